From an optimization exercise on the open Yosys and OpenROAD flow, aimed at small area and a short achievable clock period; shortcuts taken in it are not production practice.
RTL that was checked went through simulation tests only; none was proved equivalent to the original.
Runs are listed by start time; runs that overlapped did not see each other's results, and the first one shown may already differ from the original design.
Not every run is shown, and edits may drop behaviour that the tests do not exercise.
The RTL of runs 2 to 4, 7 to 9, 16, 19 and 21 was laid out without a check of its function.
No activity file was given, so power comes from the tool's default toggle rates.

==> design/flow/constraint.sdc <==
create_clock -name core_clock -period 13.0 [get_ports {clk}]
set_input_delay 2.6000 -clock core_clock [delete_from_list [all_inputs] [get_ports {clk}]]
set_output_delay 2.6000 -clock core_clock [all_outputs]
set_load 0.01 [all_outputs]
==> design/flow/design.v <==
module Small_Alu(clk, res, a, b, swap, outp);
  input clk,res;
  input [31:0] a, b;
  output swap;
  output reg [8:0] outp;
  wire [7:0] exp_a, exp_b;
  assign exp_a = (a[30:23] == 8'd0) ? 8'd1 : a[30:23];
  assign exp_b = (b[30:23] == 8'd0) ? 8'd1 : b[30:23];
  assign swap = (exp_a < exp_b);
  always @(posedge clk)
    begin
      if(res == 0)
        outp <= 0;
      else if(!swap)
        outp <= {1'b0, exp_a - exp_b};
      else
        outp <= {1'b1, exp_b - exp_a};
    end
endmodule
module Mux_2 (clk, res, x, y, en, out);
    input clk, res, en;
    input [31:0] x, y;
    output reg [31:0] out;
    always @(posedge clk) begin
      if(!res)
        out <= 0;
      else if(en)
        out <= x;
      else
        out <= y;
    end
endmodule
module Mux_3 (clk, res, x, y, en, out);
    input clk, res, en;
    input [31:0] x, y;
    output reg [31:0] out;
    always @(posedge clk) begin
      if(!res)
        out <= 0;
      else if(en)
        out <= y;
      else
        out <= x;
    end
endmodule
module Shift_Right(clk, res, shift, mux, outp);
  input clk,res;
  input [31:0] mux;
  input [7:0] shift;
  output reg [27:0] outp;
  reg [26:0] fra;
  reg [53:0] wide;
  reg sticky;
  integer i;
  always @(*) begin
    wide = {(mux[30:23] != 8'd0), mux[22:0], 30'd0};
    if(shift > 27)
      wide = {53'd0, (mux[30:23] != 8'd0) || (mux[22:0] != 23'd0)};
    else
      wide = wide >> shift;
    sticky = 0;
    for(i = 0; i < 28; i = i + 1)
      sticky = sticky | wide[i];
    fra = {wide[53:28], sticky};
  end
  always @(posedge clk) begin
    if(!res)
      outp <= 0;
    else
      outp <= {mux[31], fra};
  end
endmodule
module Big_Alu(clk, res, a, b, outp);
  input clk,res;
  input [27:0] a;
  input [31:0] b;
  output reg [28:0] outp;
  wire sig_a = a[27];
  wire sig_b = b[31];
  wire [27:0] fra_a = {1'b0, a[26:0]};
  wire [27:0] fra_b = {1'b0, (b[30:23] != 8'd0), b[22:0], 3'b000};
  always @(posedge clk)
    begin
      if(res == 0)
        outp <= 0;
      else if(sig_a == sig_b)
        outp <= {sig_b, fra_a + fra_b};
      else if(fra_a > fra_b)
        outp <= {sig_a, fra_a - fra_b};
      else if(fra_a < fra_b)
        outp <= {sig_b, fra_b - fra_a};
      else
        outp <= 0;
    end
endmodule
module Control(clk, res, big_alu_result, shift_left_bits);
  input clk,res;
  input [27:0] big_alu_result;
  output reg [4:0] shift_left_bits;
  reg [4:0] n;
  reg found;
  integer i;
  always @(*) begin
    n = 0;
    found = 0;
    for(i = 26; i >= 0; i = i - 1)
      if(!found) begin
        if(big_alu_result[i])
          found = 1;
        else
          n = n + 1;
      end
  end
  always @(posedge clk) begin
    if(!res)
      shift_left_bits <= 0;
    else
      shift_left_bits <= n;
  end
endmodule
module Incre_Decre(incre_en, decre_bit, exp_in, shift_left, exp_out);
  input incre_en;
  input [4:0] decre_bit;
  input [8:0] exp_in;
  output reg [4:0] shift_left;
  output reg [8:0] exp_out;
  always @(*) begin
    if(incre_en) begin
      shift_left = 0;
      exp_out = exp_in + 9'd1;
    end else if({4'd0, decre_bit} < exp_in) begin
      shift_left = decre_bit;
      exp_out = exp_in - {4'd0, decre_bit};
    end else begin
      shift_left = exp_in[4:0] - 5'd1;
      exp_out = 9'd1;
    end
  end
endmodule
module Shift_Left_Right(shift_left_bits, shift_right_en, big_alu_result, out);
  input shift_right_en;
  input [4:0] shift_left_bits;
  input [27:0] big_alu_result;
  output reg [26:0] out;
  always @(*) begin
    if(shift_right_en)
      out = {big_alu_result[27:2], big_alu_result[1] | big_alu_result[0]};
    else
      out = big_alu_result[26:0] << shift_left_bits;
  end
endmodule
module Rounding(clk, res, sign, fra, exp, special, result, overflow);
  input clk,res;
  input sign;
  input [26:0] fra;
  input [8:0] exp;
  input [2:0] special;
  output reg [31:0] result;
  output reg overflow;
  wire up = fra[2] & (fra[1] | fra[0] | fra[3]);
  wire [24:0] rnd = {1'b0, fra[26:3]} + {24'd0, up};
  wire [8:0] exp_r = rnd[24] ? exp + 9'd1 : (rnd[23] ? exp : 9'd0);
  wire [22:0] man_r = rnd[24] ? rnd[23:1] : rnd[22:0];
  wire ovf = (exp_r >= 9'd255);
  always @(posedge clk) begin
    if(!res) begin
      result <= 0;
      overflow <= 0;
    end else if(special[2]) begin
      result <= 32'h7fc00000;
      overflow <= 0;
    end else if(special[1]) begin
      result <= {special[0], 8'hff, 23'd0};
      overflow <= 0;
    end else if(ovf) begin
      result <= {sign, 8'hff, 23'd0};
      overflow <= 1;
    end else begin
      result <= {sign, exp_r[7:0], man_r};
      overflow <= 0;
    end
  end
endmodule
module Floating_Point_Addition(clk, reset, in_valid, x, y, out_valid, result, overflow);
input clk, reset;
input in_valid;
input [31:0] x, y;
output out_valid;
output [31:0] result;
output overflow;
wire nan_x = (x[30:23] == 8'hff) && (x[22:0] != 0);
wire nan_y = (y[30:23] == 8'hff) && (y[22:0] != 0);
wire inf_x = (x[30:23] == 8'hff) && (x[22:0] == 0);
wire inf_y = (y[30:23] == 8'hff) && (y[22:0] == 0);
wire [2:0] special_in = {nan_x | nan_y | (inf_x & inf_y & (x[31] ^ y[31])),
                         inf_x | inf_y,
                         inf_x ? x[31] : y[31]};
reg [6:1] valid;
reg [2:0] special_1, special_2, special_3, special_4, special_5;
always @(posedge clk) begin
  if(!reset) begin
    valid <= 0;
    special_1 <= 0; special_2 <= 0; special_3 <= 0; special_4 <= 0; special_5 <= 0;
  end else begin
    valid <= {valid[5:1], in_valid};
    special_1 <= special_in;
    special_2 <= special_1;
    special_3 <= special_2;
    special_4 <= special_3;
    special_5 <= special_4;
  end
end
wire swap;
wire [8:0] exp_diff;
wire [31:0] mux_2_output;  
wire [31:0] mux_3_output;  
Small_Alu Small_Alu_instance(.clk(clk), .res(reset), .a(x), .b(y), .swap(swap), .outp(exp_diff));
Mux_2 Mux_2_instance(.clk(clk), .res(reset), .x(x), .y(y), .en(swap), .out(mux_2_output));
Mux_3 Mux_3_instance(.clk(clk), .res(reset), .x(x), .y(y), .en(swap), .out(mux_3_output));
wire [27:0] shift_right_output;
reg [31:0] big_2;
Shift_Right Shift_Right_instance(.clk(clk), .res(reset), .shift(exp_diff[7:0]),
  .mux(mux_2_output), .outp(shift_right_output));
always @(posedge clk) begin
  if(!reset) big_2 <= 0;
  else big_2 <= mux_3_output;
end
wire [28:0] big_alu_result;
reg [7:0] exp_3;
Big_Alu Big_Alu_instance(.clk(clk), .res(reset), .a(shift_right_output), .b(big_2),
  .outp(big_alu_result));
always @(posedge clk) begin
  if(!reset) exp_3 <= 0;
  else exp_3 <= (big_2[30:23] == 8'd0) ? 8'd1 : big_2[30:23];
end
wire [4:0] shift_left_bits;
reg [28:0] sum_4;
reg [7:0] exp_4;
Control Control_instance(.clk(clk), .res(reset), .big_alu_result(big_alu_result[27:0]),
  .shift_left_bits(shift_left_bits));
always @(posedge clk) begin
  if(!reset) begin
    sum_4 <= 0;
    exp_4 <= 0;
  end else begin
    sum_4 <= big_alu_result;
    exp_4 <= exp_3;
  end
end
wire [4:0] shift_left;
wire [8:0] exp_norm;
wire [26:0] fra_norm;
reg [26:0] fra_5;
reg [8:0] exp_5;
reg sign_5;
Incre_Decre Incre_Decre_instance(.incre_en(sum_4[27]), .decre_bit(shift_left_bits),
  .exp_in({1'b0, exp_4}), .shift_left(shift_left), .exp_out(exp_norm));
Shift_Left_Right Shift_Left_Right_instance(.shift_left_bits(shift_left),
  .shift_right_en(sum_4[27]), .big_alu_result(sum_4[27:0]), .out(fra_norm));
always @(posedge clk) begin
  if(!reset) begin
    fra_5 <= 0;
    exp_5 <= 0;
    sign_5 <= 0;
  end else begin
    fra_5 <= fra_norm;
    exp_5 <= exp_norm;
    sign_5 <= sum_4[28];
  end
end
Rounding Rounding_instance(.clk(clk), .res(reset), .sign(sign_5), .fra(fra_5), .exp(exp_5),
  .special(special_5), .result(result), .overflow(overflow));
assign out_valid = valid[6];
endmodule
==> design/flow/run.sh <==
#!/bin/bash
# synth_recipe.tcl (not shown) runs the flow's synth.tcl, then flattens the netlist and writes it again
# the make line also repeats each setting of config.mk as NAME=value (left out here)
make -C /OpenROAD-flow-scripts/flow DESIGN_CONFIG=/design/flow/config.mk WORK_HOME=/design/flow/orfs CLKGATE_MAP_FILE= SYNTH_SCRIPT=/design/flow/synth_recipe.tcl finish
==> design/flow/config.mk <==
export PLATFORM = sky130hd
export DESIGN_NAME = Floating_Point_Addition
export DESIGN_NICKNAME = Floating_Point_Addition
export VERILOG_FILES = /design/flow/design.v
export SDC_FILE = /design/flow/constraint.sdc
export NUM_CORES = 4
export LEC_CHECK = 0
export CAP_MARGIN = 20
export CORE_MARGIN = 2
export CORE_UTILIZATION = 40
export SLEW_MARGIN = 20
==> summary.txt, run 1 <==
Status = no timing/DRC/antenna violations
Drt initial violations = 1,209
Element type at the critical path end = flop
Detailed-route wire length = 56,900 um
Fmax = 89.7 MHz
Row cnt = 81
WS Path Type = flop to flop
Worst Hold End = exp_4[3]$_SDFF_PN0_
Worst Tran Pin Value = 995 ps
Synth warn = 10
Pleak = 0.00923 uW
Initial Utilization = 40.7%
CTS Sinks = 302
Primary FF master, synth = dfxtp_1
Drt wl/cell = 17.6 um
CTS Buf Count = 35
H-Tree Depth = 2
Clk latency of the worst-skew pair = 540 ps
FF+latch area = 0.00605 sq mm
Mapped Avg Cell Area = 7.88 sq um
Buf+Inv Stages, Crit Path = 3
Period Utilization, post-route = 85.8%
DRT Pass-1 Iters = 5
Stages on the worst setup path = 64
Min-Delay Path Depth = 1
Yosys top cell area share = 30.2%
Worst path required time = 13,390 ps
Setup tns final = 0 ps
Post-route DRC = 0
Worst path max stage delay = 360 ps
Post-synth EDFFs = 0
Final slew viol count = 0
Worst R2R End = Control_instance.shift_left_bits[4]$_SDFF_PN0_
Library cells used by synthesis = 88
CTS resizes = 0
Critical Path AT = 11,540 ps
CP Max Fanout = 7
Clk_skew = 15.8 ps
Die outline height = 228 um
Grt met3 use = 2.76%
Grt met2 use = 37.5%
VDD IR-drop max = 79.2 uV
Top delay family on crit path = compound AO/OA/AOI/OAI gates
Ranking of synthesized cells by area = dfxtp_1, ha_1, mux2i_1
Worst slew margin = 32.0%
Layout cells sized above 1 = 5.65%
Mapped cell area = 0.0200 sq mm
Count leader, synth = dfxtp_1
Mapped Cells = 2,538
Max stage delay cell, worst path = dfxtp_1
Min-delay src = exp_3[3]$_SDFF_PP0_
Core area = 0.0492 sq mm
R2R cell count = 64
Final #Nets = 2,737
Via Count = 18.0k
Flops & latches, synth = 302
DP Wirelength = 43,000 um
R2r startpoint = Big_Alu_instance.outp[25]$_SDFF_PN0_
Initial antenna violation count = 1
Global-route usage over all layers = 21.9%
HP Class = flop to flop
Busiest grt layer = met2
Synth cell count leaders = dfxtp_1, nand2_1, nor2_1, a21oi_1, clkbuf_1
RePlAce Congestion = 0.937
First-pass GRT wire length = 91,500 um
Diodes inserted = 0
Final setup fails = 0
Port buffer count = 100
Final hold violation count = 0
Via density = 5.56
Cts hold-fix bufs = 0
Crit path launch type = flop
Total power = 4210 uW
Filler Cell Count = 4,918
Post-synthesis sequential area ratio = 30.2%
Async S/R FF share, synth = 0%
Most frequent CP cell = ha_1
# IOs = 101
Die width = 228 um
Synth area leader = dfxtp_1
Layout area overhead = 13.0%
RSZ-0062 raised after global routing = no
Multi-input gate area = 0.0129 sq mm
Die area = 0.0518 sq mm
Clk slew on worst S/H paths = 60 ps
Vias in the first global route = 17.1k
Pwr dens = 186 mW/mm^2
R2R setup slack = 1850 ps
TritonCTS clock tree = yes
Clock tree root driver cell = clkbuf_16
Maxcap violations = 0
Antenna-violating nets left = 0
Largest net degree at the start of global routing = 75
Synthesized Nets = 2,729
Minimum clock period = 11,150 ps
Total gr overflow = 0
Clock Path Buffers = 3
Postcts setup bufs = 0
Met1 Use GR = 28.9%
-- cell families after synthesis --
| group | share of synthesized area (%) |
|---|---|
| AO/OA/AOI/OAI | 19.3 |
| XOR/XNOR | 5.01 |
| adder cells (fa/ha/maj) | 8.00 |
| buffers and inverters | 5.28 |
| flip-flops | 30.2 |
| multiplexers | 8.15 |
| AND/OR/NAND/NOR | 24.1 |
-- registers in the layout (all words and copies together) (netlist names), 27 cells and up --
| signal | flops |
|---|---|
| Shift_Right_instance.outp | 28 |
| Mux_2_instance.out | 32 |
| Mux_3_instance.out | 32 |
| big_2 | 32 |
| Rounding_instance.result | 32 |
| sum_4 | 29 |
| Big_Alu_instance.outp | 29 |
| fra_5 | 27 |
-- where the power goes --
part	switching [uW]	leakage (uW)	internal [uW]
combinational	1220	0.00618	847
sequential	106	0.00247	1020
clock	388	0.000571	615
total	1720	0.00923	2490
-- placed cells by master (no fill, tap or decap), types with 37 or more instances in the layout --
| cell | count |
|---|---|
| nor2_1 | 264 |
| a211oi_1 | 39 |
| clkdlybuf4s50_1 | 99 |
| nand2_1 | 279 |
| clkbuf_16 | 37 |
| nand2b_1 | 41 |
| and2_1 | 106 |
| dfxtp_1 | 302 |
| xnor2_1 | 62 |
| nor3_1 | 64 |
| o21ai_0 | 90 |
| ha_1 | 119 |
| mux2i_1 | 115 |
| inv_1 | 125 |
| nand3_1 | 50 |
| a21oi_1 | 215 |
-- worst max path at each step --
stage	slack, ps	startpoint	to
floorplan	3300	Big_Alu_instance.outp[25]$_SDFF_PN0_	Control_instance.shift_left_bits[4]$_SDFF_PN0_
global placement	2600	Big_Alu_instance.outp[25]$_SDFF_PN0_	Control_instance.shift_left_bits[4]$_SDFF_PN0_
detailed placement	2040	Big_Alu_instance.outp[25]$_SDFF_PN0_	Control_instance.shift_left_bits[4]$_SDFF_PN0_
CTS	1940	Big_Alu_instance.outp[25]$_SDFF_PN0_	Control_instance.shift_left_bits[4]$_SDFF_PN0_
global route	870	Big_Alu_instance.outp[26]$_SDFF_PN0_	Control_instance.shift_left_bits[4]$_SDFF_PN0_
finish	1850	Big_Alu_instance.outp[25]$_SDFF_PN0_	Control_instance.shift_left_bits[4]$_SDFF_PN0_
-- worst register-to-register path: cells and delay by family, from the launching register on --
kind | cells | cell delay (ps)
muxes | 5 | 530
buffers and inverters | 3 | 290
DFF | 1 | 360
adders and majority gates | 12 | 3310
AOI/OAI and AO/OA | 26 | 4350
and+or+nand+nor | 16 | 1850
xor gates and xnor gates | 2 | 310
-- through the flow --
stage / area [sq um] / instances / hold slack (ps) / worst slack (ps) / utilization (%)
6_report: 22600 / 3231 / 427 / 1850 / 46.0
5_1_grt: 22600 / 3231 / 444 / 875 / 46.0
4_1_cts: 22600 / 3231 / 429 / 1940 / 46.0
3_5_place_dp: 21400 / 3173 / 417 / 2040 / 43.6
3_3_place_gp: 21400 / 3173 / 414 / 2600 / 43.6
2_1_floorplan: 20000 / 2538 / 412 / 3300 / -
-- layer usage --
layer	share of wire [%]	up-vias
li1	-	8912
met1	46	8532
met2	47	446
met3	4.5	86
met4	2.1	0
met5	0	-
-- area by class of cell --
| class | count | share of cell area (%) |
|---|---|---|
| Timing Repair Buffer | 119 | 5.04 |
| Clock inverter | 15 | 0.875 |
| Clock buffer | 43 | 4.33 |
| Multi-Input combinational cell | 1960 | 57.2 |
| Inverter | 128 | 2.14 |
| Sequential cell | 302 | 26.8 |
| Tap cell | 664 | 3.68 |
==> inputs of run 2 (changes only) <==
==> design/flow/design.v (replaced) <==
module Small_Alu(x, y, swap, eb, d, hb, hs, sign, sub, spec, nan);
  input [31:0] x, y;
  output swap;           
  output [7:0] eb;       
  output [7:0] d;        
  output hb, hs;         
  output sign;           
  output sub;            
  output spec;           
  output nan;            
  wire [7:0] ex = x[30:23], ey = y[30:23];
  assign swap = x[30:0] < y[30:0];
  wire [7:0] eb_raw = swap ? ey : ex;
  wire [7:0] es_raw = swap ? ex : ey;
  assign hb = |eb_raw;
  assign hs = |es_raw;
  assign eb = {eb_raw[7:1], eb_raw[0] | ~hb};
  wire [7:0] es = {es_raw[7:1], es_raw[0] | ~hs};
  assign d = eb - es;
  assign sign = swap ? y[31] : x[31];
  assign sub = x[31] ^ y[31];
  assign spec = &eb_raw;
  assign nan = spec & ((|(swap ? y[22:0] : x[22:0])) | (sub & (&es_raw)));
endmodule
module Mux_2(x, y, en, out);
  input [22:0] x, y;
  input en;
  output [22:0] out;
  assign out = en ? x : y;
endmodule
module Mux_3(x, y, en, out);
  input [22:0] x, y;
  input en;
  output [22:0] out;
  assign out = en ? y : x;
endmodule
module Shift_Right(d, m, outp);
  input [5:0] d;    
  input [23:0] m;
  output [26:0] outp;
  reg [25:0] al;
  reg st;
  always @(*) begin
    al = {m, 2'b00};
    st = 1'b0;
    if (d[5]) begin
      st = |m;
      al = 26'd0;
    end else begin
      if (d[4]) begin st = st | (|al[15:0]); al = al >> 16; end
      if (d[3]) begin st = st | (|al[7:0]);  al = al >> 8;  end
      if (d[2]) begin st = st | (|al[3:0]);  al = al >> 4;  end
      if (d[1]) begin st = st | (|al[1:0]);  al = al >> 2;  end
      if (d[0]) begin st = st | al[0];       al = al >> 1;  end
    end
  end
  assign outp = {al, st};
endmodule
module Big_Alu(sub, a, b, outp);
  input sub;
  input [23:0] a;        
  input [26:0] b;        
  output [27:0] outp;
  assign outp = {1'b0, a, 3'b000} + ({1'b0, b} ^ {28{sub}}) + {27'd0, sub};
endmodule
module Control(s, eb, sh, zero);
  input [27:0] s;
  input [7:0] eb;
  output [4:0] sh;
  output zero;
  reg [4:0] lz;
  reg found;
  integer i;
  always @(*) begin
    lz = 5'd28;
    found = 1'b0;
    for (i = 27; i >= 0; i = i - 1)
      if (!found && s[i]) begin
        lz = 27 - i;
        found = 1'b1;
      end
  end
  assign zero = ~|s;
  assign sh = ({3'd0, lz} < eb) ? lz : eb[4:0];
endmodule
module Incre_Decre(eb, sh, e);
  input [7:0] eb;
  input [4:0] sh;
  output [7:0] e;
  assign e = eb + 8'd1 - {3'd0, sh};
endmodule
module Shift_Left_Right(s, sh, out);
  input [27:0] s;
  input [4:0] sh;
  output [25:0] out;
  wire [27:0] t = s << sh;
  assign out = {t[27:3], |t[2:0]};
endmodule
module Rounding(sign, t, e, spec, nan, result, overflow);
  input sign;
  input [25:0] t;        
  input [7:0] e;
  input spec, nan;
  output [31:0] result;
  output overflow;
  wire up = t[1] & (t[2] | t[0]);
  wire [31:0] pk = {1'b0, (t[25] ? e : 8'd0), t[24:2]} + {31'd0, up};
  wire ovf = pk[31] | (&pk[30:23]);
  assign overflow = ~spec & ovf;
  assign result = spec ? (nan ? 32'h7fc00000 : {sign, 8'hff, 23'd0}) :
                  ovf ? {sign, 8'hff, 23'd0} : {sign, pk[30:0]};
endmodule
module Floating_Point_Addition(clk, reset, in_valid, x, y, out_valid, result, overflow);
input clk, reset;
input in_valid;
input [31:0] x, y;
output out_valid;
output [31:0] result;
output overflow;
localparam CUT0 = 0;
localparam CUT1 = 1;
localparam CUT2 = 1;
localparam CUT3 = 1;
localparam CUT4 = 1;
localparam CUT5 = 1;
localparam N = CUT0 + CUT1 + CUT2 + CUT3 + CUT4 + CUT5 + 1;
reg [N-1:0] valid;
always @(posedge clk) begin
  if (!reset) valid <= 0;
  else valid <= {valid, in_valid};
end
assign out_valid = valid[N-1];
reg [31:0] x0, y0;
generate if (CUT0) begin : c0
  always @(posedge clk) begin x0 <= x; y0 <= y; end
end else begin : n0
  always @(*) begin x0 = x; y0 = y; end
end endgenerate
wire swap, hb, hs, sign_w, sub_w, spec_w, nan_w;
wire [7:0] eb_w, d_w;
wire [22:0] fs_w, fb_w;
Small_Alu u_small_alu(.x(x0), .y(y0), .swap(swap), .eb(eb_w), .d(d_w), .hb(hb), .hs(hs),
  .sign(sign_w), .sub(sub_w), .spec(spec_w), .nan(nan_w));
Mux_2 u_mux_2(.x(x0[22:0]), .y(y0[22:0]), .en(swap), .out(fs_w));
Mux_3 u_mux_3(.x(x0[22:0]), .y(y0[22:0]), .en(swap), .out(fb_w));
reg [23:0] mb1, ms1;
reg [7:0] eb1;
reg [5:0] d1;    
reg sign1, sub1, spec1, nan1;
generate if (CUT1) begin : c1
  always @(posedge clk) begin
    mb1 <= {hb, fb_w}; ms1 <= {hs, fs_w}; eb1 <= eb_w; d1 <= {|d_w[7:5], d_w[4:0]};
    sign1 <= sign_w; sub1 <= sub_w; spec1 <= spec_w; nan1 <= nan_w;
  end
end else begin : n1
  always @(*) begin
    mb1 = {hb, fb_w}; ms1 = {hs, fs_w}; eb1 = eb_w; d1 = {|d_w[7:5], d_w[4:0]};
    sign1 = sign_w; sub1 = sub_w; spec1 = spec_w; nan1 = nan_w;
  end
end endgenerate
wire [26:0] al_w;
Shift_Right u_shift_right(.d(d1), .m(ms1), .outp(al_w));
reg [23:0] mb2;
reg [26:0] ms2;
reg [7:0] eb2;
reg sign2, sub2, spec2, nan2;
generate if (CUT2) begin : c2
  always @(posedge clk) begin
    mb2 <= mb1; ms2 <= al_w; eb2 <= eb1; sign2 <= sign1; sub2 <= sub1; spec2 <= spec1; nan2 <= nan1;
  end
end else begin : n2
  always @(*) begin
    mb2 = mb1; ms2 = al_w; eb2 = eb1; sign2 = sign1; sub2 = sub1; spec2 = spec1; nan2 = nan1;
  end
end endgenerate
wire [27:0] sum_w;
Big_Alu u_big_alu(.sub(sub2), .a(mb2), .b(ms2), .outp(sum_w));
reg [27:0] s3;
reg [7:0] eb3;
reg sign3, sub3, spec3, nan3;
generate if (CUT3) begin : c3
  always @(posedge clk) begin
    s3 <= sum_w; eb3 <= eb2; sign3 <= sign2; sub3 <= sub2; spec3 <= spec2; nan3 <= nan2;
  end
end else begin : n3
  always @(*) begin
    s3 = sum_w; eb3 = eb2; sign3 = sign2; sub3 = sub2; spec3 = spec2; nan3 = nan2;
  end
end endgenerate
wire [4:0] sh_w;
wire zero_w;
Control u_control(.s(s3), .eb(eb3), .sh(sh_w), .zero(zero_w));
reg [27:0] s4;
reg [4:0] sh4;
reg [7:0] eb4;
reg sign4, spec4, nan4;
generate if (CUT4) begin : c4
  always @(posedge clk) begin
    s4 <= s3; sh4 <= sh_w; eb4 <= eb3; sign4 <= sign3 & ~(sub3 & zero_w); spec4 <= spec3; nan4 <= nan3;
  end
end else begin : n4
  always @(*) begin
    s4 = s3; sh4 = sh_w; eb4 = eb3; sign4 = sign3 & ~(sub3 & zero_w); spec4 = spec3; nan4 = nan3;
  end
end endgenerate
wire [25:0] t_w;
wire [7:0] e_w;
Shift_Left_Right u_shift_left_right(.s(s4), .sh(sh4), .out(t_w));
Incre_Decre u_incre_decre(.eb(eb4), .sh(sh4), .e(e_w));
reg [25:0] t5;
reg [7:0] e5;
reg sign5, spec5, nan5;
generate if (CUT5) begin : c5
  always @(posedge clk) begin
    t5 <= t_w; e5 <= e_w; sign5 <= sign4; spec5 <= spec4; nan5 <= nan4;
  end
end else begin : n5
  always @(*) begin
    t5 = t_w; e5 = e_w; sign5 = sign4; spec5 = spec4; nan5 = nan4;
  end
end endgenerate
wire [31:0] res_w;
wire ovf_w;
Rounding u_rounding(.sign(sign5), .t(t5), .e(e5), .spec(spec5), .nan(nan5),
  .result(res_w), .overflow(ovf_w));
reg [31:0] result;
reg overflow;
always @(posedge clk) begin
  result <= res_w;
  overflow <= ovf_w;
end
endmodule
--- a/design/flow/config.mk
+++ b/design/flow/config.mk
@@ -6,4 +6,5 @@
 export NUM_CORES = 4
 export LEC_CHECK = 0
+export ABC_CLOCK_PERIOD_IN_PS = 3500
 export CAP_MARGIN = 20
 export CORE_MARGIN = 2
==> run 2 against run 1 <==
Still clean. Sequential power increased by 18%. First-iteration DRC count down 62%. Sequential share of layout area up 9.3 points. Via count down 44%. Global-route usage shrank 4.7 points. Maximum frequency up 59%. Area after synthesis decreased by 32%. Clock power decreased by 5%. Critical path depth fell by 44. Worst setup slack better by 4100 ps. Critical endpoint is now d1[5]$_DFF_P_.
==> summary.txt, run 2 <==
Critical Path AT = 7490 ps (-4050 ps)
Mapped cell area = 0.0135 sq mm (-32%)
Antenna-violating nets left = 0 (unchanged)
Top Registers = result: 32 flops, s3: 28 flops, s4: 28 flops
Largest register FFs = 32
Clock tree root driver cell = clkbuf_16
R2R setup slack = 8770 ps (+6920 ps)
TritonCTS clock tree = yes
Worst slew margin = 35.6% (+3.6 points)
Synth area leader = dfxtp_1
Post-Synth XOR/XNOR Area = 6.01% (+1.0 points)
Via Count = 10.0k (-44%)
Mapped Avg Cell Area = 9.43 sq um (+20%)
Final #Nets = 1,655 (-40%)
Most frequent cells in the layout = dfxtp_1, nor2_1, nand2_1, clkdlybuf4s50_1, a21oi_1
Max stage delay cell, worst path = nor3_4
Synthesized Nets = 1,579 (-42%)
Compound-Gate Fraction of Synth Area = 11.7% (-7.5 points)
H-Tree Depth = 1 (-1)
Pwr dens = 220 mW/mm^2 (+18%)
Mux contribution to synthesized area = 12.4% (+4.3 points)
CTS Sinks = 289 (-4.3%)
Post-synthesis adder-cell area fraction = 6.98% (-1.0 points)
Detailed-route wire length = 30,300 um (-47%)
Final hold violation count = 0 (unchanged)
Synth warn = 3 (-7)
Core area = 0.0334 sq mm (-32%)
Post-route cell area = 0.0160 sq mm (-29%)
Mapped Cells = 1,437 (-43%)
Crit path launch type = primary input
Largest family of logic cells by synthesized area = simple AND/OR/NAND/NOR gates
Largest net degree at the start of global routing = 77 (+2.7%)
Drt wl/cell = 15.2 um (-14%)
Layout area overhead = 18.3%
Pleak = 0.00674 uW (-27%)
Setup tns final = 0 ps (unchanged)
Multi-input gate area = 0.00720 sq mm (-44%)
Yosys top cell area share = 42.7% (+12 points)
Worst path required time = 13,460 ps (+70 ps)
CTS Buf Count = 31 (-11%)
RSZ-0062 raised after global routing = no
DP Wirelength = 24,100 um (-44%)
CP cell instances = clkdlybuf4s50_1 -> inv_1 -> ha_1 -> nand4_1 -> nor4_1 -> a211oi_2 -> o41ai_2 -> nor3_4 -> mux2_2 -> or4_1 -> nand2_1 -> inv_2 -> ha_1 -> inv_1 -> ha_1 -> nand2_1 -> a21oi_1 -> a311oi_1 -> mux2i_1 -> a31oi_1
FF+latch area = 0.00579 sq mm (-4.3%)
Die area = 0.0354 sq mm (-32%)
Flops & latches, synth = 289 (-4.3%)
Post-synthesis sequential area ratio = 42.7% (+12 points)
Cts hold-fix bufs = 0 (unchanged)
Die width = 188 um (-17%)
Layout cells sized above 1 = 9.50% (+3.9 points)
Clock Path Buffers = 3 (unchanged)
Status = no timing/DRC/antenna violations
Final Util = 47.9% (+2.0 points)
Async S/R FF share, synth = 0% (unchanged)
Port buffer count = 100 (unchanged)
Library cells used by synthesis = 76 (-14%)
Filler Cell Count = 3,181 (-35%)
Worst path max stage delay = 810 ps (+450 ps)
Global-route usage over all layers = 17.2% (-4.7 points)
Total gr overflow = 0 (unchanged)
Via density = 5.04 (-9.4%)
HP Class = flop to flop
RePlAce Congestion = 0.872 (-7.0%)
Period Utilization, post-route = 54.1% (-32 points)
CP Max Fanout = 22 (+15)
Synth cell count leaders = dfxtp_1, nor2_1, nand2_1, a21oi_1, ha_1
Fmax = 142 MHz (+59%)
Setup ws final = 5970 ps (+4120 ps)
Initial Utilization = 40.5% (-0.18 points)
Post-synth EDFFs = 0 (unchanged)
Commonest non-fill, non-tap cell in the layout = dfxtp_1
Post-synthesis simple-gate area fraction = 16.0% (-8.1 points)
Clk_skew = 9.13 ps (-6.71 ps)
Most frequent CP cell = ha_1
Minimum clock period = 7030 ps (-4120 ps)
Final setup fails = 0 (unchanged)
First-pass GRT wire length = 49,500 um (-46%)
VDD IR-drop max = 118 uV (+50%)
Placement Setup Slack = 5340 ps (+3290 ps)
Primary FF master, synth = dfxtp_1
WS Path Type = primary input to flop
Count leader, synth = dfxtp_1
Postcts setup bufs = 0 (unchanged)
Vias in the first global route = 9,608 (-44%)
Die outline height = 188 um (-17%)
CTS resizes = 0 (unchanged)
Row cnt = 67 (-17%)
Clk latency of the worst-skew pair = 560 ps (+20 ps)
Total power = 3530 uW (-16%)
Diodes inserted = 0 (unchanged)
Placed inst area = 0.0149 sq mm (-31%)
# IOs = 101 (unchanged)
Drt initial violations = 456 (-62%)
Worst Tran Pin Value = 963 ps (-31.4 ps)
Post-route DRC = 0 (unchanged)
Maxcap violations = 0 (unchanged)
DRT Pass-1 Iters = 5 (unchanged)
Initial antenna violation count = 0 (-1)
Ranking of synthesized cells by area = dfxtp_1, ha_1, mux2i_1
Clk slew on worst S/H paths = 60 ps (about the same)
Reg with most FFs = result
Final slew viol count = 0 (unchanged)
Element type at the critical path end = flop
==> run 2: changes by cell type in the layout (fill, tap and decap cells not counted), sizes merged, moves of 32 or more <==
cell / change
nand2: -145
a21oi: -129
nor2: -124
and2: -92
inv: -54
nor3: -48
mux2i: -47
ha: -45
nand2b: -32
==> run 2: layout make-up <==
cell class              count  area share (%)
clock buffers              36            5.14
clock inverters            21            2.01
inverters                  72            1.69
multi-input cells        1010            44.9
flip-flops and latches    289            36.1
well taps                 448            3.50
repair buffers            109            6.67
==> run 2: cells by family (layout without fill, tap and decap cells) <==
kind of cell    after synthesis  in the layout
mux                         134            134
simple gates                452            452
compound gates              256            256
flops                       289            289
buf+inv                     138            238
xor+xnor                     93             93
fa+ha+maj                    75             75
==> run 2: stage by stage <==
| stage | cells | hold WS, ps |
|---|---|---|
| final | 1985 | 322 |
| after global routing | 1985 | 328 |
| after CTS | 1985 | 324 |
| after detailed placement | 1928 | 312 |
| after global placement | 1928 | 311 |
| after floorplan | 1437 | 310 |
==> run 2: per-layer routing <==
layer | GRT usage, % | vias up | routed length [um]
met3 | 2.36 | 66 | 1130
met2 | 29.7 | 209 | 14200
met1 | 21.7 | 4522 | 13900
met4 | 6.63 | 0 | 1090
met5 | 0 | - | 0
li1 | - | 5207 | -
==> run 2: where the power goes <==
part | internal (uW) | leakage [uW] | switching, uW
registers | 1150 | 0.00242 | 183
clock network | 599 | 0.000567 | 354
logic | 605 | 0.00375 | 645
total | 2350 | 0.00674 | 1180
==> run 2: critical path: cells and delay by family <==
family,cells,cell delay [ps]
multiplexers,2,600
AND/OR/NAND/NOR,6,1820
adder cells (fa/ha/maj),3,750
buffers and inverters,4,830
AO/OA/AOI/OAI,5,870
==> run 2: final timing paths <==
| check | from | endpoint | depth (start not counted) |
|---|---|---|---|
| max | y[27] | d1[5]$_DFF_P_ | 20 |
| min | eb2[3]$_DFF_P_ | eb3[3]$_DFF_P_ | 0 |
| max reg2reg | s3[23]$_DFF_P_ | sh4[3]$_DFF_P_ | 13 |
| min reg2reg | eb2[3]$_DFF_P_ | eb3[3]$_DFF_P_ | 0 |
==> inputs of run 3 (changes only) <==
--- a/design/flow/design.v
+++ b/design/flow/design.v
@@ -118,9 +118,9 @@
 output [31:0] result;
 output overflow;
-localparam CUT0 = 0;
+localparam CUT0 = 1;
 localparam CUT1 = 1;
 localparam CUT2 = 1;
 localparam CUT3 = 1;
-localparam CUT4 = 1;
+localparam CUT4 = 0;
 localparam CUT5 = 1;
 localparam N = CUT0 + CUT1 + CUT2 + CUT3 + CUT4 + CUT5 + 1;
==> run 3 against run 2 <==
Sequential power is 3% higher. Still clean on timing, DRC and antenna. Worst hold slack worse by 2.8 ps. Routed wire length is 15% higher. Largest cell class unchanged. Flip-flop and latch count is 20 higher. Critical path type is now flop to flop.
==> summary.txt, run 3 <==
R2R cell count = 21 (+8)
Diodes inserted = 0 (unchanged)
WS Path Type = flop to flop
Worst Hold End = sign3$_DFF_P_
Clk_skew = 22.1 ps (+13.0 ps)
Final #Nets = 1,774 (+7.2%)
Element type at the critical path end = flop
TritonCTS clock tree = yes
Synthesized Nets = 1,696 (+7.4%)
Min-delay src = sign2$_DFF_P_
CP Max Fanout = 23 (+4.5%)
CTS Sinks = 309 (+6.9%)
Drt wl/cell = 16.4 um (+7.4%)
Synth cell count leaders = dfxtp_1, nor2_1, nand2_1, inv_1, mux2i_1
Postcts setup bufs = 0 (unchanged)
DRT Pass-1 Iters = 19 (+14)
Clock Path Buffers = 3 (unchanged)
Core area = 0.0357 sq mm (+6.6%)
Async S/R FF share, synth = 0% (unchanged)
Mux contribution to synthesized area = 10.1% (-2.3 points)
Library cells used by synthesis = 88 (+16%)
Mapped cell area = 0.0145 sq mm (+7.0%)
Largest net degree at the start of global routing = 75 (-2.6%)
Post-route DRC = 0 (unchanged)
Global-route usage over all layers = 18.0% (+0.83 points)
Clock tree root driver cell = clkbuf_16
R2R setup slack = 7140 ps (-1630 ps)
Mapped Avg Cell Area = 9.31 sq um (-1.3%)
Post-Synth XOR/XNOR Area = 5.56% (-0.46 points)
Min-Delay Path Depth = 0 (unchanged)
Layout cells sized above 1 = 8.43% (-1.1 points)
Detailed-route wire length = 34,700 um (+15%)
Drt initial violations = 586 (+29%)
Worst Tran Pin Value = 890 ps (-73.7 ps)
Crit path launch type = flop
Mapped Cells = 1,558 (+8.4%)
Post-synthesis simple-gate area fraction = 16.3% (+0.38 points)
Die width = 194 um (+3.4%)
Count leader, synth = dfxtp_1
Final setup fails = 0 (unchanged)
RSZ-0062 raised after global routing = no
Clk slew on worst S/H paths = 60 ps (about the same)
# IOs = 101 (unchanged)
Ranking of synthesized cells by area = dfxtp_1, ha_1, mux2i_1
Final slew viol count = 0 (unchanged)
Synth area leader = dfxtp_1
Worst R2R End = e5[7]$_DFF_P_
Top Registers = result: 32 flops, x0: 32 flops, y0: 32 flops
Post-synth EDFFs = 0 (unchanged)
Period Utilization, post-route = 45.1% (-9.0 points)
Antenna-violating nets left = 0 (unchanged)
First-pass GRT wire length = 55,000 um (+11%)
Initial Utilization = 40.7% (+0.16 points)
Minimum clock period = 5860 ps (-1170 ps)
Pwr dens = 218 mW/mm^2 (-0.93%)
VDD IR-drop max = 118 uV (-0.19%)
R2r startpoint = s3[19]$_DFF_P_
Flops & latches, synth = 309 (+6.9%)
RePlAce Congestion = 0.913 (+4.7%)
Layout area overhead = 17.5%
Initial antenna violation count = 0 (unchanged)
Total gr overflow = 0 (unchanged)
Setup crit start = s3[19]$_DFF_P_
Final hold violation count = 0 (unchanged)
Die area = 0.0378 sq mm (+6.9%)
Vias in the first global route = 10.6k (+10%)
Setup tns final = 0 ps (unchanged)
Port buffer count = 100 (unchanged)
Post-synthesis adder-cell area fraction = 6.18% (-0.80 points)
Maxcap violations = 0 (unchanged)
Cts hold-fix bufs = 0 (unchanged)
Most frequent cells in the layout = dfxtp_1, nor2_1, nand2_1, clkdlybuf4s50_1, inv_1
Commonest non-fill, non-tap cell in the layout = dfxtp_1
Critical Path AT = 6310 ps (-1180 ps)
Yosys top cell area share = 42.7% (-0.043 points)
H-Tree Depth = 2 (+1)
Largest family of logic cells by synthesized area = simple AND/OR/NAND/NOR gates
Pleak = 0.00701 uW (+3.9%)
Total power = 3720 uW (+5.3%)
Via density = 5.25 (+4.3%)
Fmax = 171 MHz (+20%)
Synth warn = 3 (unchanged)
CTS resizes = 0 (unchanged)
Clk latency of the worst-skew pair = 530 ps (-30 ps)
Non-Filler Instances = 2,121 (+6.9%)
Via Count = 11.1k (+11%)
Worst slew margin = 39.0% (+3.4 points)
HP Class = flop to flop
CTS Buf Count = 34 (+9.7%)
Die outline height = 194 um (+3.4%)
DP Wirelength = 26,600 um (+10%)
Compound-Gate Fraction of Synth Area = 14.8% (+3.1 points)
Status = no timing/DRC/antenna violations
Row cnt = 69 (+3.0%)
Primary FF master, synth = dfxtp_1
Post-synthesis sequential area ratio = 42.7% (-0.043 points)
Final Util = 47.8% (-0.15 points)
Placed Cells = 2,061 (+6.9%)
Worst path required time = 13,450 ps (about the same)
run 3: metrics by stage:
| stage | cell area, sq um | hold slack (ps) | setup WS (ps) |
|---|---|---|---|
| 2_1_floorplan | 14500 | 310 | 7760 |
| 3_3_place_gp | 15900 | 310 | 7300 |
| 3_5_place_dp | 15900 | 312 | 7190 |
| 4_1_cts | 17000 | 321 | 7170 |
| 5_1_grt | 17000 | 330 | 6750 |
| 6_report | 17000 | 319 | 7140 |
run 3: cell families (layout without fill, tap and decap cells):
group                    count (synthesis)  in the layout
AO/OA/AOI/OAI                          315            315
XOR/XNOR                                92             92
adder cells (fa/ha/maj)                 71             71
buffers and inverters                  152            254
flip-flops                             309            309
multiplexers                           127            127
AND/OR/NAND/NOR                        492            492
run 3: final cells by class:
cell class | count | area [sq um]
clock buffer | 46 | 946
clock inverter | 14 | 221
fill | 3355 | 18600
inverter | 82 | 308
multi-input combinational | 1097 | 7700
sequential | 309 | 6190
tap | 461 | 577
timing repair buffer | 112 | 1090
run 3: where the power goes:
part	total, uW	internal [uW]	switching [uW]	leakage, uW
clock	993	614	379	0.000575
sequential	1370	1170	200	0.00259
combinational	1360	610	749	0.00384
total	3720	2390	1330	0.00701
run 3: worst max path at each step:
| stage | slack, ps | end | cells after the start |
|---|---|---|---|
| global placement | 7300 | e5[7]$_DFF_P_ | 21 |
| global route | 6750 | e5[7]$_DFF_P_ | 21 |
| floorplan | 7760 | d1[5]$_DFF_P_ | 22 |
| detailed placement | 7190 | e5[7]$_DFF_P_ | 21 |
| finish | 7140 | e5[7]$_DFF_P_ | 21 |
| CTS | 7170 | e5[7]$_DFF_P_ | 21 |
run 3: metal layers:
layer	up-vias	global-route usage, %	share of wire (%)
met1	5115	22.0	44
met3	84	2.86	4.0
met4	0	8.32	4.0
met5	-	0	0
li1	5684	-	-
met2	262	31.2	48
run 3: critical path, stage by stage, from the launching register on:
cell      delay, ps
dfxtp_1         410
nor4_2          440
nand3_1         230
nor2_1          470
ha_1            370
nand4_1         170
nor3_1          100
or2_2           480
a211oi_4        550
mux2i_2         270
buf_4           290
inv_2           200
ha_1            320
inv_1            40
ha_1            220
fa_1            420
a21oi_1         180
nor2_1           60
nor2_1          150
o21bai_1         80
a21oi_1         180
xor2_1          140
==> inputs of run 4 (changes only) <==
--- a/design/flow/design.v
+++ b/design/flow/design.v
@@ -122,5 +122,5 @@
 localparam CUT2 = 1;
 localparam CUT3 = 1;
-localparam CUT4 = 0;
+localparam CUT4 = 1;
 localparam CUT5 = 1;
 localparam N = CUT0 + CUT1 + CUT2 + CUT3 + CUT4 + CUT5 + 1;
==> run 4 against run 3 <==
Still clean. Core utilization up 0.45 points. Clock-buffer cell count increased by 7. Routed wire length shrank 4.8%. Highest routed layer unchanged.
==> summary.txt, run 4 <==
Status = no timing/DRC/antenna violations
Postcts setup bufs = 0 (unchanged)
Core area = 0.0368 sq mm (+3.2%)
Commonest non-fill, non-tap cell in the layout = dfxtp_1
HP Class = flop to flop
Clk latency of the worst-skew pair = 550 ps (+20 ps)
WS Path Type = flop to flop
Global-route usage over all layers = 17.1% (-0.89 points)
Via Count = 10.8k (-3.0%)
Initial Utilization = 40.8% (+0.18 points)
Ranking of synthesized cells by area = dfxtp_1, ha_1, nand2_1
Synthesized Nets = 1,702 (+0.35%)
Primary FF master, synth = dfxtp_1
Non-Filler Instances = 2,146 (+1.2%)
Count leader, synth = dfxtp_1
DP Wirelength = 25,600 um (-3.8%)
Mapped Avg Cell Area = 9.63 sq um (+3.5%)
CTS Buf Count = 38 (+12%)
Crit path launch type = flop
TritonCTS clock tree = yes
Final Util = 48.2% (+0.45 points)
Top Registers = result: 32 flops, x0: 32 flops, y0: 32 flops
Pleak = 0.00748 uW (+6.8%)
CP cell instances = inv_1 -> ha_1 -> nand4_1 -> nor4_2 -> o211ai_1 -> a221oi_4 -> or2_2 -> nor2_1 -> a21oi_1 -> nand3_1 -> nand2_1 -> inv_1 -> ha_1 -> inv_1 -> ha_1 -> nand2_1 -> o311ai_4 -> o2111a_1 -> o21ai_0 -> a211oi_1 -> a211oi_1
Post-synthesis adder-cell area fraction = 6.30% (+0.12 points)
Detailed-route wire length = 33,000 um (-4.8%)
H-Tree Depth = 2 (unchanged)
Antenna-violating nets left = 0 (unchanged)
Layout cells sized above 1 = 8.05% (-0.39 points)
Library cells used by synthesis = 78 (-11%)
Initial antenna violation count = 0 (unchanged)
Max stage delay cell, worst path = or2_2
Post-synth EDFFs = 0 (unchanged)
Worst path max stage delay = 550 ps (about the same)
CTS resizes = 0 (unchanged)
Mux contribution to synthesized area = 8.62% (-1.5 points)
Synth cell count leaders = dfxtp_1, nand2_1, nor2_1, o21ai_0, a21oi_1
Top delay family on crit path = compound AO/OA/AOI/OAI gates
Layout area overhead = 18.0%
First-pass GRT wire length = 53,400 um (-2.9%)
Pwr dens = 223 mW/mm^2 (+2.1%)
Maxcap violations = 0 (unchanged)
Minimum clock period = 4980 ps (-878 ps)
Critical Path AT = 5400 ps (-910 ps)
Mapped Cells = 1,560 (+0.13%)
Fmax = 201 MHz (+18%)
Clock Path Buffers = 3 (unchanged)
Die area = 0.0391 sq mm (+3.6%)
Total gr overflow = 0 (unchanged)
Diodes inserted = 0 (unchanged)
Post-synthesis sequential area ratio = 47.2% (+4.5 points)
Worst slew margin = 37.9% (-1.1 points)
Vias in the first global route = 10.5k (-1.4%)
Die width = 198 um (+1.8%)
VDD IR-drop max = 109 uV (-8.1%)
Async S/R FF share, synth = 0% (unchanged)
Flops & latches, synth = 354 (+15%)
CTS Sinks = 354 (+15%)
Hold slack = 317 ps (-1.84 ps)
Compound-Gate Fraction of Synth Area = 13.8% (-0.98 points)
Setup tns final = 0 ps (unchanged)
Yosys top cell area share = 47.2% (+4.5 points)
Buf+Inv Stages, Crit Path = 3 (unchanged)
Worst path required time = 13,420 ps (-30 ps)
Element type at the critical path end = flop
Post-Synth XOR/XNOR Area = 4.84% (-0.72 points)
Synth warn = 3 (unchanged)
Period Utilization, post-route = 38.3% (-6.8 points)
Clk slew on worst S/H paths = 60 ps (about the same)
Clock tree root driver cell = clkbuf_16
Via density = 5.04 (-4.1%)
Clk_skew = 23.2 ps (+1.02 ps)
Post-route DRC = 0 (unchanged)
Drt initial violations = 446 (-24%)
Synth area leader = dfxtp_1
Mapped cell area = 0.0150 sq mm (+3.6%)
Row cnt = 70 (+1.4%)
RePlAce Congestion = 0.872 (-4.5%)
Die outline height = 198 um (+1.8%)
Final #Nets = 1,790 (+0.90%)
Drt wl/cell = 15.4 um (-5.9%)
Post-synthesis simple-gate area fraction = 15.4% (-0.94 points)
Largest family of logic cells by synthesized area = simple AND/OR/NAND/NOR gates
CP Max Fanout = 25 (+8.7%)
Worst Tran Pin Value = 931 ps (+41.4 ps)
Placed Cells = 2,075 (+0.68%)
RSZ-0062 raised after global routing = no
Final hold violation count = 0 (unchanged)
Cts hold-fix bufs = 0 (unchanged)
# IOs = 101 (unchanged)
Final setup fails = 0 (unchanged)
Largest net degree at the start of global routing = 56 (-25%)
Port buffer count = 100 (unchanged)
Most frequent cells in the layout = dfxtp_1, nand2_1, nor2_1, clkdlybuf4s50_1, o21ai_0
DRT Pass-1 Iters = 5 (-14)
Final slew viol count = 0 (unchanged)
[run 4: cell count changes in the layout (fill, tap and decap cells not counted), sizes merged, moves of 21 or more]
cell    before  now
nor2       169  146
dfxtp      309  354
o211ai      42   11
nand2      116  157
nand4       34   13
mux2i       78   57
mux2        38   13
o21ai       72   95
[run 4: cell type report]
cell class,instances,area (sq um)
Sequential cell,354,7090
Fill cell,3483,19000
Clock inverter,17,220
Multi-Input combinational cell,1065,7370
Clock buffer,53,1080
Inverter,77,289
Timing Repair Buffer,112,1110
Tap cell,468,586
[run 4: worst paths after layout]
path / end / slack, ps / from / cells past startpoint
setup / recovery: d1[5]$_DFF_P_ / 8020 / y0[27]$_DFF_P_ / 21
setup reg to reg: d1[5]$_DFF_P_ / 8020 / y0[27]$_DFF_P_ / 21
hold / removal: eb3[4]$_DFF_P_ / 320 / eb2[4]$_DFF_P_ / 0
hold reg to reg: eb3[4]$_DFF_P_ / 320 / eb2[4]$_DFF_P_ / 0
[run 4: routing by layer]
metal	share of wire (%)	track usage, %
met3	4.0	2.81
met2	48	29.7
met4	3.3	7.10
met5	0	0
met1	45	21.0
[run 4: report_power, final]
part | leakage [uW] | internal, uW | switching, uW
sequential | 0.00297 | 1370 | 199
clock | 0.000635 | 666 | 433
combinational | 0.00388 | 623 | 667
[run 4: stage by stage]
step	setup WS [ps]	area (sq um)	power [uW]
after global placement	8030	16400	2870
after global routing	7580	17700	4210
final	8020	17700	3960
after detailed placement	8010	16400	2880
after floorplan	8950	15000	2480
after CTS	7970	17700	4000
[run 4: kinds of logic after synthesis]
family          after synthesis
buf+inv                     141
compound gates              323
flops                       354
xor+xnor                     83
mux                          95
fa+ha+maj                    75
simple gates                489
==> inputs of run 5 (changes only) <==
--- a/design/flow/design.v
+++ b/design/flow/design.v
@@ -10,16 +10,20 @@
   output nan;            
   wire [7:0] ex = x[30:23], ey = y[30:23];
+  wire hx = |ex, hy = |ey;
+  wire [7:0] exe = {ex[7:1], ex[0] | ~hx};
+  wire [7:0] eye = {ey[7:1], ey[0] | ~hy};
+  wire [7:0] dxy = exe - eye;
+  wire [7:0] dyx = eye - exe;
   assign swap = x[30:0] < y[30:0];
-  wire [7:0] eb_raw = swap ? ey : ex;
-  wire [7:0] es_raw = swap ? ex : ey;
-  assign hb = |eb_raw;
-  assign hs = |es_raw;
-  assign eb = {eb_raw[7:1], eb_raw[0] | ~hb};
-  wire [7:0] es = {es_raw[7:1], es_raw[0] | ~hs};
-  assign d = eb - es;
+  assign d = swap ? dyx : dxy;
+  assign hb = swap ? hy : hx;
+  assign hs = swap ? hx : hy;
+  assign eb = swap ? eye : exe;
   assign sign = swap ? y[31] : x[31];
   assign sub = x[31] ^ y[31];
-  assign spec = &eb_raw;
-  assign nan = spec & ((|(swap ? y[22:0] : x[22:0])) | (sub & (&es_raw)));
+  wire sx = &ex, sy = &ey;
+  wire zx = ~|x[22:0], zy = ~|y[22:0];
+  assign spec = sx | sy;
+  assign nan = (sx & ~zx) | (sy & ~zy) | (sx & sy & sub);
 endmodule
 module Mux_2(x, y, en, out);
@@ -59,8 +63,33 @@
 module Big_Alu(sub, a, b, outp);
   input sub;
-  input [23:0] a;        
-  input [26:0] b;        
+  input [23:0] a;
+  input [26:0] b;
   output [27:0] outp;
-  assign outp = {1'b0, a, 3'b000} + ({1'b0, b} ^ {28{sub}}) + {27'd0, sub};
+  wire [26:0] A = {a, 3'b000};
+  wire [26:0] B = b ^ {27{sub}};
+  reg [27:0] g, p;
+  reg [27:0] G, P;
+  integer i, k;
+  always @(*) begin
+    g[0] = sub; p[0] = 1'b0;
+    for (i = 0; i < 27; i = i + 1) begin
+      g[i+1] = A[i] & B[i];
+      p[i+1] = A[i] ^ B[i];
+    end
+    G = g; P = p;
+    for (k = 1; k < 28; k = k * 2)
+      for (i = 2*k - 1; i < 28; i = i + 2*k) begin
+        G[i] = G[i] | (P[i] & G[i-k]);
+        P[i] = P[i] & P[i-k];
+      end
+    for (k = 8; k >= 1; k = k / 2)
+      for (i = 3*k - 1; i < 28; i = i + 2*k) begin
+        G[i] = G[i] | (P[i] & G[i-k]);
+        P[i] = P[i] & P[i-k];
+      end
+  end
+  wire [26:0] s = p[27:1] ^ G[26:0];
+  wire cout = g[27] | (p[27] & G[26]);
+  assign outp = {cout ^ sub, s};
 endmodule
 module Control(s, eb, sh, zero);
==> design/flow/flow/run.sh (new file) <==
#!/bin/bash
# Standard layout, with two changes to how it is optimised:
#  - the port buffers are buf_2 cells instead of the resizer's default pick
#  - repair_timing aims for a setup margin so that paths are sized for a
#    shorter period than the 13 ns constraint (the SDC is unchanged)
set -euo pipefail
export BUFFER_PORTS_ARGS="-buffer_cell sky130_fd_sc_hd__buf_2"
export SETUP_SLACK_MARGIN=9
bash standard.sh > standard.log 2>&1
==> design/flow/standard.sh (new file) <==
#!/bin/bash
# synth_recipe.tcl (not shown) runs the flow's synth.tcl, then flattens the netlist and writes it again
# the make line also repeats each setting of config.mk as NAME=value (left out here)
make -C /OpenROAD-flow-scripts/flow DESIGN_CONFIG=/design/flow/config.mk WORK_HOME=/design/flow/orfs CLKGATE_MAP_FILE= SYNTH_SCRIPT=/design/flow/synth_recipe.tcl "${@:-finish}"
removed: design/flow/run.sh
==> run 5 against run 4 <==
Still clean on timing, DRC and antenna. Non-clock buffer count did not move. Clock skew fell by 8.3 ps. First-iteration DRC count rose by 27%. Critical path depth fell by 6. Routed wire length fell by 5.3%. Worst setup slack improved by 1300 ps. Via count fell by 2.7%. Critical path type unchanged. Largest cell class unchanged.
==> summary.txt, run 5 <==
Post-synth EDFFs = 0 (unchanged)
Yosys top cell area share = 47.3% (+0.10 points)
HP Class = flop to flop
Pwr dens = 222 mW/mm^2 (-0.60%)
Ranking of synthesized cells by area = dfxtp_1, ha_1, mux2i_1
Largest net degree at the start of global routing = 69 (+23%)
Post-Synth XOR/XNOR Area = 4.73% (-0.11 points)
Die width = 198 um (-0.11%)
Status = no timing/DRC/antenna violations
Initial antenna violation count = 1 (+1)
Final hold violation count = 0 (unchanged)
Clock Path Buffers = 3 (unchanged)
CP Max Fanout = 32 (+28%)
Layout cells sized above 1 = 15.3% (+7.3 points)
Via Count = 10.5k (-2.7%)
Pleak = 0.00752 uW (+0.51%)
Row cnt = 70 (unchanged)
Worst path required time = 13,480 ps (+60 ps)
# IOs = 101 (unchanged)
Final setup fails = 0 (unchanged)
Crit path launch type = flop
Setup tns final = 0 ps (unchanged)
Layout area overhead = 14.8%
RSZ-0062 raised after global routing = no
Flops & latches, synth = 354 (unchanged)
Clk_skew = 14.8 ps (-8.31 ps)
DP Wirelength = 24,400 um (-4.5%)
Element type at the critical path end = flop
Total gr overflow = 0 (unchanged)
Critical Path AT = 4210 ps (-1190 ps)
Compound-Gate Fraction of Synth Area = 10.8% (-3.1 points)
Synth area leader = dfxtp_1
Post-route DRC = 0 (unchanged)
Most frequent cells in the layout = dfxtp_1, nor2_1, nand2_1, inv_1, buf_2
Drt initial violations = 565 (+27%)
Synthesized Nets = 1,673 (-1.7%)
Minimum clock period = 3720 ps (-1260 ps)
Multi-input gate area = 0.00726 sq mm (-1.5%)
Synth warn = 4 (+1)
FF+latch area = 0.00709 sq mm (unchanged)
Filler Cell Count = 3,581 (+2.8%)
Period Utilization, post-route = 28.6% (-9.7 points)
DRT Pass-1 Iters = 5 (unchanged)
Count leader, synth = dfxtp_1
Clk slew on worst S/H paths = 60 ps (about the same)
VDD IR-drop max = 121 uV (+11%)
Clock tree root driver cell = clkbuf_16
Cts hold-fix bufs = 0 (unchanged)
Commonest non-fill, non-tap cell in the layout = dfxtp_1
Port buffer count = 100 (unchanged)
Global-route usage over all layers = 16.4% (-0.76 points)
Worst slew margin = 38.4% (+0.50 points)
Post-synthesis simple-gate area fraction = 13.6% (-1.8 points)
Initial Utilization = 40.8% (-0.088 points)
Maxcap violations = 0 (unchanged)
Via density = 5.01 (-0.62%)
TritonCTS clock tree = yes
Detailed-route wire length = 31,300 um (-5.3%)
H-Tree Depth = 2 (unchanged)
Core area = 0.0368 sq mm (unchanged)
Die outline height = 198 um (-0.11%)
Mapped cell area = 0.0150 sq mm (-0.22%)
Final slew viol count = 0 (unchanged)
Antenna-violating nets left = 0 (unchanged)
Mux contribution to synthesized area = 10.5% (+1.9 points)
Worst Tran Pin Value = 923 ps (-7.48 ps)
Top Registers = result: 32 flops, x0: 32 flops, y0: 32 flops
Final #Nets = 1,765 (-1.4%)
Mapped Avg Cell Area = 9.92 sq um (+3.0%)
CTS Buf Count = 39 (+2.6%)
Primary FF master, synth = dfxtp_1
Post-synthesis adder-cell area fraction = 8.65% (+2.4 points)
Largest family of logic cells by synthesized area = simple AND/OR/NAND/NOR gates
Async S/R FF share, synth = 0% (unchanged)
Final Util = 46.8% (-1.4 points)
WS Path Type = flop to flop
Diodes inserted = 0 (unchanged)
Drt wl/cell = 14.9 um (-3.3%)
Die area = 0.0390 sq mm (-0.21%)
RePlAce Congestion = 0.862 (-1.1%)
R2R setup slack = 9280 ps (+1260 ps)
First-pass GRT wire length = 51,100 um (-4.2%)
Library cells used by synthesis = 68 (-13%)
Synth cell count leaders = dfxtp_1, nor2_1, nand2_1, inv_1, ha_1
Mapped Cells = 1,512 (-3.1%)
Fmax = 269 MHz (+34%)
Vias in the first global route = 10.2k (-2.4%)
Hold slack = 320 ps (+3.14 ps)
Clk latency of the worst-skew pair = 540 ps (about the same)
Post-synthesis sequential area ratio = 47.3% (+0.10 points)
CTS Sinks = 354 (unchanged)
==> run 5: changes by cell type after synthesis, moves of 8 or more <==
cell	previous run	this run
a21o_1	21	9
a21oi_1	86	77
and3_1	19	11
fa_1	1	16
inv_1	74	104
mux2_2	9	38
nand2_1	156	115
nand3_1	33	24
nor2_1	146	136
nor4_1	18	27
o21ai_0	88	71
==> run 5: area by class of cell <==
class | instances | share of cell area [%]
timing repair buffer | 112 | 3.50
sequential | 354 | 41.2
clock buffer | 56 | 6.70
inverter | 110 | 2.40
multi-input combinational | 987 | 42.2
clock inverter | 13 | 0.640
tap | 468 | 3.40
==> run 5: cell families after synthesis <==
family,after synthesis
AND/OR/NAND/NOR,429
flip-flops,354
AO/OA/AOI/OAI,259
buffers and inverters,171
multiplexers,124
adder cells (fa/ha/maj),94
XOR/XNOR,81
==> run 5: metal layers <==
layer	track usage, %	wire length, um
met5	0	0
met4	7.83	1320
met3	2.97	1120
met2	28.0	15100
met1	19.8	13700
==> run 5: what timing repair did <==
item / 4_1_cts / 5_1_grt
endpoints found under the setup margin: 0 / 2
setup buffers: 0 / 0
hold endpoints to repair: 0 / 0
gates resized for setup: 0 / 5
==> run 5: critical path, stage by stage, from the launching register on <==
cell	delay (ps)
dfxtp_1	350
buf_12	220
xor2_1	190
ha_1	300
a21o_1	200
a21oi_1	210
nand3_2	150
a311o_1	320
nand2_1	70
o21ai_0	90
or4_1	440
a31o_2	250
a21oi_1	170
fa_1	210
fa_1	420
inv_1	60
==> run 5: path summary, 6_finish.rpt <==
check	from	end	cells after the start
setup / recovery	sub2$_DFF_P_	s3[26]$_DFF_P_	15
hold / removal	mb1[12]$_DFF_P_	mb2[12]$_DFF_P_	0
hold reg to reg	mb1[12]$_DFF_P_	mb2[12]$_DFF_P_	0
setup reg to reg	sub2$_DFF_P_	s3[26]$_DFF_P_	15
==> run 5: where the power goes <==
group / total, uW / switching (uW) / internal, uW
Clock: 1060 / 423 / 638
Combinational: 1190 / 638 / 547
Sequential: 1570 / 203 / 1360
Total: 3810 / 1260 / 2550
==> run 5: per-stage QoR <==
| stage | instances | cell area [sq um] | power (uW) | worst slack (ps) |
|---|---|---|---|---|
| after global routing | 2100 | 17200 | 4060 | 9020 |
| final | 2100 | 17200 | 3810 | 9280 |
| after CTS | 2100 | 17200 | 3850 | 9070 |
| after global placement | 2031 | 15900 | 2760 | 9170 |
| after floorplan | 1512 | 15000 | 2440 | 9050 |
| after detailed placement | 2031 | 15900 | 2780 | 9100 |
==> inputs of run 6 (changes only) <==
==> design/flow/run.sh (new file) <==
#!/bin/bash
# synth_recipe.tcl (not shown) runs the flow's synth.tcl, then flattens the netlist and writes it again
# the make line also repeats each setting of config.mk as NAME=value (left out here)
make -C /OpenROAD-flow-scripts/flow DESIGN_CONFIG=/design/flow/config.mk WORK_HOME=/design/flow/orfs CLKGATE_MAP_FILE= SYNTH_SCRIPT=/design/flow/synth_recipe.tcl finish
removed: design/flow/flow/run.sh
removed: design/flow/standard.sh
==> run 6 against run 5 <==
Still clean on timing, DRC and antenna. Sequential power is essentially flat. Flip-flop and latch count is the same. Non-clock buffer count is the same. Clock skew grew 0.98 ps. Critical path type is now flop to output pin. Critical endpoint is now result[1]. Largest cell class unchanged.
==> summary.txt, run 6 <==
Via Count = 10.5k (+0.029%)
Flops & latches, synth = 354 (unchanged)
Synth warn = 4 (unchanged)
Pwr dens = 221 mW/mm^2 (-0.47%)
Element type at the critical path end = output pin
Row cnt = 70 (unchanged)
Met1 Use GR = 19.4% (-0.46 points)
WS Path Type = flop to output pin
Clock share of power = 28.2% (+0.4 points)
Period Utilization, post-route = 30.7% (+2.1 points)
Die outline height = 198 um (unchanged)
VDD IR-drop max = 110 uV (-9.4%)
Port buffer count = 100 (unchanged)
# IOs = 101 (unchanged)
Clk latency of the worst-skew pair = 550 ps (about the same)
Commonest non-fill, non-tap cell in the layout = dfxtp_1
Net Sw Frac = 32.6% (-0.51 points)
Non-Filler Instances = 2,102 (+0.095%)
Ranking of synthesized cells by area = dfxtp_1, ha_1, mux2i_1
Internal = 2640 uW (+3.4%)
Most frequent cells in the layout = dfxtp_1, nor2_1, nand2_1, inv_1, clkdlybuf4s50_1
First-pass GRT wire length = 50,900 um (-0.39%)
Yosys top cell area share = 47.3% (unchanged)
Pleak = 0.00751 uW (-0.16%)
DP Wirelength = 24,600 um (+0.73%)
Diodes inserted = 0 (unchanged)
Mapped Cells = 1,512 (unchanged)
Placed Cells = 2,031 (unchanged)
Vias in the first global route = 10.1k (-1.1%)
Multi-input gate area = 0.00725 sq mm (about the same)
H-Tree Depth = 2 (unchanged)
Worst path required time = 10,400 ps (-3080 ps)
Fmax = 250 MHz (-6.9%)
Library cells used by synthesis = 68 (unchanged)
Layout area overhead = 18.4%
Postcts setup bufs = 0 (unchanged)
Die area = 0.0390 sq mm (unchanged)
Cts hold-fix bufs = 0 (unchanged)
Synthesized Nets = 1,673 (unchanged)
Hold slack = 311 ps (-9.25 ps)
Grt met3 use = 3.11% (+0.14 points)
Primary FF master, synth = dfxtp_1
Final setup fails = 0 (unchanged)
Final #Nets = 1,765 (unchanged)
Largest net degree at the start of global routing = 69 (unchanged)
Detailed-route wire length = 31,600 um (+0.92%)
Post-synthesis sequential area ratio = 47.3% (unchanged)
Total gr overflow = 0 (unchanged)
Maxcap violations = 0 (unchanged)
Antenna-violating nets left = 0 (unchanged)
Crit path launch type = flop
Drt wl/cell = 15.0 um (+0.82%)
Layout cells sized above 1 = 9.49% (-5.8 points)
Initial antenna violation count = 0 (-1)
Mapped Avg Cell Area = 9.92 sq um (unchanged)
Clock tree root driver cell = clkbuf_16
CTS Buf Count = 39 (unchanged)
FF+latch area = 0.00709 sq mm (unchanged)
DRT Pass-1 Iters = 7 (+2)
Post-synth EDFFs = 0 (unchanged)
Top delay family on crit path = buffers and inverters
Critical Path AT = 1400 ps (-2810 ps)
Initial Utilization = 40.8% (unchanged)
Via density = 5.01 (about the same)
Global-route usage over all layers = 16.3% (-0.022 points)
Clk_skew = 15.8 ps (+0.979 ps)
TritonCTS clock tree = yes
Clock Path Buffers = 3 (unchanged)
Comb pwr share = 31.7% (+0.6 points)
Die width = 198 um (unchanged)
Max stage delay cell, worst path = clkdlybuf4s50_1
HP Class = flop to flop
Status = no timing/DRC/antenna violations
Placed inst area = 0.0164 sq mm (+3.1%)
Grt met2 use = 28.6% (+0.56 points)
Drt initial violations = 545 (-3.5%)
CTS resizes = 0 (unchanged)
Clk slew on worst S/H paths = 60 ps (about the same)
Switching power = 1280 uW (+1.1%)
Final hold violation count = 0 (unchanged)
Minimum clock period = 4000 ps (+276 ps)
Part of the power in registers = 40.1% (-1.0 points)
Synth area leader = dfxtp_1
Post-route DRC = 0 (unchanged)
Worst Tran Pin Value = 923 ps (-0.518 ps)
CP Max Fanout = 1 (-97%)
Mapped cell area = 0.0150 sq mm (unchanged)
Total power = 3910 uW (+2.6%)
CP cell instances = clkdlybuf4s50_1
Core area = 0.0368 sq mm (unchanged)
RSZ-0062 raised after global routing = no
Busiest grt layer = met2
Post-route cell area = 0.0177 sq mm (+3.1%)
CTS Sinks = 354 (unchanged)
Top Registers = result: 32 flops, x0: 32 flops, y0: 32 flops
Final slew viol count = 0 (unchanged)
Filler Cell Count = 3,438 (-4.0%)
Count leader, synth = dfxtp_1
RePlAce Congestion = 0.862 (about the same)
Worst path max stage delay = 550 ps (+110 ps)
Buf+Inv Stages, Crit Path = 1 (-1)
Setup tns final = 0 ps (unchanged)
Async S/R FF share, synth = 0% (unchanged)
Worst slew margin = 38.5% (about the same)
Synth cell count leaders = dfxtp_1, nor2_1, nand2_1, inv_1, ha_1
-- run 6: cell counts after synthesis --
Identical to the previous run, type by type.
-- run 6: path summary, 6_finish.rpt --
check	start	slack (ps)	cells after the start	endpoint
min reg2reg	mb1[21]$_DFF_P_	310	0	mb2[21]$_DFF_P_
min	mb1[21]$_DFF_P_	310	0	mb2[21]$_DFF_P_
max	result[1]$_SDFF_PP0_	9000	1	result[1]
max reg2reg	sub2$_DFF_P_	9070	15	s3[26]$_DFF_P_
-- run 6: power groups by stage --
stage | sequential (uW) | combinational [uW] | clock, uW
floorplan | 1550 | 893 | 0
CTS | 1570 | 1250 | 1140
finish | 1570 | 1240 | 1110
global placement | 1590 | 1230 | 0
detailed placement | 1590 | 1240 | 0
global route | 1610 | 1380 | 1180
-- run 6: through the flow --
stage                     setup slack (ps)  utilization [%]
after floorplan                       8890                -
after global routing                  8730             48.2
after CTS                             8950             48.2
final                                 9000             48.2
after global placement                9170             44.7
after detailed placement              9080             44.7
-- run 6: layout make-up --
type | count | area share, %
multi-input combinational | 987 | 40.9
clock buffer | 49 | 6.05
sequential | 354 | 39.9
inverter | 110 | 2.33
clock inverter | 22 | 1.37
tap | 468 | 3.30
timing repair buffer | 112 | 6.15
-- run 6: kinds of logic (layout without fill, tap and decap cells) --
| kind of cell | after synthesis | count (layout) | synth area share [%] |
|---|---|---|---|
| adders and majority gates | 94 | 94 | 8.65 |
| buffers and inverters | 171 | 293 | 4.45 |
| DFF | 354 | 354 | 47.3 |
| and+or+nand+nor | 429 | 429 | 13.6 |
| xor gates and xnor gates | 81 | 81 | 4.73 |
| muxes | 124 | 124 | 10.5 |
| AOI/OAI and AO/OA | 259 | 259 | 10.8 |
-- run 6: per-layer routing --
layer / up-vias / share of wire (%)
met3: 69 / 3.8
li1: 5417 / -
met5: - / 0
met4: 0 / 3.6
met2: 213 / 49
met1: 4822 / 43
==> inputs of run 7 (changes only) <==
==> design/flow/design.v (replaced) <==
module Small_Alu(x, y, swap, dxy, dyx);
  input [30:0] x, y;
  output swap;
  output [5:0] dxy, dyx;
  wire [7:0] ex = x[30:23], ey = y[30:23];
  wire [7:0] exe = {ex[7:1], ex[0] | ~|ex};
  wire [7:0] eye = {ey[7:1], ey[0] | ~|ey};
  wire [7:0] a = exe - eye;
  wire [7:0] b = eye - exe;
  assign swap = x < y;
  assign dxy = {|a[7:5], a[4:0]};
  assign dyx = {|b[7:5], b[4:0]};
endmodule
module Mux_2(x, y, en, out);
  input [30:0] x, y;
  input en;
  output [30:0] out;
  assign out = en ? x : y;
endmodule
module Mux_3(x, y, en, out);
  input [30:0] x, y;
  input en;
  output [30:0] out;
  assign out = en ? y : x;
endmodule
module Shift_Right(d, m, outp);
  input [5:0] d;    
  input [23:0] m;
  output [26:0] outp;
  reg [25:0] al;
  reg st;
  always @(*) begin
    al = {m, 2'b00};
    st = 1'b0;
    if (d[5]) begin
      st = |m;
      al = 26'd0;
    end else begin
      if (d[4]) begin st = st | (|al[15:0]); al = al >> 16; end
      if (d[3]) begin st = st | (|al[7:0]);  al = al >> 8;  end
      if (d[2]) begin st = st | (|al[3:0]);  al = al >> 4;  end
      if (d[1]) begin st = st | (|al[1:0]);  al = al >> 2;  end
      if (d[0]) begin st = st | al[0];       al = al >> 1;  end
    end
  end
  assign outp = {al, st};
endmodule
module Big_Alu(sub, a, b, outp);
  input sub;
  input [23:0] a;
  input [26:0] b;
  output [27:0] outp;
  wire [26:0] A = {a, 3'b000};
  wire [26:0] B = b ^ {27{sub}};
  reg [27:0] g, p;
  reg [27:0] G, P;
  integer i, k;
  always @(*) begin
    g[0] = sub; p[0] = 1'b0;
    for (i = 0; i < 27; i = i + 1) begin
      g[i+1] = A[i] & B[i];
      p[i+1] = A[i] ^ B[i];
    end
    G = g; P = p;
    for (k = 1; k < 28; k = k * 2)
      for (i = 2*k - 1; i < 28; i = i + 2*k) begin
        G[i] = G[i] | (P[i] & G[i-k]);
        P[i] = P[i] & P[i-k];
      end
    for (k = 8; k >= 1; k = k / 2)
      for (i = 3*k - 1; i < 28; i = i + 2*k) begin
        G[i] = G[i] | (P[i] & G[i-k]);
        P[i] = P[i] & P[i-k];
      end
  end
  wire [26:0] s = p[27:1] ^ G[26:0];
  wire cout = g[27] | (p[27] & G[26]);
  assign outp = {cout ^ sub, s};
endmodule
module Control(s, eb, sh, zero);
  input [27:0] s;
  input [7:0] eb;
  output [4:0] sh;
  output zero;
  reg [4:0] lz;
  reg found;
  integer i;
  always @(*) begin
    lz = 5'd28;
    found = 1'b0;
    for (i = 27; i >= 0; i = i - 1)
      if (!found && s[i]) begin
        lz = 27 - i;
        found = 1'b1;
      end
  end
  assign zero = ~|s;
  assign sh = ({3'd0, lz} < eb) ? lz : eb[4:0];
endmodule
module Incre_Decre(eb, sh, e);
  input [7:0] eb;
  input [4:0] sh;
  output [7:0] e;
  assign e = eb + 8'd1 - {3'd0, sh};
endmodule
module Shift_Left_Right(s, sh, out);
  input [27:0] s;
  input [4:0] sh;
  output [25:0] out;
  wire [27:0] t = s << sh;
  assign out = {t[27:3], |t[2:0]};
endmodule
module Rounding(sign, t, e, spec, nan, result, overflow);
  input sign;
  input [25:0] t;        
  input [7:0] e;
  input spec, nan;
  output [31:0] result;
  output overflow;
  wire up = t[1] & (t[2] | t[0]);
  wire [31:0] pk = {1'b0, (t[25] ? e : 8'd0), t[24:2]} + {31'd0, up};
  wire ovf = pk[31] | (&pk[30:23]);
  assign overflow = ~spec & ovf;
  assign result = spec ? (nan ? 32'h7fc00000 : {sign, 8'hff, 23'd0}) :
                  ovf ? {sign, 8'hff, 23'd0} : {sign, pk[30:0]};
endmodule
module Floating_Point_Addition(clk, reset, in_valid, x, y, out_valid, result, overflow);
input clk, reset;
input in_valid;
input [31:0] x, y;
output out_valid;
output [31:0] result;
output overflow;
reg [5:0] valid;
always @(posedge clk) begin
  if (!reset) valid <= 0;
  else valid <= {valid[4:0], in_valid};
end
assign out_valid = valid[5];
wire swap_w;
wire [5:0] dxy_w, dyx_w;
Small_Alu u_small_alu(.x(x[30:0]), .y(y[30:0]), .swap(swap_w), .dxy(dxy_w), .dyx(dyx_w));
reg [31:0] x0, y0;
reg swap0;
reg [5:0] dxy0, dyx0;
always @(posedge clk) begin
  x0 <= x; y0 <= y; swap0 <= swap_w; dxy0 <= dxy_w; dyx0 <= dyx_w;
end
wire [30:0] big, sml;
Mux_3 u_mux_3(.x(x0[30:0]), .y(y0[30:0]), .en(swap0), .out(big));
Mux_2 u_mux_2(.x(x0[30:0]), .y(y0[30:0]), .en(swap0), .out(sml));
wire hb = |big[30:23];
wire hs = |sml[30:23];
wire [5:0] d = swap0 ? dyx0 : dxy0;
wire [26:0] al_w;
Shift_Right u_shift_right(.d(d), .m({hs, sml[22:0]}), .outp(al_w));
wire sx = &x0[30:23], sy = &y0[30:23];
wire sub_w = x0[31] ^ y0[31];
wire nan_w = (sx & (|x0[22:0])) | (sy & (|y0[22:0])) | (sx & sy & sub_w);
reg [23:0] mb1;
reg [26:0] ms1;
reg [7:0] eb1;
reg sign1, sub1, spec1, nan1;
always @(posedge clk) begin
  mb1 <= {hb, big[22:0]};
  ms1 <= al_w;
  eb1 <= {big[30:24], big[23] | ~hb};
  sign1 <= swap0 ? y0[31] : x0[31];
  sub1 <= sub_w;
  spec1 <= sx | sy;
  nan1 <= nan_w;
end
wire [27:0] sum_w;
Big_Alu u_big_alu(.sub(sub1), .a(mb1), .b(ms1), .outp(sum_w));
reg [27:0] s2;
reg [7:0] eb2;
reg sign2, sub2, spec2, nan2;
always @(posedge clk) begin
  s2 <= sum_w; eb2 <= eb1; sign2 <= sign1; sub2 <= sub1; spec2 <= spec1; nan2 <= nan1;
end
wire [4:0] sh_w;
wire zero_w;
Control u_control(.s(s2), .eb(eb2), .sh(sh_w), .zero(zero_w));
reg [27:0] s3;
reg [4:0] sh3;
reg [7:0] eb3;
reg sign3, spec3, nan3;
always @(posedge clk) begin
  s3 <= s2; sh3 <= sh_w; eb3 <= eb2; sign3 <= sign2 & ~(sub2 & zero_w); spec3 <= spec2; nan3 <= nan2;
end
wire [25:0] t_w;
wire [7:0] e_w;
Shift_Left_Right u_shift_left_right(.s(s3), .sh(sh3), .out(t_w));
Incre_Decre u_incre_decre(.eb(eb3), .sh(sh3), .e(e_w));
reg [25:0] t4;
reg [7:0] e4;
reg sign4, spec4, nan4;
always @(posedge clk) begin
  t4 <= t_w; e4 <= e_w; sign4 <= sign3; spec4 <= spec3; nan4 <= nan3;
end
wire [31:0] res_w;
wire ovf_w;
Rounding u_rounding(.sign(sign4), .t(t4), .e(e4), .spec(spec4), .nan(nan4),
  .result(res_w), .overflow(ovf_w));
reg [31:0] result;
reg overflow;
always @(posedge clk) begin
  result <= res_w;
  overflow <= ovf_w;
end
endmodule
==> design/flow/flow/run.sh (new file) <==
#!/bin/bash
# Standard layout, with two changes to how it is optimised:
#  - the port buffers are buf_2 cells instead of the resizer's default pick
#  - repair_timing aims for a setup margin so that paths are sized for a
#    shorter period than the 13 ns constraint (the SDC is unchanged)
set -euo pipefail
export BUFFER_PORTS_ARGS="-buffer_cell sky130_fd_sc_hd__buf_2"
export SETUP_SLACK_MARGIN=9.4
bash standard.sh > standard.log 2>&1
==> design/flow/standard.sh (new file) <==
#!/bin/bash
# synth_recipe.tcl (not shown) runs the flow's synth.tcl, then flattens the netlist and writes it again
# the make line also repeats each setting of config.mk as NAME=value (left out here)
make -C /OpenROAD-flow-scripts/flow DESIGN_CONFIG=/design/flow/config.mk WORK_HOME=/design/flow/orfs CLKGATE_MAP_FILE= SYNTH_SCRIPT=/design/flow/synth_recipe.tcl "${@:-finish}"
removed: design/flow/run.sh
==> run 7 against run 6 <==
Worst hold slack improved by 16 ps. Still clean. Register-to-register slack improved by 410 ps. Non-clock buffer count increased by 21. Flip-flop and latch count decreased by 55. Critical path depth increased by 12. Sequential power decreased by 13%. Combinational power decreased by 3%. Die area decreased by 6.3%. Clock-buffer cell count decreased by 11. Worst setup slack improved by 65 ps. Area after synthesis decreased by 6.4%.
==> summary.txt, run 7 <==
Global-route usage over all layers = 17.0% (+0.66 points)
Synth cell count leaders = dfxtp_1, nand2_1, inv_1, nor2_1, ha_1
Most frequent cells in the layout = dfxtp_1, nand2_1, inv_1, nor2_1, buf_2
Max stage delay cell, worst path = fa_2
Layout cells sized above 1 = 20.2% (+11 points)
Critical Path AT = 4390 ps (+2990 ps)
Setup tns final = 0 ps (unchanged)
First-pass GRT wire length = 50,400 um (-1.1%)
Period Utilization, post-route = 30.2% (-0.50 points)
Via Count = 10.4k (-1.2%)
Ranking of synthesized cells by area = dfxtp_1, ha_1, mux2i_1
Final #Nets = 1,736 (-1.6%)
Final setup fails = 0 (unchanged)
Post-route DRC = 0 (unchanged)
Worst path max stage delay = 350 ps (-200 ps)
Top delay family on crit path = compound AO/OA/AOI/OAI gates
Primary FF master, synth = dfxtp_1
RePlAce Congestion = 0.898 (+4.2%)
Die width = 191 um (-3.2%)
HP Class = flop to flop
# IOs = 101 (unchanged)
DRT Pass-1 Iters = 5 (-2)
Mapped cell area = 0.0140 sq mm (-6.4%)
Clk slew on worst S/H paths = 60 ps (about the same)
Clk_skew = 33.0 ps (+17.1 ps)
Port buffer count = 100 (unchanged)
Async S/R FF share, synth = 0% (unchanged)
Die area = 0.0366 sq mm (-6.3%)
Die outline height = 191 um (-3.2%)
Total gr overflow = 0 (unchanged)
Placed Cells = 1,974 (-2.8%)
Minimum clock period = 3930 ps (-64.9 ps)
Diodes inserted = 0 (unchanged)
Detailed-route wire length = 31,900 um (+0.96%)
Top Registers = result: 32 flops, x0: 32 flops, y0: 32 flops
Drt wl/cell = 15.5 um (+3.4%)
Initial Utilization = 40.6% (-0.13 points)
CP Max Fanout = 3 (+2)
Fmax = 254 MHz (+1.6%)
Buf+Inv Stages, Crit Path = 3 (+2)
Vias in the first global route = 10.0k (-0.87%)
Synth warn = 4 (unchanged)
Library cells used by synthesis = 80 (+18%)
TritonCTS clock tree = yes
Clk latency of the worst-skew pair = 580 ps (+30 ps)
VDD IR-drop max = 125 uV (+14%)
Maxcap violations = 0 (unchanged)
Clock Path Buffers = 3 (unchanged)
Final Util = 48.1% (-0.16 points)
Worst path required time = 13,460 ps (+3060 ps)
Post-synthesis sequential area ratio = 42.7% (-4.6 points)
Final slew viol count = 0 (unchanged)
Status = no timing/DRC/antenna violations
Cts hold-fix bufs = 0 (unchanged)
Clock tree root driver cell = clkbuf_16
CTS Buf Count = 31 (-21%)
Core area = 0.0345 sq mm (-6.1%)
Post-synth EDFFs = 0 (unchanged)
Pleak = 0.00732 uW (-2.5%)
Final hold violation count = 0 (unchanged)
Element type at the critical path end = flop
Mapped Avg Cell Area = 9.58 sq um (-3.4%)
Yosys top cell area share = 42.7% (-4.6 points)
Worst Tran Pin Value = 682 ps (-241 ps)
Worst slew margin = 54.5% (+16 points)
Via density = 5.06 (+1.1%)
Initial antenna violation count = 0 (unchanged)
Synth area leader = dfxtp_1
Synthesized Nets = 1,626 (-2.8%)
Most frequent CP cell = inv_2
H-Tree Depth = 1 (-1)
CTS Sinks = 299 (-16%)
Row cnt = 68 (-2.9%)
Antenna-violating nets left = 0 (unchanged)
Flops & latches, synth = 299 (-16%)
Pwr dens = 210 mW/mm^2 (-4.7%)
Total power = 3490 uW (-11%)
Crit path launch type = primary input
DP Wirelength = 24,500 um (-0.33%)
CP cell instances = buf_8 -> nor4_4 -> nand2_1 -> nand2_2 -> inv_2 -> ha_4 -> fa_2 -> inv_2 -> a21oi_2 -> o21bai_2 -> o21ai_1 -> a21oi_1 -> o22ai_1
Non-Filler Instances = 2,053 (-2.3%)
Mapped Cells = 1,465 (-3.1%)
Layout area overhead = 18.3% (about the same)
Drt initial violations = 465 (-15%)
Count leader, synth = dfxtp_1
Commonest non-fill, non-tap cell in the layout = dfxtp_1
Largest net degree at the start of global routing = 74 (+7.2%)
Hold slack = 327 ps (+16.1 ps)
RSZ-0062 raised after global routing = yes
WS Path Type = primary input to flop
[run 7: cell types whose count changed after synthesis, moves of 9 or more]
| cell | delta |
|---|---|
| mux2_2 | +13 |
| inv_1 | +11 |
| clkbuf_1 | -11 |
| o21ai_0 | -23 |
| mux4_2 | -12 |
| nor2b_1 | -11 |
| dfxtp_1 | -55 |
| nand3_1 | +14 |
| nor2_1 | -28 |
| a31oi_1 | +9 |
| nand4_1 | +10 |
| o22ai_1 | +13 |
[run 7: timing repair]
| action | in CTS | in global routing |
|---|---|---|
| hold endpoints to repair | 0 | 0 |
| resized for setup | 39 | 32 |
| setup endpoints to repair | 40 | 44 |
| buffers inserted | 9 | 13 |
| gates cloned | 1 | 0 |
| pin swaps | 27 | 23 |
[run 7: cells by family after synthesis]
family          Yosys count  share of synthesized area (%)
compound gates          279                           13.1
xor+xnor                 84                           5.24
fa+ha+maj                94                           9.24
buf+inv                 173                           4.98
flops                   299                           42.7
mux                     126                           10.5
simple gates            410                           14.3
[run 7: worst reg2reg max path, stage by stage (launching register included)]
cell and delay [ps]:
dfxtp_4 360, buf_12 150, buf_4 150, xor2_1 150, ha_1 370, nand4_1 170
o21ai_0 200, a31oi_1 80, o31ai_2 100, a31o_2 230, a31o_4 160, a211oi_1 60
or3_1 320, fa_2 350, fa_2 520, inv_1 30
[run 7: metrics by stage]
stage	setup slack (ps)	instance area, sq um
finish	9070	16600
global route	8970	16600
CTS	9100	16300
detailed placement	8340	15000
global placement	8370	15000
floorplan	8690	14100
[run 7: worst paths after layout]
check                          to           from  slack (ps)  cells past startpoint
setup / recovery  dyx0[5]$_DFF_P_          y[29]        9070                     13
hold / removal      spec3$_DFF_P_  spec2$_DFF_P_         330                      0
setup reg to reg   s2[26]$_DFF_P_   sub1$_DFF_P_        9480                     15
hold reg to reg     spec3$_DFF_P_  spec2$_DFF_P_         330                      0
[run 7: layout make-up]
type | count | area (sq um)
clock inverters | 18 | 264
repair buffers | 133 | 911
fillers | 3327 | 17900
clock buffers | 38 | 852
flip-flops and latches | 299 | 6000
well taps | 455 | 569
inverters | 117 | 447
multi-input cells | 993 | 7560
[run 7: metal layers]
layer  up-vias  part of all wire, %  GRT usage, %  wire [um]
met3        65                  3.4          2.35       1090
met1      4793                   44          20.4      13900
li1       5352                    -             -          -
met4         0                  3.2          5.92       1010
met5         -                    0             0          0
met2       182                   50          30.9      15800
[run 7: where the power goes]
group | leakage [uW] | internal (uW) | switching (uW)
combinational | 0.00427 | 548 | 649
clock | 0.000544 | 570 | 368
sequential | 0.00251 | 1170 | 189
total | 0.00732 | 2280 | 1210
==> inputs of run 8 (changes only) <==
--- a/design/flow/design.v
+++ b/design/flow/design.v
@@ -1,14 +1,9 @@
-module Small_Alu(x, y, swap, dxy, dyx);
+module Small_Alu(x, y, swap);
   input [30:0] x, y;
   output swap;
-  output [5:0] dxy, dyx;
-  wire [7:0] ex = x[30:23], ey = y[30:23];
-  wire [7:0] exe = {ex[7:1], ex[0] | ~|ex};
-  wire [7:0] eye = {ey[7:1], ey[0] | ~|ey};
-  wire [7:0] a = exe - eye;
-  wire [7:0] b = eye - exe;
-  assign swap = x < y;
-  assign dxy = {|a[7:5], a[4:0]};
-  assign dyx = {|b[7:5], b[4:0]};
+  wire elt = x[30:23] < y[30:23];
+  wire eeq = x[30:23] == y[30:23];
+  wire mlt = x[22:0] < y[22:0];
+  assign swap = elt | (eeq & mlt);
 endmodule
 module Mux_2(x, y, en, out);
@@ -33,14 +28,10 @@
     al = {m, 2'b00};
     st = 1'b0;
-    if (d[5]) begin
-      st = |m;
-      al = 26'd0;
-    end else begin
-      if (d[4]) begin st = st | (|al[15:0]); al = al >> 16; end
-      if (d[3]) begin st = st | (|al[7:0]);  al = al >> 8;  end
-      if (d[2]) begin st = st | (|al[3:0]);  al = al >> 4;  end
-      if (d[1]) begin st = st | (|al[1:0]);  al = al >> 2;  end
-      if (d[0]) begin st = st | al[0];       al = al >> 1;  end
-    end
+    if (d[0]) begin st = st | al[0];         al = al >> 1;  end
+    if (d[1]) begin st = st | (|al[1:0]);   al = al >> 2;  end
+    if (d[2]) begin st = st | (|al[3:0]);   al = al >> 4;  end
+    if (d[3]) begin st = st | (|al[7:0]);   al = al >> 8;  end
+    if (d[4]) begin st = st | (|al[15:0]);  al = al >> 16; end
+    if (d[5]) begin st = |m; al = 26'd0; end
   end
   assign outp = {al, st};
@@ -104,4 +95,15 @@
   assign e = eb + 8'd1 - {3'd0, sh};
 endmodule
+module Exp_Diff(ex, ey, swap, d);
+  input [7:0] ex, ey;
+  input swap;
+  output [5:0] d;
+  wire [7:0] exe = {ex[7:1], ex[0] | ~|ex};
+  wire [7:0] eye = {ey[7:1], ey[0] | ~|ey};
+  wire [7:0] a = exe - eye;
+  wire [7:0] b = eye - exe;
+  wire [7:0] m = swap ? b : a;
+  assign d = {|m[7:5], m[4:0]};
+endmodule
 module Shift_Left_Right(s, sh, out);
   input [27:0] s;
@@ -139,11 +141,9 @@
 assign out_valid = valid[5];
 wire swap_w;
-wire [5:0] dxy_w, dyx_w;
-Small_Alu u_small_alu(.x(x[30:0]), .y(y[30:0]), .swap(swap_w), .dxy(dxy_w), .dyx(dyx_w));
+Small_Alu u_small_alu(.x(x[30:0]), .y(y[30:0]), .swap(swap_w));
 reg [31:0] x0, y0;
 reg swap0;
-reg [5:0] dxy0, dyx0;
-always @(posedge clk) begin
-  x0 <= x; y0 <= y; swap0 <= swap_w; dxy0 <= dxy_w; dyx0 <= dyx_w;
+always @(posedge clk) begin
+  x0 <= x; y0 <= y; swap0 <= swap_w;
 end
 wire [30:0] big, sml;
@@ -152,5 +152,6 @@
 wire hb = |big[30:23];
 wire hs = |sml[30:23];
-wire [5:0] d = swap0 ? dyx0 : dxy0;
+wire [5:0] d;
+Exp_Diff u_exp_diff(.ex(x0[30:23]), .ey(y0[30:23]), .swap(swap0), .d(d));
 wire [26:0] al_w;
 Shift_Right u_shift_right(.d(d), .m({hs, sml[22:0]}), .outp(al_w));
==> run 8 against run 7 <==
Die area grew 0.54%. Routed wire length grew 6.3%. Critical endpoint is now ms1[0]$_DFF_P_. Core utilization grew 2.0 points. Total power grew 2.0%. Register-to-register slack lost 550 ps. Non-clock buffer count grew 30. Area after synthesis grew 0.55%. Largest power group unchanged. Still clean on timing, DRC and antenna. Clock-buffer cell count grew 4. Worst setup slack lost 140 ps. Maximum frequency shrank 3.4%. Combinational power grew 12%. Global-route usage grew 1.2 points.
==> summary.txt, run 8 <==
Die outline height = 192 um (+0.27%)
Clk_skew = 9.33 ps (-23.6 ps)
Row cnt = 68 (unchanged)
Placed inst area = 0.0151 sq mm (+0.50%)
Ranking of synthesized cells by area = dfxtp_1, ha_1, mux2i_1
Clock tree root driver cell = clkbuf_16
Via Count = 11.1k (+6.8%)
Crit path launch type = flop
Primary FF master, synth = dfxtp_1
TritonCTS clock tree = yes
Yosys top cell area share = 40.9% (-1.8 points)
Synth area leader = dfxtp_1
Mapped Avg Cell Area = 9.47 sq um (-1.1%)
Flops & latches, synth = 288 (-3.7%)
Vias in the first global route = 10.6k (+5.7%)
Busiest grt layer = met2
DRT Pass-1 Iters = 5 (unchanged)
RePlAce Congestion = 0.903 (+0.57%)
Period Utilization, post-route = 31.3% (+1.1 points)
Initial Utilization = 40.8% (+0.12 points)
Worst path required time = 13,430 ps (-30 ps)
Element type at the critical path end = flop
# IOs = 101 (unchanged)
CTS Buf Count = 31 (unchanged)
Total power = 3560 uW (+2.0%)
Die width = 192 um (+0.27%)
Top Registers = result: 32 flops, x0: 32 flops, y0: 32 flops
Final #Nets = 1,799 (+3.6%)
Mapped Cells = 1,490 (+1.7%)
H-Tree Depth = 1 (unchanged)
Cts hold-fix bufs = 0 (unchanged)
WS Path Type = flop to flop
VDD IR-drop max = 115 uV (-7.9%)
Clock Path Buffers = 3 (unchanged)
Layout area overhead = 23.0%
Drt wl/cell = 16.1 um (+3.5%)
RSZ-0062 raised after global routing = yes
Placed Cells = 1,994 (+1.0%)
Commonest non-fill, non-tap cell in the layout = dfxtp_1
Critical Path AT = 4500 ps (+110 ps)
Antenna-violating nets left = 0 (unchanged)
Total gr overflow = 0 (unchanged)
Pwr dens = 205 mW/mm^2 (-2.4%)
Most frequent cells in the layout = dfxtp_1, inv_1, nor2_1, nand2_1, buf_2
Post-synth EDFFs = 0 (unchanged)
Synth cell count leaders = dfxtp_1, nor2_1, inv_1, nand2_1, ha_1
Post-route cell area = 0.0174 sq mm (+4.5%)
Global-route usage over all layers = 18.1% (+1.2 points)
Library cells used by synthesis = 77 (-3.8%)
Worst Tran Pin Value = 865 ps (+183 ps)
Fmax = 246 MHz (-3.4%)
Met1 Use GR = 23.0% (+2.6 points)
Via density = 5.26 (+3.9%)
Mapped cell area = 0.0141 sq mm (+0.55%)
CP Max Fanout = 6 (+3)
Grt met2 use = 31.7% (+0.79 points)
DP Wirelength = 25,400 um (+3.6%)
Final setup fails = 0 (unchanged)
Detailed-route wire length = 33,900 um (+6.3%)
Maxcap violations = 0 (unchanged)
Initial antenna violation count = 0 (unchanged)
Async S/R FF share, synth = 0% (unchanged)
Post-route DRC = 0 (unchanged)
Setup tns final = 0 ps (unchanged)
Pleak = 0.00763 uW (+4.3%)
Grt met3 use = 2.48% (+0.14 points)
Final hold violation count = 0 (unchanged)
Port buffer count = 100 (unchanged)
Worst slew margin = 42.3% (-12 points)
Synth warn = 4 (unchanged)
Clk latency of the worst-skew pair = 560 ps (-20 ps)
Clk slew on worst S/H paths = 60 ps (about the same)
Die area = 0.0368 sq mm (+0.54%)
Drt initial violations = 704 (+51%)
Final slew viol count = 0 (unchanged)
Synthesized Nets = 1,657 (+1.9%)
Minimum clock period = 4070 ps (+137 ps)
Status = no timing/DRC/antenna violations
Non-Filler Instances = 2,110 (+2.8%)
Post-synthesis sequential area ratio = 40.9% (-1.8 points)
HP Class = flop to flop
Largest net degree at the start of global routing = 70 (-5.4%)
Layout cells sized above 1 = 24.5% (+4.3 points)
Diodes inserted = 0 (unchanged)
Count leader, synth = dfxtp_1
CTS Sinks = 288 (-3.7%)
First-pass GRT wire length = 54,000 um (+7.2%)
Core area = 0.0346 sq mm (+0.25%)
[run 8: changes by cell type after synthesis, moves of 7 or more]
cell	delta
a21oi_1	-12
a221oi_1	+8
dfxtp_1	-11
mux2_2	-9
mux2i_1	+21
nand2_1	-11
nand4_1	-7
nor2_1	+24
nor2b_1	+7
o21ai_0	-8
o21bai_1	-10
o22ai_1	+20
o31ai_1	-8
[run 8: path summary, 6_finish.rpt]
kind,startpoint,end,slack (ps),cells past startpoint
worst min register to register,nan2$_DFF_P_,nan3$_DFF_P_,330,0
worst max-delay path,y0[26]$_DFF_P_,ms1[0]$_DFF_P_,8930,15
worst min-delay path,nan2$_DFF_P_,nan3$_DFF_P_,330,0
worst max register to register,y0[26]$_DFF_P_,ms1[0]$_DFF_P_,8930,15
[run 8: critical path: stages, from the launching register on]
cell,delay (ps)
dfxtp_4,360
or4_4,510
or4_1,400
nand2b_1,110
ha_2,190
inv_2,40
fa_2,670
buf_6,130
or2_4,150
o22ai_1,100
nor3_1,320
a21oi_1,160
mux2i_2,330
nand4_1,150
nor3_1,220
a21oi_1,110
[run 8: stage by stage]
step	hold slack (ps)	util (%)	worst slack (ps)
3_5_place_dp	312	43.5	8540
2_1_floorplan	310	-	8960
5_1_grt	335	50.1	8820
3_3_place_gp	311	43.5	8590
4_1_cts	326	48.6	9120
6_report	325	50.1	8930
[run 8: logic make-up after synthesis]
family,Yosys count,synth area share [%]
flip-flops,288,40.9
multiplexers,141,11.5
buffers and inverters,180,5.05
AND/OR/NAND/NOR,439,15.6
AO/OA/AOI/OAI,263,12.3
adder cells (fa/ha/maj),100,9.72
XOR/XNOR,79,5.01
[run 8: cell type report]
class                      instances  area, sq um
timing repair buffer             163         1190
sequential                       288         5790
multi-input combinational       1027         8290
tap                              455          569
clock inverter                    14          188
inverter                         121          459
fill                            3190        17300
clock buffer                      42          867
[run 8: routing by layer]
layer | wire length [um] | vias up
li1 | - | 5504
met1 | 15000 | 5211
met2 | 16300 | 300
met3 | 1530 | 79
met4 | 1050 | 0
met5 | 0 | -
[run 8: power by group]
| part | switching, uW | leakage (uW) | total [uW] | internal (uW) |
|---|---|---|---|---|
| Clock | 342 | 0.000518 | 886 | 545 |
| Combinational | 715 | 0.00470 | 1340 | 621 |
| Sequential | 208 | 0.00241 | 1340 | 1130 |
[run 8: timing repair]
action,4_1_cts,5_1_grt
buffers inserted,31,23
gates cloned,5,1
pin swaps,21,31
setup endpoints to repair,100,72
resized for setup,89,74
==> inputs of run 9 (changes only) <==
--- a/design/flow/config.mk
+++ b/design/flow/config.mk
@@ -10,3 +10,4 @@
 export CORE_MARGIN = 2
 export CORE_UTILIZATION = 40
+export CTS_BUF_LIST = sky130_fd_sc_hd__clkbuf_8
 export SLEW_MARGIN = 20
==> run 9 against run 8 <==
Clock power is 3.3% lower. Highest routed layer unchanged. Largest cell class unchanged. Total power decreased by 1.3%. Clock-buffer cell count grew 19. Die area is the same.
==> summary.txt, run 9 <==
Status = no timing/DRC/antenna violations
R2R setup slack = 9120 ps (+190 ps)
Drt wl/cell = 16.0 um (-0.59%)
Layout area overhead = 22.0%
Worst path required time = 13,470 ps (+40 ps)
Comb pwr share = 37.6% (about the same)
Most frequent cells in the layout = dfxtp_1, inv_1, nor2_1, nand2_1, buf_2
Commonest non-fill, non-tap cell in the layout = dfxtp_1
Mapped Avg Cell Area = 9.47 sq um (unchanged)
Total gr overflow = 0 (unchanged)
Clock Path Buffers = 3 (unchanged)
Diodes inserted = 0 (unchanged)
Mapped Cells = 1,490 (unchanged)
Element type at the critical path end = flop
Die width = 192 um (unchanged)
Die area = 0.0368 sq mm (unchanged)
Fmax = 258 MHz (+4.9%)
Setup ws final = 9120 ps (+189 ps)
Min-Delay Path Depth = 0 (unchanged)
Final #Nets = 1,813 (+0.78%)
Synth warn = 4 (unchanged)
First-pass GRT wire length = 54,300 um (+0.55%)
Crit path launch type = flop
Flops & latches, synth = 288 (unchanged)
Clock tree root driver cell = clkbuf_8
Detailed-route wire length = 34,100 um (+0.63%)
Internal = 2250 uW (-2.1%)
Ranking of synthesized cells by area = dfxtp_1, ha_1, mux2i_1
RePlAce Congestion = 0.903 (unchanged)
Synth area leader = dfxtp_1
Yosys top cell area share = 40.9% (unchanged)
Worst slew margin = 42.0% (-0.36 points)
Min-delay src = nan2$_DFF_P_
Port buffer count = 100 (unchanged)
Largest net degree at the start of global routing = 70 (unchanged)
Global-route usage over all layers = 18.5% (+0.35 points)
Final hold violation count = 0 (unchanged)
TritonCTS clock tree = yes
Pwr dens = 204 mW/mm^2 (-0.53%)
Primary FF master, synth = dfxtp_1
Switching power = 1270 uW (+0.18%)
Critical Path AT = 4360 ps (-140 ps)
Period Utilization, post-route = 29.9% (-1.5 points)
Minimum clock period = 3880 ps (-189 ps)
Antenna-violating nets left = 0 (unchanged)
HP Class = flop to flop
DRT Pass-1 Iters = 5 (unchanged)
Initial antenna violation count = 0 (unchanged)
Multi-input gate area = 0.00824 sq mm (-0.53%)
Vias in the first global route = 10.7k (+1.1%)
CTS Sinks = 288 (unchanged)
R2R cell count = 16 (+1)
Post-synth EDFFs = 0 (unchanged)
Placement Setup Slack = 8540 ps (unchanged)
Mapped cell area = 0.0141 sq mm (unchanged)
Via Count = 11.1k (+0.090%)
Synth cell count leaders = dfxtp_1, nor2_1, inv_1, nand2_1, ha_1
Top Registers = result: 32 flops, x0: 32 flops, y0: 32 flops
Synthesized Nets = 1,657 (unchanged)
Worst Hold End = nan3$_DFF_P_
Clk slew on worst S/H paths = 60 ps (about the same)
Cts hold-fix bufs = 0 (unchanged)
Core area = 0.0346 sq mm (unchanged)
Net Sw Frac = 36.1% (+0.54 points)
Via density = 5.20 (-1.1%)
Post-route DRC = 0 (unchanged)
Row cnt = 68 (unchanged)
R2r startpoint = y0[24]$_DFF_P_
Maxcap violations = 0 (unchanged)
Initial Utilization = 40.8% (unchanged)
Final slew viol count = 0 (unchanged)
CP Max Fanout = 6 (unchanged)
# IOs = 101 (unchanged)
Layout cells sized above 1 = 25.1% (+0.57 points)
Async S/R FF share, synth = 0% (unchanged)
Setup tns final = 0 ps (unchanged)
Clock share of power = 24.4% (-0.5 points)
Post-synthesis sequential area ratio = 40.9% (unchanged)
H-Tree Depth = 2 (+1)
Worst Tran Pin Value = 871 ps (+5.33 ps)
VDD IR-drop max = 104 uV (-9.4%)
Worst R2R End = ms1[0]$_DFF_P_
Part of the power in registers = 38.0% (+0.4 points)
Clk_skew = 20.5 ps (+11.2 ps)
RSZ-0062 raised after global routing = yes
Count leader, synth = dfxtp_1
Final setup fails = 0 (unchanged)
DP Wirelength = 25,400 um (unchanged)
WS Path Type = flop to flop
FF+latch area = 0.00579 sq mm (about the same)
Die outline height = 192 um (unchanged)
Library cells used by synthesis = 77 (unchanged)
Drt initial violations = 671 (-4.7%)
Clk latency of the worst-skew pair = 600 ps (+40 ps)
Filler Cell Count = 3,232 (+1.3%)
Pleak = 0.00766 uW (+0.37%)
CTS Buf Count = 47 (+52%)
-- run 9: changes by cell type in the layout (fill, tap and decap cells not counted), sizes merged --
cell,before,now
inv,121,131
clkinvlp,1,2
clkbuf,42,61
buf,162,160
clkinv,9,7
-- run 9: routing by layer --
| layer | wire, um | GRT usage [%] |
|---|---|---|
| met4 | 1120 | 7.13 |
| met3 | 1590 | 3.93 |
| met2 | 16300 | 31.4 |
| met5 | 0 | 0 |
| met1 | 15100 | 22.9 |
-- run 9: worst max-delay path by stage --
stage                     slack (ps)            endpoint  depth (start not counted)      startpoint
after floorplan                 8960       swap0$_DFF_P_                         10            x[2]
after global placement          8590       swap0$_DFF_P_                         12            y[2]
after detailed placement        8540       swap0$_DFF_P_                         12            y[2]
after CTS                       9120  ms1[25]$_SDFF_PP0_                         15  y0[24]$_DFF_P_
after global routing            8920      ms1[0]$_DFF_P_                         15  x0[24]$_DFF_P_
final                           9120      ms1[0]$_DFF_P_                         16  y0[24]$_DFF_P_
-- run 9: stage by stage --
step           cell area, sq um  utilization (%)  instances  total power, uW  hold slack, ps
6_report                  17200             49.7       2136             3510             325
5_1_grt                   17200             49.7       2136             3750             336
4_1_cts                   16700             48.3       2109             3470             326
3_5_place_dp              15100             43.5       1994             2520             312
3_3_place_gp              15100             43.5       1994             2510             311
2_1_floorplan             14300                -       1490             2190             310
-- run 9: what timing repair did --
action | 4_1_cts | 5_1_grt
setup buffers | 26 | 26
endpoints found under the setup margin | 99 | 74
pin swaps | 15 | 26
cloned | 5 | 1
resized for setup | 73 | 63
-- run 9: cell type report --
class | instances | share of cell area [%]
clock inverters | 23 | 1.25
well taps | 455 | 3.31
flip-flops and latches | 288 | 33.6
repair buffers | 161 | 6.39
multi-input cells | 1027 | 47.9
inverters | 121 | 2.67
clock buffers | 61 | 4.88
-- run 9: logic make-up (layout without fill, tap and decap cells) --
| family | after synthesis | in the layout | share of synthesized area (%) |
|---|---|---|---|
| AO/OA/AOI/OAI | 263 | 263 | 12.3 |
| XOR/XNOR | 79 | 81 | 5.01 |
| AND/OR/NAND/NOR | 439 | 442 | 15.6 |
| buffers and inverters | 180 | 366 | 5.05 |
| flip-flops | 288 | 288 | 40.9 |
| adder cells (fa/ha/maj) | 100 | 100 | 9.72 |
| multiplexers | 141 | 141 | 11.5 |
-- run 9: power groups by stage --
| stage | combinational (uW) | sequential [uW] | clock, uW |
|---|---|---|---|
| floorplan | 884 | 1300 | 0 |
| global placement | 1170 | 1340 | 0 |
| detailed placement | 1170 | 1350 | 0 |
| CTS | 1250 | 1330 | 886 |
| global route | 1460 | 1370 | 924 |
| finish | 1320 | 1340 | 857 |
-- run 9: worst max-delay path, cell delays in order, from the launching register on --
cell	delay, ps
dfxtp_4	340
or4_4	530
or4_1	410
nand2b_1	110
ha_2	190
inv_2	40
fa_2	610
buf_4	150
or2_4	160
o22ai_1	110
nor2_1	190
nand2_1	70
a21boi_1	130
mux2i_1	250
nand3_1	140
nor4_2	230
a21oi_1	90
==> inputs of run 10 (changes only) <==
--- a/design/flow/design.v
+++ b/design/flow/design.v
@@ -1,9 +1,14 @@
-module Small_Alu(x, y, swap);
+module Small_Alu(x, y, swap, dxy, dyx, hx, hy);
   input [30:0] x, y;
   output swap;
-  wire elt = x[30:23] < y[30:23];
-  wire eeq = x[30:23] == y[30:23];
-  wire mlt = x[22:0] < y[22:0];
-  assign swap = elt | (eeq & mlt);
+  output [5:0] dxy, dyx;
+  output hx, hy;
+  wire [7:0] a = x[30:23] - y[30:23];
+  wire [7:0] b = y[30:23] - x[30:23];
+  assign swap = x < y;
+  assign dxy = {|a[7:5], a[4:0]};
+  assign dyx = {|b[7:5], b[4:0]};
+  assign hx = |x[30:23];
+  assign hy = |y[30:23];
 endmodule
 module Mux_2(x, y, en, out);
@@ -28,10 +33,14 @@
     al = {m, 2'b00};
     st = 1'b0;
-    if (d[0]) begin st = st | al[0];         al = al >> 1;  end
-    if (d[1]) begin st = st | (|al[1:0]);   al = al >> 2;  end
-    if (d[2]) begin st = st | (|al[3:0]);   al = al >> 4;  end
-    if (d[3]) begin st = st | (|al[7:0]);   al = al >> 8;  end
-    if (d[4]) begin st = st | (|al[15:0]);  al = al >> 16; end
-    if (d[5]) begin st = |m; al = 26'd0; end
+    if (d[5]) begin
+      st = |m;
+      al = 26'd0;
+    end else begin
+      if (d[4]) begin st = st | (|al[15:0]); al = al >> 16; end
+      if (d[3]) begin st = st | (|al[7:0]);  al = al >> 8;  end
+      if (d[2]) begin st = st | (|al[3:0]);  al = al >> 4;  end
+      if (d[1]) begin st = st | (|al[1:0]);  al = al >> 2;  end
+      if (d[0]) begin st = st | al[0];       al = al >> 1;  end
+    end
   end
   assign outp = {al, st};
@@ -95,15 +104,4 @@
   assign e = eb + 8'd1 - {3'd0, sh};
 endmodule
-module Exp_Diff(ex, ey, swap, d);
-  input [7:0] ex, ey;
-  input swap;
-  output [5:0] d;
-  wire [7:0] exe = {ex[7:1], ex[0] | ~|ex};
-  wire [7:0] eye = {ey[7:1], ey[0] | ~|ey};
-  wire [7:0] a = exe - eye;
-  wire [7:0] b = eye - exe;
-  wire [7:0] m = swap ? b : a;
-  assign d = {|m[7:5], m[4:0]};
-endmodule
 module Shift_Left_Right(s, sh, out);
   input [27:0] s;
@@ -140,20 +138,23 @@
 end
 assign out_valid = valid[5];
-wire swap_w;
-Small_Alu u_small_alu(.x(x[30:0]), .y(y[30:0]), .swap(swap_w));
+wire swap_w, hx_w, hy_w;
+wire [5:0] dxy_w, dyx_w;
+Small_Alu u_small_alu(.x(x[30:0]), .y(y[30:0]), .swap(swap_w), .dxy(dxy_w), .dyx(dyx_w),
+  .hx(hx_w), .hy(hy_w));
 reg [31:0] x0, y0;
-reg swap0;
-always @(posedge clk) begin
-  x0 <= x; y0 <= y; swap0 <= swap_w;
+reg swap0, hx0, hy0;
+reg [5:0] dxy0, dyx0;
+always @(posedge clk) begin
+  x0 <= x; y0 <= y; swap0 <= swap_w; dxy0 <= dxy_w; dyx0 <= dyx_w; hx0 <= hx_w; hy0 <= hy_w;
 end
 wire [30:0] big, sml;
 Mux_3 u_mux_3(.x(x0[30:0]), .y(y0[30:0]), .en(swap0), .out(big));
 Mux_2 u_mux_2(.x(x0[30:0]), .y(y0[30:0]), .en(swap0), .out(sml));
-wire hb = |big[30:23];
-wire hs = |sml[30:23];
-wire [5:0] d;
-Exp_Diff u_exp_diff(.ex(x0[30:23]), .ey(y0[30:23]), .swap(swap0), .d(d));
+wire hb = swap0 ? hy0 : hx0;
+wire hs = swap0 ? hx0 : hy0;
+wire [5:0] d = swap0 ? dyx0 : dxy0;
+wire [23:0] ms = (hs | ~hb) ? {hs, sml[22:0]} : {sml[22:0], 1'b0};
 wire [26:0] al_w;
-Shift_Right u_shift_right(.d(d), .m({hs, sml[22:0]}), .outp(al_w));
+Shift_Right u_shift_right(.d(d), .m(ms), .outp(al_w));
 wire sx = &x0[30:23], sy = &y0[30:23];
 wire sub_w = x0[31] ^ y0[31];
--- a/design/flow/config.mk
+++ b/design/flow/config.mk
@@ -10,4 +10,3 @@
 export CORE_MARGIN = 2
 export CORE_UTILIZATION = 40
-export CTS_BUF_LIST = sky130_fd_sc_hd__clkbuf_8
 export SLEW_MARGIN = 20
==> run 10 against run 9 <==
Still clean on timing, DRC and antenna. Combinational power hardly changed. First-iteration DRC count fell by 13%. Flip-flop and latch count rose by 13. Maximum frequency is 6.6% higher. Clock-buffer cell count is 15 lower. Via count is 3.3% higher. Sequential power is 4% higher. Largest power group unchanged.
==> summary.txt, run 10 <==
Synth cell count leaders = dfxtp_1, nor2_1, inv_1, nand2_1, a21oi_1
Worst Tran Pin Value = 696 ps (-174 ps)
Diodes inserted = 0 (unchanged)
Vias in the first global route = 11.0k (+3.1%)
# IOs = 101 (unchanged)
H-Tree Depth = 2 (unchanged)
Initial antenna violation count = 1 (+1)
Final #Nets = 1,821 (+0.44%)
Clk_skew = 18.6 ps (-1.93 ps)
Post-synthesis sequential area ratio = 41.0% (+0.11 points)
Min-delay src = eb1[7]$_DFF_P_
Most frequent cells in the layout = dfxtp_1, nor2_1, inv_1, nand2_1, buf_2
Antenna-violating nets left = 0 (unchanged)
Layout area overhead = 17.8%
Drt wl/cell = 17.6 um (+10%)
Clk slew on worst S/H paths = 60 ps (about the same)
Clock tree root driver cell = clkbuf_16
Grt met2 use = 32.8% (+1.4 points)
Flops & latches, synth = 301 (+4.5%)
Clk latency of the worst-skew pair = 540 ps (-60 ps)
Busiest grt layer = met2
Synth warn = 4 (unchanged)
Period Utilization, post-route = 28.0% (-1.8 points)
Die area = 0.0383 sq mm (+4.1%)
Final hold violation count = 0 (unchanged)
Grt met3 use = 3.16% (-0.77 points)
Pleak = 0.00747 uW (-2.5%)
Layout cells sized above 1 = 19.8% (-5.3 points)
Core area = 0.0364 sq mm (+5.2%)
Mapped cell area = 0.0147 sq mm (+4.2%)
Die outline height = 196 um (+2.0%)
WS Path Type = primary input to flop
Clock Path Buffers = 3 (unchanged)
Total gr overflow = 0 (unchanged)
Final slew viol count = 0 (unchanged)
CTS Buf Count = 34 (-28%)
Ranking of synthesized cells by area = dfxtp_1, ha_1, mux2_2
CTS Sinks = 301 (+4.5%)
Async S/R FF share, synth = 0% (unchanged)
Element type at the critical path end = flop
Post-route DRC = 0 (unchanged)
Mapped Avg Cell Area = 9.39 sq um (-0.89%)
DP Wirelength = 29,200 um (+15%)
Yosys top cell area share = 41.0% (+0.11 points)
Via density = 5.32 (+2.4%)
Library cells used by synthesis = 78 (+1.3%)
Crit path launch type = primary input
DRT Pass-1 Iters = 7 (+2)
HP Class = flop to flop
Row cnt = 70 (+2.9%)
RePlAce Congestion = 0.898 (-0.59%)
Port buffer count = 100 (unchanged)
Post-synth EDFFs = 0 (unchanged)
R2R setup slack = 9510 ps (+390 ps)
Status = no timing/DRC/antenna violations
TritonCTS clock tree = yes
Commonest non-fill, non-tap cell in the layout = dfxtp_1
Synth area leader = dfxtp_1
Worst Hold End = eb2[7]$_DFF_P_
Worst slew margin = 53.4% (+11 points)
Top Registers = result: 32 flops, x0: 32 flops, y0: 32 flops
Met1 Use GR = 25.1% (+2.2 points)
Global-route usage over all layers = 19.5% (+0.98 points)
Minimum clock period = 3640 ps (-239 ps)
Via Count = 11.5k (+3.3%)
Critical Path AT = 4050 ps (-310 ps)
Count leader, synth = dfxtp_1
Drt initial violations = 586 (-13%)
Mapped Cells = 1,567 (+5.2%)
Detailed-route wire length = 37,900 um (+11%)
Initial Utilization = 40.4% (-0.38 points)
Pwr dens = 212 mW/mm^2 (+3.9%)
Worst R2R End = s2[27]$_DFF_P_
Final setup fails = 0 (unchanged)
CP Max Fanout = 8 (+2)
Worst path required time = 13,410 ps (-60 ps)
Cts hold-fix bufs = 0 (unchanged)
Primary FF master, synth = dfxtp_1
Synthesized Nets = 1,727 (+4.2%)
Largest net degree at the start of global routing = 58 (-17%)
First-pass GRT wire length = 59,100 um (+8.9%)
VDD IR-drop max = 92.8 uV (-11%)
Setup tns final = 0 ps (unchanged)
Min-Delay Path Depth = 0 (unchanged)
Maxcap violations = 0 (unchanged)
R2r startpoint = sub1$_DFF_P_
Die width = 196 um (+2.0%)
R2R cell count = 13 (-3)
Hold slack = 324 ps (-1.04 ps)
Fmax = 275 MHz (+6.6%)
RSZ-0062 raised after global routing = yes
-- run 10: critical path: stages --
cell,delay [ps]
buf_2,130
inv_1,50
ha_1,410
nand4_1,200
nor4_1,520
a31oi_1,140
-- run 10: cell families after synthesis --
| family | after synthesis | synth area share [%] |
|---|---|---|
| AO/OA/AOI/OAI | 313 | 13.9 |
| multiplexers | 137 | 10.8 |
| adder cells (fa/ha/maj) | 93 | 8.73 |
| buffers and inverters | 184 | 5.18 |
| AND/OR/NAND/NOR | 460 | 15.7 |
| XOR/XNOR | 79 | 4.70 |
| flip-flops | 301 | 41.0 |
-- run 10: what timing repair did --
action,in CTS,in global routing
endpoints found under the hold margin,0,0
pin swaps,9,26
endpoints found under the setup margin,28,34
cloned,0,1
gates resized for setup,38,55
setup buffers,3,8
-- run 10: final cells by class --
| type | instances | area [sq um] |
|---|---|---|
| clock buffers | 46 | 967 |
| clock inverters | 16 | 219 |
| fillers | 3464 | 19100 |
| inverters | 117 | 462 |
| multi-input cells | 1082 | 8210 |
| flip-flops and latches | 301 | 6050 |
| well taps | 468 | 586 |
| repair buffers | 125 | 842 |
-- run 10: routing by layer --
layer  wire (um)  up-vias
li1            -     5718
met1       17000     5424
met2       18100      258
met3        1580       68
met4        1250        0
met5           0        -
-- run 10: metrics by stage --
| stage | instances | utilization (%) | total power [uW] | instance area, sq um | setup slack [ps] |
|---|---|---|---|---|---|
| final | 2155 | 47.6 | 3670 | 17300 | 9360 |
| after floorplan | 1567 | - | 2260 | 14800 | 9010 |
| after global routing | 2155 | 47.6 | 3920 | 17300 | 9330 |
| after global placement | 2081 | 43.0 | 2630 | 15700 | 8660 |
| after detailed placement | 2081 | 43.0 | 2640 | 15700 | 8630 |
| after CTS | 2146 | 46.7 | 3680 | 17000 | 9350 |
-- run 10: how the worst max path moves through the flow --
stage | slack [ps] | cells past startpoint | from | to
floorplan | 9010 | 10 | x[23] | dxy0[5]$_DFF_P_
global placement | 8660 | 9 | x[2] | swap0$_DFF_P_
detailed placement | 8630 | 9 | x[2] | swap0$_DFF_P_
CTS | 9350 | 11 | x[23] | dxy0[5]$_DFF_P_
global route | 9330 | 11 | x[23] | dxy0[5]$_DFF_P_
finish | 9360 | 6 | y[28] | swap0$_DFF_P_
-- run 10: where the power goes --
part | internal [uW] | switching, uW | total [uW]
Sequential | 1180 | 213 | 1390
Combinational | 576 | 711 | 1290
Clock | 608 | 385 | 993
==> inputs of run 11 (changes only) <==
--- a/design/flow/config.mk
+++ b/design/flow/config.mk
@@ -10,3 +10,5 @@
 export CORE_MARGIN = 2
 export CORE_UTILIZATION = 40
+export CTS_CLUSTER_DIAMETER = 60
+export CTS_CLUSTER_SIZE = 40
 export SLEW_MARGIN = 20
==> run 11 against run 10 <==
Still clean on timing, DRC and antenna. Total power decreased by 4.4%. Design area decreased by 1.6%. Register-to-register slack about the same. Worst hold slack improved by 5.1 ps. Worst setup slack improved by 7.7 ps. Combinational power about the same. Critical path depth increased by 3. Maximum frequency increased by 0.21%. Global-route usage decreased by 0.38 points. Routed wire length decreased by 0.84%. Core utilization decreased by 0.75 points.
==> summary.txt, run 11 <==
Final slew viol count = 0 (unchanged)
Crit path launch type = primary input
Element type at the critical path end = flop
Initial Utilization = 40.4% (unchanged)
Period Utilization, post-route = 28.0% (-0.059 points)
WS Path Type = primary input to flop
Port buffer count = 100 (unchanged)
Layout cells sized above 1 = 19.2% (-0.62 points)
Setup tns final = 0 ps (unchanged)
Fmax = 275 MHz (+0.21%)
Multi-input gate area = 0.00820 sq mm (-0.14%)
Initial antenna violation count = 2 (+1)
Library cells used by synthesis = 78 (unchanged)
Clk slew on worst S/H paths = 80 ps (+20 ps)
DP Wirelength = 29,200 um (unchanged)
Clock Path Buffers = 3 (unchanged)
Hold slack = 329 ps (+5.14 ps)
CTS Buf Count = 27 (-21%)
R2R setup slack = 9500 ps (about the same)
First-pass GRT wire length = 58,600 um (-0.97%)
Antenna-violating nets left = 0 (unchanged)
Commonest non-fill, non-tap cell in the layout = dfxtp_1
Row cnt = 70 (unchanged)
Worst Tran Pin Value = 686 ps (-10.7 ps)
Diodes inserted = 0 (unchanged)
Final setup fails = 0 (unchanged)
Drt wl/cell = 17.6 um (-0.24%)
RePlAce Congestion = 0.898 (unchanged)
Placed Cells = 2,081 (unchanged)
Clock tree root driver cell = clkbuf_16
Worst Hold End = eb2[0]$_DFF_P_
Async S/R FF share, synth = 0% (unchanged)
Critical Path AT = 4120 ps (+70 ps)
HP Class = flop to flop
Final hold violation count = 0 (unchanged)
VDD IR-drop max = 101 uV (+8.9%)
Die width = 196 um (unchanged)
H-Tree Depth = 1 (-1)
Global-route usage over all layers = 19.1% (-0.38 points)
Total power = 3510 uW (-4.4%)
Cts hold-fix bufs = 0 (unchanged)
Primary FF master, synth = dfxtp_1
DRT Pass-1 Iters = 5 (-2)
Min-delay src = eb1[0]$_DFF_P_
Worst slew margin = 53.1% (-0.24 points)
R2R cell count = 13 (unchanged)
Largest net degree at the start of global routing = 58 (unchanged)
Die outline height = 196 um (unchanged)
Mapped Cells = 1,567 (unchanged)
Ranking of synthesized cells by area = dfxtp_1, ha_1, mux2_2
Final #Nets = 1,813 (-0.44%)
Mapped Avg Cell Area = 9.39 sq um (unchanged)
TritonCTS clock tree = yes
CTS Sinks = 301 (unchanged)
Worst path required time = 13,490 ps (+80 ps)
# IOs = 101 (unchanged)
Pwr dens = 206 mW/mm^2 (-2.8%)
Most frequent cells in the layout = dfxtp_1, nor2_1, inv_1, nand2_1, buf_2
Min-Delay Path Depth = 0 (unchanged)
Maxcap violations = 0 (unchanged)
Worst R2R End = s2[27]$_DFF_P_
Filler Cell Count = 3,500 (+1.0%)
Synthesized Nets = 1,727 (unchanged)
RSZ-0062 raised after global routing = yes
R2r startpoint = sub1$_DFF_P_
Status = no timing/DRC/antenna violations
Total gr overflow = 0 (unchanged)
Non-Filler Instances = 2,142 (-0.60%)
Die area = 0.0383 sq mm (unchanged)
Detailed-route wire length = 37,600 um (-0.84%)
Via Count = 11.3k (-1.2%)
Final Util = 46.8% (-0.75 points)
Vias in the first global route = 10.9k (-1.4%)
Clk latency of the worst-skew pair = 570 ps (+30 ps)
Via density = 5.29 (-0.55%)
Post-route DRC = 0 (unchanged)
Yosys top cell area share = 41.0% (unchanged)
Post-synth EDFFs = 0 (unchanged)
Top Registers = result: 32 flops, x0: 32 flops, y0: 32 flops
Pleak = 0.00735 uW (-1.6%)
Clk_skew = 19.8 ps (+1.24 ps)
Minimum clock period = 3630 ps (-7.73 ps)
Layout area overhead = 16.0%
Count leader, synth = dfxtp_1
Flops & latches, synth = 301 (unchanged)
Synth cell count leaders = dfxtp_1, nor2_1, inv_1, nand2_1, a21oi_1
Core area = 0.0364 sq mm (unchanged)
FF+latch area = 0.00605 sq mm (about the same)
Synth warn = 4 (unchanged)
CP Max Fanout = 2 (-6)
Drt initial violations = 582 (-0.68%)
Post-synthesis sequential area ratio = 41.0% (unchanged)
Synth area leader = dfxtp_1
Mapped cell area = 0.0147 sq mm (unchanged)
-- run 11: cell counts after synthesis --
Identical to the previous run, type by type.
-- run 11: worst max-delay path, cell delays in order --
cell,delay [ps]
buf_2,120
ha_4,250
a21oi_4,130
o21ai_2,80
a21oi_2,160
o21a_1,170
o21ai_2,60
a2111o_1,420
a31oi_1,120
-- run 11: metrics by stage --
stage | setup WS, ps | instance area (sq um)
finish | 9370 | 17100
global route | 9350 | 17100
CTS | 9360 | 16800
floorplan | 9010 | 14800
detailed placement | 8630 | 15700
global placement | 8660 | 15700
-- run 11: worst max path at each step --
stage	startpoint	end	slack [ps]	cells after the start
floorplan	x[23]	dxy0[5]$_DFF_P_	9010	10
global placement	x[2]	swap0$_DFF_P_	8660	9
detailed placement	x[2]	swap0$_DFF_P_	8630	9
CTS	result[23]$_SDFF_PP1_	result[23]	9360	1
global route	result[23]$_SDFF_PP1_	result[23]	9350	1
finish	x[2]	swap0$_DFF_P_	9370	9
-- run 11: repair_timing --
action                                  4_1_cts  5_1_grt
gates resized for setup                      40       40
pin swaps                                    11       25
endpoints found under the setup margin       50       47
hold endpoints to repair                      0        0
setup buffers                                 3        7
cloned                                        0        1
-- run 11: kinds of logic (layout without fill, tap and decap cells) --
| logic type | Yosys count | count (layout) | synth area share [%] |
|---|---|---|---|
| simple gates | 460 | 460 | 15.7 |
| compound gates | 313 | 313 | 13.9 |
| flops | 301 | 301 | 41.0 |
| buf+inv | 184 | 291 | 5.18 |
| mux | 137 | 137 | 10.8 |
| fa+ha+maj | 93 | 93 | 8.73 |
| xor+xnor | 79 | 79 | 4.70 |
-- run 11: layout make-up --
cell class,instances,area share (%)
Clock inverter,19,1.25
Clock buffer,31,4.35
Sequential cell,301,35.4
Inverter,117,2.69
Timing Repair Buffer,124,4.77
Tap cell,468,3.43
Multi-Input combinational cell,1082,48.1
-- run 11: routing by layer --
metal	vias to the layer above	part of all wire, %	GRT usage, %
met3	54	3.8	2.25
li1	5699	-	-
met1	5314	46	25.3
met4	0	2.9	6.71
met2	269	48	32.3
met5	-	0	0
-- run 11: report_power, final --
group / leakage (uW) / total [uW] / internal, uW / switching [uW]
logic: 0.00436 / 1290 / 574 / 713
clock network: 0.000465 / 836 / 437 / 399
registers: 0.00252 / 1390 / 1180 / 211
total: 0.00735 / 3510 / 2190 / 1320
==> inputs of run 12 (changes only) <==
--- a/design/flow/flow/run.sh
+++ b/design/flow/flow/run.sh
@@ -6,4 +6,4 @@
 set -euo pipefail
 export BUFFER_PORTS_ARGS="-buffer_cell sky130_fd_sc_hd__buf_2"
-export SETUP_SLACK_MARGIN=9.4
+export SETUP_SLACK_MARGIN=9.7
 bash standard.sh > standard.log 2>&1
==> run 12 against run 11 <==
Still clean on timing, DRC and antenna. Register-to-register slack better by 150 ps. Die area unchanged. Sequential power hardly changed. Clock skew rose by 24 ps. Sequential share of layout area down 0.45 points. Area after synthesis stayed put. Critical path depth shrank 8. Critical endpoint is now result[11].
==> summary.txt, run 12 <==
# IOs = 101 (unchanged)
Mapped Cells = 1,567 (unchanged)
Crit path launch type = flop
Detailed-route wire length = 38,600 um (+2.6%)
Ranking of synthesized cells by area = dfxtp_1, ha_1, mux2_2
CTS Buf Count = 26 (-3.7%)
Layout area overhead = 17.4%
Mux contribution to synthesized area = 10.8% (unchanged)
Yosys top cell area share = 41.0% (unchanged)
Buf+Inv Stages, Crit Path = 1 (unchanged)
Synthesized Nets = 1,727 (unchanged)
Post-route DRC = 0 (unchanged)
Layout cells sized above 1 = 20.2% (+0.98 points)
Row cnt = 70 (unchanged)
Synth cell count leaders = dfxtp_1, nor2_1, inv_1, nand2_1, a21oi_1
Post-synthesis adder-cell area fraction = 8.73% (unchanged)
RePlAce Congestion = 0.895 (-0.37%)
Critical Path AT = 1030 ps (-3090 ps)
Post-synth EDFFs = 0 (unchanged)
Compound-Gate Fraction of Synth Area = 13.9% (unchanged)
Total power = 3550 uW (+1.1%)
WS Path Type = flop to output pin
Global-route usage over all layers = 19.8% (+0.75 points)
Final slew viol count = 0 (unchanged)
Maxcap violations = 0 (unchanged)
TritonCTS clock tree = yes
Via Count = 11.5k (+1.5%)
Final hold violation count = 0 (unchanged)
Placed Cells = 2,078 (-0.14%)
RSZ-0062 raised after global routing = yes
Status = no timing/DRC/antenna violations
Cts hold-fix bufs = 0 (unchanged)
CP Max Fanout = 1 (-1)
Pleak = 0.00742 uW (+0.94%)
Core area = 0.0364 sq mm (unchanged)
Drt initial violations = 668 (+15%)
H-Tree Depth = 1 (unchanged)
Worst path required time = 10,400 ps (-3090 ps)
Flops & latches, synth = 301 (unchanged)
Die area = 0.0383 sq mm (unchanged)
Element type at the critical path end = output pin
Mapped Avg Cell Area = 9.39 sq um (unchanged)
Die width = 196 um (unchanged)
Max stage delay cell, worst path = dfxtp_2
Library cells used by synthesis = 78 (unchanged)
Primary FF master, synth = dfxtp_1
Fmax = 276 MHz (+0.13%)
Drt wl/cell = 17.9 um (+2.2%)
Async S/R FF share, synth = 0% (unchanged)
Count leader, synth = dfxtp_1
Post-synthesis simple-gate area fraction = 15.7% (unchanged)
Worst Tran Pin Value = 704 ps (+18.0 ps)
Largest family of logic cells by synthesized area = simple AND/OR/NAND/NOR gates
Minimum clock period = 3630 ps (-4.80 ps)
Port buffer count = 100 (unchanged)
HP Class = flop to flop
Initial antenna violation count = 2 (unchanged)
Synth area leader = dfxtp_1
Top delay family on crit path = flip-flops
Clock tree root driver cell = clkbuf_16
First-pass GRT wire length = 60,300 um (+3.1%)
DP Wirelength = 29,600 um (+1.3%)
Most frequent cells in the layout = dfxtp_1, nor2_1, inv_1, nand2_1, buf_2
Clk_skew = 43.8 ps (+24.0 ps)
Worst slew margin = 51.9% (-1.2 points)
DRT Pass-1 Iters = 7 (+2)
Non-Filler Instances = 2,150 (+0.37%)
Post-Synth XOR/XNOR Area = 4.70% (unchanged)
Filler Cell Count = 3,473 (-0.77%)
Commonest non-fill, non-tap cell in the layout = dfxtp_1
Top Registers = result: 32 flops, x0: 32 flops, y0: 32 flops
Final #Nets = 1,822 (+0.50%)
CP cell instances = buf_6
Diodes inserted = 0 (unchanged)
Total gr overflow = 0 (unchanged)
Vias in the first global route = 11.3k (+3.9%)
Clk latency of the worst-skew pair = 590 ps (+20 ps)
Worst path max stage delay = 330 ps (-90 ps)
Clock Path Buffers = 3 (unchanged)
Antenna-violating nets left = 0 (unchanged)
Largest net degree at the start of global routing = 59 (+1.7%)
Setup tns final = 0 ps (unchanged)
Synth warn = 4 (unchanged)
Period Utilization, post-route = 27.9% (-0.037 points)
Via density = 5.35 (+1.1%)
Post-synthesis sequential area ratio = 41.0% (unchanged)
Clk slew on worst S/H paths = 90 ps (about the same)
Die outline height = 196 um (unchanged)
CTS Sinks = 301 (unchanged)
Initial Utilization = 40.4% (unchanged)
Mapped cell area = 0.0147 sq mm (unchanged)
Pwr dens = 206 mW/mm^2 (-0.14%)
Final setup fails = 0 (unchanged)
VDD IR-drop max = 89.7 uV (-11%)
[run 12: worst paths after layout]
path | slack [ps] | cells past startpoint | to | from
max reg2reg | 9650 | 13 | s2[26]$_DFF_P_ | sub1$_DFF_P_
max | 9370 | 1 | result[11] | result[11]$_SDFF_PP0_
min | 330 | 0 | spec2$_DFF_P_ | spec1$_DFF_P_
min reg2reg | 330 | 0 | spec2$_DFF_P_ | spec1$_DFF_P_
[run 12: power by group]
part / leakage [uW] / internal [uW] / switching (uW)
logic: 0.00443 / 585 / 727
clock network: 0.000461 / 425 / 420
registers: 0.00252 / 1180 / 217
total: 0.00742 / 2190 / 1360
[run 12: timing repair]
action | in CTS | in global routing
resized for setup | 63 | 33
pin swaps | 34 | 14
buffers inserted | 14 | 10
setup endpoints to repair | 70 | 47
[run 12: logic make-up after synthesis]
kind of cell             after synthesis
AO/OA/AOI/OAI                        313
XOR/XNOR                              79
adder cells (fa/ha/maj)               93
buffers and inverters                184
flip-flops                           301
multiplexers                         137
AND/OR/NAND/NOR                      460
[run 12: final cells by class]
cell class / count / area, sq um / share of cell area [%]
Multi-Input combinational cell: 1082 / 8300 / 48.0
Clock buffer: 26 / 651 / 3.77
Inverter: 117 / 465 / 2.70
Tap cell: 468 / 586 / 3.39
Clock inverter: 22 / 312 / 1.80
Timing Repair Buffer: 134 / 915 / 5.30
Sequential cell: 301 / 6040 / 35.0
[run 12: metrics by stage]
step	setup slack [ps]	area [sq um]	hold slack (ps)	utilization, %
2_1_floorplan	9020	14900	310	-
6_report	9370	17300	333	47.4
3_5_place_dp	8590	15700	312	43.1
5_1_grt	9260	17300	334	47.4
4_1_cts	9340	17000	334	46.7
3_3_place_gp	8630	15700	314	43.1
[run 12: per-layer routing]
layer	vias to the layer above	track usage [%]	part of all wire (%)
li1	5739	-	-
met2	235	33.7	48
met5	-	0	0
met4	0	7.74	3.3
met1	5470	25.9	45
met3	61	2.37	3.8
==> inputs of run 13 (changes only) <==
--- a/design/flow/design.v
+++ b/design/flow/design.v
@@ -1,12 +1,11 @@
-module Small_Alu(x, y, swap, dxy, dyx, hx, hy);
+module Small_Alu(x, y, swap, dxy, eeq, hx, hy);
   input [30:0] x, y;
   output swap;
-  output [5:0] dxy, dyx;
+  output [7:0] dxy;
+  output eeq;
   output hx, hy;
-  wire [7:0] a = x[30:23] - y[30:23];
-  wire [7:0] b = y[30:23] - x[30:23];
+  assign dxy = x[30:23] - y[30:23];
   assign swap = x < y;
-  assign dxy = {|a[7:5], a[4:0]};
-  assign dyx = {|b[7:5], b[4:0]};
+  assign eeq = x[30:23] == y[30:23];
   assign hx = |x[30:23];
   assign hy = |y[30:23];
@@ -26,21 +25,17 @@
 module Shift_Right(d, m, outp);
   input [5:0] d;    
-  input [23:0] m;
+  input [25:0] m;   
   output [26:0] outp;
   reg [25:0] al;
   reg st;
   always @(*) begin
-    al = {m, 2'b00};
+    al = m;
     st = 1'b0;
-    if (d[5]) begin
-      st = |m;
-      al = 26'd0;
-    end else begin
-      if (d[4]) begin st = st | (|al[15:0]); al = al >> 16; end
-      if (d[3]) begin st = st | (|al[7:0]);  al = al >> 8;  end
-      if (d[2]) begin st = st | (|al[3:0]);  al = al >> 4;  end
-      if (d[1]) begin st = st | (|al[1:0]);  al = al >> 2;  end
-      if (d[0]) begin st = st | al[0];       al = al >> 1;  end
-    end
+    if (d[0]) begin st = st | al[0];         al = al >> 1;  end
+    if (d[1]) begin st = st | (|al[1:0]);   al = al >> 2;  end
+    if (d[2]) begin st = st | (|al[3:0]);   al = al >> 4;  end
+    if (d[3]) begin st = st | (|al[7:0]);   al = al >> 8;  end
+    if (d[4]) begin st = st | (|al[15:0]);  al = al >> 16; end
+    if (d[5]) begin st = |m; al = 26'd0; end
   end
   assign outp = {al, st};
@@ -138,13 +133,13 @@
 end
 assign out_valid = valid[5];
-wire swap_w, hx_w, hy_w;
-wire [5:0] dxy_w, dyx_w;
-Small_Alu u_small_alu(.x(x[30:0]), .y(y[30:0]), .swap(swap_w), .dxy(dxy_w), .dyx(dyx_w),
+wire swap_w, eeq_w, hx_w, hy_w;
+wire [7:0] dxy_w;
+Small_Alu u_small_alu(.x(x[30:0]), .y(y[30:0]), .swap(swap_w), .dxy(dxy_w), .eeq(eeq_w),
   .hx(hx_w), .hy(hy_w));
 reg [31:0] x0, y0;
-reg swap0, hx0, hy0;
-reg [5:0] dxy0, dyx0;
-always @(posedge clk) begin
-  x0 <= x; y0 <= y; swap0 <= swap_w; dxy0 <= dxy_w; dyx0 <= dyx_w; hx0 <= hx_w; hy0 <= hy_w;
+reg swap0, eeq0, hx0, hy0;
+reg [7:0] dxy0;
+always @(posedge clk) begin
+  x0 <= x; y0 <= y; swap0 <= swap_w; dxy0 <= dxy_w; eeq0 <= eeq_w; hx0 <= hx_w; hy0 <= hy_w;
 end
 wire [30:0] big, sml;
@@ -153,6 +148,11 @@
 wire hb = swap0 ? hy0 : hx0;
 wire hs = swap0 ? hx0 : hy0;
-wire [5:0] d = swap0 ? dyx0 : dxy0;
-wire [23:0] ms = (hs | ~hb) ? {hs, sml[22:0]} : {sml[22:0], 1'b0};
+wire pre_r = swap0 & ~eeq0;
+wire [7:0] dsel = dxy0 ^ {8{pre_r}};
+wire [5:0] d = {|dsel[7:5], dsel[4:0]};
+wire pre_l = hb & ~hs;
+wire [25:0] ms = (pre_r & ~pre_l) ? {1'b0, hs, sml[22:0], 1'b0} :
+                 (pre_l & ~pre_r) ? {sml[22:0], 3'b000} :
+                                    {hs, sml[22:0], 2'b00};
 wire [26:0] al_w;
 Shift_Right u_shift_right(.d(d), .m(ms), .outp(al_w));
--- a/design/flow/flow/run.sh
+++ b/design/flow/flow/run.sh
@@ -6,4 +6,4 @@
 set -euo pipefail
 export BUFFER_PORTS_ARGS="-buffer_cell sky130_fd_sc_hd__buf_2"
-export SETUP_SLACK_MARGIN=9.7
+export SETUP_SLACK_MARGIN=9.4
 bash standard.sh > standard.log 2>&1
==> run 13 against run 12 <==
Sequential share of layout area down 1.2 points. First-iteration DRC count up 30%. Maximum frequency down 4.6%. Combinational power up 13%. Clock power down 8.5%. Total power up 1.9%. Die area up 3.3%. Still clean on timing, DRC and antenna. Non-clock buffer count up 2. Sequential power about the same. Register-to-register slack worse by 390 ps. Critical endpoint is now swap0$_DFF_P_. Worst hold slack worse by 2.6 ps.
==> summary.txt, run 13 <==
Worst path max stage delay = 260 ps (-70 ps)
Placed Cells = 2,161 (+4.0%)
Largest net degree at the start of global routing = 81 (+37%)
Cts hold-fix bufs = 0 (unchanged)
Period Utilization, post-route = 29.3% (+1.3 points)
Flops & latches, synth = 299 (-0.66%)
# IOs = 101 (unchanged)
Clk_skew = 28.9 ps (-14.9 ps)
First-pass GRT wire length = 63,400 um (+5.1%)
Pleak = 0.00755 uW (+1.8%)
Diodes inserted = 0 (unchanged)
Port buffer count = 100 (unchanged)
Mapped cell area = 0.0152 sq mm (+3.4%)
VDD IR-drop max = 109 uV (+21%)
HP Class = flop to flop
Yosys top cell area share = 39.4% (-1.6 points)
Ranking of synthesized cells by area = dfxtp_1, ha_1, mux2i_1
Detailed-route wire length = 40,700 um (+5.4%)
Drt wl/cell = 18.3 um (+2.0%)
Vias in the first global route = 11.6k (+2.3%)
Die area = 0.0396 sq mm (+3.3%)
Maxcap violations = 0 (unchanged)
Initial Utilization = 40.5% (+0.11 points)
DRT Pass-1 Iters = 6 (-1)
Final setup fails = 0 (unchanged)
Synthesized Nets = 1,757 (+1.7%)
Critical Path AT = 4280 ps (+3250 ps)
Async S/R FF share, synth = 0% (unchanged)
Placed inst area = 0.0162 sq mm (+3.4%)
Die outline height = 199 um (+1.7%)
CTS Buf Count = 22 (-15%)
Fmax = 263 MHz (-4.6%)
Pwr dens = 204 mW/mm^2 (-0.97%)
CP Max Fanout = 2 (+1)
Layout cells sized above 1 = 20.3% (+0.13 points)
Crit path launch type = primary input
WS Path Type = primary input to flop
Core area = 0.0376 sq mm (+3.1%)
Via density = 5.44 (+1.6%)
H-Tree Depth = 1 (unchanged)
Commonest non-fill, non-tap cell in the layout = dfxtp_1
Final Util = 47.3% (-0.096 points)
Filler Cell Count = 3,521 (+1.4%)
Most frequent CP cell = a21o_1
Layout area overhead = 16.9%
Post-synthesis sequential area ratio = 39.4% (-1.6 points)
Row cnt = 71 (+1.4%)
Clk slew on worst S/H paths = 100 ps (about the same)
Mapped Cells = 1,604 (+2.4%)
Status = no timing/DRC/antenna violations
Worst slew margin = 35.0% (-17 points)
Clk latency of the worst-skew pair = 560 ps (-30 ps)
Post-route DRC = 0 (unchanged)
Library cells used by synthesis = 106 (+36%)
Count leader, synth = dfxtp_1
Non-Filler Instances = 2,222 (+3.3%)
Element type at the critical path end = flop
Post-synth EDFFs = 0 (unchanged)
Synth area leader = dfxtp_1
Most frequent cells in the layout = dfxtp_1, nand2_1, inv_1, nor2_1, buf_2
Final #Nets = 1,849 (+1.5%)
CTS Sinks = 299 (-0.66%)
Worst Tran Pin Value = 973 ps (+270 ps)
Top Registers = result: 32 flops, x0: 32 flops, y0: 32 flops
R2R setup slack = 9260 ps (-390 ps)
Antenna-violating nets left = 0 (unchanged)
Synth warn = 4 (unchanged)
TritonCTS clock tree = yes
DP Wirelength = 31,200 um (+5.5%)
Via Count = 12.1k (+5.0%)
RePlAce Congestion = 0.910 (+1.7%)
Setup tns final = 0 ps (unchanged)
Die width = 199 um (+1.7%)
Total gr overflow = 0 (unchanged)
Clock Path Buffers = 3 (unchanged)
Synth cell count leaders = dfxtp_1, nand2_1, inv_1, nor2_1, ha_1
CP cell instances = buf_8 -> ha_4 -> a21o_1 -> a21o_1 -> a21o_1 -> a21o_1 -> a21oi_2 -> o21ai_2 -> a221oi_2 -> o31ai_1 -> a21oi_1
Clock tree root driver cell = clkbuf_16
Post-route cell area = 0.0178 sq mm (+2.9%)
Global-route usage over all layers = 20.2% (+0.38 points)
Final slew viol count = 0 (unchanged)
Minimum clock period = 3800 ps (+174 ps)
Primary FF master, synth = dfxtp_1
Drt initial violations = 866 (+30%)
RSZ-0062 raised after global routing = yes
Max stage delay cell, worst path = a221oi_2
Final hold violation count = 0 (unchanged)
Initial antenna violation count = 2 (unchanged)
Worst path required time = 13,480 ps (+3080 ps)
Mapped Avg Cell Area = 9.48 sq um (+1.0%)
run 13: cell count changes in the layout (fill, tap and decap cells not counted), sizes merged, moves of 9 or more:
cell / delta
a21oi: -19
nand2: +17
mux2: -16
xnor2: +9
run 13: metal layers:
layer,GRT usage (%),up-vias,routed length [um],share of wire (%)
met5,0,-,13,0.032
met4,6.63,2,1430,3.5
li1,-,5915,-,-
met3,3.54,95,2220,5.5
met2,34.0,368,19200,47
met1,26.2,5706,17800,44
run 13: worst max-delay path, delay by kind of cell:
family,cells,cell delay (ps)
AOI/OAI and AO/OA,9,1360
adders and majority gates,1,220
buffers and inverters,1,100
run 13: logic make-up (layout without fill, tap and decap cells):
logic type,after synthesis,count (layout),synth area share [%]
and+or+nand+nor,489,489,16.3
AOI/OAI and AO/OA,323,323,15.5
DFF,299,299,39.4
buffers and inverters,186,291,5.31
muxes,127,128,9.99
xor gates and xnor gates,94,95,5.71
adders and majority gates,86,86,7.82
run 13: final timing paths:
kind	from	endpoint	cells after the start
worst max register to register	swap0$_DFF_P_	ms1[0]$_DFF_P_	11
worst max-delay path	x[1]	swap0$_DFF_P_	11
worst min-delay path	sign3$_DFF_P_	sign4$_DFF_P_	0
worst min register to register	sign3$_DFF_P_	sign4$_DFF_P_	0
run 13: where the power goes:
part,switching [uW],internal (uW),total (uW),leakage [uW]
Combinational,821,656,1480,0.00464
Clock,389,382,772,0.000410
Sequential,202,1170,1370,0.00251
Total,1410,2210,3620,0.00755
run 13: what timing repair did:
action	in CTS	in global routing
gates resized for setup	36	62
setup buffers	6	12
setup endpoints to repair	50	73
gates cloned	1	3
pin swaps	13	18
endpoints found under the hold margin	0	0
run 13: area by class of cell:
class                   count  area [sq um]  share of cell area [%]
clock inverters            15           278                    1.56
multi-input cells        1121          8860                    49.9
well taps                 511           639                    3.60
inverters                 116           455                    2.56
flip-flops and latches    299          6020                    33.8
clock buffers              24           579                    3.26
repair buffers            136           946                    5.32
run 13: per-stage QoR:
| step | hold slack [ps] | worst slack [ps] | total power, uW |
|---|---|---|---|
| 2_1_floorplan | 310 | 8900 | 2370 |
| 3_3_place_gp | 311 | 8410 | 2760 |
| 3_5_place_dp | 312 | 8380 | 2770 |
| 4_1_cts | 331 | 9170 | 3570 |
| 5_1_grt | 333 | 9110 | 3860 |
| 6_report | 331 | 9200 | 3620 |
==> inputs of run 14 (changes only) <==
==> design/flow/design.v: back to that of run 10 <==
--- a/design/flow/config.mk
+++ b/design/flow/config.mk
@@ -6,5 +6,5 @@
 export NUM_CORES = 4
 export LEC_CHECK = 0
-export ABC_CLOCK_PERIOD_IN_PS = 3500
+export ABC_AREA = 1
 export CAP_MARGIN = 20
 export CORE_MARGIN = 2
==> run 14 against run 13 <==
Highest routed layer is now met4. Critical path depth is 10 lower. Combinational power is 14% lower. Clock-buffer cell count is 7 higher. Maximum frequency is 5.4% higher.
==> summary.txt, run 14 <==
Status = no timing/DRC/antenna violations
Synth cell count leaders = nand2_1, dfxtp_1, inv_1, o21ai_0, nor2_1
Setup crit start = result[18]$_SDFF_PP0_
Post-synthesis sequential area ratio = 41.8% (+2.5 points)
Diodes inserted = 0 (unchanged)
Synthesized Nets = 2,021 (+15%)
DP Wirelength = 27,300 um (-12%)
Final hold violation count = 0 (unchanged)
VDD IR-drop max = 118 uV (+8.4%)
Detailed-route wire length = 33,600 um (-17%)
Worst path max stage delay = 320 ps (+60 ps)
Min-delay src = spec3$_DFF_P_
Filler Cell Count = 3,571 (+1.4%)
Final #Nets = 2,090 (+13%)
Mapped Avg Cell Area = 7.74 sq um (-18%)
Setup tns final = 0 ps (unchanged)
Worst slew margin = 32.5% (-2.6 points)
Port buffer count = 100 (unchanged)
Fmax = 277 MHz (+5.4%)
Yosys top cell area share = 41.8% (+2.5 points)
Drt wl/cell = 13.9 um (-24%)
RSZ-0062 raised after global routing = yes
Switching power = 1360 uW (-3.4%)
Worst Tran Pin Value = 1010 ps (+40.1 ps)
Synth area leader = dfxtp_1
Layout area overhead = 14.0%
Minimum clock period = 3610 ps (-195 ps)
Setup ws final = 9390 ps (+195 ps)
Final slew viol count = 0 (unchanged)
Net Sw Frac = 39.0% (about the same)
Antenna-violating nets left = 0 (unchanged)
Crit path launch type = flop
Initial Utilization = 40.6% (+0.10 points)
Period Utilization, post-route = 27.8% (-1.5 points)
Die width = 194 um (-2.6%)
Flops & latches, synth = 301 (+0.67%)
# IOs = 101 (unchanged)
Die area = 0.0375 sq mm (-5.2%)
Critical Path AT = 1010 ps (-3270 ps)
Synth warn = 4 (unchanged)
Mapped cell area = 0.0144 sq mm (-5.3%)
CP Max Fanout = 1 (-1)
Comb pwr share = 36.2% (-4.6 points)
Placed inst area = 0.0152 sq mm (-6.0%)
Clk slew on worst S/H paths = 70 ps (-30 ps)
Max stage delay cell, worst path = dfxtp_2
HP Class = flop to flop
Clock share of power = 24.4% (+3.1 points)
Primary FF master, synth = dfxtp_1
Post-synth EDFFs = 0 (unchanged)
First-pass GRT wire length = 55,100 um (-13%)
Largest net degree at the start of global routing = 103 (+27%)
Maxcap violations = 0 (unchanged)
Top Registers = result: 32 flops, x0: 32 flops, y0: 32 flops
Mapped Cells = 1,861 (+16%)
Async S/R FF share, synth = 0% (unchanged)
Initial antenna violation count = 0 (-2)
DRT Pass-1 Iters = 5 (-1)
Element type at the critical path end = output pin
H-Tree Depth = 1 (unchanged)
Top delay family on crit path = flip-flops
Clk latency of the worst-skew pair = 580 ps (+20 ps)
Post-route DRC = 0 (unchanged)
Clk_skew = 14.2 ps (-14.7 ps)
Die outline height = 194 um (-2.6%)
Count leader, synth = nand2_1
Placement Setup Slack = 8710 ps (+331 ps)
Buf+Inv Stages, Crit Path = 1 (unchanged)
Row cnt = 69 (-2.8%)
Ranking of synthesized cells by area = dfxtp_1, nand2_1, ha_1
CTS Buf Count = 28 (+27%)
WS Path Type = flop to output pin
Pwr dens = 213 mW/mm^2 (+4.6%)
Pleak = 0.00780 uW (+3.2%)
Non-Filler Instances = 2,412 (+8.6%)
Core area = 0.0355 sq mm (-5.6%)
Clock Path Buffers = 3 (unchanged)
R2r startpoint = sub1$_DFF_P_
RePlAce Congestion = 0.905 (-0.48%)
Part of the power in registers = 39.4% (+1.5 points)
Placed Cells = 2,359 (+9.2%)
Final setup fails = 0 (unchanged)
CTS Sinks = 301 (+0.67%)
Hold slack = 329 ps (-1.76 ps)
Post-route cell area = 0.0164 sq mm (-7.6%)
Drt initial violations = 667 (-23%)
Most frequent cells in the layout = nand2_1, dfxtp_1, inv_1, o21ai_0, nor2_1
Via Count = 11.8k (-2.8%)
Via density = 4.87 (-10%)
Internal = 2140 uW (-3.3%)
Total gr overflow = 0 (unchanged)
Commonest non-fill, non-tap cell in the layout = nand2_1
Layout cells sized above 1 = 11.9% (-8.3 points)
Clock tree root driver cell = clkbuf_16
Global-route usage over all layers = 17.7% (-2.5 points)
Library cells used by synthesis = 55 (-48%)
CP cell instances = buf_6
Vias in the first global route = 11.1k (-4.3%)
Worst path required time = 10,400 ps (-3080 ps)
TritonCTS clock tree = yes
-- run 14: changes by cell type after synthesis, sizes merged, moves of 19 or more --
cell | before | now
nand2 | 123 | 405
o21ai | 55 | 203
inv | 116 | 242
mux2i | 70 | 14
mux2 | 45 | 0
nor2 | 110 | 150
nand3 | 33 | 72
a211oi | 31 | 3
nand2b | 22 | 0
nor2b | 22 | 0
nor3 | 49 | 30
-- run 14: metrics by stage --
step | utilization (%) | power (uW)
finish | 46.3 | 3500
global route | 46.3 | 3800
CTS | 45.9 | 3510
detailed placement | 42.9 | 2640
global placement | 42.9 | 2630
floorplan | - | 2290
-- run 14: final timing paths --
kind | cells past startpoint | to | slack, ps
min reg2reg | 0 | spec4$_DFF_P_ | 330
min | 0 | spec4$_DFF_P_ | 330
max reg2reg | 15 | s2[26]$_DFF_P_ | 9660
max | 1 | result[18] | 9390
-- run 14: cell type report --
cell class | count | area (sq um) | area share (%)
Multi-Input combinational cell | 1249 | 7230 | 44.1
Inverter | 243 | 921 | 5.61
Clock buffer | 31 | 742 | 4.52
Tap cell | 461 | 577 | 3.51
Clock inverter | 20 | 270 | 1.65
Timing Repair Buffer | 107 | 634 | 3.86
Sequential cell | 301 | 6040 | 36.8
-- run 14: cell families (layout without fill, tap and decap cells) --
kind of cell | Yosys count | after routing | share of synthesized area (%)
flops | 301 | 301 | 41.8
fa+ha+maj | 93 | 93 | 8.92
buf+inv | 311 | 401 | 8.59
mux | 14 | 14 | 0.973
compound gates | 329 | 329 | 12.6
simple gates | 731 | 731 | 22.1
xor+xnor | 82 | 82 | 4.99
-- run 14: power groups by stage --
stage | sequential (uW) | clock (uW) | combinational, uW
after global placement | 1390 | 0 | 1240
after detailed placement | 1400 | 0 | 1250
final | 1380 | 854 | 1270
after CTS | 1380 | 880 | 1260
after floorplan | 1350 | 0 | 939
after global routing | 1410 | 923 | 1460
-- run 14: timing repair --
action                     4_1_cts  5_1_grt
setup buffers                    0        2
gates resized for setup          9       35
setup endpoints to repair       38       67
pin swaps                        1        6
hold endpoints to repair         0        0
hold buffers                     0        0
-- run 14: per-layer routing --
layer	GRT usage, %	vias up	share of wire, %
li1	-	6193	-
met2	31.7	220	49
met3	2.17	40	3.8
met4	4.83	0	1.9
met5	0	-	0
met1	22.4	5297	45
==> inputs of run 15 (changes only) <==
==> design/flow/design.v: back to that of run 13 <==
==> run 15 against run 14 <==
Routed wire length up 21%. Via count is 11% higher. Critical endpoint is now result[26]. Die area grew 0.89%. Worst hold slack worse by 1.6 ps. Area after synthesis is 0.91% higher. Register-to-register slack got worse by 20 ps. Total power down 0.30%. Combinational power up about 10%. Still clean on timing, DRC and antenna. Maximum frequency is 0.96% higher.
==> summary.txt, run 15 <==
Mapped Avg Cell Area = 7.56 sq um (-2.2%)
Diodes inserted = 0 (unchanged)
Pleak = 0.00779 uW (-0.15%)
Library cells used by synthesis = 50 (-9.1%)
Final setup fails = 0 (unchanged)
Top delay family on crit path = flip-flops
Comb pwr share = 40.2% (+4.0 points)
Clock share of power = 21.3% (-3.1 points)
Internal = 2020 uW (-5.3%)
RePlAce Congestion = 0.928 (+2.6%)
# IOs = 101 (unchanged)
First-pass GRT wire length = 64,000 um (+16%)
Worst Tran Pin Value = 912 ps (-102 ps)
Max stage delay cell, worst path = dfxtp_1
Net Sw Frac = 42.0% (+3.0 points)
Final #Nets = 2,152 (+3.0%)
Core area = 0.0357 sq mm (+0.49%)
Clock tree root driver cell = clkbuf_16
VDD IR-drop max = 104 uV (-12%)
DP Wirelength = 32,400 um (+19%)
Drt wl/cell = 16.5 um (+18%)
Mapped cell area = 0.0145 sq mm (+0.91%)
Maxcap violations = 0 (unchanged)
CTS Sinks = 299 (-0.66%)
Flops & latches, synth = 299 (-0.66%)
Final slew viol count = 0 (unchanged)
Non-Filler Instances = 2,476 (+2.7%)
Die area = 0.0379 sq mm (+0.89%)
Final Util = 46.5% (+0.22 points)
Async S/R FF share, synth = 0% (unchanged)
Largest net degree at the start of global routing = 62 (-40%)
Status = no timing/DRC/antenna violations
Synthesized Nets = 2,074 (+2.6%)
WS Path Type = flop to output pin
Switching power = 1470 uW (+7.5%)
Count leader, synth = nand2_1
Most frequent cells in the layout = nand2_1, dfxtp_1, nand3_1, inv_1, nor2_1
Ranking of synthesized cells by area = dfxtp_1, nand2_1, nand3_1
Drt initial violations = 1,258 (+89%)
Die outline height = 195 um (+0.44%)
Row cnt = 69 (unchanged)
Clk_skew = 22.6 ps (+8.38 ps)
Mapped Cells = 1,921 (+3.2%)
Via density = 5.26 (+8.0%)
Port buffer count = 100 (unchanged)
Layout cells sized above 1 = 10.7% (-1.2 points)
Placed inst area = 0.0155 sq mm (+1.9%)
Part of the power in registers = 38.5% (-0.9 points)
Post-synth EDFFs = 0 (unchanged)
DRT Pass-1 Iters = 5 (unchanged)
RSZ-0062 raised after global routing = yes
Period Utilization, post-route = 27.5% (-0.26 points)
Synth warn = 4 (unchanged)
Antenna-violating nets left = 0 (unchanged)
HP Class = flop to flop
TritonCTS clock tree = yes
Minimum clock period = 3570 ps (-34.3 ps)
Via Count = 13.0k (+11%)
Worst slew margin = 39.1% (+6.7 points)
Initial antenna violation count = 1 (+1)
Die width = 195 um (+0.44%)
Synth cell count leaders = nand2_1, dfxtp_1, nand3_1, inv_1, nor2_1
CP Max Fanout = 1 (unchanged)
Detailed-route wire length = 40,700 um (+21%)
Layout area overhead = 14.1% (about the same)
Primary FF master, synth = dfxtp_1
Crit path launch type = flop
Critical Path AT = 970 ps (-40 ps)
H-Tree Depth = 1 (unchanged)
Yosys top cell area share = 41.2% (-0.65 points)
Clk slew on worst S/H paths = 90 ps (+20 ps)
Placed Cells = 2,424 (+2.8%)
Final hold violation count = 0 (unchanged)
Element type at the critical path end = output pin
Global-route usage over all layers = 21.0% (+3.3 points)
Post-route cell area = 0.0166 sq mm (+0.96%)
Worst path max stage delay = 320 ps (about the same)
Vias in the first global route = 11.9k (+7.4%)
Buf+Inv Stages, Crit Path = 1 (unchanged)
Initial Utilization = 40.8% (+0.17 points)
CP cell instances = buf_2
Post-route DRC = 0 (unchanged)
Worst path required time = 10,400 ps (about the same)
Pwr dens = 210 mW/mm^2 (-1.2%)
Filler Cell Count = 3,616 (+1.3%)
Clock Path Buffers = 3 (unchanged)
Synth area leader = dfxtp_1
Post-synthesis sequential area ratio = 41.2% (-0.65 points)
Setup tns final = 0 ps (unchanged)
Fmax = 280 MHz (+0.96%)
CTS Buf Count = 23 (-18%)
Top Registers = result: 32 flops, x0: 32 flops, y0: 32 flops
Commonest non-fill, non-tap cell in the layout = nand2_1
Clk latency of the worst-skew pair = 530 ps (-50 ps)
Total gr overflow = 0 (unchanged)
run 15: changes by cell type after synthesis, moves of 21 or more:
cell | before | now
nand2_1 | 399 | 378
inv_1 | 234 | 208
nand3_1 | 70 | 272
o21ai_0 | 142 | 117
nand4_1 | 35 | 78
o21ai_1 | 56 | 7
o22ai_1 | 25 | 3
run 15: timing repair:
item,in CTS,in global routing
resized for setup,11,35
pin swaps,1,14
hold buffers,0,0
gates cloned,0,3
setup buffers,1,7
endpoints found under the setup margin,29,52
run 15: cells by family after synthesis:
kind of cell / Yosys count / share of synthesized area, %
simple gates: 937 / 29.1
fa+ha+maj: 86 / 8.18
flops: 299 / 41.2
compound gates: 227 / 8.48
xor+xnor: 80 / 4.98
mux: 7 / 0.482
buf+inv: 285 / 7.55
run 15: cell type report:
cell class	instances	area, sq um	share of cell area [%]
clock buffers	25	593	3.58
clock inverters	16	220	1.33
inverters	219	868	5.24
multi-input cells	1338	7630	46.0
flip-flops and latches	299	5990	36.2
well taps	461	577	3.48
repair buffers	116	683	4.12
repair inverters	2	10.0	0.0604
run 15: path summary, 6_finish.rpt:
| path | startpoint | to | slack (ps) | cells after the start |
|---|---|---|---|---|
| max | result[26]$_SDFF_PP1_ | result[26] | 9430 | 1 |
| min | sign1$_DFF_P_ | sign2$_DFF_P_ | 330 | 0 |
| max reg2reg | sub1$_DFF_P_ | s2[27]$_DFF_P_ | 9640 | 14 |
| min reg2reg | sign1$_DFF_P_ | sign2$_DFF_P_ | 330 | 0 |
run 15: power by group through the flow:
stage               registers [uW]  logic, uW  clock network [uW]
floorplan                     1330        968                   0
global placement              1360       1350                   0
detailed placement            1360       1360                   0
CTS                           1340       1370                 764
global route                  1370       1580                 797
finish                        1340       1400                 745
run 15: per-stage QoR:
step           hold slack (ps)  total power [uW]  setup WS, ps
3_3_place_gp               311              2710          8760
3_5_place_dp               312              2720          8760
6_report                   327              3490          9430
4_1_cts                    323              3470          9400
2_1_floorplan              310              2300          9100
5_1_grt                    334              3750          9310
run 15: metal layers:
metal | track usage, % | vias up | part of all wire (%)
met2 | 32.1 | 412 | 42
met4 | 6.15 | 0 | 3.0
met3 | 2.24 | 64 | 5.3
li1 | - | 6559 | -
met1 | 31.1 | 5995 | 49
met5 | 0 | - | 0
==> inputs of run 16 (changes only) <==
--- a/design/flow/design.v
+++ b/design/flow/design.v
@@ -73,10 +73,8 @@
   assign outp = {cout ^ sub, s};
 endmodule
-module Control(s, eb, sh, zero);
+module Control(s, lz, zero);
   input [27:0] s;
-  input [7:0] eb;
-  output [4:0] sh;
+  output reg [4:0] lz;
   output zero;
-  reg [4:0] lz;
   reg found;
   integer i;
@@ -91,10 +89,11 @@
   end
   assign zero = ~|s;
+endmodule
+module Incre_Decre(eb, lz, sh, e);
+  input [7:0] eb;
+  input [4:0] lz;
+  output [4:0] sh;
+  output [7:0] e;
   assign sh = ({3'd0, lz} < eb) ? lz : eb[4:0];
-endmodule
-module Incre_Decre(eb, sh, e);
-  input [7:0] eb;
-  input [4:0] sh;
-  output [7:0] e;
   assign e = eb + 8'd1 - {3'd0, sh};
 endmodule
@@ -127,10 +126,10 @@
 output [31:0] result;
 output overflow;
-reg [5:0] valid;
+reg [4:0] valid;
 always @(posedge clk) begin
   if (!reset) valid <= 0;
-  else valid <= {valid[4:0], in_valid};
-end
-assign out_valid = valid[5];
+  else valid <= {valid[3:0], in_valid};
+end
+assign out_valid = valid[4];
 wire swap_w, eeq_w, hx_w, hy_w;
 wire [7:0] dxy_w;
@@ -174,34 +173,30 @@
 end
 wire [27:0] sum_w;
+wire [4:0] lz_w;
+wire zero_w;
 Big_Alu u_big_alu(.sub(sub1), .a(mb1), .b(ms1), .outp(sum_w));
+Control u_control(.s(sum_w), .lz(lz_w), .zero(zero_w));
 reg [27:0] s2;
+reg [4:0] lz2;
 reg [7:0] eb2;
-reg sign2, sub2, spec2, nan2;
-always @(posedge clk) begin
-  s2 <= sum_w; eb2 <= eb1; sign2 <= sign1; sub2 <= sub1; spec2 <= spec1; nan2 <= nan1;
+reg sign2, spec2, nan2;
+always @(posedge clk) begin
+  s2 <= sum_w; lz2 <= lz_w; eb2 <= eb1; sign2 <= sign1 & ~(sub1 & zero_w);
+  spec2 <= spec1; nan2 <= nan1;
 end
 wire [4:0] sh_w;
-wire zero_w;
-Control u_control(.s(s2), .eb(eb2), .sh(sh_w), .zero(zero_w));
-reg [27:0] s3;
-reg [4:0] sh3;
-reg [7:0] eb3;
-reg sign3, spec3, nan3;
-always @(posedge clk) begin
-  s3 <= s2; sh3 <= sh_w; eb3 <= eb2; sign3 <= sign2 & ~(sub2 & zero_w); spec3 <= spec2; nan3 <= nan2;
-end
 wire [25:0] t_w;
 wire [7:0] e_w;
-Shift_Left_Right u_shift_left_right(.s(s3), .sh(sh3), .out(t_w));
-Incre_Decre u_incre_decre(.eb(eb3), .sh(sh3), .e(e_w));
-reg [25:0] t4;
-reg [7:0] e4;
-reg sign4, spec4, nan4;
-always @(posedge clk) begin
-  t4 <= t_w; e4 <= e_w; sign4 <= sign3; spec4 <= spec3; nan4 <= nan3;
+Incre_Decre u_incre_decre(.eb(eb2), .lz(lz2), .sh(sh_w), .e(e_w));
+Shift_Left_Right u_shift_left_right(.s(s2), .sh(sh_w), .out(t_w));
+reg [25:0] t3;
+reg [7:0] e3;
+reg sign3, spec3, nan3;
+always @(posedge clk) begin
+  t3 <= t_w; e3 <= e_w; sign3 <= sign2; spec3 <= spec2; nan3 <= nan2;
 end
 wire [31:0] res_w;
 wire ovf_w;
-Rounding u_rounding(.sign(sign4), .t(t4), .e(e4), .spec(spec4), .nan(nan4),
+Rounding u_rounding(.sign(sign3), .t(t3), .e(e3), .spec(spec3), .nan(nan3),
   .result(res_w), .overflow(ovf_w));
 reg [31:0] result;
==> run 16 against run 15 <==
Still clean. Maximum frequency down 27%. Design area down 1.8%. Clock-buffer cell count unchanged. Die area down 5.1%. Critical path depth up 26. Cell count down 1.7%. Core utilization up 1.8 points. Sequential share of layout area down 4.3 points. Worst hold slack better by 0.96 ps. Worst setup slack worse by 1300 ps. Critical path type is now flop to flop. Critical endpoint is now lz2[0]$_SDFF_PP1_.
==> summary.txt, run 16 <==
VDD IR-drop max = 114 uV (+9.9%)
Most frequent cells in the layout = nand2_1, dfxtp_1, nand3_1, inv_1, o21ai_0
Diodes inserted = 0 (unchanged)
Crit path launch type = flop
Pleak = 0.00772 uW (-0.80%)
Status = no timing/DRC/antenna violations
Element type at the critical path end = flop
Pwr dens = 209 mW/mm^2 (-0.82%)
Clock tree root driver cell = clkbuf_16
HP Class = flop to flop
Critical Path AT = 5360 ps (+4390 ps)
Initial Utilization = 40.9% (+0.11 points)
Post-route DRC = 0 (unchanged)
Synthesized Nets = 2,020 (-2.6%)
Hold slack = 328 ps (+0.965 ps)
Global-route usage over all layers = 19.5% (-1.5 points)
Post-synthesis sequential area ratio = 37.5% (-3.7 points)
Worst path max stage delay = 520 ps (+200 ps)
Mux contribution to synthesized area = 0.0727% (-0.41 points)
Drt wl/cell = 14.8 um (-10%)
Final setup fails = 0 (unchanged)
Vias in the first global route = 11.5k (-3.4%)
Max stage delay cell, worst path = fa_1
Row cnt = 67 (-2.9%)
Post-synthesis adder-cell area fraction = 8.72% (+0.54 points)
Clk latency of the worst-skew pair = 550 ps (+20 ps)
CTS Sinks = 258 (-14%)
Post-synthesis simple-gate area fraction = 30.7% (+1.6 points)
DP Wirelength = 28,200 um (-13%)
Port buffer count = 100 (unchanged)
TritonCTS clock tree = yes
Commonest non-fill, non-tap cell in the layout = nand2_1
Top delay family on crit path = simple AND/OR/NAND/NOR gates
Via Count = 12.4k (-4.7%)
Primary FF master, synth = dfxtp_1
Clock Path Buffers = 3 (unchanged)
Largest family of logic cells by synthesized area = simple AND/OR/NAND/NOR gates
Total gr overflow = 0 (unchanged)
Die outline height = 190 um (-2.6%)
Clk slew on worst S/H paths = 80 ps (about the same)
Minimum clock period = 4900 ps (+1330 ps)
Synth area leader = dfxtp_1
Ranking of synthesized cells by area = dfxtp_1, nand2_1, nand3_1
Post-Synth XOR/XNOR Area = 5.06% (+0.084 points)
CTS Buf Count = 24 (+4.3%)
Final Util = 48.3% (+1.8 points)
First-pass GRT wire length = 57,300 um (-10%)
Synth warn = 4 (unchanged)
Mapped cell area = 0.0138 sq mm (-5.2%)
Detailed-route wire length = 35,900 um (-12%)
Maxcap violations = 0 (unchanged)
Async S/R FF share, synth = 0% (unchanged)
Final hold violation count = 0 (unchanged)
Top Registers = result: 32 flops, x0: 32 flops, y0: 32 flops
Worst slew margin = 53.1% (+14 points)
Fmax = 204 MHz (-27%)
Buf+Inv Stages, Crit Path = 3 (+2)
Synth cell count leaders = nand2_1, dfxtp_1, nand3_1, inv_1, o21ai_0
# IOs = 101 (unchanged)
Final #Nets = 2,124 (-1.3%)
R2R setup slack = 8100 ps (-1540 ps)
Layout area overhead = 18.2%
Largest net degree at the start of global routing = 95 (+53%)
Compound-Gate Fraction of Synth Area = 9.38% (+0.90 points)
Initial antenna violation count = 0 (-1)
Mapped Cells = 1,866 (-2.9%)
Flops & latches, synth = 258 (-14%)
RePlAce Congestion = 0.948 (+2.1%)
Count leader, synth = nand2_1
Via density = 5.10 (-3.1%)
Final slew viol count = 0 (unchanged)
CP Max Fanout = 8 (+7)
WS Path Type = flop to flop
Setup tns final = 0 ps (unchanged)
Mapped Avg Cell Area = 7.38 sq um (-2.4%)
Drt initial violations = 982 (-22%)
Core area = 0.0337 sq mm (-5.5%)
Layout cells sized above 1 = 16.1% (+5.3 points)
Antenna-violating nets left = 0 (unchanged)
Cts hold-fix bufs = 0 (unchanged)
Worst Tran Pin Value = 700 ps (-212 ps)
Clk_skew = 38.8 ps (+16.2 ps)
DRT Pass-1 Iters = 6 (+1)
Yosys top cell area share = 37.5% (-3.7 points)
H-Tree Depth = 1 (unchanged)
Post-synth EDFFs = 0 (unchanged)
Library cells used by synthesis = 54 (+8.0%)
Worst path required time = 13,460 ps (+3060 ps)
RSZ-0062 raised after global routing = yes
Die area = 0.0359 sq mm (-5.1%)
Die width = 190 um (-2.6%)
Period Utilization, post-route = 37.7% (+10 points)
[run 16: final timing paths]
check,endpoint,startpoint,cells after the start
max,lz2[0]$_SDFF_PP1_,sub1$_DFF_P_,27
min,eb2[0]$_DFF_P_,eb1[0]$_DFF_P_,0
max reg2reg,lz2[0]$_SDFF_PP1_,sub1$_DFF_P_,27
min reg2reg,eb2[0]$_DFF_P_,eb1[0]$_DFF_P_,0
[run 16: per-stage QoR]
| step | cells | instance area, sq um | total power, uW | worst slack [ps] |
|---|---|---|---|---|
| 2_1_floorplan | 1866 | 13900 | 2170 | 8430 |
| 3_3_place_gp | 2360 | 14700 | 2540 | 7780 |
| 3_5_place_dp | 2360 | 14700 | 2550 | 7660 |
| 4_1_cts | 2426 | 16000 | 3370 | 8100 |
| 5_1_grt | 2435 | 16300 | 3670 | 7780 |
| 6_report | 2435 | 16300 | 3400 | 8100 |
[run 16: worst reg2reg max path, cell delays in order, from the launching register on]
cell	delay [ps]
dfxtp_4	350
buf_12	150
xor2_1	170
ha_1	340
nand2_2	80
o311ai_4	320
a21oi_2	100
o21a_1	210
o21ai_2	180
nand3_2	90
nand2_2	100
a21boi_2	70
fa_2	330
fa_1	520
nand3_2	120
nor2_4	130
nand4_1	120
nor2_2	120
nand4_1	150
buf_4	180
buf_4	120
nor3_1	270
nand3_1	110
nand4_1	120
a21oi_1	60
nand2_1	100
a21oi_1	40
a21oi_1	160
[run 16: layer usage]
metal	vias to the layer above	wire [um]	track usage, %
met5	-	0	0
met4	0	1120	6.38
met3	57	1660	2.56
met2	312	16600	32.9
met1	5611	16600	25.8
li1	6433	-	-
[run 16: logic make-up (layout without fill, tap and decap cells)]
kind of cell,count (synthesis),count (layout)
xor gates and xnor gates,77,77
adders and majority gates,87,87
DFF,258,258
muxes,1,1
AOI/OAI and AO/OA,233,233
and+or+nand+nor,910,910
buffers and inverters,300,421
[run 16: layout make-up]
| class | instances | area, sq um |
|---|---|---|
| inverter | 233 | 902 |
| timing repair buffer | 144 | 1000 |
| sequential | 258 | 5180 |
| timing repair inverter | 1 | 5.00 |
| clock inverter | 18 | 284 |
| tap | 448 | 561 |
| multi-input combinational | 1308 | 7730 |
| fill | 3388 | 17400 |
| clock buffer | 25 | 614 |
[run 16: where the power goes]
part | switching (uW) | leakage (uW) | internal, uW | total (uW)
combinational | 961 | 0.00513 | 555 | 1520
sequential | 116 | 0.00216 | 1000 | 1120
clock | 368 | 0.000430 | 398 | 766
[run 16: repair_timing]
action	CTS	global route
endpoints found under the setup margin	41	62
pin swaps	22	21
gates resized for setup	48	51
buffers inserted	21	9
cloned	2	0
==> inputs of run 17 (changes only) <==
==> design/flow/design.v: back to that of run 13 <==
--- a/design/flow/config.mk
+++ b/design/flow/config.mk
@@ -10,5 +10,5 @@
 export CORE_MARGIN = 2
 export CORE_UTILIZATION = 40
-export CTS_CLUSTER_DIAMETER = 60
-export CTS_CLUSTER_SIZE = 40
+export CTS_CLUSTER_DIAMETER = 70
+export CTS_CLUSTER_SIZE = 50
 export SLEW_MARGIN = 20
==> run 17 against run 16 <==
Highest routed layer unchanged. Total power rose by 0.52%. Critical endpoint is now result[26]. Combinational power fell by 8%. Still clean on timing, DRC and antenna. Largest cell class unchanged. Critical path type is now flop to output pin. Register-to-register slack improved by 1500 ps.
==> summary.txt, run 17 <==
Status = no timing/DRC/antenna violations
Library cells used by synthesis = 50 (-7.4%)
Via Count = 13.0k (+4.6%)
Worst R2R End = s2[27]$_DFF_P_
# IOs = 101 (unchanged)
CTS Sinks = 299 (+16%)
Post-synthesis sequential area ratio = 41.2% (+3.7 points)
CP cell instances = buf_2
TritonCTS clock tree = yes
Final hold violation count = 0 (unchanged)
Maxcap violations = 0 (unchanged)
Worst path required time = 10,400 ps (-3060 ps)
Clk slew on worst S/H paths = 100 ps (+20 ps)
Detailed-route wire length = 40,900 um (+14%)
Synth warn = 4 (unchanged)
Flops & latches, synth = 299 (+16%)
Die outline height = 195 um (+2.7%)
Final slew viol count = 0 (unchanged)
Post-synth EDFFs = 0 (unchanged)
Element type at the critical path end = output pin
Core area = 0.0357 sq mm (+5.8%)
Worst Tran Pin Value = 892 ps (+192 ps)
Most frequent cells in the layout = nand2_1, dfxtp_1, nand3_1, inv_1, nor2_1
Setup tns final = 0 ps (unchanged)
DRT Pass-1 Iters = 6 (unchanged)
Ranking of synthesized cells by area = dfxtp_1, nand2_1, nand3_1
Drt wl/cell = 16.6 um (+12%)
Final #Nets = 2,149 (+1.2%)
Row cnt = 69 (+3.0%)
HP Class = flop to flop
CP Max Fanout = 1 (-7)
Mapped cell area = 0.0145 sq mm (+5.5%)
Count leader, synth = nand2_1
Initial Utilization = 40.8% (-0.11 points)
Async S/R FF share, synth = 0% (unchanged)
Synthesized Nets = 2,074 (+2.7%)
Vias in the first global route = 11.9k (+3.3%)
Clock Path Buffers = 3 (unchanged)
Antenna-violating nets left = 0 (unchanged)
Synth area leader = dfxtp_1
VDD IR-drop max = 95.8 uV (-16%)
Min-delay src = spec3$_DFF_P_
Synth cell count leaders = nand2_1, dfxtp_1, nand3_1, inv_1, nor2_1
Commonest non-fill, non-tap cell in the layout = nand2_1
Worst path max stage delay = 320 ps (-200 ps)
Global-route usage over all layers = 21.0% (+1.5 points)
Total gr overflow = 0 (unchanged)
Diodes inserted = 0 (unchanged)
Die width = 195 um (+2.7%)
Layout cells sized above 1 = 10.4% (-5.7 points)
H-Tree Depth = 1 (unchanged)
Initial antenna violation count = 1 (+1)
Via density = 5.26 (+3.1%)
Pleak = 0.00773 uW (+0.11%)
RSZ-0062 raised after global routing = yes
Min-Delay Path Depth = 0 (unchanged)
Minimum clock period = 3580 ps (-1320 ps)
DP Wirelength = 32,400 um (+15%)
Drt initial violations = 1,248 (+27%)
Clock tree root driver cell = clkbuf_16
WS Path Type = flop to output pin
Port buffer count = 100 (unchanged)
RePlAce Congestion = 0.928 (-2.0%)
Mapped Cells = 1,921 (+2.9%)
Worst slew margin = 40.4% (-13 points)
Max stage delay cell, worst path = dfxtp_1
First-pass GRT wire length = 63,800 um (+11%)
Period Utilization, post-route = 27.6% (-10 points)
Layout area overhead = 13.4%
R2r startpoint = sub1$_DFF_P_
Final setup fails = 0 (unchanged)
Cts hold-fix bufs = 0 (unchanged)
CTS Buf Count = 19 (-21%)
Clk latency of the worst-skew pair = 540 ps (about the same)
Fmax = 279 MHz (+37%)
Primary FF master, synth = dfxtp_1
Pwr dens = 207 mW/mm^2 (-0.65%)
Largest net degree at the start of global routing = 62 (-35%)
Die area = 0.0379 sq mm (+5.4%)
Placed inst area = 0.0155 sq mm (+5.5%)
R2R cell count = 14 (-48%)
Top Registers = result: 32 flops, x0: 32 flops, y0: 32 flops
Post-route DRC = 0 (unchanged)
Worst Hold End = spec4$_DFF_P_
Top delay family on crit path = flip-flops
Critical Path AT = 980 ps (-4380 ps)
R2R setup slack = 9600 ps (+1500 ps)
Buf+Inv Stages, Crit Path = 1 (-2)
Crit path launch type = flop
Total power = 3420 uW (+0.52%)
Mapped Avg Cell Area = 7.56 sq um (+2.5%)
Clk_skew = 42.1 ps (+3.24 ps)
Post-route cell area = 0.0165 sq mm (+1.2%)
Yosys top cell area share = 41.2% (+3.7 points)
[run 17: changes by cell type after synthesis, sizes merged, moves of 8 or more]
cell	before	now
or2	18	1
o21ai	140	124
nand3	249	274
nand2	393	380
nor2	108	144
xor2	52	38
a21oi	56	64
xnor2	25	42
dfxtp	258	299
inv	231	213
o211ai	11	3
[run 17: worst max path at each step]
stage	from	endpoint	slack [ps]	depth (start not counted)
floorplan	y[25]	dxy0[7]$_DFF_P_	9100	12
global placement	y[6]	swap0$_DFF_P_	8760	12
detailed placement	y[6]	swap0$_DFF_P_	8760	12
CTS	result[26]$_SDFF_PP1_	result[26]	9390	1
global route	swap0$_DFF_P_	ms1[0]$_DFF_P_	9310	18
finish	result[26]$_SDFF_PP1_	result[26]	9420	1
[run 17: cells by family after synthesis]
family                   Yosys count  share of synthesized area [%]
AO/OA/AOI/OAI                    227                           8.48
XOR/XNOR                          80                           4.98
buffers and inverters            285                           7.55
AND/OR/NAND/NOR                  937                           29.1
flip-flops                       299                           41.2
multiplexers                       7                          0.482
adder cells (fa/ha/maj)           86                           8.18
[run 17: per-stage QoR]
stage                     utilization, %  instances  hold WS (ps)  setup slack, ps
after floorplan                        -       1921           310             9100
after detailed placement            43.5       2424           312             8760
after CTS                           45.6       2457           338             9390
after global routing                46.2       2469           343             9310
after global placement              43.5       2424           311             8760
final                               46.2       2469           334             9420
[run 17: report_power, final]
group | internal (uW) | switching (uW)
Sequential | 1170 | 169
Combinational | 486 | 915
Clock | 303 | 369
Total | 1960 | 1450
[run 17: per-layer routing]
metal | share of wire, % | track usage [%] | vias up | wire length, um
met3 | 5.1 | 2.24 | 62 | 2100
met5 | 0 | 0 | - | 0
met1 | 49 | 31.0 | 5984 | 20200
met4 | 3.1 | 6.64 | 0 | 1270
met2 | 42 | 31.9 | 384 | 17300
li1 | - | - | 6551 | -
[run 17: area by class of cell]
| class | instances | area, sq um |
|---|---|---|
| clock buffer | 19 | 475 |
| clock inverter | 14 | 225 |
| fill | 3623 | 19200 |
| inverter | 219 | 868 |
| multi-input combinational | 1338 | 7620 |
| sequential | 299 | 6000 |
| tap | 461 | 577 |
| timing repair buffer | 117 | 701 |
| timing repair inverter | 2 | 10.0 |
[run 17: timing repair]
item / in CTS / in global routing
pin swaps: 0 / 11
cloned: 0 / 4
endpoints found under the hold margin: 0 / 0
setup buffers: 0 / 8
endpoints found under the setup margin: 34 / 64
gates resized for setup: 12 / 32
==> inputs of run 18 (changes only) <==
--- a/design/flow/flow/run.sh
+++ b/design/flow/flow/run.sh
@@ -7,3 +7,4 @@
 export BUFFER_PORTS_ARGS="-buffer_cell sky130_fd_sc_hd__buf_2"
 export SETUP_SLACK_MARGIN=9.4
+export CTS_ARGS="-sink_clustering_enable -repair_clock_nets -sink_clustering_size 50 -sink_clustering_max_diameter 70 -dont_use_dummy_load"
 bash standard.sh > standard.log 2>&1
--- a/design/flow/config.mk
+++ b/design/flow/config.mk
@@ -9,5 +9,5 @@
 export CAP_MARGIN = 20
 export CORE_MARGIN = 2
-export CORE_UTILIZATION = 40
+export CORE_UTILIZATION = 55
 export CTS_CLUSTER_DIAMETER = 70
 export CTS_CLUSTER_SIZE = 50
==> run 18 against run 17 <==
First-iteration DRC count fell by 19%. Non-clock buffer count rose by 1. Synthesized cell count did not move. Maximum frequency fell by 0.15%. Flip-flop and latch count did not move. Die area fell by 27%. Worst hold slack got worse by 8.0 ps. Routed wire length fell by 6.7%. Via count fell by 0.30%. Design area fell by 2.7%. Global-route usage rose by 5.9 points. Total power fell by 5.0%.
==> summary.txt, run 18 <==
Layout cells sized above 1 = 9.28% (-1.1 points)
Die area = 0.0277 sq mm (-27%)
Min-Delay Path Depth = 0 (unchanged)
Status = no timing/DRC/antenna violations
Initial antenna violation count = 2 (+1)
Ranking of synthesized cells by area = dfxtp_1, nand2_1, nand3_1
Post-synth EDFFs = 0 (unchanged)
Async S/R FF share, synth = 0% (unchanged)
Most frequent cells in the layout = nand2_1, dfxtp_1, nand3_1, inv_1, nor2_1
Minimum clock period = 3590 ps (+5.41 ps)
Synth cell count leaders = nand2_1, dfxtp_1, nand3_1, inv_1, nor2_1
Pwr dens = 202 mW/mm^2 (-2.4%)
VDD IR-drop max = 154 uV (+61%)
Diodes inserted = 0 (unchanged)
DP Wirelength = 30,100 um (-7.1%)
Flops & latches, synth = 299 (unchanged)
Setup ws final = 9410 ps (-5.41 ps)
Non-Filler Instances = 2,329 (-5.7%)
Crit path launch type = primary input
WS Path Type = primary input to flop
H-Tree Depth = 1 (unchanged)
CTS Sinks = 299 (unchanged)
R2r startpoint = swap0$_DFF_P_
Clock Path Buffers = 3 (unchanged)
Initial Utilization = 55.9% (+15 points)
Synth warn = 4 (unchanged)
Period Utilization, post-route = 27.6% (+0.042 points)
Mapped cell area = 0.0145 sq mm (unchanged)
Total gr overflow = 0 (unchanged)
Clock tree root driver cell = clkbuf_16
First-pass GRT wire length = 60,800 um (-4.7%)
Drt initial violations = 1,005 (-19%)
CTS Buf Count = 19 (unchanged)
Via Count = 12.9k (-0.30%)
Largest net degree at the start of global routing = 62 (unchanged)
Mapped Avg Cell Area = 7.56 sq um (unchanged)
Maxcap violations = 0 (unchanged)
Global-route usage over all layers = 26.9% (+5.9 points)
Die width = 167 um (-14%)
Hold slack = 326 ps (-7.97 ps)
Pleak = 0.00762 uW (-1.4%)
Primary FF master, synth = dfxtp_1
R2R cell count = 18 (+4)
Final Util = 61.7% (+15 points)
Top Registers = result: 32 flops, x0: 32 flops, y0: 32 flops
Clk slew on worst S/H paths = 90 ps (about the same)
Worst path required time = 13,440 ps (+3040 ps)
Detailed-route wire length = 38,100 um (-6.7%)
Die outline height = 167 um (-14%)
Drt wl/cell = 16.4 um (-1.1%)
Commonest non-fill, non-tap cell in the layout = nand2_1
Synthesized Nets = 2,074 (unchanged)
Layout area overhead = 10.3%
Via density = 5.56 (+5.7%)
DRT Pass-1 Iters = 5 (-1)
TritonCTS clock tree = yes
# IOs = 101 (unchanged)
Fmax = 279 MHz (-0.15%)
Final hold violation count = 0 (unchanged)
Element type at the critical path end = flop
Antenna-violating nets left = 0 (unchanged)
Clk_skew = 78.4 ps (+36.4 ps)
HP Class = flop to flop
Post-route DRC = 0 (unchanged)
Row cnt = 59 (-14%)
RePlAce Congestion = 0.917 (-1.3%)
Final #Nets = 2,149 (unchanged)
Critical Path AT = 4020 ps (+3040 ps)
Port buffer count = 100 (unchanged)
Final slew viol count = 0 (unchanged)
Placement Setup Slack = 8820 ps (+52.5 ps)
Vias in the first global route = 12.2k (+2.7%)
Worst Tran Pin Value = 889 ps (-3.03 ps)
Mapped Cells = 1,921 (unchanged)
Setup crit start = y[25]
Min-delay src = nan3$_DFF_P_
RSZ-0062 raised after global routing = yes
Setup tns final = 0 ps (unchanged)
Yosys top cell area share = 41.2% (unchanged)
Core area = 0.0260 sq mm (-27%)
CP Max Fanout = 4 (+3)
Worst slew margin = 40.7% (+0.20 points)
Placed Cells = 2,300 (-5.1%)
Count leader, synth = nand2_1
Post-synthesis sequential area ratio = 41.2% (unchanged)
Clk latency of the worst-skew pair = 520 ps (-20 ps)
Synth area leader = dfxtp_1
Final setup fails = 0 (unchanged)
Library cells used by synthesis = 50 (unchanged)
run 18: cell counts after synthesis:
No cell type changed its count.
run 18: path summary, 6_finish.rpt:
| kind | end | slack (ps) |
|---|---|---|
| max | dxy0[7]$_DFF_P_ | 9410 |
| min | nan4$_DFF_P_ | 330 |
| max reg2reg | ms1[0]$_DFF_P_ | 9610 |
| min reg2reg | nan4$_DFF_P_ | 330 |
run 18: where the power goes:
group	internal (uW)	switching (uW)	total [uW]
Sequential	1170	165	1340
Clock	260	285	545
Combinational	482	880	1360
run 18: area by class of cell:
type	count	area, sq um
fillers	2412	9960
inverters	219	856
well taps	335	419
flip-flops and latches	299	5990
repair buffers	118	674
multi-input cells	1338	7610
clock buffers	19	475
repair inverters	1	5.00
run 18: repair_timing:
action,CTS,global route
buffers inserted,1,7
pin swaps,2,10
gates cloned,0,2
endpoints found under the setup margin,14,63
gates resized for setup,7,18
hold buffers,0,0
run 18: logic make-up after synthesis:
logic type                 count (synthesis)  share of synthesized area [%]
adders and majority gates                 86                           8.18
buffers and inverters                    285                           7.55
DFF                                      299                           41.2
muxes                                      7                          0.482
xor gates and xnor gates                  80                           4.98
and+or+nand+nor                          937                           29.1
AOI/OAI and AO/OA                        227                           8.48
run 18: critical path: stages:
cell,delay (ps)
buf_6,90
inv_4,30
ha_4,250
a21oi_4,150
o21ai_2,70
a21oi_1,130
inv_1,60
a21oi_2,150
inv_1,60
a21oi_2,120
nor2_1,50
nor2_1,120
xor2_1,140
run 18: stage by stage:
step | power [uW] | area [sq um]
2_1_floorplan | 2300 | 14700
3_3_place_gp | 2680 | 15400
3_5_place_dp | 2700 | 15400
4_1_cts | 3250 | 15900
5_1_grt | 3500 | 16000
6_report | 3240 | 16000
run 18: per-layer routing:
layer	global-route usage, %	vias up	wire, um
li1	-	6529	-
met1	32.9	5967	16100
met2	49.6	370	19200
met3	3.14	72	1630
met4	7.72	4	1180
met5	0	-	24
==> inputs of run 19 (changes only) <==
--- a/design/flow/design.v
+++ b/design/flow/design.v
@@ -73,9 +73,13 @@
   assign outp = {cout ^ sub, s};
 endmodule
-module Control(s, eb, sh, zero);
-  input [27:0] s;
+module Control(sub, a, b, eb, sh, nl);
+  input sub;
+  input [26:0] a, b;
   input [7:0] eb;
   output [4:0] sh;
-  output zero;
+  output nl;             
+  wire [26:0] nz = a ^ b;
+  wire [26:0] neg = ~a & b;
+  wire [27:0] f = {~sub, {27{sub}} & nz & ~{neg[25:0], 1'b0}};
   reg [4:0] lz;
   reg found;
@@ -85,23 +89,30 @@
     found = 1'b0;
     for (i = 27; i >= 0; i = i - 1)
-      if (!found && s[i]) begin
+      if (!found && f[i]) begin
         lz = 27 - i;
         found = 1'b1;
       end
   end
-  assign zero = ~|s;
-  assign sh = ({3'd0, lz} < eb) ? lz : eb[4:0];
-endmodule
-module Incre_Decre(eb, sh, e);
+  assign nl = {3'd0, lz} < eb;
+  assign sh = nl ? lz : eb[4:0];
+endmodule
+module Incre_Decre(eb, sh, corr, e);
   input [7:0] eb;
   input [4:0] sh;
+  input corr;
   output [7:0] e;
-  assign e = eb + 8'd1 - {3'd0, sh};
-endmodule
-module Shift_Left_Right(s, sh, out);
+  wire [7:0] e0 = eb + 8'd1 - {3'd0, sh};
+  wire [7:0] e1 = eb - {3'd0, sh};
+  assign e = corr ? e1 : e0;
+endmodule
+module Shift_Left_Right(s, sh, nl, out, corr);
   input [27:0] s;
   input [4:0] sh;
+  input nl;
   output [25:0] out;
-  wire [27:0] t = s << sh;
+  output corr;
+  wire [27:0] t0 = s << sh;
+  assign corr = nl & ~t0[27];
+  wire [27:0] t = corr ? {t0[26:0], 1'b0} : t0;
   assign out = {t[27:3], |t[2:0]};
 endmodule
@@ -127,10 +138,10 @@
 output [31:0] result;
 output overflow;
-reg [5:0] valid;
+reg [4:0] valid;
 always @(posedge clk) begin
   if (!reset) valid <= 0;
-  else valid <= {valid[4:0], in_valid};
-end
-assign out_valid = valid[5];
+  else valid <= {valid[3:0], in_valid};
+end
+assign out_valid = valid[4];
 wire swap_w, eeq_w, hx_w, hy_w;
 wire [7:0] dxy_w;
@@ -174,34 +185,31 @@
 end
 wire [27:0] sum_w;
+wire [4:0] sh_w;
+wire nl_w;
 Big_Alu u_big_alu(.sub(sub1), .a(mb1), .b(ms1), .outp(sum_w));
+Control u_control(.sub(sub1), .a({mb1, 3'b000}), .b(ms1), .eb(eb1), .sh(sh_w), .nl(nl_w));
 reg [27:0] s2;
+reg [4:0] sh2;
 reg [7:0] eb2;
-reg sign2, sub2, spec2, nan2;
-always @(posedge clk) begin
-  s2 <= sum_w; eb2 <= eb1; sign2 <= sign1; sub2 <= sub1; spec2 <= spec1; nan2 <= nan1;
-end
-wire [4:0] sh_w;
-wire zero_w;
-Control u_control(.s(s2), .eb(eb2), .sh(sh_w), .zero(zero_w));
-reg [27:0] s3;
-reg [4:0] sh3;
-reg [7:0] eb3;
+reg nl2, sign2, sub2, spec2, nan2;
+always @(posedge clk) begin
+  s2 <= sum_w; sh2 <= sh_w; nl2 <= nl_w; eb2 <= eb1; sign2 <= sign1; sub2 <= sub1;
+  spec2 <= spec1; nan2 <= nan1;
+end
+wire [25:0] t_w;
+wire corr_w;
+wire [7:0] e_w;
+Shift_Left_Right u_shift_left_right(.s(s2), .sh(sh2), .nl(nl2), .out(t_w), .corr(corr_w));
+Incre_Decre u_incre_decre(.eb(eb2), .sh(sh2), .corr(corr_w), .e(e_w));
+wire zero_w = ~|s2;
+reg [25:0] t3;
+reg [7:0] e3;
 reg sign3, spec3, nan3;
 always @(posedge clk) begin
-  s3 <= s2; sh3 <= sh_w; eb3 <= eb2; sign3 <= sign2 & ~(sub2 & zero_w); spec3 <= spec2; nan3 <= nan2;
-end
-wire [25:0] t_w;
-wire [7:0] e_w;
-Shift_Left_Right u_shift_left_right(.s(s3), .sh(sh3), .out(t_w));
-Incre_Decre u_incre_decre(.eb(eb3), .sh(sh3), .e(e_w));
-reg [25:0] t4;
-reg [7:0] e4;
-reg sign4, spec4, nan4;
-always @(posedge clk) begin
-  t4 <= t_w; e4 <= e_w; sign4 <= sign3; spec4 <= spec3; nan4 <= nan3;
+  t3 <= t_w; e3 <= e_w; sign3 <= sign2 & ~(sub2 & zero_w); spec3 <= spec2; nan3 <= nan2;
 end
 wire [31:0] res_w;
 wire ovf_w;
-Rounding u_rounding(.sign(sign4), .t(t4), .e(e4), .spec(spec4), .nan(nan4),
+Rounding u_rounding(.sign(sign3), .t(t3), .e(e3), .spec(spec3), .nan(nan3),
   .result(res_w), .overflow(ovf_w));
 reg [31:0] result;
--- a/design/flow/flow/run.sh
+++ b/design/flow/flow/run.sh
@@ -7,4 +7,3 @@
 export BUFFER_PORTS_ARGS="-buffer_cell sky130_fd_sc_hd__buf_2"
 export SETUP_SLACK_MARGIN=9.4
-export CTS_ARGS="-sink_clustering_enable -repair_clock_nets -sink_clustering_size 50 -sink_clustering_max_diameter 70 -dont_use_dummy_load"
 bash standard.sh > standard.log 2>&1
==> run 19 against run 18 <==
Still clean on timing, DRC and antenna. Non-clock buffer count up 87. Worst setup slack worse by 350 ps. Register-to-register slack worse by 550 ps. Design area up 9.7%. Highest routed layer is now met4.
==> summary.txt, run 19 <==
Crit path launch type = flop
Die outline height = 167 um (about the same)
Top Registers = result: 32 flops, x0: 32 flops, y0: 32 flops
Primary FF master, synth = dfxtp_1
Minimum clock period = 3940 ps (+353 ps)
Final #Nets = 2,286 (+6.4%)
Detailed-route wire length = 39,500 um (+3.5%)
Filler Cell Count = 2,165 (-10%)
TritonCTS clock tree = yes
Setup tns final = 0 ps (unchanged)
Flops & latches, synth = 260 (-13%)
Post-route DRC = 0 (unchanged)
Final setup fails = 0 (unchanged)
RePlAce Congestion = 0.918 (about the same)
CTS Sinks = 260 (-13%)
Most frequent cells in the layout = nand2_1, inv_1, dfxtp_1, o21ai_0, buf_2
Drt wl/cell = 16.1 um (-1.4%)
Final slew viol count = 0 (unchanged)
Clock tree root driver cell = clkbuf_16
Vias in the first global route = 12.3k (+1.0%)
Drt initial violations = 940 (-6.5%)
Placed Cells = 2,319 (+0.83%)
Maxcap violations = 0 (unchanged)
Cts hold-fix bufs = 0 (unchanged)
Hold slack = 337 ps (+10.9 ps)
Synth cell count leaders = nand2_1, inv_1, dfxtp_1, o21ai_0, ha_1
DP Wirelength = 28,500 um (-5.3%)
R2R setup slack = 9060 ps (-550 ps)
Worst R2R End = s2[26]$_DFF_P_
Row cnt = 59 (unchanged)
Synth warn = 4 (unchanged)
Worst Tran Pin Value = 879 ps (-9.69 ps)
Initial antenna violation count = 1 (-1)
Layout cells sized above 1 = 19.8% (+11 points)
Min-Delay Path Depth = 0 (unchanged)
HP Class = flop to flop
R2R cell count = 23 (+5)
Clk_skew = 21.1 ps (-57.3 ps)
Core area = 0.0260 sq mm (unchanged)
R2r startpoint = sub1$_DFF_P_
Total gr overflow = 0 (unchanged)
Clk slew on worst S/H paths = 100 ps (about the same)
Worst slew margin = 40.8% (+0.19 points)
Die area = 0.0278 sq mm (+0.14%)
Antenna-violating nets left = 0 (unchanged)
WS Path Type = flop to flop
Fmax = 254 MHz (-9.0%)
Yosys top cell area share = 35.8% (-5.4 points)
Synth area leader = dfxtp_1
Via Count = 13.1k (+0.88%)
Largest net degree at the start of global routing = 83 (+34%)
Worst path required time = 13,460 ps (+20 ps)
DRT Pass-1 Iters = 6 (+1)
Global-route usage over all layers = 27.1% (+0.22 points)
CTS Buf Count = 16 (-3)
Mapped cell area = 0.0146 sq mm (+0.15%)
Final hold violation count = 0 (unchanged)
RSZ-0062 raised after global routing = yes
Die width = 167 um (about the same)
Ranking of synthesized cells by area = dfxtp_1, nand2_1, ha_1
Post-synthesis sequential area ratio = 35.8% (-5.4 points)
Mapped Avg Cell Area = 7.49 sq um (-0.94%)
Period Utilization, post-route = 30.3% (+2.7 points)
Commonest non-fill, non-tap cell in the layout = nand2_1
First-pass GRT wire length = 61,600 um (+1.2%)
Async S/R FF share, synth = 0% (unchanged)
Non-Filler Instances = 2,445 (+5.0%)
Pleak = 0.00841 uW (+10%)
VDD IR-drop max = 220 uV (+43%)
Pwr dens = 190 mW/mm^2 (-6.3%)
Element type at the critical path end = flop
Min-delay src = spec2$_DFF_P_
Initial Utilization = 56.0% (+0.082 points)
Library cells used by synthesis = 58 (+16%)
Status = no timing/DRC/antenna violations
Clock Path Buffers = 3 (unchanged)
Port buffer count = 100 (unchanged)
Clk latency of the worst-skew pair = 510 ps (about the same)
Synthesized Nets = 2,128 (+2.6%)
CP Max Fanout = 8 (+4)
H-Tree Depth = 1 (unchanged)
# IOs = 101 (unchanged)
Via density = 5.34 (-3.9%)
Mapped Cells = 1,942 (+1.1%)
Worst Hold End = spec3$_DFF_P_
Count leader, synth = nand2_1
Post-synth EDFFs = 0 (unchanged)
Layout area overhead = 20.7%
Critical Path AT = 4400 ps (+380 ps)
run 19: changes by cell type in the layout (fill, tap and decap cells not counted), sizes merged, moves of 17 or more:
cell   before  now
nand3     274   66
nand2     380  467
o21ai     124  211
buf       118  203
inv       213  274
nand4      78   37
dfxtp     299  260
ha         71  101
nor2      144  116
mux2i       7   24
run 19: logic make-up (layout without fill, tap and decap cells):
family                     count (synthesis)  count (layout)  share of synthesized area [%]
and+or+nand+nor                          768             771                           24.1
buffers and inverters                    348             512                           9.28
AOI/OAI and AO/OA                        338             338                           12.9
DFF                                      260             260                           35.8
adders and majority gates                119             119                           11.2
xor gates and xnor gates                  85              85                           5.12
muxes                                     24              24                           1.65
other                                      0               1                              0
run 19: final cells by class:
class | instances | area [sq um] | share of cell area, %
timing repair buffer | 205 | 1540 | 8.76
timing repair inverter | 3 | 20.0 | 0.114
multi-input combinational | 1337 | 8650 | 49.2
sequential | 260 | 5220 | 29.7
clock buffer | 17 | 425 | 2.42
clock inverter | 10 | 180 | 1.03
tap | 335 | 419 | 2.39
inverter | 277 | 1110 | 6.34
antenna | 1 | 2.50 | 0.0142
run 19: critical path, cell delays in order, from the launching register on:
cell      delay [ps]
dfxtp_2          350
buf_12           140
buf_8            120
xor2_4           190
ha_4             170
a21o_1           180
nand2_1           90
nand2_2           70
a31oi_4          170
nor2_2            50
a211oi_2         190
nor2_1            70
a211oi_2         210
o21a_1           190
o21ai_2           80
a21oi_2          230
nor2_1            90
nor2_2           140
o21a_1           170
nor2_2            50
a211oi_2         180
fa_2             250
fa_2             430
inv_1             60
run 19: per-layer routing:
metal  up-vias  routed length, um  GRT usage, %
li1       6615                  -             -
met1      6082              17800          36.1
met2       292              18500          45.9
met3        67               2010          4.37
met4         0               1110          7.27
met5         -                  0             0
run 19: what timing repair did:
| item | CTS | global route |
|---|---|---|
| gates cloned | 4 | 4 |
| pin swaps | 40 | 54 |
| buffers inserted | 55 | 35 |
| endpoints found under the setup margin | 88 | 93 |
| resized for setup | 89 | 108 |
run 19: worst max path at each step:
stage                        from        endpoint  slack, ps  depth (start not counted)
global placement    swap0$_DFF_P_  ms1[0]$_DFF_P_       8200                         20
finish               sub1$_DFF_P_  s2[26]$_DFF_P_       9060                         23
CTS                 swap0$_DFF_P_  ms1[0]$_DFF_P_       9040                         20
global route         sub1$_DFF_P_  s2[26]$_DFF_P_       8850                         24
detailed placement  swap0$_DFF_P_  ms1[0]$_DFF_P_       8510                         20
floorplan                    y[1]   swap0$_DFF_P_       9170                         10
run 19: through the flow:
stage / utilization (%) / power (uW) / instance area, sq um / setup slack [ps]
CTS: 64.8 / 3210 / 16900 / 9040
floorplan: - / 2170 / 14700 / 9170
global route: 67.6 / 3600 / 17600 / 8850
detailed placement: 59.2 / 2560 / 15400 / 8510
finish: 67.6 / 3330 / 17600 / 9060
global placement: 59.1 / 2550 / 15400 / 8200
run 19: report_power, final:
| group | total [uW] | internal (uW) | switching (uW) |
|---|---|---|---|
| Sequential | 1150 | 1010 | 148 |
| Clock | 587 | 267 | 320 |
| Combinational | 1590 | 605 | 988 |
==> inputs of run 20 (changes only) <==
==> design/flow/design.v: back to that of run 13 <==
==> run 20 against run 19 <==
Cell count is 4.1% lower. Critical path depth is 22 lower. Clock power is 13% higher. Sequential share of layout area is 7.1 points higher.
==> summary.txt, run 20 <==
Status = no timing/DRC/antenna violations
Global-route usage over all layers = 26.9% (-0.17 points)
Final setup fails = 0 (unchanged)
Die outline height = 167 um (about the same)
Setup ws final = 9430 ps (+371 ps)
Top delay family on crit path = flip-flops
Worst slew margin = 41.4% (+0.53 points)
CP Max Fanout = 1 (-7)
Worst Tran Pin Value = 878 ps (-1.10 ps)
Critical Path AT = 970 ps (-3430 ps)
First-pass GRT wire length = 61,000 um (-1.0%)
Grt met2 use = 49.8% (+3.9 points)
Buf+Inv Stages, Crit Path = 1 (-2)
Initial antenna violation count = 1 (unchanged)
Final slew viol count = 0 (unchanged)
Top Registers = result: 32 flops, x0: 32 flops, y0: 32 flops
WS Path Type = flop to output pin
Maxcap violations = 0 (unchanged)
Mapped Cells = 1,921 (-1.1%)
Mapped Avg Cell Area = 7.56 sq um (+0.95%)
Clk latency of the worst-skew pair = 540 ps (+30 ps)
Antenna-violating nets left = 0 (unchanged)
Clk slew on worst S/H paths = 110 ps (about the same)
HP Class = flop to flop
Core area = 0.0260 sq mm (unchanged)
Initial Utilization = 55.9% (-0.082 points)
Synth warn = 4 (unchanged)
Non-Filler Instances = 2,344 (-4.1%)
Clock tree root driver cell = clkbuf_16
Primary FF master, synth = dfxtp_1
Worst path required time = 10,400 ps (-3060 ps)
Yosys top cell area share = 41.2% (+5.4 points)
Via density = 5.53 (+3.6%)
VDD IR-drop max = 187 uV (-15%)
Synthesized Nets = 2,074 (-2.5%)
Fmax = 280 MHz (+10%)
Pleak = 0.00772 uW (-8.2%)
H-Tree Depth = 1 (unchanged)
Diodes inserted = 0 (-1)
DP Wirelength = 30,100 um (+5.6%)
Drt wl/cell = 16.3 um (+0.80%)
Drt initial violations = 990 (+5.3%)
Post-route DRC = 0 (unchanged)
Clock Path Buffers = 3 (unchanged)
Library cells used by synthesis = 50 (-14%)
Final hold violation count = 0 (unchanged)
Met1 Use GR = 33.0% (-3.0 points)
RSZ-0062 raised after global routing = yes
Post-synth EDFFs = 0 (unchanged)
CTS Buf Count = 19 (+3)
Layout cells sized above 1 = 10.1% (-9.7 points)
Most frequent cells in the layout = nand2_1, dfxtp_1, nand3_1, inv_1, nor2_1
Stages on the worst setup path = 1 (-96%)
Cts hold-fix bufs = 0 (unchanged)
CTS Sinks = 299 (+15%)
Total gr overflow = 0 (unchanged)
Die width = 167 um (about the same)
DRT Pass-1 Iters = 6 (unchanged)
Die area = 0.0277 sq mm (-0.14%)
Largest net degree at the start of global routing = 62 (-25%)
Pwr dens = 207 mW/mm^2 (+9.1%)
Setup tns final = 0 ps (unchanged)
TritonCTS clock tree = yes
Min-Delay Path Depth = 0 (unchanged)
Via Count = 13.0k (-0.64%)
Placed Cells = 2,300 (-0.82%)
Crit path launch type = flop
Ranking of synthesized cells by area = dfxtp_1, nand2_1, nand3_1
Max stage delay cell, worst path = dfxtp_1
Count leader, synth = nand2_1
# IOs = 101 (unchanged)
Synth cell count leaders = nand2_1, dfxtp_1, nand3_1, inv_1, nor2_1
Row cnt = 59 (unchanged)
Worst path max stage delay = 330 ps (-100 ps)
Commonest non-fill, non-tap cell in the layout = nand2_1
Port buffer count = 100 (unchanged)
Period Utilization, post-route = 27.5% (-2.9 points)
Async S/R FF share, synth = 0% (unchanged)
Element type at the critical path end = output pin
Final #Nets = 2,149 (-6.0%)
Flops & latches, synth = 299 (+15%)
RePlAce Congestion = 0.917 (about the same)
Grt met3 use = 2.92% (-1.4 points)
Synth area leader = dfxtp_1
Vias in the first global route = 12.2k (-0.58%)
Post-synthesis sequential area ratio = 41.2% (+5.4 points)
Layout area overhead = 11.9%
Clk_skew = 38.5 ps (+17.4 ps)
Detailed-route wire length = 38,100 um (-3.4%)
Mapped cell area = 0.0145 sq mm (-0.15%)
Busiest grt layer = met2
R2R cell count = 19 (-17%)
Minimum clock period = 3570 ps (-371 ps)
CP cell instances = buf_2
Placement Setup Slack = 8820 ps (+307 ps)
## run 20: changes by cell type after synthesis, sizes merged, moves of 17 or more
cell / delta
dfxtp: +39
ha: -30
inv: -59
mux2i: -17
nand2: -85
nand3: +208
nand4: +41
nor2: +29
o21ai: -87
## run 20: routing by layer
metal / wire, um / vias to the layer above
li1: - / 6560
met1: 16100 / 5965
met2: 19200 / 373
met3: 1630 / 73
met4: 1240 / 2
met5: 8 / -
## run 20: logic make-up (layout without fill, tap and decap cells)
group,count (synthesis),after routing,synth area share [%]
AOI/OAI and AO/OA,227,227,8.48
xor gates and xnor gates,80,80,4.98
adders and majority gates,86,86,8.18
buffers and inverters,285,372,7.55
DFF,299,299,41.2
muxes,7,7,0.482
and+or+nand+nor,937,938,29.1
## run 20: through the flow
stage / hold WS [ps] / utilization (%) / total power (uW) / area [sq um]
finish: 336 / 62.6 / 3370 / 16300
global route: 345 / 62.6 / 3630 / 16300
CTS: 338 / 61.9 / 3370 / 16100
detailed placement: 312 / 59.2 / 2700 / 15400
global placement: 310 / 59.2 / 2680 / 15400
floorplan: 310 / - / 2300 / 14700
## run 20: what timing repair did
action	4_1_cts	5_1_grt
setup endpoints to repair	12	63
cloned	0	2
pin swaps	1	9
resized for setup	6	24
buffers inserted	1	7
## run 20: where the power goes
part,total [uW],switching [uW],internal [uW]
Sequential,1340,165,1170
Combinational,1360,880,484
Clock,663,363,300
## run 20: path summary, 6_finish.rpt
kind | end | slack (ps) | startpoint
worst min register to register | sign2$_DFF_P_ | 340 | sign1$_DFF_P_
worst max-delay path | result[17] | 9430 | result[17]$_SDFF_PP0_
worst max register to register | ms1[0]$_DFF_P_ | 9630 | swap0$_DFF_P_
worst min-delay path | sign2$_DFF_P_ | 340 | sign1$_DFF_P_
## run 20: layout make-up
type | instances | area, sq um
clock buffers | 20 | 479
repair inverters | 1 | 5.00
flip-flops and latches | 299 | 5990
fillers | 2377 | 9730
repair buffers | 118 | 681
inverters | 219 | 856
multi-input cells | 1338 | 7620
well taps | 335 | 419
clock inverters | 14 | 210
==> inputs of run 21 (changes only) <==
--- a/design/flow/design.v
+++ b/design/flow/design.v
@@ -24,5 +24,5 @@
 endmodule
 module Shift_Right(d, m, outp);
-  input [5:0] d;    
+  input [4:0] d;    
   input [25:0] m;   
   output [26:0] outp;
@@ -37,5 +37,4 @@
     if (d[3]) begin st = st | (|al[7:0]);   al = al >> 8;  end
     if (d[4]) begin st = st | (|al[15:0]);  al = al >> 16; end
-    if (d[5]) begin st = |m; al = 26'd0; end
   end
   assign outp = {al, st};
@@ -114,6 +113,6 @@
   output overflow;
   wire up = t[1] & (t[2] | t[0]);
-  wire [31:0] pk = {1'b0, (t[25] ? e : 8'd0), t[24:2]} + {31'd0, up};
-  wire ovf = pk[31] | (&pk[30:23]);
+  wire [30:0] pk = {(t[25] ? e : 8'd0), t[24:2]} + {30'd0, up};
+  wire ovf = (t[25] & (&e)) | (&pk[30:23]);
   assign overflow = ~spec & ovf;
   assign result = spec ? (nan ? 32'h7fc00000 : {sign, 8'hff, 23'd0}) :
@@ -150,5 +149,5 @@
 wire pre_r = swap0 & ~eeq0;
 wire [7:0] dsel = dxy0 ^ {8{pre_r}};
-wire [5:0] d = {|dsel[7:5], dsel[4:0]};
+wire [4:0] d = dsel[4:0] | {5{|dsel[7:5]}};
 wire pre_l = hb & ~hs;
 wire [25:0] ms = (pre_r & ~pre_l) ? {1'b0, hs, sml[22:0], 1'b0} :
@@ -159,5 +158,6 @@
 wire sx = &x0[30:23], sy = &y0[30:23];
 wire sub_w = x0[31] ^ y0[31];
-wire nan_w = (sx & (|x0[22:0])) | (sy & (|y0[22:0])) | (sx & sy & sub_w);
+wire sb = sx | sy;    
+wire nan_w = (sb & (|big[22:0])) | (sx & sy & sub_w);
 reg [23:0] mb1;
 reg [26:0] ms1;
@@ -170,5 +170,5 @@
   sign1 <= swap0 ? y0[31] : x0[31];
   sub1 <= sub_w;
-  spec1 <= sx | sy;
+  spec1 <= sb;
   nan1 <= nan_w;
 end
==> run 21 against run 20 <==
Combinational power fell by about 10%. Critical path depth did not move. Maximum frequency barely moved. Worst setup slack improved by 2.9 ps. Sequential power barely moved. Clock power rose by 8.4%. Clock skew fell by 7.8 ps. Sequential share of layout area rose by 0.19 points.
==> summary.txt, run 21 <==
Status = no timing/DRC/antenna violations
Die outline height = 167 um (about the same)
Ranking of synthesized cells by area = dfxtp_1, nand2_1, nand3_1
Placed Cells = 2,301 (+0.043%)
Most frequent cells in the layout = nand2_1, dfxtp_1, nand3_1, inv_1, nor2_1
Die width = 167 um (about the same)
Minimum clock period = 3570 ps (-2.89 ps)
Placement Setup Slack = 8880 ps (+61.9 ps)
Core area = 0.0260 sq mm (unchanged)
Clock Path Buffers = 3 (unchanged)
Post-synth EDFFs = 0 (unchanged)
Detailed-route wire length = 37,000 um (-3.0%)
Clock tree root driver cell = clkbuf_16
R2R setup slack = 9720 ps (+90 ps)
Drt initial violations = 835 (-16%)
CP cell instances = buf_2
Layout area overhead = 11.3%
CTS Sinks = 299 (unchanged)
Worst path required time = 10,400 ps (about the same)
Worst R2R End = ms1[0]$_DFF_P_
Clk slew on worst S/H paths = 110 ps (about the same)
Setup tns final = 0 ps (unchanged)
Pwr dens = 202 mW/mm^2 (-2.4%)
Row cnt = 59 (unchanged)
RSZ-0062 raised after global routing = yes
Die area = 0.0278 sq mm (about the same)
TritonCTS clock tree = yes
Synth area leader = dfxtp_1
Mapped cell area = 0.0145 sq mm (about the same)
WS Path Type = flop to output pin
RePlAce Congestion = 0.946 (+3.2%)
Yosys top cell area share = 41.2% (about the same)
First-pass GRT wire length = 60,200 um (-1.3%)
Post-synthesis sequential area ratio = 41.2% (about the same)
Placed inst area = 0.0153 sq mm (-0.49%)
Maxcap violations = 0 (unchanged)
Library cells used by synthesis = 53 (+6.0%)
HP Class = flop to flop
Clk latency of the worst-skew pair = 540 ps (about the same)
Buf+Inv Stages, Crit Path = 1 (unchanged)
Final setup fails = 0 (unchanged)
Max stage delay cell, worst path = dfxtp_2
Final Util = 62.3% (-0.31 points)
DP Wirelength = 29,600 um (-1.9%)
Filler Cell Count = 2,406 (+1.2%)
Synth cell count leaders = nand2_1, dfxtp_1, nand3_1, inv_1, nor2_1
H-Tree Depth = 1 (unchanged)
CTS Buf Count = 19 (unchanged)
Initial antenna violation count = 4 (+3)
CP Max Fanout = 1 (unchanged)
Drt wl/cell = 15.8 um (-3.0%)
Final #Nets = 2,146 (-0.14%)
Synth warn = 4 (unchanged)
Initial Utilization = 56.0% (about the same)
Min-delay src = spec2$_DFF_P_
Global-route usage over all layers = 26.5% (-0.47 points)
Final hold violation count = 0 (unchanged)
Worst Hold End = spec3$_DFF_P_
Final slew viol count = 0 (unchanged)
Vias in the first global route = 11.9k (-2.4%)
Post-route DRC = 0 (unchanged)
Synthesized Nets = 2,086 (+0.58%)
Non-Filler Instances = 2,345 (+0.043%)
Async S/R FF share, synth = 0% (unchanged)
Layout cells sized above 1 = 10.1% (+0.020 points)
Setup ws final = 9430 ps (+2.89 ps)
Top Registers = result: 32 flops, x0: 32 flops, y0: 32 flops
R2R cell count = 17 (-2)
Min-Delay Path Depth = 0 (unchanged)
Count leader, synth = nand2_1
Critical Path AT = 970 ps (about the same)
FF+latch area = 0.00599 sq mm (about the same)
Commonest non-fill, non-tap cell in the layout = nand2_1
Primary FF master, synth = dfxtp_1
Multi-input gate area = 0.00757 sq mm (-0.69%)
Port buffer count = 100 (unchanged)
Worst Tran Pin Value = 815 ps (-63.3 ps)
Flops & latches, synth = 299 (unchanged)
DRT Pass-1 Iters = 6 (unchanged)
Pleak = 0.00779 uW (+0.94%)
Worst path max stage delay = 330 ps (about the same)
R2r startpoint = swap0$_DFF_P_
Crit path launch type = flop
Clk_skew = 30.7 ps (-7.76 ps)
Via Count = 12.6k (-2.8%)
Top delay family on crit path = flip-flops
Antenna-violating nets left = 0 (unchanged)
Element type at the critical path end = output pin
Mapped Avg Cell Area = 7.52 sq um (-0.54%)
Worst slew margin = 45.6% (+4.2 points)
Mapped Cells = 1,933 (+0.62%)
Total gr overflow = 0 (unchanged)
# IOs = 101 (unchanged)
Cts hold-fix bufs = 0 (unchanged)
VDD IR-drop max = 159 uV (-15%)
Fmax = 280 MHz (about the same)
Via density = 5.38 (-2.9%)
Largest net degree at the start of global routing = 63 (+1.6%)
Post-route cell area = 0.0162 sq mm (-0.50%)
Period Utilization, post-route = 27.4% (about the same)
run 21: where the power goes:
part / leakage (uW) / internal (uW) / switching [uW]
sequential: 0.00250 / 1170 / 169
clock: 0.000356 / 358 / 362
combinational: 0.00493 / 427 / 788
run 21: worst max-delay path by stage:
stage / startpoint / end / slack, ps / depth (start not counted)
after floorplan: x[25] / dxy0[7]$_DFF_P_ / 9140 / 11
after CTS: swap0$_DFF_P_ / ms1[0]$_DFF_P_ / 9310 / 18
after detailed placement: x[25] / dxy0[7]$_DFF_P_ / 8880 / 12
after global routing: swap0$_DFF_P_ / ms1[0]$_DFF_P_ / 9320 / 16
final: result[5]$_SDFF_PP0_ / result[5] / 9430 / 1
after global placement: y[25] / dxy0[7]$_DFF_P_ / 8880 / 13
run 21: layout make-up:
cell class                 count  area share, %
inverter                     215           5.17
tap                          335           2.59
clock buffer                  19           2.94
antenna                        5         0.0773
timing repair buffer         110           3.68
clock inverter                14           1.73
sequential                   299           37.0
multi-input combinational   1348           46.8
run 21: repair_timing:
action | CTS | global route
setup buffers | 0 | 5
cloned | 0 | 1
resized for setup | 4 | 18
endpoints found under the setup margin | 4 | 31
pin swaps | 0 | 12
run 21: logic make-up (layout without fill, tap and decap cells):
logic type / count (synthesis) / count (layout) / share of synthesized area, %
other: 0 / 5 / 0
flip-flops: 299 / 299 / 41.2
AO/OA/AOI/OAI: 194 / 194 / 7.55
adder cells (fa/ha/maj): 86 / 86 / 8.17
buffers and inverters: 287 / 358 / 7.78
XOR/XNOR: 87 / 87 / 5.24
multiplexers: 3 / 3 / 0.207
AND/OR/NAND/NOR: 977 / 978 / 29.9
run 21: per-stage QoR:
step | hold WS [ps] | total power, uW
final | 300 | 3270
after CTS | 309 | 3280
after detailed placement | 312 | 2560
after floorplan | 310 | 2180
after global routing | 310 | 3520
after global placement | 310 | 2550
run 21: per-layer routing:
layer  track usage (%)  wire [um]  share of wire [%]
met5                 0          0                  0
met1              32.1      15400                 42
met4              9.67       1510                4.1
met2              47.9      18400                 50
met3              3.64       1730                4.7
==> inputs of run 22 (changes only) <==
--- a/design/flow/design.v
+++ b/design/flow/design.v
@@ -113,6 +113,6 @@
   output overflow;
   wire up = t[1] & (t[2] | t[0]);
-  wire [30:0] pk = {(t[25] ? e : 8'd0), t[24:2]} + {30'd0, up};
-  wire ovf = (t[25] & (&e)) | (&pk[30:23]);
+  wire [31:0] pk = {1'b0, (t[25] ? e : 8'd0), t[24:2]} + {31'd0, up};
+  wire ovf = pk[31] | (&pk[30:23]);
   assign overflow = ~spec & ovf;
   assign result = spec ? (nan ? 32'h7fc00000 : {sign, 8'hff, 23'd0}) :
@@ -158,6 +158,5 @@
 wire sx = &x0[30:23], sy = &y0[30:23];
 wire sub_w = x0[31] ^ y0[31];
-wire sb = sx | sy;    
-wire nan_w = (sb & (|big[22:0])) | (sx & sy & sub_w);
+wire nan_w = (sx & (|x0[22:0])) | (sy & (|y0[22:0])) | (sx & sy & sub_w);
 reg [23:0] mb1;
 reg [26:0] ms1;
@@ -170,5 +169,5 @@
   sign1 <= swap0 ? y0[31] : x0[31];
   sub1 <= sub_w;
-  spec1 <= sb;
+  spec1 <= sx | sy;
   nan1 <= nan_w;
 end
==> run 22 against run 21 <==
Still clean. Maximum frequency fell by 0.34%. Clock skew rose by 5.1 ps. Sequential power barely moved. Cell count fell by 1.9%. Worst hold slack improved by 26 ps. Clock-buffer cell count rose by 1. Highest routed layer is now met5.
==> summary.txt, run 22 <==
Initial Utilization = 55.9% (about the same)
Clock Path Buffers = 3 (unchanged)
Element type at the critical path end = output pin
First-pass GRT wire length = 58,500 um (-2.8%)
Multi-input gate area = 0.00751 sq mm (-0.74%)
Detailed-route wire length = 35,900 um (-2.8%)
Mapped cell area = 0.0145 sq mm (about the same)
Final #Nets = 2,108 (-1.8%)
Yosys top cell area share = 41.2% (about the same)
Period Utilization, post-route = 27.5% (+0.094 points)
Total power = 3170 uW (-3.1%)
Drt wl/cell = 15.6 um (-0.99%)
Count leader, synth = nand2_1
Internal = 1910 uW (-2.0%)
# IOs = 101 (unchanged)
Worst path max stage delay = 320 ps (about the same)
Ranking of synthesized cells by area = dfxtp_1, nand2_1, nand3_1
Antenna-violating nets left = 0 (unchanged)
Synth area leader = dfxtp_1
Initial antenna violation count = 1 (-3)
Via Count = 12.4k (-2.0%)
Min-delay src = eb1[5]$_DFF_P_
Synth warn = 4 (unchanged)
Switching power = 1260 uW (-4.6%)
Clk slew on worst S/H paths = 100 ps (about the same)
Port buffer count = 100 (unchanged)
Maxcap violations = 0 (unchanged)
CTS Buf Count = 18 (-1)
Status = no timing/DRC/antenna violations
Worst path required time = 10,400 ps (about the same)
Post-synthesis sequential area ratio = 41.2% (about the same)
Mapped Avg Cell Area = 7.67 sq um (+2.0%)
R2R setup slack = 9650 ps (-70 ps)
Min-Delay Path Depth = 0 (unchanged)
Mapped Cells = 1,894 (-2.0%)
CP Max Fanout = 1 (unchanged)
Comb pwr share = 37.9% (+0.7 points)
Post-route DRC = 0 (unchanged)
Via density = 5.37 (-0.14%)
Filler Cell Count = 2,406 (unchanged)
Drt initial violations = 916 (+9.7%)
Final hold violation count = 0 (unchanged)
Primary FF master, synth = dfxtp_1
Max stage delay cell, worst path = dfxtp_1
Pwr dens = 198 mW/mm^2 (-2.2%)
Fmax = 279 MHz (-0.34%)
Diodes inserted = 0 (-5)
Layout area overhead = 10.3%
Worst R2R End = s2[26]$_DFF_P_
Minimum clock period = 3580 ps (+12.2 ps)
Top delay family on crit path = flip-flops
CTS Sinks = 299 (unchanged)
Worst Hold End = eb2[5]$_DFF_P_
Setup crit start = result[29]$_SDFF_PP1_
Net Sw Frac = 39.7% (-0.66 points)
DP Wirelength = 28,600 um (-3.1%)
HP Class = flop to flop
Flops & latches, synth = 299 (unchanged)
RSZ-0062 raised after global routing = yes
Vias in the first global route = 11.8k (-1.5%)
Async S/R FF share, synth = 0% (unchanged)
Global-route usage over all layers = 25.7% (-0.82 points)
H-Tree Depth = 1 (unchanged)
Part of the power in registers = 42.0% (+1.2 points)
Worst slew margin = 41.9% (-3.6 points)
Most frequent cells in the layout = nand2_1, dfxtp_1, inv_1, nand3_1, o21ai_0
Commonest non-fill, non-tap cell in the layout = nand2_1
R2R cell count = 17 (unchanged)
Worst Tran Pin Value = 859 ps (+43.8 ps)
Clock tree root driver cell = clkbuf_16
Clk latency of the worst-skew pair = 530 ps (about the same)
Postcts setup bufs = 0 (unchanged)
Largest net degree at the start of global routing = 68 (+7.9%)
Die area = 0.0277 sq mm (about the same)
Final slew viol count = 0 (unchanged)
FF+latch area = 0.00599 sq mm (about the same)
CP cell instances = buf_2
Post-synth EDFFs = 0 (unchanged)
Clk_skew = 35.8 ps (+5.05 ps)
Synthesized Nets = 2,047 (-1.9%)
TritonCTS clock tree = yes
Pleak = 0.00758 uW (-2.8%)
DRT Pass-1 Iters = 7 (+1)
Total gr overflow = 0 (unchanged)
Clock share of power = 20.1% (-1.9 points)
Die outline height = 167 um (about the same)
VDD IR-drop max = 165 uV (+4.3%)
Setup tns final = 0 ps (unchanged)
Final setup fails = 0 (unchanged)
Crit path launch type = flop
Buf+Inv Stages, Crit Path = 1 (unchanged)
Row cnt = 59 (unchanged)
Die width = 167 um (about the same)
RePlAce Congestion = 0.916 (-3.2%)
Layout cells sized above 1 = 11.4% (+1.3 points)
R2r startpoint = sub1$_DFF_P_
Top Registers = result: 32 flops, x0: 32 flops, y0: 32 flops
Library cells used by synthesis = 51 (-3.8%)
Core area = 0.0260 sq mm (unchanged)
Synth cell count leaders = nand2_1, dfxtp_1, inv_1, nand3_1, o21ai_0
Critical Path AT = 980 ps (about the same)
WS Path Type = flop to output pin
Cts hold-fix bufs = 0 (unchanged)
run 22: cell types whose count changed after synthesis, moves of 8 or more:
cell and delta:
nand2_1 -53, nor2_2 +23, nand3_1 -52, nand4_1 +11, nor2_1 -36, nor3_1 +8
a21oi_1 +9, o21ai_0 +37
run 22: cell families (layout without fill, tap and decap cells):
kind of cell             after synthesis  in the layout  synth area share (%)
buffers and inverters                286            358                  7.79
AND/OR/NAND/NOR                      895            895                  28.3
adder cells (fa/ha/maj)               86             86                  8.18
AO/OA/AOI/OAI                        236            236                  8.82
flip-flops                           299            299                  41.2
multiplexers                          10             10                 0.689
XOR/XNOR                              82             82                  5.00
run 22: worst max-delay path by stage:
stage                     slack [ps]  depth (start not counted)              end
after global placement          9000                         11  dxy0[7]$_DFF_P_
after floorplan                 9210                         10  dxy0[7]$_DFF_P_
after CTS                       9390                         19   s2[26]$_DFF_P_
final                           9420                          1       result[29]
after detailed placement        8950                         11  dxy0[7]$_DFF_P_
after global routing            9320                         17   s2[26]$_DFF_P_
run 22: final cells by class:
cell class,count,share of cell area (%)
Multi-Input combinational cell,1309,46.9
Tap cell,335,2.62
Sequential cell,299,37.4
Timing Repair Buffer,108,3.83
Clock inverter,11,0.913
Timing Repair inverter,1,0.0468
Clock buffer,20,2.99
Inverter,218,5.32
run 22: power groups by stage:
stage | Clock (uW) | Sequential [uW] | Combinational, uW
after global routing | 688 | 1360 | 1370
after CTS | 649 | 1330 | 1190
after detailed placement | 0 | 1350 | 1180
after global placement | 0 | 1350 | 1170
final | 637 | 1330 | 1200
after floorplan | 0 | 1330 | 860
run 22: routing by layer:
layer  vias up  share of wire, %  track usage (%)
met5         -             0.036                0
met4         2               3.1             7.83
met1      5616                42             30.9
met3        65               4.5             3.37
li1       6348                 -                -
met2       322                50             47.4
run 22: stage by stage:
stage	cell area (sq um)	hold slack, ps	cells	utilization (%)	setup slack, ps
3_3_place_gp	15300	311	2269	58.8	9000
3_5_place_dp	15300	312	2269	58.8	8950
5_1_grt	16000	332	2301	61.7	9320
2_1_floorplan	14600	310	1894	-	9210
4_1_cts	15900	326	2300	61.3	9390
6_report	16000	327	2301	61.7	9420
run 22: repair_timing:
| action | 4_1_cts | 5_1_grt |
|---|---|---|
| resized for setup | 7 | 25 |
| setup endpoints to repair | 6 | 38 |
| pin swaps | 0 | 0 |
| cloned | 0 | 1 |
==> inputs of run 23 (changes only) <==
==> design/flow/flow/run.sh (replaced) <==
#!/bin/bash
# Standard layout, with two changes to how it is optimised:
#  - the port buffers are buf_1 cells (timing repair upsizes them where needed) instead of the resizer's default pick
#  - repair_timing aims for a setup margin so that paths are sized for a
#    shorter period than the 13 ns constraint (the SDC is unchanged)
set -euo pipefail
export BUFFER_PORTS_ARGS="-buffer_cell sky130_fd_sc_hd__buf_1"
export SETUP_SLACK_MARGIN=9.4
bash standard.sh > standard.log 2>&1
==> run 23 against run 22 <==
Still clean. Total power barely moved. First-iteration DRC count fell by 5.3%. Design area fell by 0.32%. Area after synthesis did not move. Routed wire length fell by 1.2%. Register-to-register slack got worse by 50 ps. Sequential power barely moved. Critical path type unchanged. Highest routed layer is now met4.
==> summary.txt, run 23 <==
CP cell instances = buf_6
CTS Sinks = 299 (unchanged)
Max stage delay cell, worst path = dfxtp_2
Drt initial violations = 867 (-5.3%)
Total gr overflow = 0 (unchanged)
Minimum clock period = 3550 ps (-23.2 ps)
Worst slew margin = 41.9% (about the same)
Synth warn = 4 (unchanged)
Worst Tran Pin Value = 870 ps (+11.4 ps)
R2R setup slack = 9600 ps (-50 ps)
R2R cell count = 17 (unchanged)
Element type at the critical path end = output pin
Final setup fails = 0 (unchanged)
Layout area overhead = 9.96%
Row cnt = 59 (unchanged)
Critical Path AT = 950 ps (-30 ps)
Flops & latches, synth = 299 (unchanged)
Die outline height = 167 um (unchanged)
Final hold violation count = 0 (unchanged)
Clock Path Buffers = 3 (unchanged)
Antenna-violating nets left = 0 (unchanged)
Worst Hold End = eb2[0]$_DFF_P_
Crit path launch type = flop
Placed inst area = 0.0152 sq mm (-0.82%)
Port buffer count = 100 (unchanged)
Clock tree root driver cell = clkbuf_16
Setup tns final = 0 ps (unchanged)
Commonest non-fill, non-tap cell in the layout = nand2_1
DP Wirelength = 28,500 um (-0.63%)
DR WL met3 = 1490 um (-8.4%)
Synth cell count leaders = nand2_1, dfxtp_1, inv_1, nand3_1, o21ai_0
# IOs = 101 (unchanged)
Vias in the first global route = 11.8k (+0.14%)
Met1 wire length = 14,800 um (-2.0%)
Diodes inserted = 0 (unchanged)
Post-synth EDFFs = 0 (unchanged)
Period Utilization, post-route = 27.3% (-0.18 points)
Top delay family on crit path = flip-flops
Worst path required time = 10,400 ps (about the same)
Detailed-route wire length = 35,500 um (-1.2%)
Synthesized Nets = 2,047 (unchanged)
Mapped Cells = 1,894 (unchanged)
Mapped Avg Cell Area = 7.67 sq um (unchanged)
Clk latency of the worst-skew pair = 520 ps (about the same)
Pwr dens = 198 mW/mm^2 (+0.22%)
Min-Delay Path Depth = 0 (unchanged)
Synth area leader = dfxtp_1
Initial antenna violation count = 0 (-1)
Buf+Inv Stages, Crit Path = 1 (unchanged)
Largest net degree at the start of global routing = 68 (unchanged)
Top Registers = result: 32 flops, x0: 32 flops, y0: 32 flops
Die area = 0.0277 sq mm (unchanged)
Min-delay src = eb1[0]$_DFF_P_
Worst path max stage delay = 330 ps (about the same)
CP Max Fanout = 1 (unchanged)
Initial Utilization = 55.9% (unchanged)
Post-route DRC = 0 (unchanged)
Primary FF master, synth = dfxtp_1
VDD IR-drop max = 205 uV (+24%)
Via density = 5.33 (-0.76%)
Core area = 0.0260 sq mm (unchanged)
HP Class = flop to flop
Pleak = 0.00743 uW (-1.9%)
Ranking of synthesized cells by area = dfxtp_1, nand2_1, nand3_1
First-pass GRT wire length = 57,700 um (-1.4%)
Post-route cell area = 0.0160 sq mm (-0.32%)
Layout cells sized above 1 = 8.63% (-2.8 points)
Drt wl/cell = 15.4 um (-1.3%)
Final #Nets = 2,110 (+0.095%)
RePlAce Congestion = 0.884 (-3.5%)
R2r startpoint = sub1$_DFF_P_
Final slew viol count = 0 (unchanged)
Routed length on met2 = 17,500 um (-3.0%)
RSZ-0062 raised after global routing = yes
Global-route usage over all layers = 25.3% (-0.38 points)
Clk_skew = 14.8 ps (-21.0 ps)
TritonCTS clock tree = yes
Maxcap violations = 0 (unchanged)
Fmax = 281 MHz (+0.65%)
Library cells used by synthesis = 51 (unchanged)
Mapped cell area = 0.0145 sq mm (unchanged)
Clk slew on worst S/H paths = 90 ps (about the same)
Post-synthesis sequential area ratio = 41.2% (unchanged)
WS Path Type = flop to output pin
Via Count = 12.3k (-0.59%)
Die width = 167 um (unchanged)
Worst R2R End = s2[26]$_DFF_P_
H-Tree Depth = 1 (unchanged)
Status = no timing/DRC/antenna violations
Count leader, synth = nand2_1
CTS Buf Count = 19 (+1)
Highest Signal Layer = met4
DRT Pass-1 Iters = 6 (-1)
Async S/R FF share, synth = 0% (unchanged)
Yosys top cell area share = 41.2% (unchanged)
Most frequent cells in the layout = nand2_1, dfxtp_1, inv_1, nand3_1, o21ai_0
Cts hold-fix bufs = 0 (unchanged)
## run 23: cell counts after synthesis
Identical to the previous run, type by type.
## run 23: timing repair
action / CTS / global route
hold endpoints to repair: 0 / 0
pin swaps: 0 / 3
setup buffers: 0 / 1
endpoints found under the setup margin: 17 / 44
resized for setup: 16 / 60
gates cloned: 0 / 1
## run 23: cell families (layout without fill, tap and decap cells)
group	after synthesis	count (layout)	synth area share [%]
and+or+nand+nor	895	895	28.3
DFF	299	299	41.2
buffers and inverters	286	362	7.79
AOI/OAI and AO/OA	236	236	8.82
adders and majority gates	86	86	8.18
xor gates and xnor gates	82	82	5.00
muxes	10	10	0.689
## run 23: final cells by class
| class | instances | area, sq um |
|---|---|---|
| repair inverters | 1 | 7.51 |
| repair buffers | 109 | 546 |
| clock buffers | 20 | 489 |
| fillers | 2470 | 10000 |
| inverters | 218 | 848 |
| multi-input cells | 1309 | 7520 |
| clock inverters | 14 | 151 |
| well taps | 335 | 419 |
| flip-flops and latches | 299 | 5990 |
## run 23: report_power, final
part	leakage (uW)	internal, uW	switching [uW]
Clock	0.000316	297	341
Sequential	0.00251	1170	164
Combinational	0.00461	437	758
Total	0.00743	1900	1260
## run 23: how the worst max path moves through the flow
stage / startpoint / to / slack, ps / cells after the start
6_report: result[18]$_SDFF_PP0_ / result[18] / 9450 / 1
5_1_grt: sub1$_DFF_P_ / s2[26]$_DFF_P_ / 9280 / 17
4_1_cts: result[23]$_SDFF_PP1_ / result[23] / 9400 / 1
3_5_place_dp: y[24] / dxy0[7]$_DFF_P_ / 8840 / 11
3_3_place_gp: y[24] / dxy0[7]$_DFF_P_ / 8920 / 11
2_1_floorplan: y[24] / dxy0[7]$_DFF_P_ / 9210 / 10
## run 23: metal layers
metal | up-vias | track usage, %
met5 | - | 0
met4 | 0 | 11.2
met3 | 83 | 3.42
met2 | 288 | 45.7
met1 | 5557 | 29.9
li1 | 6352 | -
## run 23: stage by stage
| stage | util (%) | total power, uW | setup WS, ps | cells | hold WS [ps] |
|---|---|---|---|---|---|
| finish | 61.5 | 3170 | 9450 | 2305 | 325 |
| global route | 61.5 | 3420 | 9280 | 2305 | 336 |
| CTS | 60.9 | 3170 | 9400 | 2303 | 324 |
| detailed placement | 58.3 | 2520 | 8840 | 2269 | 312 |
| global placement | 58.3 | 2510 | 8920 | 2269 | 312 |
| floorplan | - | 2190 | 9210 | 1894 | 310 |
==> inputs of run 24 (changes only) <==
--- a/design/flow/flow/run.sh
+++ b/design/flow/flow/run.sh
@@ -6,4 +6,4 @@
 set -euo pipefail
 export BUFFER_PORTS_ARGS="-buffer_cell sky130_fd_sc_hd__buf_1"
-export SETUP_SLACK_MARGIN=9.4
+export SETUP_SLACK_MARGIN=9.5
 bash standard.sh > standard.log 2>&1
==> run 24 against run 23 <==
Combinational power barely moved. Non-clock buffer count rose by 5. Via count rose by 1.1%. Clock skew rose by 23 ps. Register-to-register slack improved by 100 ps. Critical path type unchanged.
==> summary.txt, run 24 <==
Layout area overhead = 11.5%
Switching power = 1290 uW (+2.3%)
Pleak = 0.00751 uW (+1.1%)
VDD IR-drop max = 161 uV (-21%)
Port buffer count = 100 (unchanged)
Initial antenna violation count = 1 (+1)
Fmax = 279 MHz (-0.68%)
Worst slew margin = 43.1% (+1.1 points)
Clock tree root driver cell = clkbuf_16
CP cell instances = buf_6
Final hold violation count = 0 (unchanged)
Layout cells sized above 1 = 9.58% (+0.95 points)
Die area = 0.0277 sq mm (unchanged)
Worst path required time = 10,400 ps (about the same)
Period Utilization, post-route = 27.5% (+0.19 points)
Critical Path AT = 980 ps (+30 ps)
Pwr dens = 199 mW/mm^2 (+0.31%)
Status = no timing/DRC/antenna violations
Synth area leader = dfxtp_1
Drt wl/cell = 15.6 um (+1.0%)
Net Sw Frac = 40.1% (+0.20 points)
RePlAce Congestion = 0.915 (+3.5%)
Detailed-route wire length = 35,900 um (+1.1%)
Internal = 1930 uW (+1.4%)
Antenna-violating nets left = 0 (unchanged)
Mapped cell area = 0.0145 sq mm (unchanged)
Worst Tran Pin Value = 842 ps (-27.8 ps)
Core area = 0.0260 sq mm (unchanged)
Via Count = 12.4k (+1.1%)
Primary FF master, synth = dfxtp_1
Mapped Avg Cell Area = 7.67 sq um (unchanged)
DP Wirelength = 28,500 um (+0.25%)
Most frequent cells in the layout = nand2_1, dfxtp_1, inv_1, nand3_1, o21ai_0
TritonCTS clock tree = yes
HP Class = flop to flop
Diodes inserted = 0 (unchanged)
Clk slew on worst S/H paths = 110 ps (+20 ps)
Total gr overflow = 0 (unchanged)
Row cnt = 59 (unchanged)
Worst path max stage delay = 340 ps (about the same)
Die outline height = 167 um (unchanged)
Buf+Inv Stages, Crit Path = 1 (unchanged)
Setup ws final = 9420 ps (-24.3 ps)
Initial Utilization = 55.9% (unchanged)
Maxcap violations = 0 (unchanged)
Top Registers = result: 32 flops, x0: 32 flops, y0: 32 flops
DRT Pass-1 Iters = 5 (-1)
Part of the power in registers = 41.5% (-0.6 points)
Flops & latches, synth = 299 (unchanged)
Element type at the critical path end = output pin
Vias in the first global route = 11.7k (-0.45%)
Max stage delay cell, worst path = dfxtp_2
Final Util = 62.4% (+0.87 points)
Library cells used by synthesis = 51 (unchanged)
WS Path Type = flop to output pin
# IOs = 101 (unchanged)
Setup tns final = 0 ps (unchanged)
Hold slack = 338 ps (+13.4 ps)
Clock Path Buffers = 3 (unchanged)
Post-route DRC = 0 (unchanged)
Die width = 167 um (unchanged)
Synthesized Nets = 2,047 (unchanged)
Drt initial violations = 926 (+6.8%)
Post-synth EDFFs = 0 (unchanged)
Minimum clock period = 3580 ps (+24.3 ps)
Yosys top cell area share = 41.2% (unchanged)
Comb pwr share = 38.1% (+0.4 points)
Post-synthesis sequential area ratio = 41.2% (unchanged)
Commonest non-fill, non-tap cell in the layout = nand2_1
Top delay family on crit path = flip-flops
Synth warn = 4 (unchanged)
H-Tree Depth = 1 (unchanged)
Crit path launch type = flop
Clock share of power = 20.5% (+0.4 points)
CP Max Fanout = 1 (unchanged)
First-pass GRT wire length = 57,700 um (about the same)
Count leader, synth = nand2_1
Placement Setup Slack = 8830 ps (-12.2 ps)
CTS Buf Count = 18 (-1)
Final slew viol count = 0 (unchanged)
Synth cell count leaders = nand2_1, dfxtp_1, inv_1, nand3_1, o21ai_0
Clk_skew = 38.3 ps (+23.5 ps)
CTS Sinks = 299 (unchanged)
RSZ-0062 raised after global routing = yes
Largest net degree at the start of global routing = 69 (+1.5%)
Via density = 5.38 (+0.96%)
Final #Nets = 2,114 (+0.19%)
Global-route usage over all layers = 25.2% (-0.027 points)
Ranking of synthesized cells by area = dfxtp_1, nand2_1, nand3_1
Final setup fails = 0 (unchanged)
Cts hold-fix bufs = 0 (unchanged)
Mapped Cells = 1,894 (unchanged)
Clk latency of the worst-skew pair = 540 ps (+20 ps)
Async S/R FF share, synth = 0% (unchanged)
==> run 24: stage by stage <==
stage	power (uW)	area (sq um)	instances
after floorplan	2190	14700	1894
after global placement	2500	15200	2269
after detailed placement	2520	15200	2269
after CTS	3210	15900	2301
after global routing	3460	16200	2308
final	3220	16200	2308
==> run 24: worst register-to-register path: cells and delay by family, from the launching register on <==
kind / cells / cell delay (ps)
compound gates: 5 / 950
xor+xnor: 1 / 190
fa+ha+maj: 3 / 1000
buf+inv: 3 / 280
flops: 1 / 370
simple gates: 5 / 450
==> run 24: logic make-up after synthesis <==
| kind of cell | Yosys count | synth area share [%] |
|---|---|---|
| AO/OA/AOI/OAI | 236 | 8.82 |
| flip-flops | 299 | 41.2 |
| multiplexers | 10 | 0.689 |
| XOR/XNOR | 82 | 5.00 |
| adder cells (fa/ha/maj) | 86 | 8.18 |
| buffers and inverters | 286 | 7.79 |
| AND/OR/NAND/NOR | 895 | 28.3 |
==> run 24: final timing paths <==
kind / slack (ps) / from / endpoint / depth (start not counted)
setup / recovery: 9420 / result[1]$_SDFF_PP0_ / result[1] / 1
hold reg to reg: 340 / eb1[4]$_DFF_P_ / eb2[4]$_DFF_P_ / 0
setup reg to reg: 9700 / sub1$_DFF_P_ / s2[26]$_DFF_P_ / 17
hold / removal: 340 / eb1[4]$_DFF_P_ / eb2[4]$_DFF_P_ / 0
==> run 24: final cells by class <==
cell class / count / area (sq um)
fill: 2418 / 9780
multi-input combinational: 1309 / 7580
sequential: 299 / 6000
inverter: 218 / 868
timing repair buffer: 114 / 659
clock buffer: 19 / 454
tap: 335 / 419
clock inverter: 13 / 209
timing repair inverter: 1 / 7.51
==> run 24: metal layers <==
metal	wire length, um	up-vias	track usage [%]
li1	-	6374	-
met1	15100	5668	30.3
met2	18300	297	46.8
met3	1480	73	3.09
met4	1110	2	8.21
met5	13	-	0
==> run 24: what timing repair did <==
| action | CTS | global route |
|---|---|---|
| buffers inserted | 0 | 5 |
| cloned | 0 | 2 |
| pin swaps | 0 | 13 |
| gates resized for setup | 48 | 58 |
| setup endpoints to repair | 58 | 72 |
==> run 24: power by group through the flow <==
stage | Combinational [uW] | Clock (uW) | Sequential (uW)
finish | 1230 | 660 | 1340
global route | 1380 | 712 | 1360
global placement | 1150 | 0 | 1350
floorplan | 861 | 0 | 1330
CTS | 1190 | 679 | 1330
detailed placement | 1170 | 0 | 1350

afterwards: timing with drivers on the ports:
The flow's constraints put no driver on any port. The routed layouts listed below were extracted and timed again, unchanged, in two steps. Step 1 assumes that a clkbuf_16 drives the clock port and a buf_2 every other input. Step 2 times the ports against the registers' clock, not the clock port: input delays grow and output delays shrink by t, the midpoint of the rising clock arrivals with the driver on. a / b / c = no drivers / after step 1 / after step 2; a / b = the first two.
run	shift t [ns]	setup WS [ns]	worst setup path at the end
run 1	0.589	1.850 / 1.850 / 1.850	register to register
run 2	0.613	5.972 / 6.000 / 5.387	input to register
run 3	0.576	7.143 / 7.143 / 7.143	register to register
run 4	0.595	8.022 / 8.022 / 8.022	register to register
run 5	0.581	9.279 / 9.279 / 9.279	register to register
run 6	0.591	9.003 / 8.954 / 9.071	register to register
run 7	0.623	9.068 / 9.084 / 8.461	input to register
run 8	0.609	8.930 / 8.930 / 8.608	input to register
run 9	0.645	9.119 / 9.119 / 8.611	input to register
run 10	0.581	9.358 / 9.372 / 8.792	input to register
run 11	0.609	9.366 / 9.346 / 8.783	input to register
run 12	0.619	9.371 / 9.316 / 8.775	input to register
run 13	0.595	9.197 / 9.205 / 8.610	input to register
run 14	0.625	9.392 / 9.339 / 8.827	input to register
run 15	0.579	9.427 / 9.369 / 8.900	input to register
run 16	0.587	8.098 / 8.098 / 8.098	register to register
run 17	0.578	9.418 / 9.363 / 8.924	input to register
run 18	0.535	9.413 / 9.385 / 8.891	input to register
run 19	0.556	9.060 / 9.060 / 8.756	input to register
run 20	0.571	9.431 / 9.378 / 8.900	input to register
run 21	0.567	9.434 / 9.386 / 9.006	input to register
run 22	0.565	9.422 / 9.369 / 8.945	input to register
run 23	0.561	9.445 / 9.396 / 8.969	input to register
run 24	0.567	9.421 / 9.372 / 8.986	input to register
After both steps setup and hold are still met in every run listed. For run 7, which loses most, drivers alone change the setup slack by +0.016 ns; drivers and shift together by -0.607 ns.
